Context: an optimization exercise on an open-source flow, tuned for small area and a short achievable clock period. The choices shown serve that exercise and are no tape-out recipe. At most, simulation tests tie the RTL to the original design; equivalence was not proved. The runs stand in the order in which they began. Some may have run side by side, so a run need not build on the results above it, and the first need not be the original design. Some runs may be left out. An edit can pass the tests and still lose a function that they never use. No functional check of the RTL was part of runs 2 to 5, 10 and 13 to 16.

$ cat run.sh
#!/bin/bash
# synth_recipe.tcl (not shown) runs the flow's synth.tcl, then flattens the netlist and writes it again
# the make line also repeats each setting of config.mk as NAME=value (left out here)
make -C /OpenROAD-flow-scripts/flow DESIGN_CONFIG=/design/flow/config.mk WORK_HOME=/design/flow/orfs CLKGATE_MAP_FILE= SYNTH_SCRIPT=/design/flow/synth_recipe.tcl finish
$ cat config.mk
export PLATFORM = sky130hd
export DESIGN_NAME = izhikevich
export DESIGN_NICKNAME = izhikevich
export VERILOG_FILES = /design/flow/design.v
export SDC_FILE = /design/flow/constraint.sdc
export NUM_CORES = 4
export LEC_CHECK = 0
export CAP_MARGIN = 20
export CORE_MARGIN = 2
export CORE_UTILIZATION = 40
export SLEW_MARGIN = 20
$ cat design.v
module fixed_mult(a, b, ab);  
    input [16:0] a, b;
    output [16:0] ab;
    wire [16:0] a, b;
    wire [16:0] ab;
    wire[31:0] multresult;
    assign multresult = a[15:0] * b[15:0];  
    assign ab[15:0] = multresult[23:8];  
    assign ab[16] = a[16] ^ b[16];  
endmodule
module fixed_adder2 (a, b, sub, sum);
	parameter numwidth = 16;
	input [numwidth:0] a, b;
	input sub;
	output [numwidth:0] sum;
	wire sub;
	wire [numwidth:0] a, b;
	wire [numwidth:0] sum;
	assign sum = sub ? ((a[numwidth] != b[numwidth]) ? 
							{a[numwidth], a[numwidth-1:0] + b[numwidth-1:0]} : 
							(((b[numwidth-1:0] > a[numwidth-1:0]) && (a[numwidth] == b[numwidth])) ? 
								{~a[numwidth], ~a[numwidth-1:0] + b[numwidth-1:0] + 1'b1} : 
							(((a[numwidth-1:0] > b[numwidth-1:0]) && (a[numwidth] == b[numwidth])) ? 
								{a[numwidth], a[numwidth-1:0] + ~b[numwidth-1:0] + 1'b1} : 
								0))) : 
						(((a[numwidth] == b[numwidth])) ? 
							{a[numwidth], a[numwidth-1:0] + b[numwidth-1:0]} : 
							(((a[numwidth-1:0] > b[numwidth-1:0]) && (a[numwidth] != b[numwidth])) ? 
								{a[numwidth], a[numwidth-1:0] + ~b[numwidth-1:0] + 1'b1} : 
								(((b[numwidth-1:0] > a[numwidth-1:0]) && (a[numwidth] != b[numwidth])) ? 
									{b[numwidth], ~a[numwidth-1:0] + b[numwidth-1:0] + 1'b1} : 
									0)));
endmodule
module izhikevich (clk, a, b, c, d, v, u, i, v_prime, u_prime, fired);
output [16:0] v_prime, u_prime;
output fired;
input clk;
input [16:0] a, b, c, d, v, u, i;
wire clk;
wire [16:0] a, b, c, d, v, u, i;
reg [16:0] v_prime, u_prime;
reg fired;
wire [16:0] new_v, new_u, new_u2, mult1, mult2, mult3, mult4, mult5, inter, add1, add2, add3, add4;
fixed_mult U1(17'b0_0000_0000_0000_1010,v,mult1);
fixed_mult U2(mult1,v,mult2);
fixed_mult U3(17'b0_0000_0101_0000_0000,v,mult3);  
fixed_adder2 U6(mult2, mult3, 1'b0, add1);
fixed_adder2 U7(add1, 17'b0_1000_1100_0000_0000, 1'b0, add2);
fixed_adder2 U8(add2, u, 1'b1, add3);
fixed_adder2 U9(add3, i, 1'b0, add4);
fixed_adder2 U11(add4, v, 1'b0, new_v);
fixed_mult U4(b,v,mult4);
fixed_adder2 U10(mult4, u, 1'b1, inter);
fixed_mult U5(a,inter,mult5);
fixed_adder2 U12(mult5, u, 1'b0, new_u);
fixed_adder2 U13(u, d, 1'b0, new_u2);
always @ (posedge clk) begin
	if ((new_v[15:0] >= 16'b0001_1110_0000_0000) && (new_v[16] == 1'b0)) begin
		v_prime <= c;
		u_prime <= new_u2;
		fired <= 1'b1;
	end
	else begin
		v_prime <= new_v;
		u_prime <= new_u;
		fired <= 1'b0;
	end
	if ((new_v[15:0] >= 16'b0011_0010_0000_0000) && (new_v[16] == 1'b1))
		v_prime <= 17'b1_0011_0010_0000_0000;
end
endmodule
$ cat constraint.sdc
create_clock -name core_clock -period 24.0 [get_ports {clk}]
set_input_delay 4.8000 -clock core_clock [delete_from_list [all_inputs] [get_ports {clk}]]
set_output_delay 4.8000 -clock core_clock [all_outputs]
set_load 0.01 [all_outputs]
==> impl_results.md, run 1 <==
- Outcome: no timing/DRC/antenna violations
- Crit path depth: 93
- Ports: 155
- Starting density of the core: 0.403
- DRT Wirelength: 131 mm
- Crit Path Max Fanout: 8
- Slew HR: 0.232
- Yosys warns: 1
- Vias: 36939
- TritonCTS Buffers: 5
- Global-route wire length before repair: 205 mm
- Die Y: 311 µm
- Cells after Synth: 4890
- Register area share after synthesis: 0.0186
- N_diodes: 0
- Nets@finish: 6723
- Vias in the first global route: 36448
- Most used cell, CP: buf_4
- Max-Cap Viols: 0
- Count of TritonRoute iterations in the first routing pass: 6
- Family with the most delay on the worst path: compound AO/OA/AOI/OAI gates
- Clock Path Buffers: 2
- Final setup viols: 0
- Final worst path period need: 23.28 ns
- Hold bufs inserted after CTS: 0
- HP Start: c[16]
- Syn Area/Cell: 7.70 µm²
- Layout cell share with drive strength beyond 1: 0.184
- Final ANT Viol Nets: 0
- Worst-path clk slew: 0.07 ns
- Die span in x: 311 µm
- CTS Sinks: 35
- Clock root cell: clkbuf_16
- Pin count of the biggest net entering global routing: 31
- Top-count cell post-synth: inv_1
- Top cell type's share of synthesized area: 0.261
- Synthesized net count: 6038
- Setup TNS Final: 0 ns
- Synth top cells by count: inv_1, nand2_1, ha_1
- Final Hold Viols: 0
- Async set or reset register ratio after synthesis: 0
- Die Area: 0.0966 mm²
- Fin crit share: 0.970
- Detailed-route DRC error count: 0
- Core Region: 0.0933 mm²
- Fmax: 42.9 MHz
- EDFF count, synth: 0
- Worst path slowest cell: or4b_2
- Worst-margin pin slew: 1.15 ns
- Crit path required time: 24.25 ns
- Post-DP Area: 0.0451 mm²
- Initial antenna violation count: 1
- H-tree depth: 2
- Synthesized area: 0.0377 mm²
- Largest stage delay, worst path: 0.62 ns
- Total gr overflow: 0
- Final Instance Area: 0.0471 mm²
- # fillers: 9113
- Hold worst-path end: v_prime[16]
- Synth area leader: fa_1
- Synth Flop Type: dfxtp_1
- Buf+Inv Stages, Crit Path: 19
- Post-detailed-route wirelength per cell: 19.2 µm
- RD Place Congestion: 0.963
- Initial DRC count: 2693
- Yosys cell types: 98
- Vias per cell: 5.41
- DP HPWL: 107 mm
- Top area cells in the synthesized netlist: fa_1, ha_1, inv_1
- Gr usage total: 0.264
- Type of the worst setup path: in2reg
- CP Capture Type: flip-flop
- CTS tree: done
- Startpoint type of the worst setup path: input port
- P&R area growth vs syn: 25.0%
- Register bit total from synthesis: 35
- Post-layout util: 0.504
- Slew Viols, Final: 0
- Row count: 112
- PortBufs: 154
- Worst Hold Depth: 3
- Hold Path Class: in2reg
- Arrival @ worst endpoint: 23.54 ns
## final cells by class
type                    instances  area [µm²]  area share
clock inverters                 2        12.5    0.000266
repair buffers                906        7390       0.157
well taps                    1254        1570      0.0333
inverters                     841        3160      0.0671
clock buffers                   6         129     0.00274
multi-input cells            3786       34100       0.725
flip-flops and latches         35         701      0.0149
## registers in the layout, summed over array words and instances (netlist names)
name     flops
fired        1
u_prime     17
v_prime     17
## worst max-delay path by stage
| stage | startpoint | endpoint | slack, ns |
|---|---|---|---|
| after floorplan | v[2] | u_prime[15] | 0.02 |
| after CTS | v[3] | u_prime[8] | 0.002 |
| final | v[6] | u_prime[8] | 0.72 |
| after detailed placement | v[3] | u_prime[9] | -1.41 |
| after global routing | v[6] | u_prime[6] | -0.13 |
| after global placement | v[3] | u_prime[3] | -0.87 |
## logic make-up after synthesis
| family | Yosys count | synth area share |
|---|---|---|
| multiplexers | 46 | 0.0126 |
| AO/OA/AOI/OAI | 1084 | 0.196 |
| flip-flops | 35 | 0.0186 |
| adder cells (fa/ha/maj) | 1028 | 0.439 |
| XOR/XNOR | 210 | 0.0498 |
| AND/OR/NAND/NOR | 1418 | 0.175 |
| buffers and inverters | 1069 | 0.109 |
## per-stage QoR
stage	hold slack, ns	setup WS (ns)	instances
floorplan	4.91	0.0188	4890
global placement	5.34	-0.874	6757
detailed placement	5.35	-1.41	6757
CTS	5.02	0.00177	6797
global route	5.07	-0.126	6830
finish	5.03	0.716	6830
## metal layers
layer  wire (µm)  GRT usage  up-vias
met5           0          0        -
met2       61200      0.443     1210
li1            -          -    17426
met4        3470     0.0627        0
met3        8030     0.0309      174
met1       58400      0.362    18129
## cell usage in the layout (no fill, tap or decap), drive strengths merged, types with 71 or more instances in the layout
cell type / count
a21o: 89
a21oi: 276
buf: 751
nor2: 276
inv: 836
clkdlybuf4s50: 148
ha: 538
xnor2: 162
and2: 134
o21ai: 191
o21bai: 84
nor3: 71
nand2: 603
nor2b: 84
fa: 490
## repair_timing
action / 4_1_cts / 5_1_grt
gates cloned: 1 / 0
gates resized for setup: 46 / 232
buffers inserted: 31 / 33
pin swaps: 29 / 114
endpoints found under the setup margin: 35 / 35
Power of run 1 is not shown: default switching activity piles up to over one toggle a cycle in this logic, so the estimate is an artifact.
## Run 2: large edit since run 1, in outline
design.v: 71 -> 4993 lines; modules unchanged: 0
  izhikevich: edited, 38 -> 4993 lines, shown in part
  removed: fixed_mult, fixed_adder2
==> module izhikevich, changes in run 2, first 57 of 5030 lines <==
@@ -1,38 +1,4993 @@
 module izhikevich (clk, a, b, c, d, v, u, i, v_prime, u_prime, fired);
-output [16:0] v_prime, u_prime;
-output fired;
-input clk;
-input [16:0] a, b, c, d, v, u, i;
-wire clk;
-wire [16:0] a, b, c, d, v, u, i;
-reg [16:0] v_prime, u_prime;
-reg fired;
-wire [16:0] new_v, new_u, new_u2, mult1, mult2, mult3, mult4, mult5, inter, add1, add2, add3, add4;
-fixed_mult U1(17'b0_0000_0000_0000_1010,v,mult1);
-fixed_mult U2(mult1,v,mult2);
-fixed_mult U3(17'b0_0000_0101_0000_0000,v,mult3);  
-fixed_adder2 U6(mult2, mult3, 1'b0, add1);
-fixed_adder2 U7(add1, 17'b0_1000_1100_0000_0000, 1'b0, add2);
-fixed_adder2 U8(add2, u, 1'b1, add3);
-fixed_adder2 U9(add3, i, 1'b0, add4);
-fixed_adder2 U11(add4, v, 1'b0, new_v);
-fixed_mult U4(b,v,mult4);
-fixed_adder2 U10(mult4, u, 1'b1, inter);
-fixed_mult U5(a,inter,mult5);
-fixed_adder2 U12(mult5, u, 1'b0, new_u);
-fixed_adder2 U13(u, d, 1'b0, new_u2);
-always @ (posedge clk) begin
-	if ((new_v[15:0] >= 16'b0001_1110_0000_0000) && (new_v[16] == 1'b0)) begin
-		v_prime <= c;
-		u_prime <= new_u2;
-		fired <= 1'b1;
-	end
-	else begin
-		v_prime <= new_v;
-		u_prime <= new_u;
-		fired <= 1'b0;
-	end
-	if ((new_v[15:0] >= 16'b0011_0010_0000_0000) && (new_v[16] == 1'b1))
-		v_prime <= 17'b1_0011_0010_0000_0000;
-end
+  input clk;
+  input [16:0] a, b, c, d, v, u, i;
+  output reg [16:0] v_prime, u_prime;
+  output reg fired;
+  wire n1 = v[0] & v[2];
+  wire n2 = v[0] ^ v[2];
+  wire n3 = v[1] & v[3];
+  wire n4 = v[1] ^ v[3];
+  wire n5 = v[2] & v[4];
+  wire n6 = v[2] ^ v[4];
+  wire n7 = v[3] & v[5];
+  wire n8 = v[3] ^ v[5];
+  wire n9 = v[4] & v[6];
+  wire n10 = v[4] ^ v[6];
+  wire n11 = v[5] & v[7];
+  wire n12 = v[5] ^ v[7];
+  wire n13 = v[6] & v[8];
+  wire n14 = v[6] ^ v[8];
+  wire n15 = v[7] & v[9];
==> impl_results.md, run 2 <==
- Register bit total from synthesis: 35
- Total gr overflow: 0
- Type of the worst setup path: in2reg
- Synthesized area: 0.0290 mm²
- Yosys cell types: 92
- Die Area: 0.0747 mm²
- Final setup viols: 0
- Clock Path Buffers: 2
- DRT Wirelength: 82.4 mm
- Slew HR: 0.273
- RSZ-0062 raised after global routing: false
- Hold Path Class: in2reg
- Global-route wire length before repair: 132 mm
- Worst-path clk slew: 0.07 ns
- Outcome: no timing/DRC/antenna violations
- Layout cell share with drive strength beyond 1: 0.0337
- Max-Cap Viols: 0
- TritonCTS Buffers: 5
- Worst-margin pin slew: 1.09 ns
- Final ANT Viol Nets: 0
- Fin worst setup slack: 3.60 ns
- Detailed-route DRC error count: 0
- Top area cells in the synthesized netlist: fa_1, ha_1, inv_1
- Synth area leader: fa_1
- Vias per cell: 5.17
- Slew Viols, Final: 0
- Area of the multi-input gates: 0.0256 mm²
- DP HPWL: 65.4 mm
- Count of TritonRoute iterations in the first routing pass: 5
- Top flop regs: u_prime (17), v_prime (17), fired (1)
- RD Place Congestion: 0.954
- EDFF count, synth: 0
- Final worst path period need: 20.40 ns
- CTS Sinks: 35
- Nets@finish: 4419
- Post-detailed-route wirelength per cell: 18.6 µm
- Cells after Synth: 3390
- Clock root cell: clkbuf_16
- Vias in the first global route: 23787
- Synthesized net count: 4340
- Most used cell, CP: fa_1
- Pin count of the biggest net entering global routing: 43
- PortBufs: 154
- Family with the most delay on the worst path: adder cells
- Cells after DPL: 4412
- Worst path slowest cell: clkdlybuf4s50_1
- Synth Flop Type: dfxtp_1
- Initial antenna violation count: 0
- CTS tree: done
- Resized Gates After CTS: 0
- Crit path required time: 24.17 ns
- Fmax: 49.0 MHz
- # fillers: 7208
- Top-count cell post-synth: inv_1
- Largest stage delay, worst path: 1.03 ns
- Fin crit share: 0.850
- Starting density of the core: 0.405
- Commonest cells after routing, fill and taps aside: inv_1, fa_1, nand2_1
- Gr usage total: 0.224
- Die Y: 273 µm
- Die span in x: 273 µm
- Synth top cells by count: inv_1, fa_1, nand2_1
- Buf+Inv Stages, Crit Path: 7
- Arrival @ worst endpoint: 20.57 ns
- Core Region: 0.0716 mm²
- Crit Path Max Fanout: 18
- Syn Area/Cell: 8.56 µm²
- Post-CTS Setup Bufs: 0
- Async set or reset register ratio after synthesis: 0
- Ports: 155
- P&R area growth vs syn: 9.66%
- Vias: 22872
- N_diodes: 0
- Setup TNS Final: 0 ns
- Yosys warns: 1
- Initial DRC count: 1294
- Fin cells: 4420
- H-tree depth: 2
- Register area share after synthesis: 0.0241
- Startpoint type of the worst setup path: input port
- Sequential cell area: 701 µm²
- Pre-CTS WS: 3.37 ns
- CP Capture Type: flip-flop
- Leading cell type in the layout, fill and taps excluded: inv_1
- Hold bufs inserted after CTS: 0
- Final Hold Viols: 0
- Row count: 98
- Top cell type's share of synthesized area: 0.339
run 2: cell count changes after synthesis, sizes merged, moves of 141 or more:
cell | before | now
nor2 | 276 | 84
and2 | 134 | 275
ha | 538 | 338
inv | 835 | 594
a21oi | 276 | 99
nand2 | 603 | 413
run 2: path summary, 6_finish.rpt:
check | from | to | slack, ns | depth (start not counted)
worst max-delay path | v[3] | u_prime[15] | 3.60 | 62
worst min-delay path | c[14] | v_prime[14] | 5.03 | 3
run 2: cell type report:
| class | instances | area share |
|---|---|---|
| Tap cell | 950 | 0.0373 |
| Multi-Input combinational cell | 2625 | 0.804 |
| Sequential cell | 35 | 0.0220 |
| Inverter | 595 | 0.0702 |
| Clock buffer | 6 | 0.00436 |
| Timing Repair Buffer | 207 | 0.0608 |
| Clock inverter | 2 | 0.00110 |
run 2: cells by family (layout without fill, tap and decap cells):
logic type / Yosys count / after routing / share of synthesized area
mux: 35 / 35 / 0.0123
flops: 35 / 35 / 0.0241
compound gates: 390 / 390 / 0.0926
fa+ha+maj: 831 / 831 / 0.485
simple gates: 973 / 973 / 0.166
xor+xnor: 396 / 396 / 0.124
buf+inv: 730 / 810 / 0.0955
run 2: per-layer routing:
metal | share of wire | global-route usage | wire [µm] | vias up
met3 | 0.059 | 0.0284 | 4860 | 77
met2 | 0.46 | 0.369 | 37500 | 633
li1 | - | - | - | 10776
met1 | 0.47 | 0.319 | 38600 | 11386
met4 | 0.016 | 0.0370 | 1310 | 0
met5 | 0 | 0 | 0 | -
run 2: metrics by stage:
step / utilization / hold slack, ns / area [µm²]
2_1_floorplan: - / 4.91 / 29000
3_3_place_gp: 0.442 / 5.34 / 31700
3_5_place_dp: 0.442 / 5.33 / 31700
4_1_cts: 0.444 / 5.03 / 31800
5_1_grt: 0.444 / 5.07 / 31800
6_report: 0.444 / 5.03 / 31800
Power of run 2 is left out for the same reason.
==> run 3: changes to the inputs <==
--- a/config.mk
+++ b/config.mk
@@ -6,4 +6,5 @@
 export NUM_CORES = 4
 export LEC_CHECK = 0
+export ABC_CLOCK_PERIOD_IN_PS = 2000
 export CAP_MARGIN = 20
 export CORE_MARGIN = 2
==> impl_results.md, run 3 <==
- Largest stage delay, worst path: 1.03 ns
- DRT Wirelength: 82.4 mm
- Register bit total from synthesis: 35
- Slew HR: 0.273
- Top flop regs: u_prime (17), v_prime (17), fired (1)
- Layout cell share with drive strength beyond 1: 0.0337
- Most used cell, CP: fa_1
- Synthesized area: 0.0290 mm²
- Top-count cell post-synth: inv_1
- Type of the worst setup path: in2reg
- Final Instance Area: 0.0318 mm²
- Final ANT Viol Nets: 0
- Post-CTS Setup Bufs: 0
- Cells after DPL: 4412
- Worst-path clk slew: 0.07 ns
- Slew Viols, Final: 0
- Count of TritonRoute iterations in the first routing pass: 5
- TritonCTS Buffers: 5
- Clock root cell: clkbuf_16
- # fillers: 7208
- Vias in the first global route: 23787
- Cells after Synth: 3390
- Fmax: 49.0 MHz
- Vias per cell: 5.17
- Final setup viols: 0
- Register area share after synthesis: 0.0241
- Max-Cap Viols: 0
- Yosys cell types: 92
- Top area cells in the synthesized netlist: fa_1, ha_1, inv_1
- Vias: 22872
- H-tree depth: 2
- DP HPWL: 65.4 mm
- RSZ-0062 raised after global routing: false
- Die Area: 0.0747 mm²
- Commonest cells after routing, fill and taps aside: inv_1, fa_1, nand2_1
- Synth top cells by count: inv_1, fa_1, nand2_1
- PortBufs: 154
- Yosys warns: 1
- EDFF count, synth: 0
- Post-detailed-route wirelength per cell: 18.6 µm
- Syn Area/Cell: 8.56 µm²
- Pin count of the biggest net entering global routing: 43
- Top cell type's share of synthesized area: 0.339
- Initial antenna violation count: 0
- Global-route wire length before repair: 132 mm
- Fin cells: 4420
- Total gr overflow: 0
- Die span in x: 273 µm
- Async set or reset register ratio after synthesis: 0
- Hold Path Class: in2reg
- Starting density of the core: 0.405
- CTS Sinks: 35
- CP Capture Type: flip-flop
- P&R area growth vs syn: 9.66%
- Resized Gates After CTS: 0
- Gr usage total: 0.224
- Hold bufs inserted after CTS: 0
- Arrival @ worst endpoint: 20.57 ns
- Setup TNS Final: 0 ns
- N_diodes: 0
- Die Y: 273 µm
- Leading cell type in the layout, fill and taps excluded: inv_1
- Final Hold Viols: 0
- Final worst path period need: 20.40 ns
- Crit path required time: 24.17 ns
- CTS tree: done
- Worst path slowest cell: clkdlybuf4s50_1
- Synth Flop Type: dfxtp_1
- Worst-margin pin slew: 1.09 ns
- Row count: 98
- Nets@finish: 4419
- Crit Path Max Fanout: 18
- RD Place Congestion: 0.954
- Ports: 155
- Clock Path Buffers: 2
- Synthesized net count: 4340
- Post-DP Area: 0.0317 mm²
- Outcome: no timing/DRC/antenna violations
- Synth area leader: fa_1
- Startpoint type of the worst setup path: input port
- Initial DRC count: 1294
- Detailed-route DRC error count: 0
- Fin crit share: 0.850
- Core Region: 0.0716 mm²
run 3: final timing paths:
check                      to  slack, ns  cells after the start   from
setup / recovery  u_prime[15]       3.60                     62   v[3]
hold / removal    v_prime[14]       5.03                      3  c[14]
run 3: critical path, delay by kind of cell:
kind / cells / cell delay (ns)
xor gates and xnor gates: 3 / 1.17
buffers and inverters: 7 / 1.36
AOI/OAI and AO/OA: 19 / 3.88
adders and majority gates: 18 / 6.87
and+or+nand+nor: 13 / 2.22
muxes: 2 / 0.23
run 3: stage by stage:
stage	setup slack, ns	utilization	hold slack [ns]
after floorplan	5.09	-	4.91
after global placement	3.56	0.442	5.34
after detailed placement	3.37	0.442	5.33
after CTS	3.64	0.444	5.03
after global routing	2.66	0.444	5.07
final	3.60	0.444	5.03
run 3: final cells by class:
type,count,area (µm²),share of cell area
Tap cell,950,1190,0.0373
Clock buffer,6,139,0.00436
Clock inverter,2,35.0,0.00110
Sequential cell,35,701,0.0220
Inverter,595,2230,0.0702
Multi-Input combinational cell,2625,25600,0.804
Timing Repair Buffer,207,1930,0.0608
run 3: cell families (layout without fill, tap and decap cells):
group           Yosys count  after routing  synth area share
simple gates            973            973             0.166
fa+ha+maj               831            831             0.485
buf+inv                 730            810            0.0955
xor+xnor                396            396             0.124
compound gates          390            390            0.0926
mux                      35             35            0.0123
flops                    35             35            0.0241
run 3: per-layer routing:
layer,vias to the layer above,wire length [µm],global-route usage
met5,-,0,0
met4,0,1310,0.0370
met3,77,4860,0.0284
met2,633,37500,0.369
met1,11386,38600,0.319
li1,10776,-,-
Power of run 3 is left out for the same reason.
--- run 4: outline of the changes from run 3 ---
design.v: 4993 -> 5455 lines; modules unchanged: 0
  izhikevich: edited, 4993 -> 5455 lines, shown in part
==> module izhikevich as of run 4, first 70 of 5455 lines <==
module izhikevich (clk, a, b, c, d, v, u, i, v_prime, u_prime, fired);
  input clk;
  input [16:0] a, b, c, d, v, u, i;
  output reg [16:0] v_prime, u_prime;
  output reg fired;
  wire n1 = v[0] & v[2];
  wire n2 = v[0] ^ v[2];
  wire n3 = v[1] & v[3];
  wire n4 = v[1] ^ v[3];
  wire n5 = v[2] & v[4];
  wire n6 = v[2] ^ v[4];
  wire n7 = v[3] & v[5];
  wire n8 = v[3] ^ v[5];
  wire n9 = v[4] & v[6];
  wire n10 = v[4] ^ v[6];
  wire n11 = v[5] & v[7];
  wire n12 = v[5] ^ v[7];
  wire n13 = v[6] & v[8];
  wire n14 = v[6] ^ v[8];
  wire n15 = v[7] & v[9];
  wire n16 = v[7] ^ v[9];
  wire n17 = v[8] & v[10];
  wire n18 = v[8] ^ v[10];
  wire n19 = v[9] & v[11];
  wire n20 = v[9] ^ v[11];
  wire n21 = v[10] & v[12];
  wire n22 = v[10] ^ v[12];
  wire n23 = v[11] & v[13];
  wire n24 = v[11] ^ v[13];
  wire n25 = v[12] & v[14];
  wire n26 = v[12] ^ v[14];
  wire n27 = v[13] & v[15];
  wire n28 = v[13] ^ v[15];
  wire n29 = v[1] & v[0];
  wire n30 = n4 & n1;
  wire n31 = n3 | n30;
  wire n32 = n4 & n2;
  wire n33 = n8 & n5;
  wire n34 = n7 | n33;
  wire n35 = n8 & n6;
  wire n36 = n12 & n9;
  wire n37 = n11 | n36;
  wire n38 = n12 & n10;
  wire n39 = n16 & n13;
  wire n40 = n15 | n39;
  wire n41 = n16 & n14;
  wire n42 = n20 & n17;
  wire n43 = n19 | n42;
  wire n44 = n20 & n18;
  wire n45 = n24 & n21;
  wire n46 = n23 | n45;
  wire n47 = n24 & n22;
  wire n48 = n28 & n25;
  wire n49 = n27 | n48;
  wire n50 = n28 & n26;
  wire n51 = v[15] & v[14];
  wire n52 = n2 & n29;
  wire n53 = n32 & n29;
  wire n54 = n10 & n34;
  wire n55 = n9 | n54;
  wire n56 = n10 & n35;
  wire n57 = n38 & n34;
  wire n58 = n37 | n57;
  wire n59 = n38 & n35;
  wire n60 = n18 & n40;
  wire n61 = n17 | n60;
  wire n62 = n18 & n41;
  wire n63 = n44 & n40;
  wire n64 = n43 | n63;
  wire n65 = n44 & n41;
--- a/config.mk
+++ b/config.mk
@@ -6,5 +6,4 @@
 export NUM_CORES = 4
 export LEC_CHECK = 0
-export ABC_CLOCK_PERIOD_IN_PS = 2000
 export CAP_MARGIN = 20
 export CORE_MARGIN = 2
==> impl_results.md, run 4 <==
- Fin crit share: 0.852
- TritonCTS Buffers: 5
- Row count: 96
- Worst-margin pin slew: 1.15 ns
- Hold Path Class: in2reg
- Nets@finish: 4063
- Yosys warns: 1
- Slew HR: 0.233
- M1 WL: 38.7 mm
- Vias in the first global route: 22918
- Synth top cells by count: xnor2_1, inv_1, ha_1
- Post-detailed-route wirelength per cell: 19.8 µm
- Clock Path Buffers: 2
- Gr usage total: 0.231
- Register bit total from synthesis: 35
- Die Y: 266 µm
- Detailed-route DRC error count: 0
- Synthesized net count: 4036
- Final setup viols: 0
- Async set or reset register ratio after synthesis: 0
- Crit path required time: 24.17 ns
- Largest stage delay, worst path: 1.01 ns
- Outcome: no timing/DRC/antenna violations
- Sequential cell area: 701 µm²
- Type of the worst setup path: in2reg
- Top-count cell post-synth: xnor2_1
- Final ANT Viol Nets: 0
- Register area share after synthesis: 0.0255
- Layout cell share with drive strength beyond 1: 0.0425
- Worst path slowest cell: clkdlybuf4s50_1
- Synth area leader: fa_1
- DR top layer: met4
- Top cell type's share of synthesized area: 0.187
- Startpoint type of the worst setup path: input port
- DP HPWL: 64.8 mm
- N_diodes: 0
- RSZ-0062 raised after global routing: false
- Worst-path clk slew: 0.06 ns
- Max-Cap Viols: 0
- Commonest cells after routing, fill and taps aside: xnor2_1, inv_1, ha_1
- Setup TNS Final: 0 ns
- P&R area growth vs syn: 8.98%
- Arrival @ worst endpoint: 20.61 ns
- Crit Path Max Fanout: 18
- Starting density of the core: 0.402
- Initial antenna violation count: 0
- Count of TritonRoute iterations in the first routing pass: 7
- Synth Flop Type: dfxtp_1
- Final Hold Viols: 0
- Final worst path period need: 20.44 ns
- Slew Viols, Final: 0
- Vias: 23236
- Clock root cell: clkbuf_16
- Total gr overflow: 0
- WHS: 5.06 ns
- Resized Gates After CTS: 0
- DRT Wirelength: 82.8 mm
- Area of the multi-input gates: 0.0243 mm²
- Routed wl met2: 37.6 mm
- Top flop regs: u_prime (17), v_prime (17), fired (1)
- Vias per cell: 5.57
- Fmax: 48.9 MHz
- EDFF count, synth: 0
- RD Place Congestion: 0.916
- Die Area: 0.0708 mm²
- CP Capture Type: flip-flop
- CTS tree: done
- CTS Sinks: 35
- Synthesized area: 0.0275 mm²
- Initial DRC count: 1953
- PortBufs: 154
- Post-CTS Setup Bufs: 0
- Top area cells in the synthesized netlist: fa_1, ha_1, xnor2_1
- Ports: 155
- Global-route wire length before repair: 131 mm
- Pin count of the biggest net entering global routing: 44
- H-tree depth: 2
- Cells after Synth: 3265
- # fillers: 6880
- Hold bufs inserted after CTS: 0
- Core Region: 0.0683 mm²
- Met3 routed WL: 4.97 mm
- Yosys cell types: 87
- Leading cell type in the layout, fill and taps excluded: xnor2_1
- Die span in x: 266 µm
- Syn Area/Cell: 8.42 µm²
==> run 4: final timing paths <==
| path | start | endpoint | slack, ns | cells past startpoint |
|---|---|---|---|---|
| worst max-delay path | b[9] | u_prime[1] | 3.56 | 59 |
| worst min-delay path | c[16] | v_prime[16] | 5.06 | 3 |
==> run 4: layout make-up <==
| cell class | count | share of cell area |
|---|---|---|
| timing repair buffer | 206 | 0.0632 |
| inverter | 465 | 0.0583 |
| tap | 882 | 0.0368 |
| clock buffer | 8 | 0.00522 |
| sequential | 35 | 0.0234 |
| multi-input combinational | 2579 | 0.813 |
==> run 4: per-layer routing <==
metal,track usage,vias up
met4,0.0480,0
met2,0.370,822
met5,0,-
li1,-,11086
met3,0.0161,82
met1,0.341,11246
==> run 4: through the flow <==
stage | instances | setup slack, ns | utilization | area (µm²)
CTS | 4175 | 3.60 | 0.438 | 29900
global route | 4175 | 2.37 | 0.438 | 29900
detailed placement | 4167 | 3.31 | 0.436 | 29800
finish | 4175 | 3.56 | 0.438 | 29900
floorplan | 3265 | 5.34 | - | 27500
global placement | 4167 | 3.57 | 0.436 | 29800
==> run 4: cell families (layout without fill, tap and decap cells) <==
group                    Yosys count  after routing  synth area share
flip-flops                        35             35            0.0255
adder cells (fa/ha/maj)          652            652             0.367
AND/OR/NAND/NOR                  428            428            0.0772
XOR/XNOR                         692            692             0.224
buffers and inverters            651            679            0.0899
multiplexers                      67             67            0.0255
AO/OA/AOI/OAI                    740            740             0.191
==> run 4: worst max-delay path: cells and delay by family <==
| family | cells | cell delay, ns |
|---|---|---|
| compound gates | 19 | 4.44 |
| xor+xnor | 7 | 1.15 |
| fa+ha+maj | 12 | 5.24 |
| buf+inv | 10 | 2.40 |
| mux | 1 | 0.29 |
| simple gates | 10 | 2.33 |
Power of run 4 is left out for the same reason.
==> run 5: changes to the inputs <==
--- a/config.mk
+++ b/config.mk
@@ -9,3 +9,4 @@
 export CORE_MARGIN = 2
 export CORE_UTILIZATION = 40
+export SETUP_SLACK_MARGIN = 5
 export SLEW_MARGIN = 20
==> impl_results.md, run 5 <==
- Setup TNS Final: 0 ns
- HP Start: c[16]
- Top area cells in the synthesized netlist: fa_1, ha_1, xnor2_1
- CP Capture Type: flip-flop
- Starting density of the core: 0.402
- Ports: 155
- Detailed-route DRC error count: 0
- M1 GR Usage: 0.342
- Nets@finish: 4081
- Top flop regs: u_prime (17), v_prime (17), fired (1)
- Async set or reset register ratio after synthesis: 0
- Final worst path period need: 18.34 ns
- Initial DRC count: 2013
- Top-count cell post-synth: xnor2_1
- Top cell type's share of synthesized area: 0.187
- Synth Flop Type: dfxtp_1
- Post-DP Area: 0.0298 mm²
- Register area share after synthesis: 0.0255
- Multiplexer area fraction after synthesis: 0.0255
- TritonCTS Buffers: 5
- Post-detailed-route wirelength per cell: 19.9 µm
- Leading cell type in the layout, fill and taps excluded: xnor2_1
- Final Hold Viols: 0
- Clock root cell: clkbuf_16
- Pin count of the biggest net entering global routing: 44
- CTS Sinks: 35
- Initial antenna violation count: 0
- Final Instance Area: 0.0304 mm²
- M2 GR Usage: 0.370
- DP HPWL: 64.8 mm
- Synth area leader: fa_1
- Crit path required time: 24.15 ns
- EDFF count, synth: 0
- Row count: 96
- Outcome: no timing/DRC/antenna violations
- XOR/XNOR share of the synthesized area: 0.224
- Layout cell share with drive strength beyond 1: 0.0568
- Hold worst-path end: v_prime[16]
- Worst Hold Depth: 3
- Synthesized net count: 4036
- Crit Path Max Fanout: 20
- Count of TritonRoute iterations in the first routing pass: 5
- Startpoint type of the worst setup path: input port
- Post-Synth Adder-Cell Area: 0.367
- Clock Path Buffers: 2
- Grt peak-use layer: met2
- Yosys warns: 1
- Vias: 23449
- Largest stage delay, worst path: 0.53 ns
- Global-route wire length before repair: 131 mm
- Fin crit share: 0.764
- Synth top cells by count: xnor2_1, inv_1, ha_1
- Max-Cap Viols: 0
- Worst-margin pin slew: 1.14 ns
- Most used cell, CP: xnor2_1
- Die span in x: 266 µm
- Final ANT Viol Nets: 0
- Total gr overflow: 0
- PortBufs: 154
- Synth Area in Compound Gates: 0.191
- DRT Wirelength: 83.3 mm
- Cells after Synth: 3265
- Met3 Resource Use GR: 0.0152
- # fillers: 6847
- Type of the worst setup path: in2reg
- RSZ-0062 raised after global routing: false
- Final setup viols: 0
- H-tree depth: 2
- Slew HR: 0.239
- Vias per cell: 5.59
- Commonest cells after routing, fill and taps aside: xnor2_1, inv_1, ha_1
- Main combinational cell family by area after synthesis: adder cells
- Syn Area/Cell: 8.42 µm²
- CTS tree: done
- Yosys cell types: 87
- Die Area: 0.0708 mm²
- Gr usage total: 0.232
- RD Place Congestion: 0.916
- Fmax: 54.5 MHz
- Hold Path Class: in2reg
- Vias in the first global route: 22928
- Core Region: 0.0683 mm²
- Synthesized area: 0.0275 mm²
- Slew Viols, Final: 0
- Arrival @ worst endpoint: 18.49 ns
- Die Y: 266 µm
- Worst-path clk slew: 0.06 ns
- Worst path slowest cell: fa_1
- Simple-gate area share of the yosys netlist: 0.0772
- Register bit total from synthesis: 35
- N_diodes: 0
- P&R area growth vs syn: 10.5%
-- run 5: cell counts after synthesis --
Identical to the previous run, type by type.
-- run 5: kinds of logic (layout without fill, tap and decap cells) --
kind of cell	Yosys count	after routing
AO/OA/AOI/OAI	740	740
buffers and inverters	651	697
multiplexers	67	67
AND/OR/NAND/NOR	428	428
flip-flops	35	35
adder cells (fa/ha/maj)	652	652
XOR/XNOR	692	692
-- run 5: how the worst max path moves through the flow --
stage,depth (start not counted),endpoint,start,slack [ns]
finish,59,u_prime[12],b[1],5.66
global route,62,u_prime[12],b[1],4.97
CTS,61,u_prime[1],b[1],5.05
detailed placement,59,u_prime[1],b[9],3.31
global placement,55,u_prime[1],b[9],3.57
floorplan,62,u_prime[13],b[1],5.34
-- run 5: final cells by class --
cell class	instances	area [µm²]	share of cell area
inverters	465	1750	0.0576
repair buffers	224	2080	0.0685
clock buffers	8	156	0.00515
multi-input cells	2579	24600	0.809
flip-flops and latches	35	701	0.0231
well taps	882	1100	0.0363
-- run 5: what timing repair did --
item | 4_1_cts | 5_1_grt
gates resized for setup | 22 | 46
setup buffers | 2 | 16
hold buffers | 0 | 0
gates cloned | 0 | 0
endpoints found under the setup margin | 16 | 16
endpoints found under the hold margin | 0 | 0
pin swaps | 1 | 7
-- run 5: through the flow --
stage	hold slack (ns)	std cells	util	setup WS (ns)
finish	5.06	4193	0.444	5.66
global route	5.07	4193	0.444	4.97
CTS	5.05	4177	0.439	5.05
floorplan	4.91	3265	-	5.34
global placement	5.35	4167	0.436	3.57
detailed placement	5.35	4167	0.436	3.31
-- run 5: layer usage --
| metal | vias to the layer above | wire length [µm] | share of wire |
|---|---|---|---|
| met5 | - | 0 | 0 |
| met4 | 0 | 1630 | 0.020 |
| met3 | 95 | 4880 | 0.059 |
| met2 | 834 | 37700 | 0.45 |
| met1 | 11386 | 39100 | 0.47 |
| li1 | 11134 | - | - |
-- run 5: critical path: cells and delay by family --
| kind | cells | cell delay, ns |
|---|---|---|
| buffers and inverters | 10 | 1.58 |
| adder cells (fa/ha/maj) | 11 | 4.41 |
| AO/OA/AOI/OAI | 20 | 4.37 |
| multiplexers | 2 | 0.44 |
| AND/OR/NAND/NOR | 9 | 1.91 |
| XOR/XNOR | 7 | 0.96 |
Power of run 5 is left out for the same reason.
## Run 6: large edit since run 5, in outline
design.v: 5455 -> 5435 lines; modules unchanged: 0
  izhikevich: edited, 5455 -> 5435 lines, shown in part
==> module izhikevich as of run 6, first 70 of 5435 lines <==
module izhikevich (clk, a, b, c, d, v, u, i, v_prime, u_prime, fired);
  input clk;
  input [16:0] a, b, c, d, v, u, i;
  output reg [16:0] v_prime, u_prime;
  output reg fired;
  wire n1 = v[0] & v[2];
  wire n2 = v[0] ^ v[2];
  wire n3 = v[1] & v[3];
  wire n4 = v[1] ^ v[3];
  wire n5 = v[2] & v[4];
  wire n6 = v[2] ^ v[4];
  wire n7 = v[3] & v[5];
  wire n8 = v[3] ^ v[5];
  wire n9 = v[4] & v[6];
  wire n10 = v[4] ^ v[6];
  wire n11 = v[5] & v[7];
  wire n12 = v[5] ^ v[7];
  wire n13 = v[6] & v[8];
  wire n14 = v[6] ^ v[8];
  wire n15 = v[7] & v[9];
  wire n16 = v[7] ^ v[9];
  wire n17 = v[8] & v[10];
  wire n18 = v[8] ^ v[10];
  wire n19 = v[9] & v[11];
  wire n20 = v[9] ^ v[11];
  wire n21 = v[10] & v[12];
  wire n22 = v[10] ^ v[12];
  wire n23 = v[11] & v[13];
  wire n24 = v[11] ^ v[13];
  wire n25 = v[12] & v[14];
  wire n26 = v[12] ^ v[14];
  wire n27 = v[13] & v[15];
  wire n28 = v[13] ^ v[15];
  wire n29 = v[1] & v[0];
  wire n30 = n4 & n1;
  wire n31 = n3 | n30;
  wire n32 = n4 & n2;
  wire n33 = n8 & n5;
  wire n34 = n7 | n33;
  wire n35 = n8 & n6;
  wire n36 = n12 & n9;
  wire n37 = n11 | n36;
  wire n38 = n12 & n10;
  wire n39 = n16 & n13;
  wire n40 = n15 | n39;
  wire n41 = n16 & n14;
  wire n42 = n20 & n17;
  wire n43 = n19 | n42;
  wire n44 = n20 & n18;
  wire n45 = n24 & n21;
  wire n46 = n23 | n45;
  wire n47 = n24 & n22;
  wire n48 = n28 & n25;
  wire n49 = n27 | n48;
  wire n50 = n28 & n26;
  wire n51 = v[15] & v[14];
  wire n52 = n2 & n29;
  wire n53 = n32 & n29;
  wire n54 = n10 & n34;
  wire n55 = n9 | n54;
  wire n56 = n10 & n35;
  wire n57 = n38 & n34;
  wire n58 = n37 | n57;
  wire n59 = n38 & n35;
  wire n60 = n18 & n40;
  wire n61 = n17 | n60;
  wire n62 = n18 & n41;
  wire n63 = n44 & n40;
  wire n64 = n43 | n63;
  wire n65 = n44 & n41;
--- a/config.mk
+++ b/config.mk
@@ -9,4 +9,3 @@
 export CORE_MARGIN = 2
 export CORE_UTILIZATION = 40
-export SETUP_SLACK_MARGIN = 5
 export SLEW_MARGIN = 20
==> impl_results.md, run 6 <==
- Outcome: no timing/DRC/antenna violations
- Slew HR: 0.264
- Hold Path Class: in2reg
- Core Region: 0.0700 mm²
- Syn Area/Cell: 8.37 µm²
- Synth Flop Type: dfxtp_1
- Synthesized area: 0.0283 mm²
- RSZ-0062 raised after global routing: false
- Nets@finish: 4214
- Vias per cell: 5.47
- DRT Wirelength: 84.5 mm
- PortBufs: 154
- Yosys warns: 1
- Max-Cap Viols: 0
- Type of the worst setup path: in2reg
- Count of TritonRoute iterations in the first routing pass: 7
- H-tree depth: 2
- P&R area growth vs syn: 9.15%
- Post-detailed-route wirelength per cell: 19.4 µm
- Starting density of the core: 0.404
- Final ANT Viol Nets: 0
- Vias: 23759
- Detailed-route DRC error count: 0
- Synth area leader: fa_1
- Total gr overflow: 0
- CP Capture Type: flip-flop
- Gr usage total: 0.228
- Register bit total from synthesis: 35
- Initial DRC count: 1824
- Layout cell share with drive strength beyond 1: 0.0464
- Setup TNS Final: 0 ns
- Synth top cells by count: inv_1, xnor2_1, ha_1
- Clock root cell: clkbuf_16
- Global-route wire length before repair: 133 mm
- Top cell type's share of synthesized area: 0.208
- Crit Path Max Fanout: 17
- Yosys cell types: 98
- Final Hold Viols: 0
- Resized Gates After CTS: 0
- Top-count cell post-synth: inv_1
- Final worst path period need: 18.71 ns
- Family with the most delay on the worst path: adder cells
- CTS Sinks: 35
- CTS tree: done
- Worst path slowest cell: clkdlybuf4s50_1
- Slew Viols, Final: 0
- Final setup viols: 0
- Async set or reset register ratio after synthesis: 0
- Fin crit share: 0.780
- Initial antenna violation count: 1
- RD Place Congestion: 0.900
- Worst-path clk slew: 0.06 ns
- Die Y: 270 µm
- # fillers: 7108
- Vias in the first global route: 23289
- Top area cells in the synthesized netlist: fa_1, ha_1, xnor2_1
- Worst-margin pin slew: 1.10 ns
- Arrival @ worst endpoint: 18.90 ns
- EDFF count, synth: 0
- Clock Path Buffers: 2
- Startpoint type of the worst setup path: input port
- TritonCTS Buffers: 5
- Commonest cells after routing, fill and taps aside: inv_1, xnor2_1, ha_1
- N_diodes: 0
- Fmax: 53.4 MHz
- Hold bufs inserted after CTS: 0
- Row count: 97
- Synthesized net count: 4189
- Die Area: 0.0728 mm²
- Top flop regs: u_prime (17), v_prime (17), fired (1)
- Largest stage delay, worst path: 1.09 ns
- Crit path required time: 24.19 ns
- Ports: 155
- Leading cell type in the layout, fill and taps excluded: inv_1
- Cells after Synth: 3378
- Buf+Inv Stages, Crit Path: 12
- Pin count of the biggest net entering global routing: 47
- Die span in x: 270 µm
- Register area share after synthesis: 0.0248
- DP HPWL: 66.8 mm
- Post-CTS Setup Bufs: 0
run 6: changes by cell type after synthesis, moves of 11 or more:
cell      change
fa_1         +36
o21bai_1     -15
xnor2_1      -61
o21a_1       +11
o21ai_0      +19
o21ai_1      +12
nand2_1      +15
nand4_1      -11
inv_1        +66
mux2i_1      -21
xor2_1       +23
run 6: layout make-up:
class | count | area, µm² | share of cell area
repair buffers | 210 | 1930 | 0.0626
multi-input cells | 2614 | 24900 | 0.806
inverters | 537 | 2020 | 0.0653
clock inverters | 3 | 43.8 | 0.00142
well taps | 940 | 1180 | 0.0381
flip-flops and latches | 35 | 701 | 0.0227
clock buffers | 5 | 125 | 0.00406
run 6: cell families (layout without fill, tap and decap cells):
group / Yosys count / count (layout) / synth area share
simple gates: 462 / 462 / 0.0817
flops: 35 / 35 / 0.0248
fa+ha+maj: 694 / 694 / 0.385
compound gates: 764 / 764 / 0.191
buf+inv: 729 / 755 / 0.0981
xor+xnor: 649 / 649 / 0.203
mux: 45 / 45 / 0.0169
run 6: path summary, 6_finish.rpt:
path | to | start | cells past startpoint | slack, ns
worst max-delay path | u_prime[3] | b[3] | 52 | 5.29
worst min-delay path | v_prime[16] | c[16] | 3 | 5.04
run 6: layer usage:
layer	routed length, µm	share of wire	GRT usage
met5	12	0.00014	0
met4	1780	0.021	0.0501
met3	5370	0.064	0.0218
met2	38200	0.45	0.369
met1	39200	0.46	0.327
run 6: metrics by stage:
step / cell area, µm² / instances / util / hold slack [ns] / setup WS (ns)
floorplan: 28300 / 3378 / - / 4.91 / 6.66
detailed placement: 30700 / 4336 / 0.438 / 5.35 / 5.14
CTS: 30900 / 4344 / 0.441 / 5.04 / 5.44
finish: 30900 / 4344 / 0.441 / 5.04 / 5.29
global placement: 30700 / 4336 / 0.438 / 5.35 / 5.35
global route: 30900 / 4344 / 0.441 / 5.08 / 4.23
Power of run 6 is left out for the same reason.
==> run 7: changes to the inputs <==
==> flow/run.sh (new file) <==
#!/bin/bash
# Standard ORFS layout (standard.sh, unchanged synthesis), with the
# timing-repair steps aiming for a larger setup slack than the default.
set -euo pipefail
bash standard.sh SETUP_SLACK_MARGIN=8 finish > standard_flow.log 2>&1
==> standard.sh (new file) <==
#!/bin/bash
# synth_recipe.tcl (not shown) runs the flow's synth.tcl, then flattens the netlist and writes it again
# the make line also repeats each setting of config.mk as NAME=value (left out here)
make -C /OpenROAD-flow-scripts/flow DESIGN_CONFIG=/design/flow/config.mk WORK_HOME=/design/flow/orfs CLKGATE_MAP_FILE= SYNTH_SCRIPT=/design/flow/synth_recipe.tcl "${@:-finish}"
removed: run.sh
==> impl_results.md, run 7 <==
- Clock root cell: clkbuf_16
- H-tree depth: 2
- Core Region: 0.0700 mm²
- Main combinational cell family by area after synthesis: adder cells
- Synthesized net count: 4189
- Top flop regs: u_prime (17), v_prime (17), fired (1)
- Vias per cell: 5.55
- TritonCTS Buffers: 5
- Detailed-route DRC error count: 0
- Synth Area in Compound Gates: 0.191
- Gr usage total: 0.236
- Setup TNS Final: 0 ns
- EDFF count, synth: 0
- Synth area leader: fa_1
- P&R area growth vs syn: 19.7%
- Nets@finish: 4358
- Final Hold Viols: 0
- Hold bufs inserted after CTS: 0
- Largest stage delay, worst path: 0.56 ns
- Global-route wire length before repair: 138 mm
- Post-Synth Adder-Cell Area: 0.385
- Type of the worst setup path: in2reg
- Die Y: 270 µm
- Synthesized area: 0.0283 mm²
- Outcome: no timing/DRC/antenna violations
- Worst path slowest cell: or4_4
- Die Area: 0.0728 mm²
- CP Capture Point: u_prime[15]
- Async set or reset register ratio after synthesis: 0
- Total gr overflow: 0
- Final worst path period need: 16.15 ns
- Yosys warns: 1
- Slew HR: 0.249
- Initial DRC count: 2109
- Pin count of the biggest net entering global routing: 47
- Ports: 155
- Die span in x: 270 µm
- Arrival @ worst endpoint: 16.32 ns
- Worst-path clk slew: 0.06 ns
- Final Instance Area: 0.0338 mm²
- DRT Wirelength: 89.3 mm
- Row count: 97
- DP HPWL: 66.4 mm
- Top area cells in the synthesized netlist: fa_1, ha_1, xnor2_1
- Post-detailed-route wirelength per cell: 19.9 µm
- Fin crit share: 0.673
- Crit Path Max Fanout: 6
- Post-DP Area: 0.0308 mm²
- Register bit total from synthesis: 35
- Vias: 24897
- Leading cell type in the layout, fill and taps excluded: inv_1
- Post-layout util: 0.483
- CTS tree: done
- Simple-gate area share of the yosys netlist: 0.0817
- Crit path required time: 24.16 ns
- Worst-margin pin slew: 1.12 ns
- # fillers: 6729
- Fmax: 61.9 MHz
- Final setup viols: 0
- Startpoint type of the worst setup path: input port
- XOR/XNOR share of the synthesized area: 0.203
- Synth top cells by count: inv_1, xnor2_1, ha_1
- Syn Area/Cell: 8.37 µm²
- Top cell type's share of synthesized area: 0.208
- Count of TritonRoute iterations in the first routing pass: 6
- Vias in the first global route: 24356
- Layout cell share with drive strength beyond 1: 0.149
- Crit path from: b[1]
- Cells after Synth: 3378
- Max-Cap Viols: 0
- Synth Flop Type: dfxtp_1
- Multiplexer area fraction after synthesis: 0.0169
- Clock Path Buffers: 2
- WHS: 5.05 ns
- RSZ-0062 raised after global routing: true
- Commonest cells after routing, fill and taps aside: inv_1, xnor2_1, ha_1
- CTS Sinks: 35
- Slew Viols, Final: 0
- RD Place Congestion: 0.899
- Initial antenna violation count: 1
- Final ANT Viol Nets: 0
- PortBufs: 154
- Hold Path Class: in2reg
- CP Capture Type: flip-flop
- Yosys cell types: 98
- Top-count cell post-synth: inv_1
- Register area share after synthesis: 0.0248
- N_diodes: 0
- Starting density of the core: 0.404
- Most used cell, CP: fa_1
==> run 7: timing repair <==
action,CTS,global route
gates cloned,13,1
pin swaps,110,76
buffers inserted,102,29
resized for setup,291,139
endpoints found under the setup margin,34,32
==> run 7: final cells by class <==
type | count | area (µm²) | share of cell area
multi-input cells | 2620 | 26200 | 0.774
repair buffers | 348 | 3530 | 0.104
inverters | 537 | 2060 | 0.0610
well taps | 940 | 1180 | 0.0348
flip-flops and latches | 35 | 701 | 0.0207
clock buffers | 5 | 125 | 0.00370
clock inverters | 3 | 43.8 | 0.00129
==> run 7: cell families (layout without fill, tap and decap cells) <==
kind of cell / Yosys count / count (layout)
buf+inv: 729 / 893
compound gates: 764 / 765
mux: 45 / 49
flops: 35 / 35
xor+xnor: 649 / 649
fa+ha+maj: 694 / 694
simple gates: 462 / 463
==> run 7: how the worst min path moves through the flow <==
stage           from          end  slack [ns]  depth (start not counted)
5_1_grt        c[16]  v_prime[16]        5.06                          3
2_1_floorplan  c[16]  v_prime[16]        4.91                          2
6_report       c[16]  v_prime[16]        5.05                          3
3_5_place_dp   c[16]  v_prime[16]        5.35                          3
3_3_place_gp   c[16]  v_prime[16]        5.35                          3
4_1_cts        c[16]  v_prime[16]        5.05                          3
==> run 7: critical path, delay by kind of cell <==
| kind | cells | cell delay, ns |
|---|---|---|
| adders and majority gates | 13 | 5.38 |
| AOI/OAI and AO/OA | 19 | 2.60 |
| and+or+nand+nor | 3 | 1.20 |
| buffers and inverters | 12 | 1.19 |
| xor gates and xnor gates | 4 | 0.69 |
| muxes | 2 | 0.41 |
==> run 7: stage by stage <==
stage	std cells	setup slack, ns
after floorplan	3378	7.67
after global placement	4335	5.31
after detailed placement	4335	5.14
after CTS	4458	7.85
after global routing	4488	7.46
final	4488	7.85
==> run 7: routing by layer <==
layer	up-vias	GRT usage	part of all wire	wire length (µm)
li1	11669	-	-	-
met1	12156	0.337	0.46	41000
met2	918	0.383	0.45	40600
met3	152	0.0243	0.064	5690
met4	2	0.0537	0.023	2080
met5	-	0	0.00013	12
Power of run 7 is left out for the same reason.
==> run 8: changes to the inputs <==
==> flow/run.sh (replaced) <==
#!/bin/bash
# Standard ORFS layout (standard.sh, unchanged synthesis), with the
# timing-repair steps aiming for a larger setup slack than the default.
set -euo pipefail
bash standard.sh SETUP_SLACK_MARGIN=12 finish > standard_flow.log 2>&1
==> impl_results.md, run 8 <==
- Type of the worst setup path: in2reg
- Layout cell share with drive strength beyond 1: 0.228
- Outcome: no timing/DRC/antenna violations
- Final Hold Viols: 0
- Vias: 25617
- Fin crit share: 0.676
- Area of the multi-input gates: 0.0275 mm²
- Worst path slowest cell: fa_1
- Detailed-route DRC error count: 0
- EDFF count, synth: 0
- Register area share after synthesis: 0.0248
- Row count: 97
- Top area cells in the synthesized netlist: fa_1, ha_1, xnor2_1
- Yosys cell types: 98
- Synth Flop Type: dfxtp_1
- RSZ-0062 raised after global routing: true
- Top cell type's share of synthesized area: 0.208
- HP Start: c[16]
- Post-detailed-route wirelength per cell: 20.5 µm
- Commonest cells after routing, fill and taps aside: inv_1, xnor2_1, ha_1
- Slew HR: 0.325
- Final ANT Viol Nets: 0
- Pin count of the biggest net entering global routing: 47
- Crit path required time: 24.18 ns
- Worst-path clk slew: 0.06 ns
- Max-Cap Viols: 0
- Vias in the first global route: 25671
- Slew Viols, Final: 0
- Vias per cell: 5.55
- Final Instance Area: 0.0364 mm²
- Setup TNS Final: 0 ns
- Leading cell type in the layout, fill and taps excluded: inv_1
- Hold worst-path end: v_prime[16]
- RD Place Congestion: 0.886
- N_diodes: 0
- # fillers: 6479
- H-tree depth: 2
- Cells after Synth: 3378
- TritonCTS Buffers: 5
- Nets@finish: 4489
- CTS Sinks: 35
- Synth area leader: fa_1
- Yosys warns: 1
- Register bit total from synthesis: 35
- Synth top cells by count: inv_1, xnor2_1, ha_1
- Total gr overflow: 0
- Synthesized net count: 4189
- Crit Path Max Fanout: 5
- Count of TritonRoute iterations in the first routing pass: 5
- Core Region: 0.0700 mm²
- Initial antenna violation count: 1
- Global-route wire length before repair: 146 mm
- Final setup viols: 0
- DRT Wirelength: 94.6 mm
- Top flop regs: u_prime (17), v_prime (17), fired (1)
- Hold Path Class: in2reg
- Syn Area/Cell: 8.37 µm²
- Startpoint type of the worst setup path: input port
- DP HPWL: 66.8 mm
- WHS: 5.05 ns
- P&R area growth vs syn: 28.8%
- Top-count cell post-synth: inv_1
- Initial DRC count: 1913
- Ports: 155
- Final worst path period need: 16.22 ns
- Fmax: 61.6 MHz
- Async set or reset register ratio after synthesis: 0
- Gr usage total: 0.249
- Post-DP Area: 0.0309 mm²
- Worst Hold Depth: 3
- Largest stage delay, worst path: 0.55 ns
- Die Y: 270 µm
- Synthesized area: 0.0283 mm²
- Die span in x: 270 µm
- PortBufs: 154
- Arrival @ worst endpoint: 16.41 ns
- Worst-margin pin slew: 1.01 ns
- Starting density of the core: 0.404
- Clock root cell: clkbuf_16
- Sequential cell area: 701 µm²
- CP Capture Type: flip-flop
- CTS tree: done
- Die Area: 0.0728 mm²
- Clock Path Buffers: 2
[run 8: cell counts after synthesis]
Identical to the previous run, type by type.
[run 8: repair_timing]
action | in CTS | in global routing
pin swaps | 186 | 202
hold buffers | 0 | 0
setup buffers | 194 | 60
gates cloned | 21 | 2
endpoints found under the setup margin | 35 | 35
gates resized for setup | 520 | 169
[run 8: cell families (layout without fill, tap and decap cells)]
family,after synthesis,after routing,share of synthesized area
adder cells (fa/ha/maj),694,694,0.385
flip-flops,35,35,0.0248
multiplexers,45,49,0.0169
buffers and inverters,729,1024,0.0981
XOR/XNOR,649,649,0.203
AND/OR/NAND/NOR,462,463,0.0817
AO/OA/AOI/OAI,764,765,0.191
[run 8: metal layers]
metal,up-vias,GRT usage,part of all wire
li1,11939,-,-
met1,12496,0.349,0.44
met2,1014,0.411,0.46
met3,166,0.0227,0.065
met4,2,0.0665,0.028
met5,-,0,0.00014
[run 8: through the flow]
stage          instances  utilization  worst slack, ns
4_1_cts             4557        0.501             7.93
3_3_place_gp        4334        0.441             5.54
6_report            4619        0.520             7.78
5_1_grt             4619        0.520             7.45
2_1_floorplan       3378            -             7.67
3_5_place_dp        4334        0.441             5.39
[run 8: layout make-up]
| class | count | share of cell area |
|---|---|---|
| multi-input combinational | 2620 | 0.757 |
| timing repair buffer | 479 | 0.130 |
| inverter | 537 | 0.0570 |
| tap | 940 | 0.0323 |
| sequential | 35 | 0.0192 |
| clock buffer | 5 | 0.00344 |
| clock inverter | 3 | 0.00120 |
[run 8: critical path, delay by kind of cell]
family | cells | cell delay, ns
AO/OA/AOI/OAI | 18 | 2.80
XOR/XNOR | 4 | 0.80
adder cells (fa/ha/maj) | 13 | 5.45
buffers and inverters | 15 | 1.56
multiplexers | 2 | 0.39
AND/OR/NAND/NOR | 3 | 0.61
[run 8: how the worst max path moves through the flow]
stage,startpoint,to,slack (ns)
global placement,b[3],u_prime[3],5.54
detailed placement,b[3],u_prime[3],5.39
floorplan,b[1],u_prime[3],7.67
CTS,b[1],u_prime[15],7.93
finish,b[1],u_prime[12],7.78
global route,b[1],u_prime[12],7.45
Power of run 8 is left out for the same reason.
==> run 9: changes to the inputs <==
==> flow/run.sh (replaced) <==
#!/bin/bash
# Standard ORFS layout (standard.sh, unchanged synthesis), with the
# timing-repair steps aiming for a larger setup slack than the default.
set -euo pipefail
bash standard.sh SETUP_SLACK_MARGIN=6 finish > standard_flow.log 2>&1
==> impl_results.md, run 9 <==
- Vias in the first global route: 23292
- Initial antenna violation count: 2
- Simple-gate area share of the yosys netlist: 0.0817
- Synth top cells by count: inv_1, xnor2_1, ha_1
- Yosys cell types: 98
- Main combinational cell family by area after synthesis: adder cells
- EDFF count, synth: 0
- Die Y: 270 µm
- Top-count cell post-synth: inv_1
- Final Hold Viols: 0
- Synth Area in Compound Gates: 0.191
- Synth Flop Type: dfxtp_1
- XOR/XNOR share of the synthesized area: 0.203
- Hold Path Class: in2reg
- Crit Path Max Fanout: 17
- Post-Synth Adder-Cell Area: 0.385
- Arrival @ worst endpoint: 17.59 ns
- DRT Wirelength: 84.6 mm
- Synth area leader: fa_1
- Multiplexer area fraction after synthesis: 0.0169
- Startpoint type of the worst setup path: input port
- Crit path required time: 24.19 ns
- Final ANT Viol Nets: 0
- DP HPWL: 66.8 mm
- RSZ-0062 raised after global routing: false
- Ports: 155
- Post-DP Area: 0.0307 mm²
- RD Place Congestion: 0.900
- Register area share after synthesis: 0.0248
- Pin count of the biggest net entering global routing: 47
- Clock Path Buffers: 2
- Worst-path clk slew: 0.06 ns
- Cells after Synth: 3378
- Final worst path period need: 17.40 ns
- Initial DRC count: 1911
- Gr usage total: 0.228
- Core Region: 0.0700 mm²
- Die span in x: 270 µm
- Setup TNS Final: 0 ns
- Top flop regs: u_prime (17), v_prime (17), fired (1)
- Commonest cells after routing, fill and taps aside: inv_1, xnor2_1, ha_1
- Max-Cap Viols: 0
- Final setup viols: 0
- Type of the worst setup path: in2reg
- Nets@finish: 4221
- TritonCTS Buffers: 5
- Worst-margin pin slew: 1.06 ns
- Die Area: 0.0728 mm²
- Count of TritonRoute iterations in the first routing pass: 5
- Leading cell type in the layout, fill and taps excluded: inv_1
- Fin crit share: 0.725
- CP Capture Type: flip-flop
- Row count: 97
- Syn Area/Cell: 8.37 µm²
- Yosys warns: 1
- Fmax: 57.5 MHz
- Post-layout util: 0.442
- Slew HR: 0.292
- PortBufs: 154
- Async set or reset register ratio after synthesis: 0
- Slew Viols, Final: 0
- Starting density of the core: 0.404
- Final Instance Area: 0.0310 mm²
- Top cell type's share of synthesized area: 0.208
- Outcome: no timing/DRC/antenna violations
- Family with the most delay on the worst path: adder cells
- Clock root cell: clkbuf_16
- H-tree depth: 2
- WHS: 5.04 ns
- Post-detailed-route wirelength per cell: 19.4 µm
- Largest stage delay, worst path: 0.51 ns
- Vias per cell: 5.48
- Buf+Inv Stages, Crit Path: 11
- Synthesized net count: 4189
- CTS Sinks: 35
- Most used cell, CP: fa_1
- Hold bufs inserted after CTS: 0
- Synthesized area: 0.0283 mm²
- Register bit total from synthesis: 35
- Total gr overflow: 0
- Vias: 23868
- Layout cell share with drive strength beyond 1: 0.0539
- Top area cells in the synthesized netlist: fa_1, ha_1, xnor2_1
- Detailed-route DRC error count: 0
- Worst path slowest cell: fa_1
- Global-route wire length before repair: 133 mm
- CTS tree: done
- P&R area growth vs syn: 9.52%
-- run 9: changes by cell type in the layout (fill, tap and decap cells not counted), moves of 39 or more --
cell,before,now
a22oi_1,220,265
a22oi_2,45,0
buf_4,242,62
buf_6,44,0
fa_1,253,293
fa_2,40,0
ha_1,336,393
ha_4,47,0
inv_1,479,518
xnor2_1,438,491
xnor2_2,51,5
-- run 9: timing repair --
item                       4_1_cts  5_1_grt
setup endpoints to repair       16       19
gates resized for setup         14       27
setup buffers                    0        7
pin swaps                        0        3
-- run 9: final timing paths --
check          end  cells past startpoint  start
max     u_prime[3]                     52  b[11]
min    v_prime[16]                      3  c[16]
-- run 9: layout make-up --
| class | instances | area (µm²) |
|---|---|---|
| clock inverters | 3 | 43.8 |
| inverters | 537 | 2020 |
| flip-flops and latches | 35 | 701 |
| repair buffers | 217 | 1980 |
| multi-input cells | 2614 | 24900 |
| clock buffers | 5 | 125 |
| fillers | 7090 | 39100 |
| well taps | 940 | 1180 |
| diodes | 1 | 2.50 |
-- run 9: cells by family after synthesis --
logic type | after synthesis
compound gates | 764
buf+inv | 729
fa+ha+maj | 694
xor+xnor | 649
simple gates | 462
mux | 45
flops | 35
-- run 9: per-stage QoR --
stage               worst slack, ns  cells
finish                         6.60   4352
global route                   6.03   4352
CTS                            6.10   4344
detailed placement             5.14   4336
global placement               5.35   4336
floorplan                      6.66   3378
-- run 9: metal layers --
metal,global-route usage,routed length [µm],vias to the layer above,part of all wire
met5,0,12,-,0.00014
met4,0.0501,1940,2,0.023
met3,0.0218,5430,124,0.064
met2,0.369,38200,849,0.45
met1,0.327,39000,11532,0.46
li1,-,-,11361,-
Power of run 9 is left out for the same reason.
--- run 10: outline of the changes from run 9 ---
design.v: 5435 -> 5375 lines; modules unchanged: 0
  izhikevich: edited, 5435 -> 5375 lines, shown in part
==> module izhikevich as of run 10, first 70 of 5375 lines <==
module izhikevich (clk, a, b, c, d, v, u, i, v_prime, u_prime, fired);
  input clk;
  input [16:0] a, b, c, d, v, u, i;
  output reg [16:0] v_prime, u_prime;
  output reg fired;
  wire n1 = v[0] & v[2];
  wire n2 = v[0] ^ v[2];
  wire n3 = v[1] & v[3];
  wire n4 = v[1] ^ v[3];
  wire n5 = v[2] & v[4];
  wire n6 = v[2] ^ v[4];
  wire n7 = v[3] & v[5];
  wire n8 = v[3] ^ v[5];
  wire n9 = v[4] & v[6];
  wire n10 = v[4] ^ v[6];
  wire n11 = v[5] & v[7];
  wire n12 = v[5] ^ v[7];
  wire n13 = v[6] & v[8];
  wire n14 = v[6] ^ v[8];
  wire n15 = v[7] & v[9];
  wire n16 = v[7] ^ v[9];
  wire n17 = v[8] & v[10];
  wire n18 = v[8] ^ v[10];
  wire n19 = v[9] & v[11];
  wire n20 = v[9] ^ v[11];
  wire n21 = v[10] & v[12];
  wire n22 = v[10] ^ v[12];
  wire n23 = v[11] & v[13];
  wire n24 = v[11] ^ v[13];
  wire n25 = v[12] & v[14];
  wire n26 = v[12] ^ v[14];
  wire n27 = v[13] & v[15];
  wire n28 = v[13] ^ v[15];
  wire n29 = v[1] & v[0];
  wire n30 = n4 & n1;
  wire n31 = n3 | n30;
  wire n32 = n4 & n2;
  wire n33 = n8 & n5;
  wire n34 = n7 | n33;
  wire n35 = n8 & n6;
  wire n36 = n12 & n9;
  wire n37 = n11 | n36;
  wire n38 = n12 & n10;
  wire n39 = n16 & n13;
  wire n40 = n15 | n39;
  wire n41 = n16 & n14;
  wire n42 = n20 & n17;
  wire n43 = n19 | n42;
  wire n44 = n20 & n18;
  wire n45 = n24 & n21;
  wire n46 = n23 | n45;
  wire n47 = n24 & n22;
  wire n48 = n28 & n25;
  wire n49 = n27 | n48;
  wire n50 = n28 & n26;
  wire n51 = v[15] & v[14];
  wire n52 = n2 & n29;
  wire n53 = n32 & n29;
  wire n54 = n10 & n34;
  wire n55 = n9 | n54;
  wire n56 = n10 & n35;
  wire n57 = n38 & n34;
  wire n58 = n37 | n57;
  wire n59 = n38 & n35;
  wire n60 = n18 & n40;
  wire n61 = n17 | n60;
  wire n62 = n18 & n41;
  wire n63 = n44 & n40;
  wire n64 = n43 | n63;
  wire n65 = n44 & n41;
==> flow/run.sh (replaced) <==
#!/bin/bash
# Standard ORFS layout (standard.sh, unchanged synthesis), with the
# timing-repair steps aiming for a larger setup slack than the default.
set -euo pipefail
bash standard.sh SETUP_SLACK_MARGIN=8 finish > standard_flow.log 2>&1
--- a/config.mk
+++ b/config.mk
@@ -6,4 +6,5 @@
 export NUM_CORES = 4
 export LEC_CHECK = 0
+export ABC_AREA = 1
 export CAP_MARGIN = 20
 export CORE_MARGIN = 2
==> impl_results.md, run 10 <==
- H-tree depth: 2
- # fillers: 6535
- Top cell type's share of synthesized area: 0.221
- Synth top cells by count: inv_1, xor2_1, nand2_1
- Top flop regs: u_prime (17), v_prime (17), fired (1)
- Arrival @ worst endpoint: 16.01 ns
- CP Capture Type: flip-flop
- DP HPWL: 67.5 mm
- Worst-path clk slew: 0.06 ns
- Die Y: 267 µm
- Most used cell, CP: nand2_1
- Layout cell share with drive strength beyond 1: 0.165
- Type of the worst setup path: in2reg
- Worst-margin pin slew: 1.24 ns
- Die Area: 0.0711 mm²
- Register bit total from synthesis: 35
- Ports: 155
- Nets@finish: 4729
- Outcome: no timing/DRC/antenna violations
- Yosys cell types: 64
- Starting density of the core: 0.403
- Fin crit share: 0.660
- RSZ-0062 raised after global routing: true
- Family with the most delay on the worst path: adder cells
- WHS: 5.03 ns
- Setup TNS Final: 0 ns
- Synth area leader: fa_1
- Top area cells in the synthesized netlist: fa_1, ha_1, xor2_1
- PortBufs: 154
- Synthesized net count: 4417
- Crit path required time: 24.18 ns
- N_diodes: 0
- Top-count cell post-synth: inv_1
- Global-route wire length before repair: 139 mm
- Worst path slowest cell: fa_1
- Count of TritonRoute iterations in the first routing pass: 6
- Max-Cap Viols: 0
- Post-detailed-route wirelength per cell: 19.4 µm
- Leading cell type in the layout, fill and taps excluded: inv_1
- Commonest cells after routing, fill and taps aside: inv_1, xor2_1, nand2_1
- Clock root cell: clkbuf_16
- Initial antenna violation count: 0
- Initial DRC count: 2704
- Buf+Inv Stages, Crit Path: 18
- Fmax: 63.2 MHz
- Final setup viols: 0
- CTS Sinks: 35
- Vias: 26010
- Hold Path Class: in2reg
- Crit Path Max Fanout: 8
- Vias per cell: 5.42
- Cells after Synth: 3607
- Synth Flop Type: dfxtp_1
- Slew Viols, Final: 0
- Slew HR: 0.146
- Startpoint type of the worst setup path: input port
- Core Region: 0.0685 mm²
- Final worst path period need: 15.83 ns
- P&R area growth vs syn: 23.2%
- EDFF count, synth: 0
- DRT Wirelength: 92.9 mm
- Syn Area/Cell: 7.65 µm²
- Detailed-route DRC error count: 0
- Pin count of the biggest net entering global routing: 38
- CTS tree: done
- Vias in the first global route: 24547
- Row count: 96
- Synthesized area: 0.0276 mm²
- Largest stage delay, worst path: 0.62 ns
- TritonCTS Buffers: 5
- Gr usage total: 0.247
- Final Hold Viols: 0
- Total gr overflow: 0
- RD Place Congestion: 0.927
- Final ANT Viol Nets: 0
- Async set or reset register ratio after synthesis: 0
- Die span in x: 267 µm
- Yosys warns: 1
- Clock Path Buffers: 2
- Register area share after synthesis: 0.0254
run 10: cell types whose count changed after synthesis, moves of 38 or more:
cell and delta:
xnor2_1 -384, xor2_1 +339, o22ai_1 +300, nand2_1 +274, a22oi_1 -264, inv_1 +205, nand3_1 +43, a21o_1 -39
clkbuf_1 -38
run 10: cell families (layout without fill, tap and decap cells):
kind of cell / Yosys count / count (layout) / synth area share
buffers and inverters: 913 / 1225 / 0.126
and+or+nand+nor: 765 / 766 / 0.124
adders and majority gates: 692 / 692 / 0.396
xor gates and xnor gates: 606 / 606 / 0.194
AOI/OAI and AO/OA: 587 / 587 / 0.131
DFF: 35 / 35 / 0.0254
muxes: 9 / 9 / 0.00326
run 10: cell type report:
| type | count | area [µm²] | share of cell area |
|---|---|---|---|
| timing repair buffer | 446 | 4290 | 0.126 |
| clock buffer | 7 | 153 | 0.00449 |
| multi-input combinational | 2660 | 24600 | 0.723 |
| tap | 882 | 1100 | 0.0325 |
| sequential | 35 | 701 | 0.0206 |
| inverter | 759 | 3100 | 0.0911 |
| clock inverter | 1 | 7.51 | 0.000221 |
| timing repair inverter | 12 | 65.1 | 0.00191 |
run 10: final timing paths:
kind | startpoint | to | cells past startpoint
max | b[12] | u_prime[15] | 59
min | c[15] | v_prime[15] | 3
run 10: what timing repair did:
| item | CTS | global route |
|---|---|---|
| pin swaps | 41 | 107 |
| resized for setup | 184 | 255 |
| setup buffers | 77 | 164 |
| hold buffers | 0 | 0 |
| cloned | 17 | 5 |
| endpoints found under the setup margin | 29 | 32 |
run 10: per-stage QoR:
step,setup WS [ns],std cells,instance area [µm²],util
final,8.17,4802,34000,0.497
after global routing,7.56,4802,34000,0.497
after CTS,8.00,4633,31600,0.462
after detailed placement,5.22,4531,30000,0.438
after global placement,5.48,4531,30000,0.438
after floorplan,8.01,3607,27800,-
run 10: layer usage:
| metal | global-route usage | part of all wire | vias to the layer above |
|---|---|---|---|
| met5 | 0 | 0 | - |
| met4 | 0.0597 | 0.037 | 0 |
| met3 | 0.0237 | 0.081 | 324 |
| met2 | 0.411 | 0.45 | 1279 |
| met1 | 0.345 | 0.43 | 12285 |
| li1 | - | - | 12122 |
Power of run 10 is left out for the same reason.
==> run 11: changes to the inputs <==
==> design.v: back to that of run 6 <==
==> flow/run.sh (replaced) <==
#!/bin/bash
# Standard ORFS layout (standard.sh, unchanged synthesis), with the
# timing-repair steps aiming for a larger setup slack than the default.
set -euo pipefail
bash standard.sh SETUP_SLACK_MARGIN=10 finish > standard_flow.log 2>&1
==> impl_results.md, run 11 <==
- N_diodes: 0
- Post-layout util: 0.518
- TritonCTS Buffers: 5
- EDFF count, synth: 0
- Slew Viols, Final: 0
- Gr usage total: 0.249
- RSZ-0062 raised after global routing: true
- Synth Flop Type: dfxtp_1
- Yosys warns: 1
- Family with the most delay on the worst path: adder cells
- Total gr overflow: 0
- Clock root cell: clkbuf_16
- Nets@finish: 4778
- Die Y: 267 µm
- Hold Path Class: in2reg
- Hold bufs inserted after CTS: 0
- Worst Hold Depth: 3
- Vias per cell: 5.27
- HP Start: c[15]
- Die Area: 0.0713 mm²
- DP HPWL: 67.5 mm
- P&R area growth vs syn: 28.4%
- Clock Path Buffers: 2
- Type of the worst setup path: in2reg
- Commonest cells after routing, fill and taps aside: inv_1, xor2_1, nand2_1
- Top cell type's share of synthesized area: 0.212
- Initial antenna violation count: 0
- Post-detailed-route wirelength per cell: 18.8 µm
- # fillers: 6411
- Detailed-route DRC error count: 0
- Crit path required time: 24.23 ns
- DRT Wirelength: 92.0 mm
- Vias in the first global route: 25735
- Core Region: 0.0686 mm²
- Layout cell share with drive strength beyond 1: 0.212
- Crit Path Max Fanout: 12
- Final worst path period need: 15.33 ns
- Top flop regs: u_prime (17), v_prime (17), fired (1)
- Pin count of the biggest net entering global routing: 43
- Synth top cells by count: inv_1, xor2_1, nand2_1
- Synth area leader: fa_1
- Setup TNS Final: 0 ns
- CTS tree: done
- Register bit total from synthesis: 35
- Syn Area/Cell: 7.62 µm²
- H-tree depth: 2
- Fmax: 65.2 MHz
- Synthesized net count: 4446
- Yosys cell types: 62
- Fin crit share: 0.639
- Async set or reset register ratio after synthesis: 0
- Largest stage delay, worst path: 0.55 ns
- Count of TritonRoute iterations in the first routing pass: 6
- Cells after Synth: 3635
- Top-count cell post-synth: inv_1
- Most used cell, CP: fa_1
- CP Capture Type: flip-flop
- Worst-margin pin slew: 1.13 ns
- Max-Cap Viols: 0
- Final Hold Viols: 0
- Register area share after synthesis: 0.0253
- CTS Sinks: 35
- PortBufs: 154
- Hold worst-path end: v_prime[15]
- Arrival @ worst endpoint: 15.56 ns
- Vias: 25835
- Die span in x: 267 µm
- Row count: 96
- Ports: 155
- Final setup viols: 0
- Outcome: no timing/DRC/antenna violations
- Final ANT Viol Nets: 0
- Synthesized area: 0.0277 mm²
- Starting density of the core: 0.404
- Initial DRC count: 1975
- Worst-path clk slew: 0.05 ns
- Worst path slowest cell: fa_1
- Global-route wire length before repair: 141 mm
- Buf+Inv Stages, Crit Path: 23
- Slew HR: 0.241
- RD Place Congestion: 0.918
- Startpoint type of the worst setup path: input port
- Leading cell type in the layout, fill and taps excluded: inv_1
- Top area cells in the synthesized netlist: fa_1, ha_1, xor2_1
run 11: kinds of logic after synthesis:
kind of cell               count (synthesis)  synth area share
muxes                                     15           0.00551
buffers and inverters                    908             0.125
AOI/OAI and AO/OA                        602             0.133
xor gates and xnor gates                 610             0.194
and+or+nand+nor                          772             0.125
adders and majority gates                693             0.392
DFF                                       35            0.0253
run 11: routing by layer:
layer	global-route usage	up-vias	share of wire
met4	0.0768	0	0.035
met5	0	-	0
met2	0.429	940	0.48
li1	-	12302	-
met1	0.330	12399	0.43
met3	0.0205	194	0.055
run 11: how the worst max path moves through the flow:
stage	slack [ns]	to	start	cells past startpoint
2_1_floorplan	9.09	u_prime[12]	b[1]	70
3_3_place_gp	6.69	u_prime[15]	b[3]	61
3_5_place_dp	6.49	u_prime[15]	b[1]	63
4_1_cts	9.00	u_prime[15]	b[5]	60
5_1_grt	8.25	u_prime[16]	b[5]	70
6_report	8.67	u_prime[7]	b[7]	58
run 11: area by class of cell:
cell class              count  area, µm²  area share
flip-flops and latches     35        701      0.0197
clock buffers               6        139     0.00391
inverters                 754       3140      0.0882
well taps                 931       1160      0.0328
multi-input cells        2699      25900       0.729
repair inverters            5       51.3     0.00144
clock inverters             1       5.00    0.000141
repair buffers            467       4460       0.125
run 11: stage by stage:
stage	hold slack (ns)	area (µm²)	worst slack [ns]	instances
after CTS	5.04	34400	9.00	4846
after floorplan	4.91	28400	9.09	3635
after global routing	5.07	35600	8.25	4898
after global placement	5.33	30400	6.69	4596
final	5.04	35600	8.67	4898
after detailed placement	5.33	30400	6.49	4596
run 11: timing repair:
| action | CTS | global route |
|---|---|---|
| resized for setup | 528 | 169 |
| pin swaps | 132 | 94 |
| cloned | 13 | 4 |
| buffers inserted | 230 | 48 |
| hold endpoints to repair | 0 | 0 |
| setup endpoints to repair | 35 | 35 |
run 11: tightest hold or removal path: stages:
cell	delay [ns]
clkdlybuf4s50_1	0.39
inv_1	0.05
nor2_1	0.03
Power of run 11 is left out for the same reason.
==> run 12: changes to the inputs <==
==> flow/run.sh (replaced) <==
#!/bin/bash
# Standard ORFS layout (standard.sh, unchanged synthesis), with the
# timing-repair steps aiming for a larger setup slack than the default.
set -euo pipefail
bash standard.sh SETUP_SLACK_MARGIN=8 finish > standard_flow.log 2>&1
==> impl_results.md, run 12 <==
- Vias: 24983
- Type of the worst setup path: in2reg
- Sequential cell area: 701 µm²
- Top flop regs: u_prime (17), v_prime (17), fired (1)
- Leading cell type in the layout, fill and taps excluded: inv_1
- EDFF count, synth: 0
- Hold bufs inserted after CTS: 0
- RSZ-0062 raised after global routing: false
- Pre-CTS WS: 5.32 ns
- Syn Area/Cell: 7.62 µm²
- Total gr overflow: 0
- Clock Path Buffers: 2
- TritonCTS Buffers: 5
- Nets@finish: 4642
- Area of the multi-input gates: 0.0246 mm²
- Ports: 155
- Startpoint type of the worst setup path: input port
- DRT Wirelength: 87.2 mm
- P&R area growth vs syn: 18.9%
- Layout cell share with drive strength beyond 1: 0.128
- Max-Cap Viols: 0
- Slew Viols, Final: 0
- Cells after Synth: 3635
- Synthesized area: 0.0277 mm²
- Worst-path clk slew: 0.05 ns
- Vias per cell: 5.25
- Starting density of the core: 0.404
- Yosys warns: 1
- Post-DP Area: 0.0301 mm²
- Largest stage delay, worst path: 0.55 ns
- Core Region: 0.0686 mm²
- Synth area leader: fa_1
- H-tree depth: 2
- Top-count cell post-synth: inv_1
- Register area share after synthesis: 0.0253
- CP Capture Type: flip-flop
- Post-detailed-route wirelength per cell: 18.3 µm
- Fin crit share: 0.651
- Final Instance Area: 0.0329 mm²
- CTS tree: done
- Fmax: 64.0 MHz
- Final setup viols: 0
- Clock root cell: clkbuf_16
- RD Place Congestion: 0.903
- Pin count of the biggest net entering global routing: 43
- Final Hold Viols: 0
- N_diodes: 0
- Synthesized net count: 4446
- Initial DRC count: 1855
- CTS Sinks: 35
- Detailed-route DRC error count: 0
- Synth top cells by count: inv_1, xor2_1, nand2_1
- Post-layout util: 0.480
- Crit path required time: 24.17 ns
- Yosys cell types: 62
- Worst path slowest cell: fa_1
- Die Y: 267 µm
- Synth Flop Type: dfxtp_1
- Top area cells in the synthesized netlist: fa_1, ha_1, xor2_1
- Vias in the first global route: 24044
- Commonest cells after routing, fill and taps aside: inv_1, xor2_1, nand2_1
- Arrival @ worst endpoint: 15.81 ns
- Register bit total from synthesis: 35
- Top cell type's share of synthesized area: 0.212
- Count of TritonRoute iterations in the first routing pass: 6
- Hold Path Class: in2reg
- Async set or reset register ratio after synthesis: 0
- DP HPWL: 66.8 mm
- Die span in x: 267 µm
- Initial antenna violation count: 0
- Global-route wire length before repair: 132 mm
- Die Area: 0.0713 mm²
- Gr usage total: 0.234
- Final worst path period need: 15.64 ns
- # fillers: 6709
- Worst-margin pin slew: 1.05 ns
- Final ANT Viol Nets: 0
- Slew HR: 0.279
- Crit Path Max Fanout: 15
- Row count: 96
- Outcome: no timing/DRC/antenna violations
- PortBufs: 154
- Fin worst setup slack: 8.36 ns
- Setup TNS Final: 0 ns
-- run 12: cell counts after synthesis --
No cell type changed its count.
-- run 12: layout make-up --
class | instances | share of cell area
repair buffers | 338 | 0.101
clock buffers | 6 | 0.00422
clock inverters | 1 | 0.000152
inverters | 754 | 0.0907
well taps | 931 | 0.0354
repair inverters | 3 | 0.000532
multi-input cells | 2694 | 0.747
flip-flops and latches | 35 | 0.0213
-- run 12: final timing paths --
kind,depth (start not counted),to,slack [ns],startpoint
worst max-delay path,67,u_prime[6],8.36,b[3]
worst min-delay path,3,v_prime[15],5.04,c[15]
-- run 12: repair_timing --
| action | CTS | global route |
|---|---|---|
| cloned | 5 | 2 |
| gates resized for setup | 158 | 240 |
| pin swaps | 14 | 74 |
| endpoints found under the setup margin | 31 | 34 |
| setup buffers | 71 | 75 |
-- run 12: metal layers --
metal	routed length (µm)	vias up	global-route usage
met5	0	-	0
met4	2640	0	0.0648
met3	5410	170	0.0188
met2	41000	959	0.397
met1	38200	11822	0.318
li1	-	12032	-
-- run 12: per-stage QoR --
step           cells  hold slack [ns]
2_1_floorplan   3635             4.91
3_3_place_gp    4601             5.33
3_5_place_dp    4601             5.33
4_1_cts         4684             5.03
5_1_grt         4762             5.08
6_report        4762             5.04
-- run 12: critical path, delay by kind of cell --
family          cells  cell delay [ns]
buf+inv            21             1.76
fa+ha+maj          13             5.22
xor+xnor            2             0.48
compound gates      5             0.95
simple gates       26             2.59
-- run 12: logic make-up (layout without fill, tap and decap cells) --
family,after synthesis,count (layout),share of synthesized area
xor+xnor,610,610,0.194
buf+inv,908,1102,0.125
mux,15,15,0.00551
simple gates,772,774,0.125
fa+ha+maj,693,693,0.392
compound gates,602,602,0.133
flops,35,35,0.0253
Power of run 12 is left out for the same reason.
--- run 13: outline of the changes from run 12 ---
design.v: 5435 -> 5462 lines; modules unchanged: 0
  izhikevich: edited, 5435 -> 5462 lines, shown in part
==> module izhikevich, changes in run 13, first 47 of 9556 lines <==
@@ -602,192 +602,192 @@
   wire s597 = n291 ^ n341;
   wire c598 = n291 & n341;
-  wire s599 = 1'b1 ^ n190 ^ n495;
-  wire c600 = (1'b1 & n190) | (n495 & (1'b1 ^ n190));
-  wire s601 = n295 ^ n345 ^ n395;
-  wire c602 = (n295 & n345) | (n395 & (n295 ^ n345));
-  wire s603 = 1'b1 ^ v[15] ^ n546;
-  wire c604 = (1'b1 & v[15]) | (n546 & (1'b1 ^ v[15]));
+  wire s599 = v[1] ^ n495 ^ n295;
+  wire c600 = (v[1] & n495) | (n295 & (v[1] ^ n495));
+  wire s601 = n345 ^ n395;
+  wire c602 = n345 & n395;
+  wire s603 = v[1] ^ v[15] ^ n546;
+  wire c604 = (v[1] & v[15]) | (n546 & (v[1] ^ v[15]));
   wire s605 = n247 ^ n349 ^ n399;
   wire c606 = (n247 & n349) | (n399 & (n247 ^ n349));
   wire s607 = n449 ^ n499;
   wire c608 = n449 & n499;
-  wire s609 = n248 ^ n550 ^ n353;
-  wire c610 = (n248 & n550) | (n353 & (n248 ^ n550));
-  wire s611 = n403 ^ n453 ^ n503;
-  wire c612 = (n403 & n453) | (n503 & (n403 ^ n453));
-  wire s613 = 1'b1 ^ n583 ^ n305;
-  wire c614 = (1'b1 & n583) | (n305 & (1'b1 ^ n583));
-  wire s615 = n407 ^ n457 ^ n507;
-  wire c616 = (n407 & n457) | (n507 & (n407 ^ n457));
-  wire s617 = n306 ^ n584 ^ n411;
-  wire c618 = (n306 & n584) | (n411 & (n306 ^ n584));
-  wire s619 = n461 ^ n511;
-  wire c620 = n461 & n511;
-  wire s621 = 1'b1 ^ n585 ^ n363;
-  wire c622 = (1'b1 & n585) | (n363 & (1'b1 ^ n585));
-  wire s623 = n465 ^ n515;
-  wire c624 = n465 & n515;
-  wire s625 = n364 ^ n586 ^ n469;
-  wire c626 = (n364 & n586) | (n469 & (n364 ^ n586));
-  wire s627 = 1'b1 ^ n587;
-  wire c628 = 1'b1 & n587;
-  wire s629 = v[7] ^ n317;
-  wire c630 = v[7] & n317;
-  wire s631 = n321 ^ n171;
-  wire c632 = n321 & n171;
-  wire s633 = v[9] ^ n375 ^ n175;
-  wire c634 = (v[9] & n375) | (n175 & (v[9] ^ n375));
-  wire s635 = n225 ^ n275;
-  wire c636 = n225 & n275;
==> impl_results.md, run 13 <==
- Arrival @ worst endpoint: 16.10 ns
- Vias in the first global route: 24805
- Detailed-route DRC error count: 0
- Count of TritonRoute iterations in the first routing pass: 6
- Fin crit share: 0.663
- Top flop regs: u_prime (17), v_prime (17), fired (1)
- Pin count of the biggest net entering global routing: 44
- Synth area leader: fa_1
- CTS tree: done
- Vias per cell: 5.42
- Core Region: 0.0700 mm²
- Crit Path Max Fanout: 8
- Register bit total from synthesis: 35
- Total gr overflow: 0
- Row count: 97
- Async set or reset register ratio after synthesis: 0
- Vias: 26601
- Synthesized net count: 4539
- Fin cells: 4910
- Hold bufs inserted after CTS: 0
- Commonest cells after routing, fill and taps aside: inv_1, xor2_1, nand2_1
- PortBufs: 154
- Global-route wire length before repair: 141 mm
- Worst path slowest cell: fa_1
- Die Area: 0.0730 mm²
- Final ANT Viol Nets: 0
- Cells after DPL: 4688
- Max-Cap Viols: 0
- Top cell type's share of synthesized area: 0.218
- Nets@finish: 4802
- Clock root cell: clkbuf_16
- RD Place Congestion: 0.906
- N_diodes: 0
- Synth Flop Type: dfxtp_1
- Die Y: 270 µm
- Worst-margin pin slew: 1.09 ns
- Initial antenna violation count: 0
- DRT Wirelength: 95.8 mm
- # fillers: 6805
- TritonCTS Buffers: 5
- Type of the worst setup path: in2reg
- Clock Path Buffers: 2
- Ports: 155
- Sequential cell area: 701 µm²
- Hold Path Class: in2reg
- Final setup viols: 0
- Synthesized area: 0.0283 mm²
- Yosys cell types: 61
- Synth top cells by count: inv_1, xor2_1, nand2_1
- EDFF count, synth: 0
- Family with the most delay on the worst path: adder cells
- Syn Area/Cell: 7.64 µm²
- Top-count cell post-synth: inv_1
- Layout cell share with drive strength beyond 1: 0.145
- WHS: 5.03 ns
- Crit path required time: 24.19 ns
- DP HPWL: 70.4 mm
- Final worst path period need: 15.91 ns
- Slew HR: 0.274
- Register area share after synthesis: 0.0247
- Setup TNS Final: 0 ns
- Outcome: no timing/DRC/antenna violations
- Final Hold Viols: 0
- H-tree depth: 2
- Startpoint type of the worst setup path: input port
- Starting density of the core: 0.405
- P&R area growth vs syn: 20.9%
- Buf+Inv Stages, Crit Path: 22
- Post-detailed-route wirelength per cell: 19.5 µm
- Leading cell type in the layout, fill and taps excluded: inv_1
- Most used cell, CP: inv_2
- Largest stage delay, worst path: 0.54 ns
- Die span in x: 270 µm
- Initial DRC count: 2709
- Area of the multi-input gates: 0.0251 mm²
- Yosys warns: 1
- CP Capture Type: flip-flop
- Slew Viols, Final: 0
- Cells after Synth: 3706
- Gr usage total: 0.245
- Worst-path clk slew: 0.06 ns
- CTS Sinks: 35
- RSZ-0062 raised after global routing: true
- Top area cells in the synthesized netlist: fa_1, ha_1, xor2_1
- Fmax: 62.9 MHz
==> run 13: cell count changes after synthesis, moves of 8 or more <==
| cell | delta |
|---|---|
| a21o_1 | -15 |
| a31oi_1 | +9 |
| clkbuf_1 | +9 |
| fa_1 | +16 |
| inv_1 | +36 |
| nand2_1 | -17 |
| nor2_1 | +16 |
| or2_2 | +8 |
| xor2_1 | -9 |
==> run 13: worst paths after layout <==
check	from	endpoint	slack [ns]	cells past startpoint
worst max-delay path	v[9]	u_prime[4]	8.09	66
worst min-delay path	c[14]	v_prime[14]	5.03	3
==> run 13: logic make-up after synthesis <==
| group | after synthesis | synth area share |
|---|---|---|
| xor gates and xnor gates | 606 | 0.189 |
| muxes | 7 | 0.00247 |
| and+or+nand+nor | 780 | 0.124 |
| AOI/OAI and AO/OA | 628 | 0.137 |
| adders and majority gates | 714 | 0.397 |
| DFF | 35 | 0.0247 |
| buffers and inverters | 936 | 0.126 |
==> run 13: what timing repair did <==
| item | CTS | global route |
|---|---|---|
| cloned | 14 | 13 |
| pin swaps | 13 | 115 |
| buffers inserted | 35 | 152 |
| gates resized for setup | 150 | 277 |
| setup endpoints to repair | 32 | 35 |
==> run 13: area by class of cell <==
class	instances	area share
well taps	940	0.0343
inverters	782	0.0920
clock buffers	7	0.00387
repair buffers	397	0.114
clock inverters	1	0.000146
repair inverters	11	0.00175
flip-flops and latches	35	0.0205
multi-input cells	2737	0.733
==> run 13: metrics by stage <==
stage / area [µm²] / worst slack [ns] / utilization
after CTS: 31800 / 8.00 / 0.454
after floorplan: 28400 / 8.01 / -
after global placement: 30800 / 5.18 / 0.439
final: 34300 / 8.09 / 0.489
after global routing: 34300 / 7.55 / 0.489
after detailed placement: 30800 / 4.90 / 0.439
==> run 13: routing by layer <==
metal  routed length (µm)  share of wire  global-route usage
met4                 3570          0.037              0.0693
met1                41300           0.43               0.345
met3                 8750          0.091              0.0364
met5                    0              0                   0
met2                42200           0.44               0.386
Power of run 13 is left out for the same reason.
==> run 14: changes to the inputs <==
==> flow/run.sh (replaced) <==
#!/bin/bash
# Standard ORFS layout (standard.sh, unchanged synthesis), with the
# timing-repair steps aiming for a larger setup slack than the default.
set -euo pipefail
bash standard.sh SETUP_SLACK_MARGIN=7 finish > standard_flow.log 2>&1
==> impl_results.md, run 14 <==
- Synthesized net count: 4539
- Outcome: no timing/DRC/antenna violations
- Layout cell share with drive strength beyond 1: 0.0696
- Post-detailed-route wirelength per cell: 18.9 µm
- Commonest cells after routing, fill and taps aside: inv_1, xor2_1, nand2_1
- Detailed-route DRC error count: 0
- N_diodes: 0
- Register bit total from synthesis: 35
- Grt peak-use layer: met2
- Slew Viols, Final: 0
- Hold Path Class: in2reg
- CP Capture Type: flip-flop
- Worst path slowest cell: fa_1
- Max-Cap Viols: 0
- Crit Path Max Fanout: 27
- Pin count of the biggest net entering global routing: 44
- Die span in x: 270 µm
- Synth top cells by count: inv_1, xor2_1, nand2_1
- Vias in the first global route: 24352
- Row count: 97
- Hold bufs inserted after CTS: 0
- Top cell type's share of synthesized area: 0.218
- Fin crit share: 0.679
- Ports: 155
- M2 GR Usage: 0.383
- Count of TritonRoute iterations in the first routing pass: 5
- CTS Sinks: 35
- Vias: 25414
- Startpoint type of the worst setup path: input port
- Yosys cell types: 61
- Register area share after synthesis: 0.0247
- Final setup viols: 0
- Slew HR: 0.261
- Top-count cell post-synth: inv_1
- Clock root cell: clkbuf_16
- Largest stage delay, worst path: 0.52 ns
- Nets@finish: 4642
- RSZ-0062 raised after global routing: false
- Die Y: 270 µm
- Starting density of the core: 0.405
- Arrival @ worst endpoint: 16.47 ns
- H-tree depth: 2
- Setup TNS Final: 0 ns
- Initial DRC count: 2126
- Crit path from: v[9]
- Synth area leader: fa_1
- RD Place Congestion: 0.920
- Top flop regs: u_prime (17), v_prime (17), fired (1)
- Met3 Resource Use GR: 0.0186
- M1 GR Usage: 0.350
- Global-route wire length before repair: 140 mm
- TritonCTS Buffers: 5
- Cells after Synth: 3706
- Synth Flop Type: dfxtp_1
- CP Capture Point: u_prime[16]
- Yosys warns: 1
- Die Area: 0.0730 mm²
- Async set or reset register ratio after synthesis: 0
- Fmax: 61.4 MHz
- Worst-path clk slew: 0.06 ns
- Worst-margin pin slew: 1.09 ns
- Final worst path period need: 16.29 ns
- Initial antenna violation count: 0
- Type of the worst setup path: in2reg
- EDFF count, synth: 0
- Final Hold Viols: 0
- Most used cell, CP: fa_1
- Final ANT Viol Nets: 0
- PortBufs: 154
- Top area cells in the synthesized netlist: fa_1, ha_1, xor2_1
- Gr usage total: 0.239
- Vias per cell: 5.35
- Crit path required time: 24.18 ns
- DRT Wirelength: 89.9 mm
- Core Region: 0.0700 mm²
- CTS tree: done
- Syn Area/Cell: 7.64 µm²
- Synthesized area: 0.0283 mm²
- Total gr overflow: 0
- DP HPWL: 70.0 mm
- P&R area growth vs syn: 12.5%
- Clock Path Buffers: 2
- Leading cell type in the layout, fill and taps excluded: inv_1
run 14: cell counts after synthesis:
No cell type changed its count.
run 14: worst min-delay path by stage:
| stage | from | to | slack [ns] | depth (start not counted) |
|---|---|---|---|---|
| after global placement | c[14] | v_prime[14] | 5.33 | 3 |
| after detailed placement | c[15] | v_prime[15] | 5.34 | 3 |
| final | c[14] | v_prime[14] | 5.04 | 3 |
| after floorplan | c[0] | v_prime[0] | 4.91 | 2 |
| after CTS | c[15] | v_prime[15] | 5.03 | 3 |
| after global routing | c[14] | v_prime[14] | 5.05 | 3 |
run 14: cells by family (layout without fill, tap and decap cells):
kind of cell    after synthesis  after routing  share of synthesized area
fa+ha+maj                   714            714                      0.397
compound gates              628            628                      0.137
xor+xnor                    606            606                      0.189
buf+inv                     936           1039                      0.126
mux                           7              7                    0.00247
flops                        35             35                     0.0247
simple gates                780            781                      0.124
run 14: layout make-up:
cell class / count / area [µm²]
clock buffer: 6 / 129
sequential: 35 / 701
inverter: 782 / 3020
timing repair inverter: 6 / 30.0
fill: 7046 / 38200
timing repair buffer: 243 / 2420
multi-input combinational: 2736 / 24300
clock inverter: 2 / 60.1
tap: 940 / 1180
run 14: timing repair:
action | 4_1_cts | 5_1_grt
setup buffers | 13 | 27
pin swaps | 4 | 7
endpoints found under the setup margin | 16 | 32
endpoints found under the hold margin | 0 | 0
gates cloned | 3 | 10
gates resized for setup | 61 | 90
run 14: routing by layer:
layer	share of wire	vias to the layer above	wire length, µm
li1	-	12096	-
met1	0.46	12216	41700
met2	0.45	982	40100
met3	0.069	120	6230
met4	0.021	0	1920
met5	0	-	0
run 14: worst max-delay path, delay by kind of cell:
| kind | cells | cell delay, ns |
|---|---|---|
| AOI/OAI and AO/OA | 11 | 1.67 |
| xor gates and xnor gates | 2 | 0.44 |
| adders and majority gates | 13 | 5.77 |
| buffers and inverters | 16 | 1.73 |
| and+or+nand+nor | 15 | 1.97 |
run 14: stage by stage:
step	setup WS [ns]	hold WS (ns)	std cells	instance area, µm²	utilization
6_report	7.71	5.04	4750	31900	0.455
5_1_grt	6.99	5.05	4750	31900	0.455
2_1_floorplan	7.01	4.91	3706	28300	-
4_1_cts	7.02	5.03	4713	31300	0.446
3_5_place_dp	4.25	5.34	4689	30700	0.439
3_3_place_gp	4.57	5.33	4689	30700	0.439
Power of run 14 is left out for the same reason.
==> run 15: too many edits to list; what changed since run 14 <==
design.v: 5462 -> 5466 lines; modules unchanged: 0
  izhikevich: edited, 5462 -> 5466 lines, shown in part
==> module izhikevich, changes in run 15, first 47 of 7155 lines <==
@@ -602,192 +602,192 @@
   wire s597 = n291 ^ n341;
   wire c598 = n291 & n341;
-  wire s599 = v[1] ^ n495 ^ n295;
-  wire c600 = (v[1] & n495) | (n295 & (v[1] ^ n495));
-  wire s601 = n345 ^ n395;
-  wire c602 = n345 & n395;
-  wire s603 = v[1] ^ v[15] ^ n546;
-  wire c604 = (v[1] & v[15]) | (n546 & (v[1] ^ v[15]));
+  wire s599 = 1'b1 ^ n190 ^ n495;
+  wire c600 = (1'b1 & n190) | (n495 & (1'b1 ^ n190));
+  wire s601 = n295 ^ n345 ^ n395;
+  wire c602 = (n295 & n345) | (n395 & (n295 ^ n345));
+  wire s603 = 1'b1 ^ v[15] ^ n546;
+  wire c604 = (1'b1 & v[15]) | (n546 & (1'b1 ^ v[15]));
   wire s605 = n247 ^ n349 ^ n399;
   wire c606 = (n247 & n349) | (n399 & (n247 ^ n349));
   wire s607 = n449 ^ n499;
   wire c608 = n449 & n499;
-  wire s609 = n190 ^ n248 ^ n550;
-  wire c610 = (n190 & n248) | (n550 & (n190 ^ n248));
-  wire s611 = n353 ^ n403 ^ n453;
-  wire c612 = (n353 & n403) | (n453 & (n353 ^ n403));
-  wire s613 = n503 ^ n303;
-  wire c614 = n503 & n303;
-  wire s615 = 1'b1 ^ n583 ^ n305;
-  wire c616 = (1'b1 & n583) | (n305 & (1'b1 ^ n583));
-  wire s617 = n407 ^ n457 ^ n507;
-  wire c618 = (n407 & n457) | (n507 & (n407 ^ n457));
-  wire s619 = n554 ^ n357;
-  wire c620 = n554 & n357;
-  wire s621 = n306 ^ n584 ^ n411;
-  wire c622 = (n306 & n584) | (n411 & (n306 ^ n584));
-  wire s623 = n461 ^ n511 ^ n558;
-  wire c624 = (n461 & n511) | (n558 & (n461 ^ n511));
-  wire s625 = 1'b1 ^ n585 ^ n363;
-  wire c626 = (1'b1 & n585) | (n363 & (1'b1 ^ n585));
-  wire s627 = n465 ^ n515;
-  wire c628 = n465 & n515;
-  wire s629 = n364 ^ n586 ^ n469;
-  wire c630 = (n364 & n586) | (n469 & (n364 ^ n586));
-  wire s631 = 1'b1 ^ n587;
-  wire c632 = 1'b1 & n587;
-  wire s633 = v[7] ^ n317;
-  wire c634 = v[7] & n317;
-  wire s635 = n321 ^ n171;
-  wire c636 = n321 & n171;
==> flow/run.sh (replaced) <==
#!/bin/bash
# Standard ORFS layout (standard.sh, unchanged synthesis), with the
# timing-repair steps aiming for a larger setup slack than the default.
set -euo pipefail
bash standard.sh SETUP_SLACK_MARGIN=8 finish > standard_flow.log 2>&1
==> impl_results.md, run 15 <==
- Layout cell share with drive strength beyond 1: 0.124
- Global-route wire length before repair: 141 mm
- Top-count cell post-synth: inv_1
- Starting density of the core: 0.403
- Die Area: 0.0739 mm²
- Top area cells in the synthesized netlist: fa_1, ha_1, xor2_1
- Yosys cell types: 66
- Syn Area/Cell: 7.67 µm²
- RSZ-0062 raised after global routing: true
- Worst path slowest cell: fa_1
- DP HPWL: 71.5 mm
- Hold bufs inserted after CTS: 0
- Crit path required time: 24.18 ns
- Initial antenna violation count: 1
- Grt peak-use layer: met2
- EDFF count, synth: 0
- Slew Viols, Final: 0
- Vias: 26294
- Register area share after synthesis: 0.0244
- P&R area growth vs syn: 18.0%
- Core Region: 0.0712 mm²
- Worst-path clk slew: 0.06 ns
- Synth Flop Type: dfxtp_1
- PortBufs: 154
- Yosys warns: 1
- Async set or reset register ratio after synthesis: 0
- Clock root cell: clkbuf_16
- Top cell type's share of synthesized area: 0.215
- Pin count of the biggest net entering global routing: 42
- Leading cell type in the layout, fill and taps excluded: inv_1
- Post-detailed-route wirelength per cell: 19.0 µm
- H-tree depth: 2
- Vias per cell: 5.37
- Row count: 98
- Clock Path Buffers: 2
- Final ANT Viol Nets: 0
- Gr usage total: 0.240
- Vias in the first global route: 25043
- Final Hold Viols: 0
- CTS tree: done
- Startpoint type of the worst setup path: input port
- Count of TritonRoute iterations in the first routing pass: 6
- RD Place Congestion: 0.942
- Synthesized net count: 4588
- M1 GR Usage: 0.334
- Type of the worst setup path: in2reg
- Crit Path Max Fanout: 16
- Die span in x: 272 µm
- Synth area leader: fa_1
- CP Capture Type: flip-flop
- Commonest cells after routing, fill and taps aside: inv_1, xor2_1, ha_1
- Die Y: 272 µm
- M2 GR Usage: 0.393
- Worst-margin pin slew: 1.17 ns
- Synthesized area: 0.0287 mm²
- Arrival @ worst endpoint: 15.89 ns
- Final worst path period need: 15.70 ns
- Outcome: no timing/DRC/antenna violations
- Register bit total from synthesis: 35
- DRT Wirelength: 92.9 mm
- Total gr overflow: 0
- Largest stage delay, worst path: 0.54 ns
- Cells after Synth: 3742
- Slew HR: 0.201
- Fmax: 63.7 MHz
- Met3 Resource Use GR: 0.0234
- Detailed-route DRC error count: 0
- Top flop regs: u_prime (17), v_prime (17), fired (1)
- Hold Path Class: in2reg
- Fin crit share: 0.654
- Synth top cells by count: inv_1, xor2_1, ha_1
- Initial DRC count: 2250
- Most used cell, CP: inv_1
- Max-Cap Viols: 0
- Setup TNS Final: 0 ns
- TritonCTS Buffers: 5
- Nets@finish: 4789
- Ports: 155
- Final setup viols: 0
- CTS Sinks: 35
-- run 15: cell types whose count changed after synthesis, sizes merged, moves of 14 or more --
| cell | change |
|---|---|
| xor2 | -20 |
| xnor2 | +17 |
| or2 | -23 |
| ha | +14 |
| a21oi | +26 |
-- run 15: path summary, 6_finish.rpt --
kind / startpoint / endpoint / slack, ns / depth (start not counted)
worst min-delay path: c[14] / v_prime[14] / 5.03 / 3
worst max-delay path: b[15] / u_prime[13] / 8.30 / 56
-- run 15: repair_timing --
item	in CTS	in global routing
cloned	7	8
pin swaps	20	64
resized for setup	133	214
buffers inserted	65	79
hold endpoints to repair	0	0
endpoints found under the setup margin	30	34
-- run 15: layout make-up --
class	count	area (µm²)
Sequential cell	35	701
Timing Repair inverter	8	55.1
Fill cell	7022	37400
Timing Repair Buffer	339	3150
Tap cell	950	1190
Inverter	778	3030
Clock buffer	6	139
Multi-Input combinational cell	2776	25600
Antenna cell	1	2.50
Clock inverter	1	5.00
-- run 15: worst max-delay path: cells and delay by family --
family	cells	cell delay (ns)
compound gates	12	1.74
xor+xnor	3	0.59
fa+ha+maj	12	5.33
buf+inv	17	1.93
mux	1	0.37
simple gates	11	1.09
-- run 15: metrics by stage --
stage               cell area [µm²]  hold WS [ns]  utilization  setup WS [ns]  cells
finish                        33800          5.03        0.475           8.30   4894
global route                  33800          5.05        0.475           7.68   4893
CTS                           32100          5.03        0.451           8.00   4806
detailed placement            31100          5.33        0.436           5.57   4727
global placement              31100          5.33        0.436           5.73   4727
floorplan                     28700          4.91            -           8.03   3742
-- run 15: kinds of logic after synthesis --
kind of cell,after synthesis,synth area share
simple gates,762,0.119
compound gates,667,0.143
fa+ha+maj,726,0.397
buf+inv,935,0.124
xor+xnor,603,0.187
flops,35,0.0244
mux,14,0.00489
-- run 15: per-layer routing --
metal | wire length (µm) | vias to the layer above | share of wire
met5 | 0 | - | 0
li1 | - | 12464 | -
met3 | 6250 | 219 | 0.067
met2 | 42700 | 1090 | 0.46
met4 | 3210 | 0 | 0.035
met1 | 40800 | 12521 | 0.44
Power of run 15 is left out for the same reason.
## Run 16: large edit since run 15, in outline
design.v: 5466 -> 5332 lines; modules unchanged: 0
  izhikevich: edited, 5466 -> 5332 lines, shown in part
==> module izhikevich, changes in run 16, first 47 of 9310 lines <==
@@ -602,192 +602,192 @@
   wire s597 = n291 ^ n341;
   wire c598 = n291 & n341;
-  wire s599 = 1'b1 ^ n190 ^ n495;
-  wire c600 = (1'b1 & n190) | (n495 & (1'b1 ^ n190));
-  wire s601 = n295 ^ n345 ^ n395;
-  wire c602 = (n295 & n345) | (n395 & (n295 ^ n345));
-  wire s603 = 1'b1 ^ v[15] ^ n546;
-  wire c604 = (1'b1 & v[15]) | (n546 & (1'b1 ^ v[15]));
+  wire s599 = v[1] ^ n495 ^ n295;
+  wire c600 = (v[1] & n495) | (n295 & (v[1] ^ n495));
+  wire s601 = n345 ^ n395;
+  wire c602 = n345 & n395;
+  wire s603 = v[1] ^ v[15] ^ n546;
+  wire c604 = (v[1] & v[15]) | (n546 & (v[1] ^ v[15]));
   wire s605 = n247 ^ n349 ^ n399;
   wire c606 = (n247 & n349) | (n399 & (n247 ^ n349));
   wire s607 = n449 ^ n499;
   wire c608 = n449 & n499;
-  wire s609 = n248 ^ n550 ^ n353;
-  wire c610 = (n248 & n550) | (n353 & (n248 ^ n550));
-  wire s611 = n403 ^ n453 ^ n503;
-  wire c612 = (n403 & n453) | (n503 & (n403 ^ n453));
-  wire s613 = 1'b1 ^ n583 ^ n305;
-  wire c614 = (1'b1 & n583) | (n305 & (1'b1 ^ n583));
-  wire s615 = n407 ^ n457 ^ n507;
-  wire c616 = (n407 & n457) | (n507 & (n407 ^ n457));
-  wire s617 = n306 ^ n584 ^ n411;
-  wire c618 = (n306 & n584) | (n411 & (n306 ^ n584));
-  wire s619 = n461 ^ n511;
-  wire c620 = n461 & n511;
-  wire s621 = 1'b1 ^ n585 ^ n363;
-  wire c622 = (1'b1 & n585) | (n363 & (1'b1 ^ n585));
-  wire s623 = n465 ^ n515;
-  wire c624 = n465 & n515;
-  wire s625 = n364 ^ n586 ^ n469;
-  wire c626 = (n364 & n586) | (n469 & (n364 ^ n586));
-  wire s627 = 1'b1 ^ n587;
-  wire c628 = 1'b1 & n587;
-  wire s629 = v[7] ^ n317;
-  wire c630 = v[7] & n317;
-  wire s631 = n321 ^ n171;
-  wire c632 = n321 & n171;
-  wire s633 = v[9] ^ n375 ^ n175;
-  wire c634 = (v[9] & n375) | (n175 & (v[9] ^ n375));
-  wire s635 = n225 ^ n275;
-  wire c636 = n225 & n275;
==> impl_results.md, run 16 <==
- Outcome: no timing/DRC/antenna violations
- Syn Area/Cell: 7.48 µm²
- Detailed-route DRC error count: 0
- RSZ-0062 raised after global routing: false
- Ports: 155
- Yosys warns: 1
- Register bit total from synthesis: 35
- Max-Cap Viols: 0
- Arrival @ worst endpoint: 15.91 ns
- CTS tree: done
- Grt peak-use layer: met2
- Final ANT Viol Nets: 0
- Area of the multi-input gates: 0.0253 mm²
- Startpoint type of the worst setup path: input port
- Leading cell type in the layout, fill and taps excluded: inv_1
- Vias in the first global route: 25196
- Slew Viols, Final: 0
- Total gr overflow: 0
- CTS Sinks: 35
- Largest stage delay, worst path: 0.55 ns
- M2 GR Usage: 0.403
- Worst path slowest cell: fa_1
- Worst-margin pin slew: 1.09 ns
- Synthesized net count: 4590
- Final setup viols: 0
- Sequential cell area: 701 µm²
- Hold Path Class: in2reg
- Row count: 97
- Cells after Synth: 3765
- Initial DRC count: 2093
- Count of TritonRoute iterations in the first routing pass: 8
- Family with the most delay on the worst path: adder cells
- Type of the worst setup path: in2reg
- Clock Path Buffers: 2
- Pin count of the biggest net entering global routing: 40
- Vias per cell: 5.31
- Clock root cell: clkbuf_16
- Starting density of the core: 0.403
- Nets@finish: 4836
- EDFF count, synth: 0
- Worst-path clk slew: 0.05 ns
- H-tree depth: 2
- Layout cell share with drive strength beyond 1: 0.145
- Buf+Inv Stages, Crit Path: 22
- Top flop regs: u_prime (17), v_prime (17), fired (1)
- Synth area leader: fa_1
- RD Place Congestion: 0.933
- Core Region: 0.0699 mm²
- Register area share after synthesis: 0.0249
- Gr usage total: 0.239
- Die Y: 269 µm
- DRT Wirelength: 92.8 mm
- Met3 Resource Use GR: 0.0184
- Top-count cell post-synth: inv_1
- Yosys cell types: 67
- Die Area: 0.0726 mm²
- Vias: 26308
- Fmax: 63.6 MHz
- Commonest cells after routing, fill and taps aside: inv_1, nand2_1, xor2_1
- PortBufs: 154
- Synth top cells by count: inv_1, nand2_1, xor2_1
- N_diodes: 0
- M1 GR Usage: 0.325
- P&R area growth vs syn: 20.8%
- Setup TNS Final: 0 ns
- Die span in x: 269 µm
- Fin crit share: 0.656
- Global-route wire length before repair: 139 mm
- Synth Flop Type: dfxtp_1
- Slew HR: 0.250
- TritonCTS Buffers: 5
- Final Hold Viols: 0
- CP Capture Type: flip-flop
- Final worst path period need: 15.73 ns
- Top cell type's share of synthesized area: 0.217
- Synthesized area: 0.0282 mm²
- Crit Path Max Fanout: 13
- DP HPWL: 70.5 mm
- Initial antenna violation count: 0
- Crit path required time: 24.18 ns
- Top area cells in the synthesized netlist: fa_1, ha_1, xor2_1
- # fillers: 6939
- Post-detailed-route wirelength per cell: 18.8 µm
- Async set or reset register ratio after synthesis: 0
run 16: cell types whose count changed after synthesis, sizes merged, moves of 10 or more:
cell    before  now
nand2      434  523
a21oi      137  105
nand3       85  114
xnor2      136  109
o21ai      103   79
ha         418  399
or2         19   37
a21o        29   14
nand3b       9   19
xor2       467  457
run 16: layer usage:
layer / wire length, µm / vias up
met5: 0 / -
met4: 2800 / 0
met3: 6100 / 166
met2: 43600 / 1085
met1: 40300 / 12540
li1: - / 12517
run 16: layout make-up:
| type | instances | share of cell area |
|---|---|---|
| Multi-Input combinational cell | 2782 | 0.743 |
| Timing Repair Buffer | 394 | 0.106 |
| Inverter | 786 | 0.0907 |
| Tap cell | 940 | 0.0346 |
| Sequential cell | 35 | 0.0206 |
| Clock buffer | 6 | 0.00408 |
| Timing Repair inverter | 7 | 0.00140 |
| Clock inverter | 1 | 0.000147 |
run 16: path summary, 6_finish.rpt:
| path | startpoint | end | slack, ns | cells past startpoint |
|---|---|---|---|---|
| worst max-delay path | b[9] | u_prime[11] | 8.27 | 58 |
| worst min-delay path | c[15] | v_prime[15] | 5.03 | 3 |
run 16: kinds of logic (layout without fill, tap and decap cells):
| logic type | count (synthesis) | after routing | synth area share |
|---|---|---|---|
| XOR/XNOR | 566 | 566 | 0.177 |
| buffers and inverters | 951 | 1194 | 0.129 |
| multiplexers | 15 | 15 | 0.00533 |
| adder cells (fa/ha/maj) | 706 | 706 | 0.395 |
| AO/OA/AOI/OAI | 588 | 588 | 0.129 |
| flip-flops | 35 | 35 | 0.0249 |
| AND/OR/NAND/NOR | 904 | 907 | 0.141 |
run 16: repair_timing:
item                                    in CTS  in global routing
resized for setup                          158                303
buffers inserted                            87                102
endpoints found under the setup margin      34                 35
hold buffers                                 0                  0
pin swaps                                   17                 71
cloned                                       5                 13
run 16: per-stage QoR:
step	utilization	worst slack, ns	std cells	hold slack (ns)	area [µm²]
after floorplan	-	8.01	3765	4.91	28200
after global placement	0.437	5.47	4737	5.33	30600
after detailed placement	0.437	5.32	4737	5.33	30600
after CTS	0.456	8.02	4836	5.03	31800
after global routing	0.487	7.80	4951	5.05	34000
final	0.487	8.27	4951	5.03	34000
run 16: tightest hold or removal path, stage by stage:
cell,delay [ns]
clkdlybuf4s50_1,0.39
inv_1,0.05
nor2_1,0.03
Power of run 16 is left out for the same reason.
==> run 17: too many edits to list; what changed since run 16 <==
design.v: 5332 -> 5222 lines; modules unchanged: 0
  izhikevich: edited, 5332 -> 5222 lines, shown in part
==> module izhikevich as of run 17, first 70 of 5222 lines <==
module izhikevich (clk, a, b, c, d, v, u, i, v_prime, u_prime, fired);
  input clk;
  input [16:0] a, b, c, d, v, u, i;
  output reg [16:0] v_prime, u_prime;
  output reg fired;
  wire n1 = v[0] & v[2];
  wire n2 = v[0] ^ v[2];
  wire n3 = v[1] & v[3];
  wire n4 = v[1] ^ v[3];
  wire n5 = v[2] & v[4];
  wire n6 = v[2] ^ v[4];
  wire n7 = v[3] & v[5];
  wire n8 = v[3] ^ v[5];
  wire n9 = v[4] & v[6];
  wire n10 = v[4] ^ v[6];
  wire n11 = v[5] & v[7];
  wire n12 = v[5] ^ v[7];
  wire n13 = v[6] & v[8];
  wire n14 = v[6] ^ v[8];
  wire n15 = v[7] & v[9];
  wire n16 = v[7] ^ v[9];
  wire n17 = v[8] & v[10];
  wire n18 = v[8] ^ v[10];
  wire n19 = v[9] & v[11];
  wire n20 = v[9] ^ v[11];
  wire n21 = v[10] & v[12];
  wire n22 = v[10] ^ v[12];
  wire n23 = v[11] & v[13];
  wire n24 = v[11] ^ v[13];
  wire n25 = v[12] & v[14];
  wire n26 = v[12] ^ v[14];
  wire n27 = v[13] & v[15];
  wire n28 = v[13] ^ v[15];
  wire n29 = v[1] & v[0];
  wire n30 = n4 & n1;
  wire n31 = n3 | n30;
  wire n32 = n4 & n2;
  wire n33 = n8 & n5;
  wire n34 = n7 | n33;
  wire n35 = n8 & n6;
  wire n36 = n12 & n9;
  wire n37 = n11 | n36;
  wire n38 = n12 & n10;
  wire n39 = n16 & n13;
  wire n40 = n15 | n39;
  wire n41 = n16 & n14;
  wire n42 = n20 & n17;
  wire n43 = n19 | n42;
  wire n44 = n20 & n18;
  wire n45 = n24 & n21;
  wire n46 = n23 | n45;
  wire n47 = n24 & n22;
  wire n48 = n28 & n25;
  wire n49 = n27 | n48;
  wire n50 = n28 & n26;
  wire n51 = v[15] & v[14];
  wire n52 = n2 & n29;
  wire n53 = n32 & n29;
  wire n54 = n10 & n34;
  wire n55 = n9 | n54;
  wire n56 = n10 & n35;
  wire n57 = n38 & n34;
  wire n58 = n37 | n57;
  wire n59 = n38 & n35;
  wire n60 = n18 & n40;
  wire n61 = n17 | n60;
  wire n62 = n18 & n41;
  wire n63 = n44 & n40;
  wire n64 = n43 | n63;
  wire n65 = n44 & n41;
==> impl_results.md, run 17 <==
- Top area cells in the synthesized netlist: fa_1, ha_1, xor2_1
- RD Place Congestion: 0.907
- Synthesized area: 0.0277 mm²
- Setup TNS Final: 0 ns
- Yosys cell types: 67
- Slew HR: 0.204
- Register area share after synthesis: 0.0253
- Nets@finish: 4632
- Total gr overflow: 0
- Clock root cell: clkbuf_16
- Sequential cell area: 701 µm²
- Syn Area/Cell: 7.69 µm²
- CP Capture Type: flip-flop
- Gr usage total: 0.234
- Hold bufs inserted after CTS: 0
- WHS: 5.03 ns
- Die Area: 0.0713 mm²
- Final worst path period need: 15.72 ns
- Commonest cells after routing, fill and taps aside: inv_1, xor2_1, nand2_1
- Die span in x: 267 µm
- PortBufs: 154
- Synth Flop Type: dfxtp_1
- H-tree depth: 2
- CTS Sinks: 35
- Startpoint type of the worst setup path: input port
- Initial DRC count: 1995
- Hold Path Class: in2reg
- Layout cell share with drive strength beyond 1: 0.164
- Outcome: no timing/DRC/antenna violations
- P&R area growth vs syn: 21.0%
- Max-Cap Viols: 0
- Starting density of the core: 0.404
- Arrival @ worst endpoint: 15.91 ns
- Ports: 155
- Initial antenna violation count: 2
- DRT Wirelength: 88.4 mm
- Crit Path Max Fanout: 22
- Core Region: 0.0686 mm²
- Fmax: 63.6 MHz
- Crit path required time: 24.18 ns
- Leading cell type in the layout, fill and taps excluded: inv_1
- Clock Path Buffers: 2
- Top flop regs: u_prime (17), v_prime (17), fired (1)
- Vias per cell: 5.26
- Largest stage delay, worst path: 0.59 ns
- RSZ-0062 raised after global routing: true
- Post-detailed-route wirelength per cell: 18.6 µm
- Row count: 96
- Final ANT Viol Nets: 0
- Slew Viols, Final: 0
- Fin crit share: 0.655
- CTS tree: done
- Die Y: 267 µm
- Count of TritonRoute iterations in the first routing pass: 8
- Register bit total from synthesis: 35
- # fillers: 6690
- HP Start: c[14]
- Final Hold Viols: 0
- Most used cell, CP: inv_1
- Cells after Synth: 3598
- Worst-margin pin slew: 1.16 ns
- Top cell type's share of synthesized area: 0.236
- Yosys warns: 1
- Async set or reset register ratio after synthesis: 0
- DP HPWL: 67.2 mm
- Pin count of the biggest net entering global routing: 40
- Crit path from: v[7]
- Area of the multi-input gates: 0.0250 mm²
- Detailed-route DRC error count: 0
- Type of the worst setup path: in2reg
- Worst path slowest cell: fa_1
- Vias in the first global route: 24087
- Synth top cells by count: inv_1, xor2_1, nand2_1
- Final setup viols: 0
- Global-route wire length before repair: 132 mm
- EDFF count, synth: 0
- Vias: 25022
- Top-count cell post-synth: inv_1
- Synthesized net count: 4404
- TritonCTS Buffers: 5
- Worst-path clk slew: 0.07 ns
- Synth area leader: fa_1
## run 17: cell types whose count changed after synthesis, moves of 19 or more
cell and change:
a21oi_1 -19, fa_1 +21, ha_1 -40, nand2_1 -75, xor2_1 -21, inv_1 -52
## run 17: kinds of logic after synthesis
kind of cell | after synthesis | share of synthesized area
AND/OR/NAND/NOR | 831 | 0.136
AO/OA/AOI/OAI | 569 | 0.130
buffers and inverters | 903 | 0.125
XOR/XNOR | 560 | 0.179
multiplexers | 14 | 0.00511
flip-flops | 35 | 0.0253
adder cells (fa/ha/maj) | 686 | 0.399
## run 17: path summary, 6_finish.rpt
check	to	slack (ns)	depth (start not counted)
worst min-delay path	v_prime[14]	5.03	3
worst max-delay path	u_prime[11]	8.28	54
## run 17: layer usage
layer	track usage	wire [µm]	vias to the layer above
met5	0	17	-
met1	0.318	37900	11943
met4	0.0627	2950	2
met2	0.398	42100	960
met3	0.0193	5470	182
li1	-	-	11935
## run 17: worst max-delay path, delay by kind of cell
family | cells | cell delay [ns]
and+or+nand+nor | 15 | 1.29
AOI/OAI and AO/OA | 6 | 1.34
buffers and inverters | 17 | 2.26
xor gates and xnor gates | 3 | 0.54
adders and majority gates | 13 | 5.61
## run 17: final cells by class
type / count / share of cell area
diodes: 1 / 0.0000747
clock buffers: 5 / 0.00374
clock inverters: 3 / 0.00131
inverters: 747 / 0.0882
multi-input cells: 2665 / 0.747
flip-flops and latches: 35 / 0.0209
well taps: 931 / 0.0348
repair buffers: 369 / 0.104
repair inverters: 3 / 0.000635
## run 17: through the flow
stage	worst slack (ns)	utilization	std cells	cell area (µm²)
final	8.28	0.488	4759	33500
after global placement	6.22	0.438	4573	30100
after detailed placement	6.04	0.438	4573	30100
after CTS	8.00	0.454	4652	31100
after floorplan	8.05	-	3598	27700
after global routing	7.80	0.488	4759	33500
## run 17: timing repair
item | in CTS | in global routing
resized for setup | 119 | 316
cloned | 1 | 10
endpoints found under the setup margin | 34 | 34
setup buffers | 70 | 96
pin swaps | 14 | 106
Power of run 17 is left out for the same reason.
==> run 18: changes to the inputs <==
==> design.v: back to that of run 6 <==
==> flow/run.sh (replaced) <==
#!/bin/bash
# Standard ORFS layout (standard.sh, unchanged synthesis), with the
# timing-repair steps aiming for a larger setup slack than the default.
set -euo pipefail
bash standard.sh SETUP_SLACK_MARGIN=9 finish > standard_flow.log 2>&1
==> impl_results.md, run 18 <==
- XOR/XNOR share of the synthesized area: 0.194
- Register bit total from synthesis: 35
- Worst-path clk slew: 0.05 ns
- N_diodes: 0
- Slew HR: 0.199
- Detailed-route DRC error count: 0
- Buf+Inv Stages, Crit Path: 17
- # fillers: 6475
- Initial antenna violation count: 1
- Vias: 25738
- Die Area: 0.0713 mm²
- Post-layout util: 0.512
- Top area cells in the synthesized netlist: fa_1, ha_1, xor2_1
- Synthesized area: 0.0277 mm²
- Fin cells: 4874
- Core Region: 0.0686 mm²
- EDFF count, synth: 0
- Clock root cell: clkbuf_16
- Synth area leader: fa_1
- Worst path slowest cell: fa_2
- Cells after DPL: 4597
- Family with the most delay on the worst path: adder cells
- Initial DRC count: 2146
- Crit path required time: 24.18 ns
- DP HPWL: 67.4 mm
- Outcome: no timing/DRC/antenna violations
- Synth Flop Type: dfxtp_1
- Nets@finish: 4754
- Top cell type's share of synthesized area: 0.212
- Register area share after synthesis: 0.0253
- Final setup viols: 0
- Async set or reset register ratio after synthesis: 0
- H-tree depth: 2
- DRT Wirelength: 91.6 mm
- Clock Path Buffers: 2
- Die Y: 267 µm
- Synth top cells by count: inv_1, xor2_1, nand2_1
- RSZ-0062 raised after global routing: true
- Count of TritonRoute iterations in the first routing pass: 5
- TritonCTS Buffers: 5
- Worst Hold Depth: 3
- Commonest cells after routing, fill and taps aside: inv_1, xor2_1, nand2_1
- Max-Cap Viols: 0
- Total gr overflow: 0
- Hold Path Class: in2reg
- Cells after Synth: 3635
- Hold bufs inserted after CTS: 0
- Leading cell type in the layout, fill and taps excluded: inv_1
- Slew Viols, Final: 0
- Gr usage total: 0.245
- Final Hold Viols: 0
- CTS tree: done
- Simple-gate area share of the yosys netlist: 0.125
- Yosys cell types: 62
- Crit Path Max Fanout: 7
- Main combinational cell family by area after synthesis: adder cells
- Vias per cell: 5.28
- Arrival @ worst endpoint: 15.48 ns
- Largest stage delay, worst path: 0.59 ns
- Ports: 155
- Synthesized net count: 4446
- Post-Synth Adder-Cell Area: 0.392
- Top flop regs: u_prime (17), v_prime (17), fired (1)
- Post-detailed-route wirelength per cell: 18.8 µm
- Setup TNS Final: 0 ns
- Syn Area/Cell: 7.62 µm²
- Top-count cell post-synth: inv_1
- Most used cell, CP: fa_1
- Fin crit share: 0.638
- Final ANT Viol Nets: 0
- Worst-margin pin slew: 1.18 ns
- CTS Sinks: 35
- Layout cell share with drive strength beyond 1: 0.201
- RD Place Congestion: 0.911
- Synth Area in Compound Gates: 0.133
- CP Capture Type: flip-flop
- P&R area growth vs syn: 26.8%
- Die span in x: 267 µm
- Row count: 96
- Type of the worst setup path: in2reg
- Vias in the first global route: 24642
- Crit path depth: 55
- Yosys warns: 1
- PortBufs: 154
- Final worst path period need: 15.30 ns
- Pin count of the biggest net entering global routing: 43
- Global-route wire length before repair: 138 mm
- Multiplexer area fraction after synthesis: 0.00551
- Startpoint type of the worst setup path: input port
- Starting density of the core: 0.404
- Fmax: 65.3 MHz
run 18: layout make-up:
class | count | area [µm²] | share of cell area
Clock buffer | 6 | 139 | 0.00396
Multi-Input combinational cell | 2698 | 25700 | 0.732
Timing Repair inverter | 2 | 16.3 | 0.000464
Tap cell | 931 | 1160 | 0.0332
Timing Repair Buffer | 447 | 4300 | 0.123
Sequential cell | 35 | 701 | 0.0200
Clock inverter | 1 | 5.00 | 0.000143
Inverter | 754 | 3090 | 0.0880
run 18: final timing paths:
kind	start	endpoint	slack [ns]
setup / recovery	b[9]	u_prime[11]	8.70
hold / removal	c[14]	v_prime[14]	5.04
run 18: logic make-up after synthesis:
group                    count (synthesis)
AO/OA/AOI/OAI                          602
adder cells (fa/ha/maj)                693
flip-flops                              35
XOR/XNOR                               610
buffers and inverters                  908
multiplexers                            15
AND/OR/NAND/NOR                        772
run 18: per-layer routing:
| layer | track usage | wire length (µm) | share of wire | vias to the layer above |
|---|---|---|---|---|
| li1 | - | - | - | 12264 |
| met1 | 0.334 | 39800 | 0.43 | 12232 |
| met2 | 0.411 | 42400 | 0.46 | 1019 |
| met3 | 0.0238 | 5950 | 0.065 | 221 |
| met4 | 0.0729 | 3500 | 0.038 | 2 |
| met5 | 0 | 13 | 0.00014 | - |
run 18: worst min-delay path, cell delays in order:
cell and delay, ns:
clkdlybuf4s50_1 0.40, inv_1 0.05, nor2_1 0.03
run 18: stage by stage:
| stage | instance area (µm²) | setup WS (ns) | hold slack, ns |
|---|---|---|---|
| 3_3_place_gp | 30400 | 6.56 | 5.33 |
| 6_report | 35100 | 8.70 | 5.04 |
| 3_5_place_dp | 30400 | 6.37 | 5.34 |
| 4_1_cts | 33500 | 8.98 | 5.04 |
| 5_1_grt | 35100 | 8.28 | 5.08 |
| 2_1_floorplan | 28300 | 9.01 | 4.91 |
run 18: timing repair:
action,4_1_cts,5_1_grt
pin swaps,107,145
setup endpoints to repair,35,35
resized for setup,418,236
setup buffers,178,79
cloned,11,2
Power of run 18 is left out for the same reason.
==> run 19: changes to the inputs <==
==> flow/run.sh (replaced) <==
#!/bin/bash
# Standard ORFS layout (standard.sh, unchanged synthesis), with the
# timing-repair steps aiming for a larger setup slack than the default.
set -euo pipefail
bash standard.sh SETUP_SLACK_MARGIN=7 finish > standard_flow.log 2>&1
==> impl_results.md, run 19 <==
- Outcome: no timing/DRC/antenna violations
- Top-count cell post-synth: inv_1
- Yosys warns: 1
- Startpoint type of the worst setup path: input port
- EDFF count, synth: 0
- Vias in the first global route: 23953
- Slew Viols, Final: 0
- Type of the worst setup path: in2reg
- TritonCTS Buffers: 5
- Leading cell type in the layout, fill and taps excluded: inv_1
- Final setup viols: 0
- Crit Path Max Fanout: 15
- Cells after DPL: 4602
- Initial DRC count: 1873
- Register area share after synthesis: 0.0253
- Total gr overflow: 0
- RD Place Congestion: 0.921
- Top cell type's share of synthesized area: 0.212
- Row count: 96
- H-tree depth: 2
- Fin worst setup slack: 7.72 ns
- Buf+Inv Stages, Crit Path: 16
- Final worst path period need: 16.28 ns
- CTS tree: done
- Worst-path clk slew: 0.06 ns
- Worst Hold Depth: 3
- Commonest cells after routing, fill and taps aside: inv_1, xor2_1, nand2_1
- Synthesized net count: 4446
- Family with the most delay on the worst path: adder cells
- Fmax: 61.4 MHz
- Final ANT Viol Nets: 0
- Pre-CTS WS: 5.29 ns
- Slew HR: 0.254
- Synth Flop Type: dfxtp_1
- Syn Area/Cell: 7.62 µm²
- DRT Wirelength: 84.6 mm
- Pin count of the biggest net entering global routing: 43
- Area of the multi-input gates: 0.0238 mm²
- Layout cell share with drive strength beyond 1: 0.0732
- Die span in x: 267 µm
- Starting density of the core: 0.404
- Most used cell, CP: nand2_1
- Setup TNS Final: 0 ns
- Synth top cells by count: inv_1, xor2_1, nand2_1
- N_diodes: 0
- Vias: 24491
- Ports: 155
- DP HPWL: 67.3 mm
- RSZ-0062 raised after global routing: true
- Cells after Synth: 3635
- Crit path required time: 24.22 ns
- Synth area leader: fa_1
- Die Area: 0.0713 mm²
- Async set or reset register ratio after synthesis: 0
- # fillers: 6994
- Die Y: 267 µm
- Hold bufs inserted after CTS: 0
- Core Region: 0.0686 mm²
- Arrival @ worst endpoint: 16.50 ns
- Initial antenna violation count: 1
- Gr usage total: 0.233
- CTS Sinks: 35
- Post-detailed-route wirelength per cell: 18.1 µm
- Vias per cell: 5.24
- Fin cells: 4676
- PortBufs: 154
- Yosys cell types: 62
- Hold Path Class: in2reg
- Final Hold Viols: 0
- Count of TritonRoute iterations in the first routing pass: 5
- Worst-margin pin slew: 1.11 ns
- Synthesized area: 0.0277 mm²
- Clock root cell: clkbuf_16
- Detailed-route DRC error count: 0
- Top flop regs: u_prime (17), v_prime (17), fired (1)
- Worst path slowest cell: fa_1
- Crit path depth: 63
- Clock Path Buffers: 2
- Max-Cap Viols: 0
- CP Capture Type: flip-flop
- Global-route wire length before repair: 132 mm
- Sequential cell area: 701 µm²
- Fin crit share: 0.678
- Top area cells in the synthesized netlist: fa_1, ha_1, xor2_1
- P&R area growth vs syn: 12.5%
- Register bit total from synthesis: 35
- Nets@finish: 4556
- Largest stage delay, worst path: 0.52 ns
run 19: cell counts after synthesis:
No cell type changed its count.
run 19: repair_timing:
action / in CTS / in global routing
gates resized for setup: 55 / 70
buffers inserted: 5 / 58
pin swaps: 0 / 5
cloned: 0 / 4
setup endpoints to repair: 16 / 16
run 19: cells by family (layout without fill, tap and decap cells):
kind of cell               count (synthesis)  in the layout  share of synthesized area
muxes                                     15             15                    0.00551
buffers and inverters                    908           1017                      0.125
adders and majority gates                693            693                      0.392
DFF                                       35             35                     0.0253
xor gates and xnor gates                 610            610                      0.194
and+or+nand+nor                          772            773                      0.125
AOI/OAI and AO/OA                        602            602                      0.133
run 19: final timing paths:
check / from / end / slack [ns]
max: b[11] / u_prime[11] / 7.72
min: c[14] / v_prime[14] / 5.04
run 19: final cells by class:
class / count / share of cell area
clock buffers: 6 / 0.00446
clock inverters: 1 / 0.000161
inverters: 754 / 0.0934
multi-input cells: 2693 / 0.764
flip-flops and latches: 35 / 0.0225
well taps: 931 / 0.0374
repair buffers: 253 / 0.0773
repair inverters: 3 / 0.000723
run 19: metrics by stage:
stage,hold slack [ns],instance area [µm²],util
floorplan,4.91,27700,-
detailed placement,5.33,30100,0.438
CTS,5.03,30300,0.442
global placement,5.33,30100,0.438
finish,5.04,31200,0.454
global route,5.08,31200,0.454
run 19: worst min-delay path, cell delays in order:
cell             delay [ns]
clkdlybuf4s50_1        0.39
inv_1                  0.05
nor2_1                 0.03
run 19: layer usage:
metal | track usage | vias to the layer above | routed length [µm]
met3 | 0.0183 | 138 | 5390
met4 | 0.0536 | 2 | 2070
met1 | 0.316 | 11586 | 37200
met2 | 0.402 | 911 | 39900
met5 | 0 | - | 11
li1 | - | 11854 | -
Power of run 19 is left out for the same reason.
==> run 20: changes to the inputs <==
==> flow/run.sh (replaced) <==
#!/bin/bash
# Standard ORFS layout (standard.sh), with Yosys's generic ABC pass
# skipped before adder extraction and the timing repair aiming for more slack.
set -euo pipefail
bash standard.sh SETUP_SLACK_MARGIN=7.5 SYNTH_ARGS=-noabc finish > standard_flow.log 2>&1
==> impl_results.md, run 20 <==
- Outcome: no timing/DRC/antenna violations
- Row count: 95
- Register area share after synthesis: 0.0259
- Yosys warns: 1
- Global-route wire length before repair: 132 mm
- Synthesized net count: 4183
- Synth Area in Compound Gates: 0.138
- Syn Area/Cell: 8.10 µm²
- Max-Cap Viols: 0
- Type of the worst setup path: in2reg
- Worst-path clk slew: 0.06 ns
- Clock Path Buffers: 2
- Multiplexer area fraction after synthesis: 0.00445
- Leading cell type in the layout, fill and taps excluded: xor2_1
- Arrival @ worst endpoint: 16.45 ns
- Initial antenna violation count: 2
- Ports: 155
- Cells after DPL: 4248
- Top area cells in the synthesized netlist: fa_1, ha_1, xor2_1
- Die Y: 264 µm
- Nets@finish: 4400
- Synth Flop Type: dfxtp_1
- Async set or reset register ratio after synthesis: 0
- PortBufs: 154
- Crit Path Max Fanout: 16
- Commonest cells after routing, fill and taps aside: xor2_1, ha_1, inv_1
- Final worst path period need: 16.29 ns
- TritonCTS Buffers: 5
- Final Hold Viols: 0
- DP HPWL: 64.8 mm
- Top cell type's share of synthesized area: 0.226
- Gr usage total: 0.237
- Top flop regs: u_prime (17), v_prime (17), fired (1)
- DRT Wirelength: 86.2 mm
- RSZ-0062 raised after global routing: true
- HP Start: c[10]
- Worst-margin pin slew: 1.12 ns
- Starting density of the core: 0.403
- Post-detailed-route wirelength per cell: 19.5 µm
- P&R area growth vs syn: 20.5%
- Fin cells: 4425
- XOR/XNOR share of the synthesized area: 0.198
- Crit path from: v[9]
- Final setup viols: 0
- Slew HR: 0.254
- Register bit total from synthesis: 35
- Count of TritonRoute iterations in the first routing pass: 5
- Synth top cells by count: xor2_1, ha_1, inv_1
- Clock root cell: clkbuf_16
- Synth area leader: fa_1
- Yosys cell types: 61
- Pin count of the biggest net entering global routing: 46
- Die Area: 0.0696 mm²
- EDFF count, synth: 0
- Top-count cell post-synth: xor2_1
- Post-layout util: 0.486
- Vias in the first global route: 23337
- CTS Sinks: 35
- Main combinational cell family by area after synthesis: adder cells
- Layout cell share with drive strength beyond 1: 0.152
- CP Capture Type: flip-flop
- Vias per cell: 5.48
- Cells after Synth: 3334
- Slew Viols, Final: 0
- RD Place Congestion: 0.890
- Simple-gate area share of the yosys netlist: 0.124
- Core Region: 0.0670 mm²
- H-tree depth: 2
- Fmax: 61.4 MHz
- Hold Path Class: in2reg
- Final ANT Viol Nets: 0
- Most used cell, CP: fa_1
- Post-Synth Adder-Cell Area: 0.423
- Largest stage delay, worst path: 0.63 ns
- Synthesized area: 0.0270 mm²
- Worst path slowest cell: fa_2
- Detailed-route DRC error count: 0
- Initial DRC count: 2109
- CTS tree: done
- Fin crit share: 0.679
- N_diodes: 0
- Total gr overflow: 0
- Vias: 24241
- Startpoint type of the worst setup path: input port
- Die span in x: 264 µm
- Crit path required time: 24.17 ns
- Setup TNS Final: 0 ns
-- run 20: cell types whose count changed in the layout (fill, tap and decap cells not counted), sizes merged, moves of 11 or more --
cell           before  now
buf               103  209
inv               726  416
ha                398  424
xor2              494  521
a21oi             103  114
clkbuf              9   20
fa                293  305
xnor2             116   79
or2                38   14
nand2             455  415
nand3              82  113
clkdlybuf4s50     140  127
o21ai              98   84
-- run 20: metal layers --
layer | global-route usage | part of all wire | vias up
met5 | 0 | 0.00028 | -
met3 | 0.0212 | 0.070 | 118
met1 | 0.338 | 0.45 | 11613
met4 | 0.0580 | 0.023 | 4
li1 | - | - | 11507
met2 | 0.385 | 0.45 | 999
-- run 20: final timing paths --
path                     endpoint  slack, ns  cells after the start
worst min-delay path  v_prime[10]       5.06                      3
worst max-delay path  u_prime[16]       7.71                     60
-- run 20: what timing repair did --
item / in CTS / in global routing
endpoints found under the setup margin: 31 / 34
hold buffers: 0 / 0
cloned: 11 / 4
resized for setup: 177 / 215
pin swaps: 39 / 124
buffers inserted: 82 / 72
-- run 20: kinds of logic (layout without fill, tap and decap cells) --
logic type	after synthesis	in the layout
and+or+nand+nor	740	742
adders and majority gates	730	730
AOI/OAI and AO/OA	609	609
buffers and inverters	608	824
xor gates and xnor gates	600	600
DFF	35	35
muxes	12	12
-- run 20: cell type report --
class                           instances  area, µm²
Multi-Input combinational cell       2693      25100
Inverter                              444       1810
Clock inverter                          2       12.5
Tap cell                              873       1090
Timing Repair inverter                  4       27.5
Fill cell                            6422      34500
Sequential cell                        35        701
Clock buffer                            6        129
Timing Repair Buffer                  368       3660
-- run 20: metrics by stage --
step	hold slack [ns]	area [µm²]	setup slack, ns
final	5.06	32600	7.71
after global routing	5.06	32600	7.05
after CTS	5.05	31100	7.51
after detailed placement	5.35	29400	4.59
after global placement	5.36	29400	4.81
after floorplan	4.91	27100	7.50
-- run 20: critical path: cells and delay by family --
kind | cells | cell delay, ns
adder cells (fa/ha/maj) | 11 | 5.10
AND/OR/NAND/NOR | 21 | 2.41
XOR/XNOR | 2 | 0.39
buffers and inverters | 15 | 2.05
AO/OA/AOI/OAI | 11 | 1.66
Power of run 20 is left out for the same reason.
==> run 21: changes to the inputs <==
==> flow/run.sh (replaced) <==
#!/bin/bash
# Standard ORFS layout (standard.sh, unchanged synthesis), with the
# timing-repair steps aiming for a larger setup slack than the default.
set -euo pipefail
bash standard.sh SETUP_SLACK_MARGIN=7.5 finish > standard_flow.log 2>&1
--- a/config.mk
+++ b/config.mk
@@ -11,2 +11,3 @@
 export CORE_UTILIZATION = 40
 export SLEW_MARGIN = 20
+export TNS_END_PERCENT = 50
==> impl_results.md, run 21 <==
- Outcome: no timing/DRC/antenna violations
- Initial antenna violation count: 1
- Layout cell share with drive strength beyond 1: 0.0937
- Commonest cells after routing, fill and taps aside: inv_1, xor2_1, nand2_1
- Row count: 96
- H-tree depth: 2
- Top-count cell post-synth: inv_1
- Yosys warns: 1
- Die Area: 0.0713 mm²
- Final ANT Viol Nets: 0
- P&R area growth vs syn: 14.6%
- Top area cells in the synthesized netlist: fa_1, ha_1, xor2_1
- RD Place Congestion: 0.921
- CTS Sinks: 35
- Synth Flop Type: dfxtp_1
- Startpoint type of the worst setup path: input port
- Count of TritonRoute iterations in the first routing pass: 6
- Initial DRC count: 1886
- Arrival @ worst endpoint: 16.16 ns
- CTS tree: done
- Type of the worst setup path: in2reg
- Final worst path period need: 15.98 ns
- Vias: 24620
- Largest stage delay, worst path: 0.55 ns
- Async set or reset register ratio after synthesis: 0
- Starting density of the core: 0.404
- Die span in x: 267 µm
- Cells after Synth: 3635
- Global-route wire length before repair: 133 mm
- CP Capture Type: flip-flop
- Hold bufs inserted after CTS: 0
- Gr usage total: 0.235
- Nets@finish: 4580
- Register area share after synthesis: 0.0253
- Final setup viols: 0
- Leading cell type in the layout, fill and taps excluded: inv_1
- Final Hold Viols: 0
- Setup TNS Final: 0 ns
- Crit path from: b[11]
- Top flop regs: u_prime (17), v_prime (17), fired (1)
- Core Region: 0.0686 mm²
- Most used cell, CP: inv_1
- Synthesized area: 0.0277 mm²
- DRT Wirelength: 85.8 mm
- Post-detailed-route wirelength per cell: 18.3 µm
- RSZ-0062 raised after global routing: false
- Yosys cell types: 62
- Synth area leader: fa_1
- Worst-path clk slew: 0.06 ns
- Worst-margin pin slew: 1.12 ns
- PortBufs: 154
- DP HPWL: 67.3 mm
- Slew Viols, Final: 0
- Synth top cells by count: inv_1, xor2_1, nand2_1
- Worst path slowest cell: fa_2
- Hold Path Class: in2reg
- Top cell type's share of synthesized area: 0.212
- HP Start: c[14]
- Slew HR: 0.249
- Vias in the first global route: 24082
- Max-Cap Viols: 0
- EDFF count, synth: 0
- N_diodes: 0
- Register bit total from synthesis: 35
- TritonCTS Buffers: 5
- Vias per cell: 5.24
- Ports: 155
- Die Y: 267 µm
- Total gr overflow: 0
- Syn Area/Cell: 7.62 µm²
- Detailed-route DRC error count: 0
- Crit path required time: 24.18 ns
- Clock root cell: clkbuf_16
- Crit Path Max Fanout: 11
- Fmax: 62.6 MHz
- Fin crit share: 0.666
- Synthesized net count: 4446
- Clock Path Buffers: 2
- Pin count of the biggest net entering global routing: 43
## run 21: cell count changes in the layout (fill, tap and decap cells not counted), sizes merged, moves of 27 or more
| cell | before | now |
|---|---|---|
| nand3 | 113 | 83 |
| inv | 416 | 725 |
| xor2 | 521 | 494 |
| xnor2 | 79 | 116 |
| buf | 209 | 128 |
| nand2 | 415 | 456 |
## run 21: critical path: cells and delay by family
kind / cells / cell delay, ns
buffers and inverters: 20 / 2.20
AO/OA/AOI/OAI: 6 / 0.88
adder cells (fa/ha/maj): 13 / 5.60
AND/OR/NAND/NOR: 22 / 2.23
XOR/XNOR: 2 / 0.41
## run 21: timing repair
action	in CTS	in global routing
gates resized for setup	84	139
setup buffers	26	60
endpoints found under the setup margin	16	31
gates cloned	2	3
pin swaps	3	27
## run 21: logic make-up (layout without fill, tap and decap cells)
family	after synthesis	count (layout)	synth area share
AOI/OAI and AO/OA	602	602	0.133
xor gates and xnor gates	610	610	0.194
adders and majority gates	693	693	0.392
buffers and inverters	908	1039	0.125
DFF	35	35	0.0253
muxes	15	15	0.00551
and+or+nand+nor	772	775	0.125
## run 21: metal layers
layer / wire length [µm] / vias to the layer above / GRT usage
met5: 11 / - / 0
met4: 2210 / 2 / 0.0569
met3: 5500 / 141 / 0.0161
met2: 40800 / 943 / 0.407
met1: 37300 / 11628 / 0.319
li1: - / 11906 / -
## run 21: metrics by stage
step / cell area, µm² / hold WS (ns) / std cells / util / setup slack, ns
6_report: 31700 / 5.04 / 4700 / 0.462 / 8.02
5_1_grt: 31700 / 5.08 / 4700 / 0.462 / 7.38
4_1_cts: 30600 / 5.03 / 4637 / 0.446 / 7.51
3_5_place_dp: 30100 / 5.33 / 4602 / 0.438 / 5.29
3_3_place_gp: 30100 / 5.33 / 4602 / 0.438 / 5.42
2_1_floorplan: 27700 / 4.91 / 3635 / - / 7.58
## run 21: worst paths after layout
| check | endpoint | slack [ns] | depth (start not counted) |
|---|---|---|---|
| worst min-delay path | v_prime[14] | 5.04 | 3 |
| worst max-delay path | u_prime[15] | 8.02 | 63 |
## run 21: layout make-up
class	count	area [µm²]
Timing Repair inverter	2	15.0
Timing Repair Buffer	276	2590
Clock buffer	6	139
Multi-Input combinational cell	2695	24200
Tap cell	931	1160
Inverter	754	2950
Clock inverter	1	5.00
Sequential cell	35	701
Fill cell	6945	36900
Power of run 21 is left out for the same reason.
==> run 22: changes to the inputs <==
--- a/config.mk
+++ b/config.mk
@@ -9,5 +9,4 @@
 export CAP_MARGIN = 20
 export CORE_MARGIN = 2
-export CORE_UTILIZATION = 40
+export CORE_UTILIZATION = 55
 export SLEW_MARGIN = 20
-export TNS_END_PERCENT = 50
==> impl_results.md, run 22 <==
- Die Area: 0.0521 mm²
- Initial DRC count: 2220
- Async set or reset register ratio after synthesis: 0
- Final worst path period need: 16.13 ns
- DRT Wirelength: 90.0 mm
- Hold Path Class: in2reg
- Hold bufs inserted after CTS: 0
- Initial antenna violation count: 0
- Global-route wire length before repair: 139 mm
- Worst path slowest cell: fa_1
- Die span in x: 228 µm
- Row count: 82
- RD Place Congestion: 0.947
- M1 WL: 37.0 mm
- Synthesized net count: 4446
- TritonCTS Buffers: 5
- WHS: 5.05 ns
- Total gr overflow: 0
- Layout cell share with drive strength beyond 1: 0.113
- Fmax: 62.0 MHz
- Top flop regs: u_prime (17), v_prime (17), fired (1)
- Crit path required time: 24.18 ns
- Most used cell, CP: inv_1
- Worst Hold Depth: 3
- Startpoint type of the worst setup path: input port
- # fillers: 4627
- Largest stage delay, worst path: 0.55 ns
- EDFF count, synth: 0
- Synth Flop Type: dfxtp_1
- P&R area growth vs syn: 15.3%
- RSZ-0062 raised after global routing: false
- Buf+Inv Stages, Crit Path: 21
- Yosys cell types: 62
- Final setup viols: 0
- Cells after DPL: 4351
- Met3 routed WL: 6.26 mm
- Fin cells: 4490
- Top cell type's share of synthesized area: 0.212
- Arrival @ worst endpoint: 16.31 ns
- Top-count cell post-synth: inv_1
- Synth area leader: fa_1
- Die Y: 228 µm
- Register bit total from synthesis: 35
- CP Capture Type: flip-flop
- Outcome: no timing/DRC/antenna violations
- Routed wl met2: 42.9 mm
- Gr usage total: 0.333
- Crit path from: b[10]
- Starting density of the core: 0.554
- Worst-margin pin slew: 1.09 ns
- Crit Path Max Fanout: 8
- Hold worst-path end: v_prime[14]
- Nets@finish: 4628
- Worst-path clk slew: 0.06 ns
- H-tree depth: 2
- Final ANT Viol Nets: 0
- Crit path depth: 67
- N_diodes: 0
- Core Region: 0.0500 mm²
- Leading cell type in the layout, fill and taps excluded: inv_1
- Type of the worst setup path: in2reg
- Final Hold Viols: 0
- Syn Area/Cell: 7.62 µm²
- Pin count of the biggest net entering global routing: 43
- Ports: 155
- Clock root cell: clkbuf_16
- CTS Sinks: 35
- DP HPWL: 69.7 mm
- Clock Path Buffers: 2
- Top area cells in the synthesized netlist: fa_1, ha_1, xor2_1
- Commonest cells after routing, fill and taps aside: inv_1, xor2_1, nand2_1
- CTS tree: done
- Vias: 25702
- Vias per cell: 5.72
- Post-detailed-route wirelength per cell: 20.1 µm
- Vias in the first global route: 25829
- PortBufs: 154
- Synthesized area: 0.0277 mm²
- Setup TNS Final: 0 ns
- Slew Viols, Final: 0
- Yosys warns: 1
- Cells after Synth: 3635
- Detailed-route DRC error count: 0
- DR top layer: met4
- HP Start: c[14]
- Synth top cells by count: inv_1, xor2_1, nand2_1
- Register area share after synthesis: 0.0253
- Family with the most delay on the worst path: adder cells
- Max-Cap Viols: 0
- Slew HR: 0.251
- Fin crit share: 0.672
- Count of TritonRoute iterations in the first routing pass: 6
[run 22: cell families (layout without fill, tap and decap cells)]
logic type,count (synthesis),count (layout),synth area share
flops,35,35,0.0253
xor+xnor,610,610,0.194
buf+inv,908,1088,0.125
mux,15,15,0.00551
compound gates,602,602,0.133
simple gates,772,775,0.125
fa+ha+maj,693,693,0.392
[run 22: area by class of cell]
type	count	area, µm²	area share
Sequential cell	35	701	0.0219
Multi-Input combinational cell	2695	24300	0.760
Clock buffer	5	125	0.00392
Clock inverter	3	67.6	0.00212
Timing Repair Buffer	324	2950	0.0925
Tap cell	672	841	0.0263
Timing Repair inverter	2	15.0	0.000470
Inverter	754	2950	0.0924
[run 22: worst max-delay path by stage]
stage | endpoint | slack [ns]
2_1_floorplan | u_prime[12] | 7.58
4_1_cts | u_prime[8] | 7.51
5_1_grt | u_prime[6] | 7.32
3_3_place_gp | u_prime[16] | 5.48
3_5_place_dp | u_prime[13] | 5.30
6_report | u_prime[11] | 7.87
[run 22: worst min-delay path, stage by stage]
cell and delay (ns):
clkdlybuf4s50_1 0.40, inv_1 0.06, nor2_1 0.04
[run 22: metal layers]
layer  global-route usage  vias to the layer above
met2                0.572                     1115
li1                     -                    11997
met5                    0                        -
met1                0.429                    12357
met3               0.0371                      233
met4                0.129                        0
[run 22: timing repair]
action | in CTS | in global routing
setup buffers | 44 | 80
pin swaps | 5 | 52
gates resized for setup | 103 | 163
setup endpoints to repair | 17 | 31
endpoints found under the hold margin | 0 | 0
gates cloned | 4 | 3
[run 22: stage by stage]
stage / cell area, µm² / setup slack [ns] / utilization
floorplan: 27700 / 7.58 / -
global placement: 29800 / 5.48 / 0.596
detailed placement: 29800 / 5.30 / 0.596
CTS: 30600 / 7.51 / 0.612
global route: 31900 / 7.32 / 0.639
finish: 31900 / 7.87 / 0.639
Power of run 22 is left out for the same reason.
==> run 23: changes to the inputs <==
--- a/config.mk
+++ b/config.mk
@@ -9,4 +9,4 @@
 export CAP_MARGIN = 20
 export CORE_MARGIN = 2
-export CORE_UTILIZATION = 55
+export CORE_UTILIZATION = 40
 export SLEW_MARGIN = 20
==> impl_results.md, run 23 <==
- Outcome: no timing/DRC/antenna violations
- Fmax: 62.6 MHz
- Synthesized net count: 4446
- PortBufs: 154
- Layout cell share with drive strength beyond 1: 0.0937
- Final setup viols: 0
- Leading cell type in the layout, fill and taps excluded: inv_1
- Register bit total from synthesis: 35
- P&R area growth vs syn: 14.6%
- Worst path slowest cell: fa_2
- Most used cell, CP: inv_1
- Top area cells in the synthesized netlist: fa_1, ha_1, xor2_1
- Async set or reset register ratio after synthesis: 0
- Synth top cells by count: inv_1, xor2_1, nand2_1
- Final worst path period need: 15.98 ns
- Clock root cell: clkbuf_16
- Vias: 24620
- N_diodes: 0
- DRT Wirelength: 85.8 mm
- Largest stage delay, worst path: 0.55 ns
- Max-Cap Viols: 0
- Register area share after synthesis: 0.0253
- Crit path required time: 24.18 ns
- Hold bufs inserted after CTS: 0
- Vias in the first global route: 24082
- Die span in x: 267 µm
- Final ANT Viol Nets: 0
- CP Capture Type: flip-flop
- Final Hold Viols: 0
- Synth area leader: fa_1
- Setup TNS Final: 0 ns
- Syn Area/Cell: 7.62 µm²
- Die Y: 267 µm
- Global-route wire length before repair: 133 mm
- Post-detailed-route wirelength per cell: 18.3 µm
- Top flop regs: u_prime (17), v_prime (17), fired (1)
- Worst-margin pin slew: 1.12 ns
- Fin crit share: 0.666
- Type of the worst setup path: in2reg
- Nets@finish: 4580
- RSZ-0062 raised after global routing: false
- Arrival @ worst endpoint: 16.16 ns
- Yosys cell types: 62
- Commonest cells after routing, fill and taps aside: inv_1, xor2_1, nand2_1
- Ports: 155
- Yosys warns: 1
- Synthesized area: 0.0277 mm²
- Startpoint type of the worst setup path: input port
- CTS tree: done
- Top-count cell post-synth: inv_1
- Vias per cell: 5.24
- H-tree depth: 2
- Core Region: 0.0686 mm²
- Slew HR: 0.249
- Initial antenna violation count: 1
- Crit Path Max Fanout: 11
- Gr usage total: 0.235
- Synth Flop Type: dfxtp_1
- Initial DRC count: 1886
- Total gr overflow: 0
- Cells after Synth: 3635
- Worst-path clk slew: 0.06 ns
- Slew Viols, Final: 0
- Count of TritonRoute iterations in the first routing pass: 6
- TritonCTS Buffers: 5
- Top cell type's share of synthesized area: 0.212
- Row count: 96
- RD Place Congestion: 0.921
- Clock Path Buffers: 2
- Pin count of the biggest net entering global routing: 43
- Detailed-route DRC error count: 0
- EDFF count, synth: 0
- CTS Sinks: 35
- Die Area: 0.0713 mm²
- Hold Path Class: in2reg
- DP HPWL: 67.3 mm
- Starting density of the core: 0.404
-- run 23: cell counts after synthesis --
No cell type changed its count.
-- run 23: cell type report --
class	instances	area, µm²
clock inverters	1	5.00
multi-input cells	2695	24200
clock buffers	6	139
fillers	6945	36900
well taps	931	1160
repair buffers	276	2590
inverters	754	2950
repair inverters	2	15.0
flip-flops and latches	35	701
-- run 23: repair_timing --
item,4_1_cts,5_1_grt
gates cloned,2,3
resized for setup,84,139
setup buffers,26,60
pin swaps,3,27
setup endpoints to repair,16,31
-- run 23: metal layers --
layer | part of all wire | vias up | track usage
met4 | 0.026 | 2 | 0.0569
met1 | 0.43 | 11628 | 0.319
li1 | - | 11906 | -
met2 | 0.48 | 943 | 0.407
met3 | 0.064 | 141 | 0.0161
met5 | 0.00013 | - | 0
-- run 23: cell families after synthesis --
group                    share of synthesized area
XOR/XNOR                                     0.194
multiplexers                               0.00551
AO/OA/AOI/OAI                                0.133
AND/OR/NAND/NOR                              0.125
adder cells (fa/ha/maj)                      0.392
flip-flops                                  0.0253
buffers and inverters                        0.125
-- run 23: final timing paths --
kind	from	to	depth (start not counted)
setup / recovery	b[11]	u_prime[15]	63
hold / removal	c[14]	v_prime[14]	3
-- run 23: through the flow --
step           utilization  hold slack [ns]  std cells  cell area [µm²]  setup WS (ns)
2_1_floorplan            -             4.91       3635            27700           7.58
3_3_place_gp         0.438             5.33       4602            30100           5.42
3_5_place_dp         0.438             5.33       4602            30100           5.29
4_1_cts              0.446             5.03       4637            30600           7.51
5_1_grt              0.462             5.08       4700            31700           7.38
6_report             0.462             5.04       4700            31700           8.02
-- run 23: worst max-delay path: cells and delay by family --
family / cells / cell delay, ns
adders and majority gates: 13 / 5.60
and+or+nand+nor: 22 / 2.23
buffers and inverters: 20 / 2.20
AOI/OAI and AO/OA: 6 / 0.88
xor gates and xnor gates: 2 / 0.41
Power of run 23 is left out for the same reason.
==> run 24: changes to the inputs <==
==> flow/run.sh (replaced) <==
#!/bin/bash
# Standard ORFS layout through standard.sh, with two changes:
# no full/half-adder cell extraction in synthesis (ABC maps the adder logic
# to ordinary gates), and timing repair aiming for a larger setup slack.
set -euo pipefail
bash standard.sh ADDER_MAP_FILE= SETUP_SLACK_MARGIN=10 finish > standard_flow.log 2>&1
==> impl_results.md, run 24 <==
- Outcome: no timing/DRC/antenna violations
- Crit path required time: 24.21 ns
- Top flop regs: u_prime (17), v_prime (17), fired (1)
- Clock root cell: clkbuf_16
- Pin count of the biggest net entering global routing: 33
- Synth area leader: nand2_1
- Largest stage delay, worst path: 0.47 ns
- Ports: 155
- Type of the worst setup path: in2reg
- RD Place Congestion: 0.967
- Vias per cell: 5.29
- Register area share after synthesis: 0.0209
- Final setup viols: 0
- CP Capture Point: u_prime[13]
- Yosys warns: 1
- Register bit total from synthesis: 35
- EDFF count, synth: 0
- Die span in x: 294 µm
- Slew Viols, Final: 0
- Layout cell share with drive strength beyond 1: 0.0625
- Core Region: 0.0834 mm²
- Initial antenna violation count: 1
- Nets@finish: 7147
- Syn Area/Cell: 4.81 µm²
- CTS tree: done
- Crit path from: b[5]
- Count of TritonRoute iterations in the first routing pass: 7
- Async set or reset register ratio after synthesis: 0
- Vias in the first global route: 37577
- Vias: 42935
- Gr usage total: 0.281
- Arrival @ worst endpoint: 13.46 ns
- Post-detailed-route wirelength per cell: 15.4 µm
- Total gr overflow: 0
- Startpoint type of the worst setup path: input port
- TritonCTS Buffers: 5
- Die Y: 294 µm
- DRT Wirelength: 125 mm
- Worst path slowest cell: clkdlybuf4s50_1
- # fillers: 9394
- Worst-path clk slew: 0.07 ns
- Leading cell type in the layout, fill and taps excluded: nand2_1
- Max-Cap Viols: 0
- Initial DRC count: 3770
- Yosys cell types: 70
- DP HPWL: 99.1 mm
- Row count: 106
- Top area cells in the synthesized netlist: nand2_1, nand3_1, inv_1
- Setup TNS Final: 0 ns
- CP Capture Type: flip-flop
- Hold Path Class: in2reg
- Synth top cells by count: nand2_1, nand3_1, inv_1
- PortBufs: 154
- Synthesized area: 0.0336 mm²
- Final worst path period need: 13.25 ns
- Starting density of the core: 0.402
- Clock Path Buffers: 2
- Final Hold Viols: 0
- Global-route wire length before repair: 196 mm
- P&R area growth vs syn: 8.41%
- CTS Sinks: 35
- Top cell type's share of synthesized area: 0.338
- Hold bufs inserted after CTS: 0
- Most used cell, CP: nand2_1
- Die Area: 0.0862 mm²
- Worst-margin pin slew: 1.15 ns
- Fmax: 75.5 MHz
- Slew HR: 0.225
- Synthesized net count: 7098
- RSZ-0062 raised after global routing: true
- Top-count cell post-synth: nand2_1
- Detailed-route DRC error count: 0
- Synth Flop Type: dfxtp_1
- Cells after Synth: 6978
- H-tree depth: 2
- Crit Path Max Fanout: 27
- Final ANT Viol Nets: 0
- Commonest cells after routing, fill and taps aside: nand2_1, nand3_1, inv_1
- Fin crit share: 0.552
run 24: cell types whose count changed in the layout (fill, tap and decap cells not counted), moves of 35 or more:
| cell | change |
|---|---|
| buf_4 | -36 |
| inv_1 | +117 |
| ha_1 | -384 |
| nor2_1 | +301 |
| xor2_1 | -190 |
| fa_1 | -284 |
| o21ai_1 | +55 |
| o21ai_0 | +47 |
| nand3_1 | +848 |
| a21boi_0 | +35 |
| nand2_2 | +52 |
| nand2_1 | +2606 |
| nand4_1 | +101 |
| o22ai_1 | -187 |
run 24: cells by family after synthesis:
group	Yosys count	share of synthesized area
simple gates	4833	0.624
fa+ha+maj	2	0.000596
xor+xnor	440	0.116
flops	35	0.0209
compound gates	601	0.109
buf+inv	1067	0.130
run 24: worst min path at each step:
stage               slack, ns          end  start  depth (start not counted)
finish                   5.05  v_prime[16]  c[16]                          3
detailed placement       5.38  v_prime[16]  c[16]                          3
floorplan                4.90  v_prime[16]  c[16]                          2
global placement         5.38  v_prime[11]  c[11]                          3
global route             5.06  v_prime[10]  c[10]                          3
CTS                      5.05  v_prime[16]  c[16]                          3
run 24: critical path, delay by kind of cell:
family | cells | cell delay (ns)
and+or+nand+nor | 55 | 6.17
buffers and inverters | 7 | 1.45
AOI/OAI and AO/OA | 4 | 0.99
run 24: layout make-up:
type / instances / area, µm² / area share
Inverter: 875 / 3340 / 0.0918
Timing Repair inverter: 1 / 5.00 / 0.000138
Tap cell: 1080 / 1350 / 0.0371
Clock buffer: 6 / 129 / 0.00354
Antenna cell: 1 / 2.50 / 0.0000688
Multi-Input combinational cell: 5876 / 28700 / 0.788
Clock inverter: 2 / 12.5 / 0.000344
Timing Repair Buffer: 233 / 2180 / 0.0599
Sequential cell: 35 / 701 / 0.0193
run 24: timing repair:
action	in CTS	in global routing
gates cloned	0	1
resized for setup	3	68
pin swaps	0	7
hold endpoints to repair	0	0
setup endpoints to repair	16	33
buffers inserted	4	34
run 24: metal layers:
metal / global-route usage / up-vias / routed length [µm]
met4: 0.125 / 0 / 5830
met2: 0.452 / 1581 / 53900
met3: 0.0329 / 272 / 9810
met1: 0.375 / 18815 / 55400
met5: 0 / - / 0
li1: - / 22267 / -
run 24: stage by stage:
stage | hold WS [ns] | area, µm² | worst slack [ns] | std cells | util
6_report | 5.05 | 36400 | 10.75 | 8109 | 0.436
5_1_grt | 5.06 | 36400 | 9.95 | 8109 | 0.436
4_1_cts | 5.05 | 35900 | 10.19 | 8073 | 0.430
3_5_place_dp | 5.38 | 35700 | 9.39 | 8061 | 0.428
3_3_place_gp | 5.38 | 35700 | 9.45 | 8061 | 0.428
2_1_floorplan | 4.90 | 33600 | 13.13 | 6978 | -
Power of run 24 is left out for the same reason.
==> run 25: changes to the inputs <==
--- a/flow/run.sh
+++ b/flow/run.sh
@@ -4,3 +4,3 @@
 # to ordinary gates), and timing repair aiming for a larger setup slack.
 set -euo pipefail
-bash standard.sh ADDER_MAP_FILE= SETUP_SLACK_MARGIN=10 finish > standard_flow.log 2>&1
+bash standard.sh ADDER_MAP_FILE= SETUP_SLACK_MARGIN=11 finish > standard_flow.log 2>&1
==> impl_results.md, run 25 <==
- Outcome: no timing/DRC/antenna violations
- CTS tree: done
- Fmax: 80.1 MHz
- Clock Path Buffers: 2
- Clock root cell: clkbuf_16
- Family with the most delay on the worst path: simple AND/OR/NAND/NOR gates
- Top-count cell post-synth: nand2_1
- Register bit total from synthesis: 35
- Arrival @ worst endpoint: 12.75 ns
- Largest stage delay, worst path: 0.47 ns
- Fin crit share: 0.520
- Vias: 43854
- Setup TNS Final: 0 ns
- RSZ-0062 raised after global routing: true
- CP Capture Type: flip-flop
- Global-route wire length before repair: 197 mm
- DP HPWL: 99.1 mm
- Buf+Inv Stages, Crit Path: 12
- Slew Viols, Final: 0
- P&R area growth vs syn: 14.9%
- Yosys warns: 1
- Post-detailed-route wirelength per cell: 16.0 µm
- Synthesized net count: 7098
- Initial antenna violation count: 1
- Worst-path clk slew: 0.07 ns
- Commonest cells after routing, fill and taps aside: nand2_1, nand3_1, inv_1
- # fillers: 9184
- EDFF count, synth: 0
- Crit path from: v[10]
- Layout cell share with drive strength beyond 1: 0.0981
- Synth top cells by count: nand2_1, nand3_1, inv_1
- Pin count of the biggest net entering global routing: 33
- Startpoint type of the worst setup path: input port
- Cells after Synth: 6978
- Worst-margin pin slew: 1.18 ns
- CP Capture Point: u_prime[15]
- Die span in x: 294 µm
- Crit Path Max Fanout: 18
- Syn Area/Cell: 4.81 µm²
- Leading cell type in the layout, fill and taps excluded: nand2_1
- Crit path required time: 24.26 ns
- Area of the multi-input gates: 0.0298 mm²
- Ports: 155
- Row count: 106
- Max-Cap Viols: 0
- Synth Flop Type: dfxtp_1
- Final ANT Viol Nets: 0
- Fin cells: 8194
- Vias in the first global route: 37760
- Core Region: 0.0834 mm²
- Nets@finish: 7232
- Detailed-route DRC error count: 0
- Final Hold Viols: 0
- Starting density of the core: 0.402
- Type of the worst setup path: in2reg
- Die Area: 0.0862 mm²
- Synthesized area: 0.0336 mm²
- Initial DRC count: 4003
- Synth area leader: nand2_1
- Slew HR: 0.210
- Final worst path period need: 12.48 ns
- TritonCTS Buffers: 5
- Top cell type's share of synthesized area: 0.338
- Total gr overflow: 0
- Async set or reset register ratio after synthesis: 0
- Yosys cell types: 70
- Top flop regs: u_prime (17), v_prime (17), fired (1)
- Count of TritonRoute iterations in the first routing pass: 8
- Vias per cell: 5.35
- CTS Sinks: 35
- Cells after DPL: 8061
- Hold bufs inserted after CTS: 0
- Final setup viols: 0
- Worst path slowest cell: clkdlybuf4s50_1
- H-tree depth: 2
- Hold Path Class: in2reg
- RD Place Congestion: 0.967
- Most used cell, CP: nand2_1
- Crit path depth: 62
- Die Y: 294 µm
- Register area share after synthesis: 0.0209
- PortBufs: 154
- Sequential cell area: 701 µm²
- Top area cells in the synthesized netlist: nand2_1, nand3_1, inv_1
- DRT Wirelength: 131 mm
- Gr usage total: 0.282
run 25: through the flow:
step                      utilization  setup WS [ns]  hold slack, ns  cell area, µm²
after floorplan                     -          13.13            4.90           33600
after global placement          0.428           9.45            5.38           35700
after detailed placement        0.428           9.39            5.38           35700
after CTS                       0.435          10.98            5.05           36300
after global routing            0.462          10.86            5.06           38600
final                           0.462          11.52            5.05           38600
run 25: layout make-up:
type | count | share of cell area
diodes | 1 | 0.0000649
clock buffers | 6 | 0.00334
clock inverters | 2 | 0.000324
inverters | 875 | 0.0881
multi-input cells | 5884 | 0.773
flip-flops and latches | 35 | 0.0182
well taps | 1080 | 0.0350
repair buffers | 309 | 0.0814
repair inverters | 2 | 0.000260
run 25: worst min-delay path by stage:
stage / start / endpoint / cells after the start
global placement: c[11] / v_prime[11] / 3
CTS: c[10] / v_prime[10] / 3
floorplan: c[16] / v_prime[16] / 2
finish: c[16] / v_prime[16] / 3
detailed placement: c[16] / v_prime[16] / 3
global route: c[10] / v_prime[10] / 3
run 25: metal layers:
metal	share of wire	vias up	GRT usage
met5	0	-	0
met4	0.052	0	0.126
met3	0.086	328	0.0301
met2	0.43	1773	0.455
met1	0.43	19319	0.377
li1	-	22434	-
run 25: cells by family (layout without fill, tap and decap cells):
kind of cell | count (synthesis) | count (layout) | synth area share
buffers and inverters | 1067 | 1194 | 0.130
AO/OA/AOI/OAI | 601 | 601 | 0.109
adder cells (fa/ha/maj) | 2 | 2 | 0.000596
AND/OR/NAND/NOR | 4833 | 4841 | 0.624
flip-flops | 35 | 35 | 0.0209
other | 0 | 1 | 0
XOR/XNOR | 440 | 440 | 0.116
run 25: repair_timing:
| item | CTS | global route |
|---|---|---|
| buffers inserted | 24 | 81 |
| setup endpoints to repair | 33 | 35 |
| resized for setup | 67 | 358 |
| cloned | 1 | 18 |
| pin swaps | 4 | 59 |
Power of run 25 is left out for the same reason.
==> run 26: changes to the inputs <==
==> design.v: back to that of run 17 <==
--- a/flow/run.sh
+++ b/flow/run.sh
@@ -4,3 +4,3 @@
 # to ordinary gates), and timing repair aiming for a larger setup slack.
 set -euo pipefail
-bash standard.sh ADDER_MAP_FILE= SETUP_SLACK_MARGIN=11 finish > standard_flow.log 2>&1
+bash standard.sh ADDER_MAP_FILE= SETUP_SLACK_MARGIN=10 finish > standard_flow.log 2>&1
==> impl_results.md, run 26 <==
- Leading cell type in the layout, fill and taps excluded: nand2_1
- Clock Path Buffers: 2
- Type of the worst setup path: in2reg
- Gr usage total: 0.284
- Crit path required time: 24.17 ns
- DP HPWL: 99.5 mm
- Family with the most delay on the worst path: simple AND/OR/NAND/NOR gates
- Yosys cell types: 66
- Vias: 42793
- Synth area leader: nand2_1
- RSZ-0062 raised after global routing: false
- Synthesized area: 0.0335 mm²
- Outcome: no timing/DRC/antenna violations
- Synth top cells by count: nand2_1, nand3_1, inv_1
- Arrival @ worst endpoint: 13.30 ns
- Top flop regs: u_prime (17), v_prime (17), fired (1)
- Post-detailed-route wirelength per cell: 15.5 µm
- Initial DRC count: 3563
- Async set or reset register ratio after synthesis: 0
- Top cell type's share of synthesized area: 0.345
- Cells after Synth: 6987
- Vias in the first global route: 38633
- Synth Flop Type: dfxtp_1
- Register area share after synthesis: 0.0209
- P&R area growth vs syn: 9.12%
- Ports: 155
- Startpoint type of the worst setup path: input port
- Max-Cap Viols: 0
- Global-route wire length before repair: 199 mm
- Top area cells in the synthesized netlist: nand2_1, nand3_1, xor2_1
- H-tree depth: 2
- CTS tree: done
- Nets@finish: 7170
- Yosys warns: 1
- Worst-path clk slew: 0.06 ns
- Die Y: 294 µm
- Slew Viols, Final: 0
- Worst-margin pin slew: 1.11 ns
- Die span in x: 294 µm
- PortBufs: 154
- Most used cell, CP: nand2_1
- Buf+Inv Stages, Crit Path: 9
- N_diodes: 0
- Row count: 106
- Pin count of the biggest net entering global routing: 36
- Clock root cell: clkbuf_16
- Die Area: 0.0862 mm²
- Final Hold Viols: 0
- Setup TNS Final: 0 ns
- EDFF count, synth: 0
- Final worst path period need: 13.13 ns
- TritonCTS Buffers: 5
- Count of TritonRoute iterations in the first routing pass: 8
- Final ANT Viol Nets: 0
- Fin crit share: 0.547
- Starting density of the core: 0.403
- Total gr overflow: 0
- DRT Wirelength: 126 mm
- CP Capture Type: flip-flop
- Crit Path Max Fanout: 28
- Detailed-route DRC error count: 0
- CTS Sinks: 35
- Largest stage delay, worst path: 0.47 ns
- Top-count cell post-synth: nand2_1
- Final setup viols: 0
- Register bit total from synthesis: 35
- Layout cell share with drive strength beyond 1: 0.0593
- Worst path slowest cell: clkdlybuf4s50_1
- Commonest cells after routing, fill and taps aside: nand2_1, nand3_1, inv_1
- Core Region: 0.0833 mm²
- Initial antenna violation count: 0
- Hold Path Class: in2reg
- Syn Area/Cell: 4.80 µm²
- Vias per cell: 5.26
- Slew HR: 0.255
- Synthesized net count: 7107
- RD Place Congestion: 0.988
- Fmax: 76.2 MHz
==> run 26: routing by layer <==
metal	track usage	vias to the layer above	part of all wire
li1	-	22172	-
met1	0.364	18824	0.43
met2	0.488	1492	0.46
met3	0.0228	305	0.070
met4	0.116	0	0.045
met5	0	-	0
==> run 26: per-stage QoR <==
step	cell area (µm²)	std cells	hold WS [ns]	setup slack (ns)	utilization
final	36600	8130	5.06	10.87	0.439
after global routing	36600	8130	5.06	9.98	0.439
after CTS	36100	8101	5.05	10.15	0.433
after detailed placement	35900	8094	5.35	9.85	0.431
after global placement	35900	8094	5.36	9.90	0.431
after floorplan	33500	6987	4.90	12.98	-
==> run 26: timing repair <==
action / 4_1_cts / 5_1_grt
buffers inserted: 0 / 28
setup endpoints to repair: 0 / 35
hold buffers: 0 / 0
resized for setup: 0 / 83
==> run 26: final timing paths <==
kind / slack [ns] / endpoint / cells after the start / start
hold / removal: 5.06 / v_prime[16] / 3 / c[16]
setup / recovery: 10.87 / v_prime[2] / 54 / v[7]
==> run 26: area by class of cell <==
cell class,instances,area (µm²)
Inverter,887,3380
Clock inverter,1,5.00
Multi-Input combinational cell,5883,28800
Tap cell,1080,1350
Fill cell,9517,46700
Sequential cell,35,701
Clock buffer,6,139
Timing Repair inverter,1,5.00
Timing Repair Buffer,237,2220
==> run 26: logic make-up after synthesis <==
kind of cell | count (synthesis) | share of synthesized area
xor+xnor | 533 | 0.142
compound gates | 598 | 0.107
buf+inv | 1069 | 0.127
simple gates | 4750 | 0.603
mux | 2 | 0.000634
flops | 35 | 0.0209
Power of run 26 is left out for the same reason.
==> run 27: changes to the inputs <==
--- a/config.mk
+++ b/config.mk
@@ -9,4 +9,4 @@
 export CAP_MARGIN = 20
 export CORE_MARGIN = 2
-export CORE_UTILIZATION = 40
+export CORE_UTILIZATION = 55
 export SLEW_MARGIN = 20
==> impl_results.md, run 27 <==
- Arrival @ worst endpoint: 13.43 ns
- Top flop regs: u_prime (17), v_prime (17), fired (1)
- Total gr overflow: 0
- RD Place Congestion: 1.00
- Synth Flop Type: dfxtp_1
- Syn Area/Cell: 4.80 µm²
- Global-route wire length before repair: 185 mm
- Synthesized area: 0.0335 mm²
- Post-layout util: 0.595
- Vias in the first global route: 37064
- Gr usage total: 0.355
- DRT Wirelength: 116 mm
- Clock root cell: clkbuf_16
- EDFF count, synth: 0
- Final worst path period need: 13.20 ns
- Synth area leader: nand2_1
- Yosys warns: 1
- Worst-path clk slew: 0.06 ns
- Initial DRC count: 3144
- Final ANT Viol Nets: 0
- Synthesized net count: 7107
- Yosys cell types: 66
- Layout cell share with drive strength beyond 1: 0.0541
- Top cell type's share of synthesized area: 0.345
- Hold bufs inserted after CTS: 0
- Slew HR: 0.233
- Clock Path Buffers: 2
- CP Capture Type: flip-flop
- Ports: 155
- Die span in x: 251 µm
- Commonest cells after routing, fill and taps aside: nand2_1, nand3_1, inv_1
- Vias: 42652
- Final Hold Viols: 0
- Starting density of the core: 0.555
- Detailed-route DRC error count: 0
- Family with the most delay on the worst path: simple AND/OR/NAND/NOR gates
- Slew Viols, Final: 0
- Initial antenna violation count: 1
- Pin count of the biggest net entering global routing: 36
- Async set or reset register ratio after synthesis: 0
- Register bit total from synthesis: 35
- Leading cell type in the layout, fill and taps excluded: nand2_1
- # fillers: 6622
- Type of the worst setup path: in2reg
- Max-Cap Viols: 0
- Outcome: no timing/DRC/antenna violations
- Final setup viols: 0
- TritonCTS Buffers: 5
- Nets@finish: 7148
- Most used cell, CP: nand2_1
- RSZ-0062 raised after global routing: false
- CTS Sinks: 35
- Crit Path Max Fanout: 25
- PortBufs: 154
- Row count: 90
- Fin crit share: 0.550
- Setup TNS Final: 0 ns
- CTS tree: done
- DP HPWL: 92.0 mm
- Die Area: 0.0630 mm²
- Top-count cell post-synth: nand2_1
- Fmax: 75.8 MHz
- Register area share after synthesis: 0.0209
- Startpoint type of the worst setup path: input port
- Worst path slowest cell: clkdlybuf4s50_1
- H-tree depth: 2
- Synth top cells by count: nand2_1, nand3_1, inv_1
- Die Y: 251 µm
- Hold Path Class: in2reg
- Core Region: 0.0604 mm²
- Cells after Synth: 6987
- Largest stage delay, worst path: 0.45 ns
- WHS: 5.06 ns
- Top area cells in the synthesized netlist: nand2_1, nand3_1, xor2_1
- Vias per cell: 5.46
- Cells after DPL: 7792
- N_diodes: 0
- Fin cells: 7811
- Buf+Inv Stages, Crit Path: 9
- Post-detailed-route wirelength per cell: 14.9 µm
- Count of TritonRoute iterations in the first routing pass: 6
- Worst-margin pin slew: 1.15 ns
- Crit path required time: 24.23 ns
- P&R area growth vs syn: 7.10%
==> run 27: cell count changes in the layout (fill, tap and decap cells not counted), sizes merged <==
cell / previous run / this run
dlymetal6s2s: 2 / 3
clkbuf: 10 / 9
inv: 871 / 872
clkinv: 12 / 13
buf: 83 / 63
bufinv: 0 / 1
clkdlybuf4s50: 148 / 147
clkinvlp: 6 / 3
==> run 27: timing repair <==
action	4_1_cts	5_1_grt
setup endpoints to repair	0	34
setup buffers	0	11
resized for setup	0	51
==> run 27: final timing paths <==
| check | end | from | cells past startpoint |
|---|---|---|---|
| setup / recovery | u_prime[10] | b[3] | 59 |
| hold / removal | v_prime[11] | c[11] | 3 |
==> run 27: through the flow <==
stage,setup WS (ns),cell area [µm²]
floorplan,12.98,33500
global placement,10.07,35500
detailed placement,9.97,35500
CTS,10.24,35700
global route,10.01,35900
finish,10.80,35900
==> run 27: cell type report <==
cell class                 instances  area [µm²]  share of cell area
sequential                        35         701              0.0195
multi-input combinational       5883       28700               0.799
clock buffer                       6         139             0.00387
tap                              782         978              0.0272
inverter                         887        3360              0.0936
clock inverter                     2        38.8             0.00108
timing repair buffer             216        2010              0.0559
==> run 27: logic make-up after synthesis <==
kind of cell	count (synthesis)	share of synthesized area
xor gates and xnor gates	533	0.142
and+or+nand+nor	4750	0.603
DFF	35	0.0209
AOI/OAI and AO/OA	598	0.107
muxes	2	0.000634
buffers and inverters	1069	0.127
==> run 27: layer usage <==
metal,global-route usage,part of all wire,vias up
met5,0,0.000095,-
li1,-,-,22111
met2,0.610,0.45,1660
met1,0.444,0.42,18508
met4,0.169,0.055,2
met3,0.0369,0.079,371
Power of run 27 is left out for the same reason.
==> run 28: changes to the inputs <==
--- a/flow/run.sh
+++ b/flow/run.sh
@@ -4,3 +4,3 @@
 # to ordinary gates), and timing repair aiming for a larger setup slack.
 set -euo pipefail
-bash standard.sh ADDER_MAP_FILE= SETUP_SLACK_MARGIN=10 finish > standard_flow.log 2>&1
+bash standard.sh ADDER_MAP_FILE= SETUP_SLACK_MARGIN=10.5 finish > standard_flow.log 2>&1
--- a/config.mk
+++ b/config.mk
@@ -9,4 +9,4 @@
 export CAP_MARGIN = 20
 export CORE_MARGIN = 2
-export CORE_UTILIZATION = 55
+export CORE_UTILIZATION = 50
 export SLEW_MARGIN = 20
==> impl_results.md, run 28 <==
- CTS tree: done
- Worst path slowest cell: clkdlybuf4s50_1
- Gr usage total: 0.332
- Max-Cap Viols: 0
- Fmax: 78.4 MHz
- Leading cell type in the layout, fill and taps excluded: nand2_1
- Yosys cell types: 66
- Syn Area/Cell: 4.80 µm²
- Synthesized area: 0.0335 mm²
- Top-count cell post-synth: nand2_1
- Slew HR: 0.224
- HP Start: c[8]
- Worst-margin pin slew: 1.16 ns
- Fin crit share: 0.531
- Startpoint type of the worst setup path: input port
- Largest stage delay, worst path: 0.53 ns
- H-tree depth: 2
- Synth top cells by count: nand2_1, nand3_1, inv_1
- RD Place Congestion: 0.967
- Die span in x: 263 µm
- Arrival @ worst endpoint: 12.93 ns
- Most used cell, CP: nand2_1
- Final Hold Viols: 0
- Vias per cell: 5.36
- TritonCTS Buffers: 5
- DP HPWL: 94.4 mm
- Hold Path Class: in2reg
- Top cell type's share of synthesized area: 0.345
- Crit path required time: 24.18 ns
- Worst Hold Depth: 3
- P&R area growth vs syn: 10.8%
- Layout cell share with drive strength beyond 1: 0.0739
- # fillers: 7273
- Row count: 94
- Pin count of the biggest net entering global routing: 34
- Final worst path period need: 12.75 ns
- Register area share after synthesis: 0.0209
- EDFF count, synth: 0
- Count of TritonRoute iterations in the first routing pass: 7
- Clock Path Buffers: 2
- Setup TNS Final: 0 ns
- Final ANT Viol Nets: 0
- Crit Path Max Fanout: 25
- Die Y: 263 µm
- Outcome: no timing/DRC/antenna violations
- Final setup viols: 0
- Synthesized net count: 7107
- Vias in the first global route: 37363
- RSZ-0062 raised after global routing: false
- Starting density of the core: 0.507
- Yosys warns: 1
- Detailed-route DRC error count: 0
- Hold worst-path end: v_prime[8]
- Global-route wire length before repair: 190 mm
- DRT Wirelength: 121 mm
- Nets@finish: 7209
- Synth Flop Type: dfxtp_1
- Worst-path clk slew: 0.06 ns
- Slew Viols, Final: 0
- Register bit total from synthesis: 35
- PortBufs: 154
- Async set or reset register ratio after synthesis: 0
- Type of the worst setup path: in2reg
- Top area cells in the synthesized netlist: nand2_1, nand3_1, xor2_1
- Total gr overflow: 0
- Initial DRC count: 3414
- Cells after Synth: 6987
- Clock root cell: clkbuf_16
- CP Capture Type: flip-flop
- Top flop regs: u_prime (17), v_prime (17), fired (1)
- Vias: 42594
- Initial antenna violation count: 0
- N_diodes: 0
- Core Region: 0.0661 mm²
- Ports: 155
- Commonest cells after routing, fill and taps aside: nand2_1, nand3_1, inv_1
- Die Area: 0.0691 mm²
- Synth area leader: nand2_1
- CTS Sinks: 35
- Post-detailed-route wirelength per cell: 15.2 µm
- Hold bufs inserted after CTS: 0
run 28: repair_timing:
item                                   CTS  global route
gates cloned                             0             4
pin swaps                                2            23
setup endpoints to repair               16            35
buffers inserted                         3            61
endpoints found under the hold margin    0             0
resized for setup                       11           226
run 28: worst max-delay path by stage:
stage / startpoint / cells past startpoint / end / slack [ns]
4_1_cts: b[5] / 64 / u_prime[11] / 10.59
3_3_place_gp: b[15] / 60 / u_prime[15] / 9.77
3_5_place_dp: b[15] / 64 / u_prime[15] / 9.60
5_1_grt: b[3] / 74 / u_prime[15] / 10.44
6_report: b[3] / 64 / u_prime[15] / 11.25
2_1_floorplan: v[5] / 51 / v_prime[2] / 12.98
run 28: metrics by stage:
stage	hold WS [ns]	cells	setup WS (ns)	util	cell area, µm²
CTS	5.07	7888	10.59	0.542	35800
finish	5.07	7953	11.25	0.562	37200
detailed placement	5.36	7878	9.60	0.539	35600
global placement	5.36	7878	9.77	0.539	35600
floorplan	4.90	6987	12.98	-	33500
global route	5.09	7953	10.44	0.562	37200
run 28: logic make-up (layout without fill, tap and decap cells):
kind of cell           count (synthesis)  count (layout)  share of synthesized area
AND/OR/NAND/NOR                     4750            4751                      0.603
buffers and inverters               1069            1170                      0.127
AO/OA/AOI/OAI                        598             598                      0.107
XOR/XNOR                             533             533                      0.142
flip-flops                            35              35                     0.0209
multiplexers                           2               2                   0.000634
run 28: final cells by class:
| class | instances | area, µm² | share of cell area |
|---|---|---|---|
| multi-input cells | 5884 | 29200 | 0.785 |
| inverters | 887 | 3430 | 0.0923 |
| repair buffers | 275 | 2620 | 0.0704 |
| well taps | 864 | 1080 | 0.0291 |
| flip-flops and latches | 35 | 701 | 0.0189 |
| clock buffers | 6 | 139 | 0.00374 |
| repair inverters | 1 | 7.51 | 0.000202 |
| clock inverters | 1 | 5.00 | 0.000135 |
run 28: layer usage:
metal | share of wire | GRT usage
met3 | 0.073 | 0.0252
met5 | 0 | 0
met2 | 0.45 | 0.564
met4 | 0.045 | 0.137
met1 | 0.43 | 0.433
run 28: worst max-delay path, delay by kind of cell:
family                 cells  cell delay [ns]
AO/OA/AOI/OAI              3             0.49
buffers and inverters      9             1.48
AND/OR/NAND/NOR           49             5.51
XOR/XNOR                   3             0.62
Power of run 28 is left out for the same reason.
==> run 29: changes to the inputs <==
==> design.v: back to that of run 6 <==
--- a/flow/run.sh
+++ b/flow/run.sh
@@ -4,3 +4,3 @@
 # to ordinary gates), and timing repair aiming for a larger setup slack.
 set -euo pipefail
-bash standard.sh ADDER_MAP_FILE= SETUP_SLACK_MARGIN=10.5 finish > standard_flow.log 2>&1
+bash standard.sh ADDER_MAP_FILE= SETUP_SLACK_MARGIN=10 finish > standard_flow.log 2>&1
--- a/config.mk
+++ b/config.mk
@@ -9,4 +9,4 @@
 export CAP_MARGIN = 20
 export CORE_MARGIN = 2
-export CORE_UTILIZATION = 50
+export CORE_UTILIZATION = 60
 export SLEW_MARGIN = 20
==> impl_results.md, run 29 <==
- Total gr overflow: 0
- Async set or reset register ratio after synthesis: 0
- Layout cell share with drive strength beyond 1: 0.0603
- Largest stage delay, worst path: 0.47 ns
- Crit Path Max Fanout: 30
- Fin worst setup slack: 10.79 ns
- Buf+Inv Stages, Crit Path: 8
- Crit path required time: 24.18 ns
- Clock Path Buffers: 2
- RSZ-0062 raised after global routing: true
- Worst path slowest cell: clkdlybuf4s50_1
- Cells after Synth: 6978
- Top-count cell post-synth: nand2_1
- Register area share after synthesis: 0.0209
- Starting density of the core: 0.608
- CTS Sinks: 35
- Startpoint type of the worst setup path: input port
- Outcome: no timing/DRC/antenna violations
- Die Y: 241 µm
- Max-Cap Viols: 0
- Pin count of the biggest net entering global routing: 33
- CTS tree: done
- Ports: 155
- Slew HR: 0.167
- Top area cells in the synthesized netlist: nand2_1, nand3_1, inv_1
- Final ANT Viol Nets: 0
- Most used cell, CP: nand2_1
- Count of TritonRoute iterations in the first routing pass: 10
- PortBufs: 154
- Worst-margin pin slew: 1.24 ns
- Top cell type's share of synthesized area: 0.338
- Die span in x: 241 µm
- TritonCTS Buffers: 5
- Hold Path Class: in2reg
- Clock root cell: clkbuf_16
- Fmax: 75.7 MHz
- Final Hold Viols: 0
- Slew Viols, Final: 0
- Register bit total from synthesis: 35
- Family with the most delay on the worst path: simple AND/OR/NAND/NOR gates
- EDFF count, synth: 0
- Global-route wire length before repair: 189 mm
- Yosys warns: 1
- Vias in the first global route: 37530
- Type of the worst setup path: in2reg
- N_diodes: 0
- Setup TNS Final: 0 ns
- Worst-path clk slew: 0.06 ns
- Fin crit share: 0.551
- WHS: 5.04 ns
- Syn Area/Cell: 4.81 µm²
- Yosys cell types: 70
- DP HPWL: 94.6 mm
- Die Area: 0.0578 mm²
- Initial antenna violation count: 1
- Row count: 86
- Vias: 43561
- Initial DRC count: 4461
- Top flop regs: u_prime (17), v_prime (17), fired (1)
- Nets@finish: 7139
- Gr usage total: 0.401
- Synth Flop Type: dfxtp_1
- Leading cell type in the layout, fill and taps excluded: nand2_1
- Final worst path period need: 13.21 ns
- RD Place Congestion: 1.03
- Synthesized net count: 7098
- Final setup viols: 0
- Vias per cell: 5.61
- Arrival @ worst endpoint: 13.39 ns
- H-tree depth: 2
- Detailed-route DRC error count: 0
- Core Region: 0.0552 mm²
- Synth top cells by count: nand2_1, nand3_1, inv_1
- Post-detailed-route wirelength per cell: 15.4 µm
- DRT Wirelength: 119 mm
- Synthesized area: 0.0336 mm²
- P&R area growth vs syn: 6.73%
- Synth area leader: nand2_1
- Hold bufs inserted after CTS: 0
- Pre-CTS WS: 9.50 ns
- Commonest cells after routing, fill and taps aside: nand2_1, nand3_1, inv_1
- CP Capture Type: flip-flop
[run 29: routing by layer]
layer	global-route usage	vias to the layer above	share of wire
met3	0.0741	392	0.11
met1	0.519	18878	0.41
met5	0	-	0.000084
met2	0.624	2072	0.41
met4	0.228	2	0.064
li1	-	22217	-
[run 29: stage by stage]
stage	utilization	instances	cell area, µm²
3_5_place_dp	0.640	7731	35300
4_1_cts	0.642	7740	35500
6_report	0.649	7768	35800
5_1_grt	0.649	7768	35800
3_3_place_gp	0.640	7731	35300
2_1_floorplan	-	6978	33600
[run 29: path summary, 6_finish.rpt]
check | start | end | slack [ns] | cells past startpoint
max | v[3] | v_prime[12] | 10.79 | 50
min | c[16] | v_prime[16] | 5.04 | 3
[run 29: logic make-up (layout without fill, tap and decap cells)]
kind of cell	count (synthesis)	in the layout	synth area share
AOI/OAI and AO/OA	601	601	0.109
xor gates and xnor gates	440	440	0.116
buffers and inverters	1067	1109	0.130
and+or+nand+nor	4833	4833	0.624
DFF	35	35	0.0209
adders and majority gates	2	2	0.000596
[run 29: final cells by class]
type / count / area [µm²]
Clock buffer: 6 / 129
Clock inverter: 2 / 12.5
Fill cell: 5792 / 19400
Inverter: 875 / 3340
Multi-Input combinational cell: 5876 / 28600
Sequential cell: 35 / 701
Tap cell: 748 / 936
Timing Repair Buffer: 225 / 2100
Timing Repair inverter: 1 / 5.00
[run 29: repair_timing]
action,in CTS,in global routing
setup endpoints to repair,15,34
gates resized for setup,2,47
cloned,1,0
setup buffers,0,28
pin swaps,0,2
Power of run 29 is left out for the same reason.
==> run 30: changes to the inputs <==
--- a/config.mk
+++ b/config.mk
@@ -9,4 +9,4 @@
 export CAP_MARGIN = 20
 export CORE_MARGIN = 2
-export CORE_UTILIZATION = 60
+export CORE_UTILIZATION = 50
 export SLEW_MARGIN = 20
==> impl_results.md, run 30 <==
- Outcome: no timing/DRC/antenna violations
- RSZ-0062 raised after global routing: false
- Global-route wire length before repair: 196 mm
- H-tree depth: 2
- HP Start: c[14]
- Largest stage delay, worst path: 0.47 ns
- Final worst path period need: 13.10 ns
- Layout cell share with drive strength beyond 1: 0.0599
- Top cell type's share of synthesized area: 0.338
- Register bit total from synthesis: 35
- Post-detailed-route wirelength per cell: 15.8 µm
- CTS Sinks: 35
- Most used cell, CP: nand2_1
- Synth Flop Type: dfxtp_1
- Cells after Synth: 6978
- CTS tree: done
- Async set or reset register ratio after synthesis: 0
- Commonest cells after routing, fill and taps aside: nand2_1, nand3_1, inv_1
- Slew HR: 0.170
- RD Place Congestion: 0.983
- DP HPWL: 98.9 mm
- Top-count cell post-synth: nand2_1
- Vias in the first global route: 37168
- Die span in x: 263 µm
- Leading cell type in the layout, fill and taps excluded: nand2_1
- Total gr overflow: 0
- Startpoint type of the worst setup path: input port
- Hold worst-path end: v_prime[14]
- Vias per cell: 5.41
- Worst Hold Depth: 3
- Starting density of the core: 0.508
- Vias: 42639
- Die Y: 263 µm
- EDFF count, synth: 0
- Syn Area/Cell: 4.81 µm²
- CP Capture Type: flip-flop
- # fillers: 7295
- Initial DRC count: 4227
- Worst-path clk slew: 0.06 ns
- Hold Path Class: in2reg
- P&R area growth vs syn: 7.15%
- Buf+Inv Stages, Crit Path: 7
- Top area cells in the synthesized netlist: nand2_1, nand3_1, inv_1
- Type of the worst setup path: in2reg
- PortBufs: 154
- Final setup viols: 0
- Register area share after synthesis: 0.0209
- Max-Cap Viols: 0
- Top flop regs: u_prime (17), v_prime (17), fired (1)
- Gr usage total: 0.346
- Crit Path Max Fanout: 30
- Worst path slowest cell: clkdlybuf4s50_1
- Yosys warns: 1
- N_diodes: 0
- Die Area: 0.0692 mm²
- Detailed-route DRC error count: 0
- Core Region: 0.0661 mm²
- Initial antenna violation count: 0
- Setup TNS Final: 0 ns
- Crit path required time: 24.25 ns
- Post-DP Area: 0.0354 mm²
- Arrival @ worst endpoint: 13.34 ns
- Final ANT Viol Nets: 0
- Synthesized area: 0.0336 mm²
- TritonCTS Buffers: 5
- DRT Wirelength: 124 mm
- Synthesized net count: 7098
- Yosys cell types: 70
- Final Instance Area: 0.0360 mm²
- Fmax: 76.4 MHz
- Hold bufs inserted after CTS: 0
- Ports: 155
- Fin crit share: 0.546
- Clock Path Buffers: 2
- Clock root cell: clkbuf_16
- Nets@finish: 7131
- Final Hold Viols: 0
- Pin count of the biggest net entering global routing: 33
- Synth area leader: nand2_1
- Count of TritonRoute iterations in the first routing pass: 8
- Family with the most delay on the worst path: simple AND/OR/NAND/NOR gates
- Synth top cells by count: nand2_1, nand3_1, inv_1
- Row count: 94
- Slew Viols, Final: 0
- Worst-margin pin slew: 1.24 ns
-- run 30: cell counts after synthesis --
Identical to the previous run, type by type.
-- run 30: layout make-up --
cell class,count,area [µm²],share of cell area
multi-input combinational,5876,28600,0.796
inverter,875,3340,0.0929
timing repair buffer,217,2070,0.0575
tap,864,1080,0.0301
sequential,35,701,0.0195
clock buffer,6,129,0.00358
clock inverter,2,12.5,0.000348
timing repair inverter,1,5.00,0.000139
-- run 30: tightest hold or removal path: stages --
cell and delay, ns:
clkdlybuf4s50_1 0.39, nand2_1 0.06, nand2_1 0.04
-- run 30: layer usage --
| metal | GRT usage | share of wire |
|---|---|---|
| met1 | 0.477 | 0.45 |
| met2 | 0.539 | 0.42 |
| met3 | 0.0286 | 0.076 |
| met4 | 0.173 | 0.052 |
| met5 | 0 | 0 |
-- run 30: timing repair --
item                                    CTS  global route
endpoints found under the setup margin   24            34
buffers inserted                          0            28
pin swaps                                 0             3
gates resized for setup                   4            49
cloned                                    1             0
-- run 30: worst max-delay path by stage --
stage | start | end | slack (ns) | cells past startpoint
floorplan | v[0] | u_prime[6] | 13.13 | 53
global placement | v[3] | u_prime[14] | 9.47 | 52
detailed placement | v[3] | u_prime[14] | 9.45 | 52
CTS | v[3] | u_prime[14] | 9.98 | 49
global route | v[0] | v_prime[14] | 9.98 | 56
finish | v[1] | v_prime[14] | 10.90 | 54
-- run 30: metrics by stage --
step	hold slack [ns]	util	setup WS [ns]	std cells
detailed placement	5.36	0.536	9.45	7839
floorplan	4.90	-	13.13	6978
finish	5.04	0.544	10.90	7876
global route	5.08	0.544	9.98	7876
global placement	5.36	0.536	9.47	7839
CTS	5.04	0.538	9.98	7848
-- run 30: kinds of logic (layout without fill, tap and decap cells) --
logic type	after synthesis	after routing	synth area share
simple gates	4833	4833	0.624
xor+xnor	440	440	0.116
compound gates	601	601	0.109
buf+inv	1067	1101	0.130
flops	35	35	0.0209
fa+ha+maj	2	2	0.000596
Power of run 30 is left out for the same reason.
==> run 31: changes to the inputs <==
--- a/flow/run.sh
+++ b/flow/run.sh
@@ -4,3 +4,3 @@
 # to ordinary gates), and timing repair aiming for a larger setup slack.
 set -euo pipefail
-bash standard.sh ADDER_MAP_FILE= SETUP_SLACK_MARGIN=10 finish > standard_flow.log 2>&1
+bash standard.sh ADDER_MAP_FILE= SETUP_SLACK_MARGIN=10.5 finish > standard_flow.log 2>&1
==> impl_results.md, run 31 <==
- Outcome: no timing/DRC/antenna violations
- Total gr overflow: 0
- Register area share after synthesis: 0.0209
- Layout cell share with drive strength beyond 1: 0.0692
- Worst path slowest cell: clkdlybuf4s50_1
- Initial antenna violation count: 0
- Final ANT Viol Nets: 0
- Yosys warns: 1
- Post-Synth Adder-Cell Area: 0.000596
- Leading cell type in the layout, fill and taps excluded: nand2_1
- EDFF count, synth: 0
- Die Y: 263 µm
- Row count: 94
- Commonest cells after routing, fill and taps aside: nand2_1, nand3_1, inv_1
- Largest stage delay, worst path: 0.45 ns
- Syn Area/Cell: 4.81 µm²
- Area of the multi-input gates: 0.0289 mm²
- Synth Flop Type: dfxtp_1
- DP HPWL: 98.9 mm
- Cells after Synth: 6978
- Ports: 155
- Starting density of the core: 0.508
- Startpoint type of the worst setup path: input port
- CTS Sinks: 35
- TritonCTS Buffers: 5
- Final Instance Area: 0.0366 mm²
- Crit Path Max Fanout: 23
- CTS tree: done
- N_diodes: 0
- Fin crit share: 0.540
- Hold Path Class: in2reg
- Initial DRC count: 4276
- Slew Viols, Final: 0
- Multiplexer area fraction after synthesis: 0
- Register bit total from synthesis: 35
- Core Region: 0.0661 mm²
- Fmax: 77.2 MHz
- Count of TritonRoute iterations in the first routing pass: 9
- Nets@finish: 7166
- Max-Cap Viols: 0
- Slew HR: 0.201
- Synth area leader: nand2_1
- Synth top cells by count: nand2_1, nand3_1, inv_1
- # fillers: 7263
- Vias: 43048
- Type of the worst setup path: in2reg
- Post-detailed-route wirelength per cell: 16.0 µm
- Clock Path Buffers: 2
- Detailed-route DRC error count: 0
- Gr usage total: 0.347
- DRT Wirelength: 127 mm
- Clock root cell: clkbuf_16
- XOR/XNOR share of the synthesized area: 0.116
- Top area cells in the synthesized netlist: nand2_1, nand3_1, inv_1
- Yosys cell types: 70
- P&R area growth vs syn: 9.18%
- Top flop regs: u_prime (17), v_prime (17), fired (1)
- Pin count of the biggest net entering global routing: 33
- Worst-path clk slew: 0.06 ns
- Post-DP Area: 0.0354 mm²
- Synthesized area: 0.0336 mm²
- CP Capture Type: flip-flop
- Sequential cell area: 701 µm²
- Worst-margin pin slew: 1.19 ns
- Setup TNS Final: 0 ns
- Vias in the first global route: 37275
- RSZ-0062 raised after global routing: false
- Simple-gate area share of the yosys netlist: 0.624
- Vias per cell: 5.44
- Async set or reset register ratio after synthesis: 0
- Most used cell, CP: nand2_1
- Final worst path period need: 12.95 ns
- Final setup viols: 0
- H-tree depth: 2
- Top-count cell post-synth: nand2_1
- Global-route wire length before repair: 196 mm
- PortBufs: 154
- Die Area: 0.0692 mm²
- Arrival @ worst endpoint: 13.19 ns
- Synthesized net count: 7098
- WHS: 5.05 ns
- Synth Area in Compound Gates: 0.109
- Main combinational cell family by area after synthesis: simple AND/OR/NAND/NOR gates
- Top cell type's share of synthesized area: 0.338
- Die span in x: 263 µm
- RD Place Congestion: 0.983
- Final Hold Viols: 0
- Crit path required time: 24.24 ns
run 31: final cells by class:
| class | count | area share |
|---|---|---|
| well taps | 864 | 0.0295 |
| flip-flops and latches | 35 | 0.0191 |
| clock inverters | 2 | 0.000341 |
| multi-input cells | 5879 | 0.788 |
| clock buffers | 6 | 0.00352 |
| repair inverters | 1 | 0.000137 |
| repair buffers | 249 | 0.0671 |
| inverters | 875 | 0.0919 |
run 31: what timing repair did:
action / in CTS / in global routing
resized for setup: 20 / 121
buffers inserted: 11 / 47
pin swaps: 0 / 13
cloned: 1 / 5
hold buffers: 0 / 0
endpoints found under the setup margin: 33 / 35
run 31: routing by layer:
layer | global-route usage | part of all wire
met5 | 0 | 0
met4 | 0.171 | 0.052
met3 | 0.0295 | 0.080
met2 | 0.542 | 0.42
met1 | 0.477 | 0.45
run 31: critical path: cells and delay by family:
family	cells	cell delay [ns]
AOI/OAI and AO/OA	3	0.60
xor gates and xnor gates	1	0.32
and+or+nand+nor	48	5.90
buffers and inverters	7	1.54
run 31: final timing paths:
path / start / end / cells after the start / slack, ns
max: v[4] / u_prime[13] / 59 / 11.05
min: c[14] / v_prime[14] / 3 / 5.05
run 31: cell families after synthesis:
| kind of cell | after synthesis |
|---|---|
| compound gates | 601 |
| buf+inv | 1067 |
| fa+ha+maj | 2 |
| simple gates | 4833 |
| xor+xnor | 440 |
| flops | 35 |
run 31: per-stage QoR:
step                utilization  worst slack (ns)  cells
floorplan                     -             13.13   6978
global placement          0.536              9.47   7839
detailed placement        0.536              9.45   7839
CTS                       0.540             10.62   7859
global route              0.554             10.43   7911
finish                    0.554             11.05   7911
Power of run 31 is left out for the same reason.
==> run 32: changes to the inputs <==
--- a/flow/run.sh
+++ b/flow/run.sh
@@ -4,3 +4,3 @@
 # to ordinary gates), and timing repair aiming for a larger setup slack.
 set -euo pipefail
-bash standard.sh ADDER_MAP_FILE= SETUP_SLACK_MARGIN=10.5 finish > standard_flow.log 2>&1
+bash standard.sh ADDER_MAP_FILE= SETUP_SLACK_MARGIN=9.5 finish > standard_flow.log 2>&1
==> impl_results.md, run 32 <==
- Fmax: 73.6 MHz
- Max-Cap Viols: 0
- Initial antenna violation count: 0
- Core Region: 0.0661 mm²
- Slew Viols, Final: 0
- Type of the worst setup path: in2reg
- Hold worst-path end: v_prime[14]
- Most used cell, CP: nand2_1
- Worst Hold Depth: 3
- Top-count cell post-synth: nand2_1
- Worst path slowest cell: clkdlybuf4s50_1
- Synth top cells by count: nand2_1, nand3_1, inv_1
- Clock root cell: clkbuf_16
- Slew HR: 0.193
- Arrival @ worst endpoint: 13.75 ns
- Top cell type's share of synthesized area: 0.338
- CTS tree: done
- Crit path from: v[12]
- Global-route wire length before repair: 196 mm
- Synthesized area: 0.0336 mm²
- Syn Area/Cell: 4.81 µm²
- DP HPWL: 98.9 mm
- Ports: 155
- Fin crit share: 0.566
- CTS Sinks: 35
- Total gr overflow: 0
- H-tree depth: 2
- Largest stage delay, worst path: 1.23 ns
- PortBufs: 154
- Leading cell type in the layout, fill and taps excluded: nand2_1
- CP Capture Type: flip-flop
- N_diodes: 0
- Synthesized net count: 7098
- Area of the multi-input gates: 0.0286 mm²
- Setup TNS Final: 0 ns
- Cells after Synth: 6978
- Vias: 42660
- EDFF count, synth: 0
- Outcome: no timing/DRC/antenna violations
- Detailed-route DRC error count: 0
- Crit path required time: 24.16 ns
- Count of TritonRoute iterations in the first routing pass: 6
- Vias per cell: 5.43
- Pin count of the biggest net entering global routing: 33
- Hold Path Class: in2reg
- Nets@finish: 7116
- Die span in x: 263 µm
- Worst-margin pin slew: 1.21 ns
- # fillers: 7336
- Register area share after synthesis: 0.0209
- Die Y: 263 µm
- Async set or reset register ratio after synthesis: 0
- Worst-path clk slew: 0.06 ns
- Commonest cells after routing, fill and taps aside: nand2_1, nand3_1, inv_1
- Top flop regs: u_prime (17), v_prime (17), fired (1)
- Clock Path Buffers: 2
- Final Hold Viols: 0
- P&R area growth vs syn: 6.37%
- RD Place Congestion: 0.983
- Post-layout util: 0.540
- Synth area leader: nand2_1
- Hold bufs inserted after CTS: 0
- Layout cell share with drive strength beyond 1: 0.0560
- Synth Flop Type: dfxtp_1
- Row count: 94
- HP Start: c[14]
- RSZ-0062 raised after global routing: true
- Gr usage total: 0.346
- Final ANT Viol Nets: 0
- Crit Path Max Fanout: 17
- Yosys warns: 1
- Vias in the first global route: 37152
- DRT Wirelength: 124 mm
- Top area cells in the synthesized netlist: nand2_1, nand3_1, inv_1
- Starting density of the core: 0.508
- Startpoint type of the worst setup path: input port
- Yosys cell types: 70
- Sequential cell area: 701 µm²
- Post-detailed-route wirelength per cell: 15.8 µm
- TritonCTS Buffers: 5
- Register bit total from synthesis: 35
- Final worst path period need: 13.59 ns
- Initial DRC count: 4040
- Final setup viols: 0
- Die Area: 0.0692 mm²
==> run 32: cell types whose count changed in the layout (fill, tap and decap cells not counted), moves of 6 or more <==
cell,change
nand2_1,+10
buf_4,-27
inv_2,+6
nor2_1,+6
nand3_4,-7
buf_12,-12
nand2_4,-6
==> run 32: area by class of cell <==
type,count,share of cell area
multi-input cells,5876,0.800
inverters,875,0.0927
repair buffers,202,0.0532
well taps,864,0.0303
flip-flops and latches,35,0.0196
clock buffers,6,0.00361
clock inverters,2,0.000350
repair inverters,1,0.000140
==> run 32: critical path, delay by kind of cell <==
kind | cells | cell delay (ns)
simple gates | 41 | 5.24
xor+xnor | 1 | 0.22
compound gates | 6 | 1.50
buf+inv | 7 | 1.97
==> run 32: kinds of logic (layout without fill, tap and decap cells) <==
family,after synthesis,after routing,share of synthesized area
AO/OA/AOI/OAI,601,601,0.109
AND/OR/NAND/NOR,4833,4833,0.624
buffers and inverters,1067,1086,0.130
flip-flops,35,35,0.0209
XOR/XNOR,440,440,0.116
adder cells (fa/ha/maj),2,2,0.000596
==> run 32: repair_timing <==
action | in CTS | in global routing
gates resized for setup | 0 | 16
buffers inserted | 0 | 13
endpoints found under the setup margin | 0 | 34
==> run 32: per-layer routing <==
metal | up-vias | global-route usage | wire length (µm)
met4 | 0 | 0.173 | 6820
met2 | 1687 | 0.539 | 51300
met1 | 18549 | 0.477 | 56200
met5 | - | 0 | 0
met3 | 289 | 0.0291 | 9620
li1 | 22135 | - | -
==> run 32: worst max path at each step <==
stage,slack (ns),cells past startpoint,end
after floorplan,13.13,53,u_prime[6]
after global placement,9.47,52,u_prime[14]
after detailed placement,9.45,52,u_prime[14]
after CTS,9.75,52,u_prime[14]
after global routing,9.46,54,u_prime[14]
final,10.41,55,u_prime[16]
==> run 32: metrics by stage <==
step	instances	setup slack (ns)	hold WS, ns	area [µm²]
final	7861	10.41	5.05	35700
after global routing	7861	9.46	5.08	35700
after CTS	7847	9.75	5.04	35500
after detailed placement	7839	9.45	5.36	35400
after global placement	7839	9.47	5.36	35400
after floorplan	6978	13.13	4.90	33600
Power of run 32 is left out for the same reason.
==> run 33: changes to the inputs <==
==> design.v: back to that of run 17 <==
--- a/flow/run.sh
+++ b/flow/run.sh
@@ -4,3 +4,3 @@
 # to ordinary gates), and timing repair aiming for a larger setup slack.
 set -euo pipefail
-bash standard.sh ADDER_MAP_FILE= SETUP_SLACK_MARGIN=9.5 finish > standard_flow.log 2>&1
+bash standard.sh ADDER_MAP_FILE= SETUP_SLACK_MARGIN=10 finish > standard_flow.log 2>&1
==> impl_results.md, run 33 <==
- Outcome: no timing/DRC/antenna violations
- Cells after Synth: 6987
- Worst-path clk slew: 0.06 ns
- Async set or reset register ratio after synthesis: 0
- Synth area leader: nand2_1
- Yosys cell types: 66
- Die Area: 0.0691 mm²
- RD Place Congestion: 0.967
- RSZ-0062 raised after global routing: false
- Worst-margin pin slew: 1.13 ns
- Row count: 94
- Type of the worst setup path: in2reg
- Die Y: 263 µm
- Startpoint type of the worst setup path: input port
- Vias: 42381
- Hold Path Class: in2reg
- Top cell type's share of synthesized area: 0.345
- Initial DRC count: 3248
- PortBufs: 154
- Final setup viols: 0
- Hold worst-path end: v_prime[8]
- Largest stage delay, worst path: 0.67 ns
- Vias in the first global route: 37302
- Worst path slowest cell: dlymetal6s2s_1
- Cells after DPL: 7878
- Initial antenna violation count: 0
- Crit path from: v[5]
- Crit path required time: 24.20 ns
- Slew HR: 0.244
- Gr usage total: 0.332
- N_diodes: 0
- Starting density of the core: 0.507
- Family with the most delay on the worst path: simple AND/OR/NAND/NOR gates
- Fin cells: 7912
- Vias per cell: 5.36
- Max-Cap Viols: 0
- Die span in x: 263 µm
- Synthesized net count: 7107
- Fin crit share: 0.548
- TritonCTS Buffers: 5
- Top area cells in the synthesized netlist: nand2_1, nand3_1, xor2_1
- DRT Wirelength: 120 mm
- DP HPWL: 94.4 mm
- Final worst path period need: 13.16 ns
- HP Start: c[8]
- Hold bufs inserted after CTS: 0
- Detailed-route DRC error count: 0
- Final Hold Viols: 0
- Worst Hold Depth: 3
- Setup TNS Final: 0 ns
- Syn Area/Cell: 4.80 µm²
- Post-detailed-route wirelength per cell: 15.1 µm
- CTS tree: done
- Clock Path Buffers: 2
- Fmax: 76.0 MHz
- WHS: 5.07 ns
- Yosys warns: 1
- Core Region: 0.0661 mm²
- Nets@finish: 7168
- Most used cell, CP: nand2_1
- Register bit total from synthesis: 35
- Synth Flop Type: dfxtp_1
- Pin count of the biggest net entering global routing: 34
- P&R area growth vs syn: 8.21%
- Clock root cell: clkbuf_16
- Leading cell type in the layout, fill and taps excluded: nand2_1
- Commonest cells after routing, fill and taps aside: nand2_1, nand3_1, inv_1
- Synth top cells by count: nand2_1, nand3_1, inv_1
- Arrival @ worst endpoint: 13.36 ns
- Final ANT Viol Nets: 0
- Register area share after synthesis: 0.0209
- H-tree depth: 2
- Slew Viols, Final: 0
- Total gr overflow: 0
- CTS Sinks: 35
- CP Capture Type: flip-flop
- Crit Path Max Fanout: 17
- Layout cell share with drive strength beyond 1: 0.0569
- Ports: 155
- Count of TritonRoute iterations in the first routing pass: 7
- EDFF count, synth: 0
- Synthesized area: 0.0335 mm²
- Buf+Inv Stages, Crit Path: 7
- Top-count cell post-synth: nand2_1
- Top flop regs: u_prime (17), v_prime (17), fired (1)
- Global-route wire length before repair: 190 mm
-- run 33: cell count changes in the layout (fill, tap and decap cells not counted), sizes merged, moves of 12 or more --
cell / previous run / this run
nand3: 971 / 907
xor2: 306 / 387
nor2: 431 / 384
xnor2: 134 / 146
o21ai: 206 / 242
nand2: 3113 / 3159
buf: 50 / 83
nand4: 136 / 111
-- run 33: per-layer routing --
metal,share of wire,global-route usage,vias up
met1,0.44,0.434,18522
met2,0.45,0.563,1429
met3,0.069,0.0252,280
met5,0,0,-
met4,0.045,0.135,0
li1,-,-,22150
-- run 33: timing repair --
action / in CTS / in global routing
hold endpoints to repair: 0 / 0
endpoints found under the setup margin: 14 / 34
resized for setup: 2 / 73
buffers inserted: 0 / 26
gates cloned: 0 / 1
pin swaps: 0 / 6
-- run 33: layout make-up --
class	instances	area [µm²]
fill	7350	29800
multi-input combinational	5883	28800
inverter	887	3370
timing repair buffer	236	2210
tap	864	1080
sequential	35	701
clock buffer	6	139
clock inverter	1	5.00
-- run 33: through the flow --
stage	instance area (µm²)	worst slack [ns]	utilization
5_1_grt	36300	10.0	0.549
6_report	36300	10.84	0.549
4_1_cts	35800	10.01	0.541
3_5_place_dp	35600	9.60	0.539
3_3_place_gp	35600	9.77	0.539
2_1_floorplan	33500	12.98	-
-- run 33: cell families (layout without fill, tap and decap cells) --
kind of cell,after synthesis,in the layout,share of synthesized area
AND/OR/NAND/NOR,4750,4750,0.603
buffers and inverters,1069,1130,0.127
AO/OA/AOI/OAI,598,598,0.107
XOR/XNOR,533,533,0.142
flip-flops,35,35,0.0209
multiplexers,2,2,0.000634
-- run 33: how the worst max path moves through the flow --
stage / slack (ns) / cells after the start / endpoint
floorplan: 12.98 / 51 / v_prime[2]
global placement: 9.77 / 60 / u_prime[15]
detailed placement: 9.60 / 64 / u_prime[15]
CTS: 10.01 / 62 / u_prime[15]
global route: 10.0 / 68 / u_prime[15]
finish: 10.84 / 61 / u_prime[11]
Power of run 33 is left out for the same reason.

==> re-timing with driven ports <==
The flow's constraints put no driver on any port. The routed layouts listed below were extracted and timed again, unchanged, in two steps.
Step 1 sets driving cells, clkbuf_16 on the clock port and buf_2 on the other inputs (assumed; they add their load-dependent delay and slew).
Step 2 also shifts input and output timing later by t, the mid clock arrival at the registers, as if the neighbouring blocks saw the same clock.
Slacks: ideal / step 1 / step 2; pairs: ideal / step 1.
run | t (ns) | slack for setup (ns) | worst setup path at the end | latest minus earliest clock arrival (ns) | pins driven straight from the clock port
run 1 | 0.365 | 0.716 / 0.729 / 0.364 | input to register | 0.015 / 0.016 | 1
run 2 | 0.339 | 3.601 / 3.540 / 3.201 | input to register | 0.011 / 0.011 | 1
run 3 | 0.339 | 3.601 / 3.540 / 3.201 | input to register | 0.011 / 0.011 | 1
run 4 | 0.323 | 3.555 / 3.571 / 3.249 | input to register | 0.009 / 0.009 | 1
run 5 | 0.323 | 5.662 / 5.676 / 5.353 | input to register | 0.008 / 0.008 | 1
run 6 | 0.334 | 5.289 / 5.256 / 4.922 | input to register | 0.009 / 0.008 | 1
run 7 | 0.337 | 7.848 / 7.850 / 7.513 | input to register | 0.010 / 0.010 | 1
run 8 | 0.336 | 7.776 / 7.781 / 7.446 | input to register | 0.015 / 0.015 | 1
run 9 | 0.336 | 6.599 / 6.617 / 6.282 | input to register | 0.009 / 0.009 | 1
run 10 | 0.320 | 8.171 / 8.171 / 7.852 | input to register | 0.007 / 0.007 | 1
run 11 | 0.317 | 8.673 / 8.619 / 8.302 | input to register | 0.006 / 0.006 | 1
run 12 | 0.309 | 8.365 / 8.326 / 8.016 | input to register | 0.005 / 0.005 | 1
run 13 | 0.335 | 8.093 / 8.091 / 7.756 | input to register | 0.004 / 0.004 | 1
run 14 | 0.340 | 7.712 / 7.735 / 7.396 | input to register | 0.007 / 0.007 | 1
run 15 | 0.323 | 8.296 / 8.307 / 7.984 | input to register | 0.010 / 0.010 | 1
run 16 | 0.319 | 8.267 / 8.259 / 7.941 | input to register | 0.007 / 0.007 | 1
run 17 | 0.320 | 8.276 / 8.281 / 7.962 | input to register | 0.008 / 0.009 | 1
run 18 | 0.310 | 8.696 / 8.628 / 8.318 | input to register | 0.006 / 0.007 | 1
run 19 | 0.314 | 7.718 / 7.722 / 7.408 | input to register | 0.006 / 0.005 | 1
run 20 | 0.315 | 7.714 / 7.706 / 7.392 | input to register | 0.005 / 0.005 | 1
run 21 | 0.312 | 8.020 / 8.022 / 7.709 | input to register | 0.004 / 0.005 | 1
run 22 | 0.325 | 7.866 / 7.879 / 7.554 | input to register | 0.004 / 0.004 | 1
run 23 | 0.312 | 8.020 / 8.022 / 7.709 | input to register | 0.004 / 0.005 | 1
run 24 | 0.362 | 10.750 / 10.780 / 10.418 | input to register | 0.010 / 0.010 | 1
run 25 | 0.363 | 11.519 / 11.552 / 11.189 | input to register | 0.011 / 0.010 | 1
run 26 | 0.311 | 10.869 / 10.876 / 10.565 | input to register | 0.005 / 0.005 | 1
run 27 | 0.315 | 10.800 / 10.812 / 10.497 | input to register | 0.004 / 0.004 | 1
run 28 | 0.311 | 11.248 / 11.259 / 10.948 | input to register | 0.004 / 0.004 | 1
run 29 | 0.350 | 10.786 / 10.814 / 10.464 | input to register | 0.004 / 0.004 | 1
run 30 | 0.351 | 10.904 / 10.932 / 10.581 | input to register | 0.006 / 0.006 | 1
run 31 | 0.351 | 11.049 / 11.077 / 10.726 | input to register | 0.007 / 0.006 | 1
run 32 | 0.350 | 10.412 / 10.441 / 10.091 | input to register | 0.005 / 0.005 | 1
run 33 | 0.310 | 10.839 / 10.854 / 10.544 | input to register | 0.003 / 0.003 | 1
After both steps setup and hold are still met in every run listed.
